From an optimization exercise on the open Yosys and OpenROAD flow, aimed at small area, a short achievable clock period and few clock cycles per item; shortcuts taken in it are not production practice.
Where RTL was checked, it was by simulation tests only, not by an equivalence proof against the original.
Order is by start time. A run may have started before the one above it ended, and the first run may already hold edits.
Some runs may be left out. An edit can pass the tests and still lose a function that they never use.
The RTL of runs 1 and 4 was laid out without a check of its function.
Power and IR drop assume default switching activity.

--- flow/config.mk ---
export PLATFORM = sky130hd
export DESIGN_NAME = multiplier
export DESIGN_NICKNAME = multiplier
export VERILOG_FILES = /design/flow/design.v
export SDC_FILE = /design/flow/constraint.sdc
export NUM_CORES = 4
export LEC_CHECK = 0
export ABC_AREA = 1
export CAP_MARGIN = 20
export CORE_MARGIN = 2
export CORE_UTILIZATION = 40
export SLEW_MARGIN = 20
export SYNTH_HIERARCHICAL = 1
export SYNTH_MINIMUM_KEEP_SIZE = 0
--- flow/constraint.sdc ---
create_clock -name core_clock -period 5.0 [get_ports {clk}]
set_input_delay 1.0000 -clock core_clock [delete_from_list [all_inputs] [get_ports {clk}]]
set_output_delay 1.0000 -clock core_clock [all_outputs]
set_load 0.01 [all_outputs]
--- flow/design.v ---
module multiplier #(
    parameter WIDTH = 32
)(
    input  logic                   clk,
    input  logic                   rst_n,
    input  logic                   start,
    input  logic [WIDTH-1:0]       a,
    input  logic [WIDTH-1:0]       b,
    output logic [2*WIDTH-1:0]     result,
    output logic                   done
);
  wire [34:0] bz = {2'b00, b, 1'b0};
  wire [15:0] bo, bt, bn;
  wire [32:0] ax = {1'b0, a};
  wire [32:0] ax2 = {a, 1'b0};
  wire [32:0] bp [0:15];
  genvar gi;
  generate
    for (gi = 0; gi < 16; gi = gi + 1) begin : g_booth
      assign bo[gi] = bz[2*gi+1] ^ bz[2*gi];
      assign bt[gi] = (bz[2*gi+2] & ~bz[2*gi+1] & ~bz[2*gi]) | (~bz[2*gi+2] & bz[2*gi+1] & bz[2*gi]);
      assign bn[gi] = bz[2*gi+2];
      assign bp[gi] = ({33{bo[gi]}} & ax | {33{bt[gi]}} & ax2) ^ {33{bn[gi]}};
    end
  endgenerate
  wire s1_s0, s1_c0;
  mul_fa s1_u0 (.x(bp[1][0]), .y(bp[0][2]), .z(bn[1]), .s(s1_s0), .c(s1_c0));
  wire s1_s1, s1_c1;
  mul_fa s1_u1 (.x(s1_c0), .y(bp[0][3]), .z(bp[1][1]), .s(s1_s1), .c(s1_c1));
  wire s1_s2, s1_c2;
  mul_fa s1_u2 (.x(bn[2]), .y(bp[0][4]), .z(bp[1][2]), .s(s1_s2), .c(s1_c2));
  wire s1_s3, s1_c3;
  mul_fa s1_u3 (.x(s1_c1), .y(bp[2][0]), .z(s1_s2), .s(s1_s3), .c(s1_c3));
  wire s1_s4, s1_c4;
  mul_fa s1_u4 (.x(bp[2][1]), .y(bp[0][5]), .z(bp[1][3]), .s(s1_s4), .c(s1_c4));
  wire s1_s5, s1_c5;
  mul_fa s1_u5 (.x(s1_c3), .y(s1_c2), .z(s1_s4), .s(s1_s5), .c(s1_c5));
  wire s1_s6, s1_c6;
  mul_fa s1_u6 (.x(bp[2][2]), .y(bp[0][6]), .z(bp[1][4]), .s(s1_s6), .c(s1_c6));
  wire s1_s7, s1_c7;
  mul_fa s1_u7 (.x(s1_c4), .y(bn[3]), .z(bp[3][0]), .s(s1_s7), .c(s1_c7));
  wire s1_s8, s1_c8;
  mul_fa s1_u8 (.x(s1_c5), .y(s1_s6), .z(s1_s7), .s(s1_s8), .c(s1_c8));
  wire s1_s9, s1_c9;
  mul_fa s1_u9 (.x(bp[2][3]), .y(bp[0][7]), .z(bp[1][5]), .s(s1_s9), .c(s1_c9));
  wire s1_s10, s1_c10;
  mul_fa s1_u10 (.x(s1_s9), .y(bp[3][1]), .z(s1_c6), .s(s1_s10), .c(s1_c10));
  wire s1_s11, s1_c11;
  mul_fa s1_u11 (.x(bp[2][4]), .y(bp[0][8]), .z(bp[1][6]), .s(s1_s11), .c(s1_c11));
  wire s1_s12, s1_c12;
  mul_fa s1_u12 (.x(bp[4][0]), .y(bp[3][2]), .z(bn[4]), .s(s1_s12), .c(s1_c12));
  wire s1_s13, s1_c13;
  mul_fa s1_u13 (.x(s1_s12), .y(s1_c9), .z(s1_s11), .s(s1_s13), .c(s1_c13));
  wire s1_s14, s1_c14;
  mul_fa s1_u14 (.x(bp[2][5]), .y(bp[0][9]), .z(bp[1][7]), .s(s1_s14), .c(s1_c14));
  wire s1_s15, s1_c15;
  mul_fa s1_u15 (.x(s1_c11), .y(bp[3][3]), .z(bp[4][1]), .s(s1_s15), .c(s1_c15));
  wire s1_s16, s1_c16;
  mul_fa s1_u16 (.x(s1_c13), .y(s1_c12), .z(s1_s14), .s(s1_s16), .c(s1_c16));
  wire s1_s17, s1_c17;
  mul_fa s1_u17 (.x(bp[2][6]), .y(bp[0][10]), .z(bp[1][8]), .s(s1_s17), .c(s1_c17));
  wire s1_s18, s1_c18;
  mul_fa s1_u18 (.x(bn[5]), .y(bp[3][4]), .z(bp[4][2]), .s(s1_s18), .c(s1_c18));
  wire s1_s19, s1_c19;
  mul_fa s1_u19 (.x(s1_s17), .y(bp[5][0]), .z(s1_c14), .s(s1_s19), .c(s1_c19));
  wire s1_s20, s1_c20;
  mul_fa s1_u20 (.x(s1_s19), .y(s1_s18), .z(s1_c15), .s(s1_s20), .c(s1_c20));
  wire s1_s21, s1_c21;
  mul_fa s1_u21 (.x(bp[2][7]), .y(bp[0][11]), .z(bp[1][9]), .s(s1_s21), .c(s1_c21));
  wire s1_s22, s1_c22;
  mul_fa s1_u22 (.x(bp[5][1]), .y(bp[3][5]), .z(bp[4][3]), .s(s1_s22), .c(s1_c22));
  wire s1_s23, s1_c23;
  mul_fa s1_u23 (.x(s1_s21), .y(s1_c17), .z(s1_c18), .s(s1_s23), .c(s1_c23));
  wire s1_s24, s1_c24;
  mul_fa s1_u24 (.x(s1_s23), .y(s1_s22), .z(s1_c19), .s(s1_s24), .c(s1_c24));
  wire s1_s25, s1_c25;
  mul_fa s1_u25 (.x(bp[2][8]), .y(bp[0][12]), .z(bp[1][10]), .s(s1_s25), .c(s1_c25));
  wire s1_s26, s1_c26;
  mul_fa s1_u26 (.x(bp[5][2]), .y(bp[3][6]), .z(bp[4][4]), .s(s1_s26), .c(s1_c26));
  wire s1_s27, s1_c27;
  mul_fa s1_u27 (.x(s1_c21), .y(bn[6]), .z(bp[6][0]), .s(s1_s27), .c(s1_c27));
  wire s1_s28, s1_c28;
  mul_fa s1_u28 (.x(s1_s26), .y(s1_c22), .z(s1_s25), .s(s1_s28), .c(s1_c28));
  wire s1_s29, s1_c29;
  mul_fa s1_u29 (.x(s1_s28), .y(s1_c23), .z(s1_s27), .s(s1_s29), .c(s1_c29));
  wire s1_s30, s1_c30;
  mul_fa s1_u30 (.x(bp[2][9]), .y(bp[0][13]), .z(bp[1][11]), .s(s1_s30), .c(s1_c30));
  wire s1_s31, s1_c31;
  mul_fa s1_u31 (.x(bp[5][3]), .y(bp[3][7]), .z(bp[4][5]), .s(s1_s31), .c(s1_c31));
  wire s1_s32, s1_c32;
  mul_fa s1_u32 (.x(s1_c26), .y(bp[6][1]), .z(s1_c25), .s(s1_s32), .c(s1_c32));
  wire s1_s33, s1_c33;
  mul_fa s1_u33 (.x(s1_c27), .y(s1_s30), .z(s1_s31), .s(s1_s33), .c(s1_c33));
  wire s1_s34, s1_c34;
  mul_fa s1_u34 (.x(s1_s33), .y(s1_c28), .z(s1_s32), .s(s1_s34), .c(s1_c34));
  wire s1_s35, s1_c35;
  mul_fa s1_u35 (.x(bp[2][10]), .y(bp[0][14]), .z(bp[1][12]), .s(s1_s35), .c(s1_c35));
  wire s1_s36, s1_c36;
  mul_fa s1_u36 (.x(bp[5][4]), .y(bp[3][8]), .z(bp[4][6]), .s(s1_s36), .c(s1_c36));
  wire s1_s37, s1_c37;
  mul_fa s1_u37 (.x(bp[7][0]), .y(bp[6][2]), .z(bn[7]), .s(s1_s37), .c(s1_c37));
  wire s1_s38, s1_c38;
  mul_fa s1_u38 (.x(s1_s35), .y(s1_c30), .z(s1_c31), .s(s1_s38), .c(s1_c38));
  wire s1_s39, s1_c39;
  mul_fa s1_u39 (.x(s1_c32), .y(s1_s36), .z(s1_s37), .s(s1_s39), .c(s1_c39));
  wire s1_s40, s1_c40;
  mul_fa s1_u40 (.x(s1_s39), .y(s1_s38), .z(s1_c33), .s(s1_s40), .c(s1_c40));
  wire s1_s41, s1_c41;
  mul_fa s1_u41 (.x(bp[2][11]), .y(bp[0][15]), .z(bp[1][13]), .s(s1_s41), .c(s1_c41));
  wire s1_s42, s1_c42;
  mul_fa s1_u42 (.x(bp[5][5]), .y(bp[3][9]), .z(bp[4][7]), .s(s1_s42), .c(s1_c42));
  wire s1_s43, s1_c43;
  mul_fa s1_u43 (.x(s1_c35), .y(bp[6][3]), .z(bp[7][1]), .s(s1_s43), .c(s1_c43));
  wire s1_s44, s1_c44;
  mul_fa s1_u44 (.x(s1_s41), .y(s1_c36), .z(s1_c37), .s(s1_s44), .c(s1_c44));
  wire s1_s45, s1_c45;
  mul_fa s1_u45 (.x(s1_s43), .y(s1_s42), .z(s1_c38), .s(s1_s45), .c(s1_c45));
  wire s1_s46, s1_c46;
  mul_fa s1_u46 (.x(s1_s45), .y(s1_s44), .z(s1_c39), .s(s1_s46), .c(s1_c46));
  wire s1_s47, s1_c47;
  mul_fa s1_u47 (.x(bp[2][12]), .y(bp[0][16]), .z(bp[1][14]), .s(s1_s47), .c(s1_c47));
  wire s1_s48, s1_c48;
  mul_fa s1_u48 (.x(bp[5][6]), .y(bp[3][10]), .z(bp[4][8]), .s(s1_s48), .c(s1_c48));
  wire s1_s49, s1_c49;
  mul_fa s1_u49 (.x(bn[8]), .y(bp[6][4]), .z(bp[7][2]), .s(s1_s49), .c(s1_c49));
  wire s1_s50, s1_c50;
  mul_fa s1_u50 (.x(s1_c42), .y(bp[8][0]), .z(s1_c41), .s(s1_s50), .c(s1_c50));
  wire s1_s51, s1_c51;
  mul_fa s1_u51 (.x(s1_s49), .y(s1_s47), .z(s1_s48), .s(s1_s51), .c(s1_c51));
  wire s1_s52, s1_c52;
  mul_fa s1_u52 (.x(s1_s50), .y(s1_c43), .z(s1_c44), .s(s1_s52), .c(s1_c52));
  wire s1_s53, s1_c53;
  mul_fa s1_u53 (.x(s1_s52), .y(s1_s51), .z(s1_c45), .s(s1_s53), .c(s1_c53));
  wire s1_s54, s1_c54;
  mul_fa s1_u54 (.x(bp[2][13]), .y(bp[0][17]), .z(bp[1][15]), .s(s1_s54), .c(s1_c54));
  wire s1_s55, s1_c55;
  mul_fa s1_u55 (.x(bp[5][7]), .y(bp[3][11]), .z(bp[4][9]), .s(s1_s55), .c(s1_c55));
  wire s1_s56, s1_c56;
  mul_fa s1_u56 (.x(bp[8][1]), .y(bp[6][5]), .z(bp[7][3]), .s(s1_s56), .c(s1_c56));
  wire s1_s57, s1_c57;
  mul_fa s1_u57 (.x(s1_c49), .y(s1_c47), .z(s1_c48), .s(s1_s57), .c(s1_c57));
  wire s1_s58, s1_c58;
  mul_fa s1_u58 (.x(s1_s56), .y(s1_s54), .z(s1_s55), .s(s1_s58), .c(s1_c58));
  wire s1_s59, s1_c59;
  mul_fa s1_u59 (.x(s1_s57), .y(s1_c50), .z(s1_c51), .s(s1_s59), .c(s1_c59));
  wire s1_s60, s1_c60;
  mul_fa s1_u60 (.x(s1_s59), .y(s1_s58), .z(s1_c52), .s(s1_s60), .c(s1_c60));
  wire s1_s61, s1_c61;
  mul_fa s1_u61 (.x(bp[2][14]), .y(bp[0][18]), .z(bp[1][16]), .s(s1_s61), .c(s1_c61));
  wire s1_s62, s1_c62;
  mul_fa s1_u62 (.x(bp[5][8]), .y(bp[3][12]), .z(bp[4][10]), .s(s1_s62), .c(s1_c62));
  wire s1_s63, s1_c63;
  mul_fa s1_u63 (.x(bp[8][2]), .y(bp[6][6]), .z(bp[7][4]), .s(s1_s63), .c(s1_c63));
  wire s1_s64, s1_c64;
  mul_fa s1_u64 (.x(s1_c54), .y(bn[9]), .z(bp[9][0]), .s(s1_s64), .c(s1_c64));
  wire s1_s65, s1_c65;
  mul_fa s1_u65 (.x(s1_s61), .y(s1_c55), .z(s1_c56), .s(s1_s65), .c(s1_c65));
  wire s1_s66, s1_c66;
  mul_fa s1_u66 (.x(s1_c57), .y(s1_s62), .z(s1_s63), .s(s1_s66), .c(s1_c66));
  wire s1_s67, s1_c67;
  mul_fa s1_u67 (.x(s1_s65), .y(s1_c58), .z(s1_s64), .s(s1_s67), .c(s1_c67));
  wire s1_s68, s1_c68;
  mul_fa s1_u68 (.x(s1_s67), .y(s1_c59), .z(s1_s66), .s(s1_s68), .c(s1_c68));
  wire s1_s69, s1_c69;
  mul_fa s1_u69 (.x(bp[2][15]), .y(bp[0][19]), .z(bp[1][17]), .s(s1_s69), .c(s1_c69));
  wire s1_s70, s1_c70;
  mul_fa s1_u70 (.x(bp[5][9]), .y(bp[3][13]), .z(bp[4][11]), .s(s1_s70), .c(s1_c70));
  wire s1_s71, s1_c71;
  mul_fa s1_u71 (.x(bp[8][3]), .y(bp[6][7]), .z(bp[7][5]), .s(s1_s71), .c(s1_c71));
  wire s1_s72, s1_c72;
  mul_fa s1_u72 (.x(s1_c62), .y(bp[9][1]), .z(s1_c61), .s(s1_s72), .c(s1_c72));
  wire s1_s73, s1_c73;
  mul_fa s1_u73 (.x(s1_s70), .y(s1_c63), .z(s1_s69), .s(s1_s73), .c(s1_c73));
  wire s1_s74, s1_c74;
  mul_fa s1_u74 (.x(s1_c65), .y(s1_s71), .z(s1_c64), .s(s1_s74), .c(s1_c74));
  wire s1_s75, s1_c75;
  mul_fa s1_u75 (.x(s1_c66), .y(s1_s72), .z(s1_s73), .s(s1_s75), .c(s1_c75));
  wire s1_s76, s1_c76;
  mul_fa s1_u76 (.x(s1_s75), .y(s1_c67), .z(s1_s74), .s(s1_s76), .c(s1_c76));
  wire s1_s77, s1_c77;
  mul_fa s1_u77 (.x(bp[2][16]), .y(bp[0][20]), .z(bp[1][18]), .s(s1_s77), .c(s1_c77));
  wire s1_s78, s1_c78;
  mul_fa s1_u78 (.x(bp[5][10]), .y(bp[3][14]), .z(bp[4][12]), .s(s1_s78), .c(s1_c78));
  wire s1_s79, s1_c79;
  mul_fa s1_u79 (.x(bp[8][4]), .y(bp[6][8]), .z(bp[7][6]), .s(s1_s79), .c(s1_c79));
  wire s1_s80, s1_c80;
  mul_fa s1_u80 (.x(bp[10][0]), .y(bp[9][2]), .z(bn[10]), .s(s1_s80), .c(s1_c80));
  wire s1_s81, s1_c81;
  mul_fa s1_u81 (.x(s1_c71), .y(s1_c69), .z(s1_c70), .s(s1_s81), .c(s1_c81));
  wire s1_s82, s1_c82;
  mul_fa s1_u82 (.x(s1_s79), .y(s1_s77), .z(s1_s78), .s(s1_s82), .c(s1_c82));
  wire s1_s83, s1_c83;
  mul_fa s1_u83 (.x(s1_c73), .y(s1_s80), .z(s1_c72), .s(s1_s83), .c(s1_c83));
  wire s1_s84, s1_c84;
  mul_fa s1_u84 (.x(s1_c74), .y(s1_s81), .z(s1_s82), .s(s1_s84), .c(s1_c84));
  wire s1_s85, s1_c85;
  mul_fa s1_u85 (.x(s1_s84), .y(s1_s83), .z(s1_c75), .s(s1_s85), .c(s1_c85));
  wire s1_s86, s1_c86;
  mul_fa s1_u86 (.x(bp[2][17]), .y(bp[0][21]), .z(bp[1][19]), .s(s1_s86), .c(s1_c86));
  wire s1_s87, s1_c87;
  mul_fa s1_u87 (.x(bp[5][11]), .y(bp[3][15]), .z(bp[4][13]), .s(s1_s87), .c(s1_c87));
  wire s1_s88, s1_c88;
  mul_fa s1_u88 (.x(bp[8][5]), .y(bp[6][9]), .z(bp[7][7]), .s(s1_s88), .c(s1_c88));
  wire s1_s89, s1_c89;
  mul_fa s1_u89 (.x(s1_c77), .y(bp[9][3]), .z(bp[10][1]), .s(s1_s89), .c(s1_c89));
  wire s1_s90, s1_c90;
  mul_fa s1_u90 (.x(s1_c80), .y(s1_c78), .z(s1_c79), .s(s1_s90), .c(s1_c90));
  wire s1_s91, s1_c91;
  mul_fa s1_u91 (.x(s1_s88), .y(s1_s86), .z(s1_s87), .s(s1_s91), .c(s1_c91));
  wire s1_s92, s1_c92;
  mul_fa s1_u92 (.x(s1_s89), .y(s1_c81), .z(s1_c82), .s(s1_s92), .c(s1_c92));
  wire s1_s93, s1_c93;
  mul_fa s1_u93 (.x(s1_c83), .y(s1_s90), .z(s1_s91), .s(s1_s93), .c(s1_c93));
  wire s1_s94, s1_c94;
  mul_fa s1_u94 (.x(s1_s93), .y(s1_s92), .z(s1_c84), .s(s1_s94), .c(s1_c94));
  wire s1_s95, s1_c95;
  mul_fa s1_u95 (.x(bp[2][18]), .y(bp[0][22]), .z(bp[1][20]), .s(s1_s95), .c(s1_c95));
  wire s1_s96, s1_c96;
  mul_fa s1_u96 (.x(bp[5][12]), .y(bp[3][16]), .z(bp[4][14]), .s(s1_s96), .c(s1_c96));
  wire s1_s97, s1_c97;
  mul_fa s1_u97 (.x(bp[8][6]), .y(bp[6][10]), .z(bp[7][8]), .s(s1_s97), .c(s1_c97));
  wire s1_s98, s1_c98;
  mul_fa s1_u98 (.x(bn[11]), .y(bp[9][4]), .z(bp[10][2]), .s(s1_s98), .c(s1_c98));
  wire s1_s99, s1_c99;
  mul_fa s1_u99 (.x(s1_c87), .y(bp[11][0]), .z(s1_c86), .s(s1_s99), .c(s1_c99));
  wire s1_s100, s1_c100;
  mul_fa s1_u100 (.x(s1_s96), .y(s1_c88), .z(s1_s95), .s(s1_s100), .c(s1_c100));
  wire s1_s101, s1_c101;
  mul_fa s1_u101 (.x(s1_c89), .y(s1_s97), .z(s1_s98), .s(s1_s101), .c(s1_c101));
  wire s1_s102, s1_c102;
  mul_fa s1_u102 (.x(s1_s99), .y(s1_c90), .z(s1_c91), .s(s1_s102), .c(s1_c102));
  wire s1_s103, s1_c103;
  mul_fa s1_u103 (.x(s1_s101), .y(s1_s100), .z(s1_c92), .s(s1_s103), .c(s1_c103));
  wire s1_s104, s1_c104;
  mul_fa s1_u104 (.x(s1_s103), .y(s1_s102), .z(s1_c93), .s(s1_s104), .c(s1_c104));
  wire s1_s105, s1_c105;
  mul_fa s1_u105 (.x(bp[2][19]), .y(bp[0][23]), .z(bp[1][21]), .s(s1_s105), .c(s1_c105));
  wire s1_s106, s1_c106;
  mul_fa s1_u106 (.x(bp[5][13]), .y(bp[3][17]), .z(bp[4][15]), .s(s1_s106), .c(s1_c106));
  wire s1_s107, s1_c107;
  mul_fa s1_u107 (.x(bp[8][7]), .y(bp[6][11]), .z(bp[7][9]), .s(s1_s107), .c(s1_c107));
  wire s1_s108, s1_c108;
  mul_fa s1_u108 (.x(bp[11][1]), .y(bp[9][5]), .z(bp[10][3]), .s(s1_s108), .c(s1_c108));
  wire s1_s109, s1_c109;
  mul_fa s1_u109 (.x(s1_c97), .y(s1_c95), .z(s1_c96), .s(s1_s109), .c(s1_c109));
  wire s1_s110, s1_c110;
  mul_fa s1_u110 (.x(s1_s106), .y(s1_c98), .z(s1_s105), .s(s1_s110), .c(s1_c110));
  wire s1_s111, s1_c111;
  mul_fa s1_u111 (.x(s1_c99), .y(s1_s107), .z(s1_s108), .s(s1_s111), .c(s1_c111));
  wire s1_s112, s1_c112;
  mul_fa s1_u112 (.x(s1_s110), .y(s1_c100), .z(s1_s109), .s(s1_s112), .c(s1_c112));
  wire s1_s113, s1_c113;
  mul_fa s1_u113 (.x(s1_s111), .y(s1_c101), .z(s1_c102), .s(s1_s113), .c(s1_c113));
  wire s1_s114, s1_c114;
  mul_fa s1_u114 (.x(s1_s113), .y(s1_s112), .z(s1_c103), .s(s1_s114), .c(s1_c114));
  wire s1_s115, s1_c115;
  mul_fa s1_u115 (.x(bp[2][20]), .y(bp[0][24]), .z(bp[1][22]), .s(s1_s115), .c(s1_c115));
  wire s1_s116, s1_c116;
  mul_fa s1_u116 (.x(bp[5][14]), .y(bp[3][18]), .z(bp[4][16]), .s(s1_s116), .c(s1_c116));
  wire s1_s117, s1_c117;
  mul_fa s1_u117 (.x(bp[8][8]), .y(bp[6][12]), .z(bp[7][10]), .s(s1_s117), .c(s1_c117));
  wire s1_s118, s1_c118;
  mul_fa s1_u118 (.x(bp[11][2]), .y(bp[9][6]), .z(bp[10][4]), .s(s1_s118), .c(s1_c118));
  wire s1_s119, s1_c119;
  mul_fa s1_u119 (.x(s1_c105), .y(bn[12]), .z(bp[12][0]), .s(s1_s119), .c(s1_c119));
  wire s1_s120, s1_c120;
  mul_fa s1_u120 (.x(s1_c108), .y(s1_c106), .z(s1_c107), .s(s1_s120), .c(s1_c120));
  wire s1_s121, s1_c121;
  mul_fa s1_u121 (.x(s1_s117), .y(s1_s115), .z(s1_s116), .s(s1_s121), .c(s1_c121));
  wire s1_s122, s1_c122;
  mul_fa s1_u122 (.x(s1_c110), .y(s1_s118), .z(s1_c109), .s(s1_s122), .c(s1_c122));
  wire s1_s123, s1_c123;
  mul_fa s1_u123 (.x(s1_s121), .y(s1_s120), .z(s1_s119), .s(s1_s123), .c(s1_c123));
  wire s1_s124, s1_c124;
  mul_fa s1_u124 (.x(s1_s122), .y(s1_c111), .z(s1_c112), .s(s1_s124), .c(s1_c124));
  wire s1_s125, s1_c125;
  mul_fa s1_u125 (.x(s1_s124), .y(s1_s123), .z(s1_c113), .s(s1_s125), .c(s1_c125));
  wire s1_s126, s1_c126;
  mul_fa s1_u126 (.x(bp[2][21]), .y(bp[0][25]), .z(bp[1][23]), .s(s1_s126), .c(s1_c126));
  wire s1_s127, s1_c127;
  mul_fa s1_u127 (.x(bp[5][15]), .y(bp[3][19]), .z(bp[4][17]), .s(s1_s127), .c(s1_c127));
  wire s1_s128, s1_c128;
  mul_fa s1_u128 (.x(bp[8][9]), .y(bp[6][13]), .z(bp[7][11]), .s(s1_s128), .c(s1_c128));
  wire s1_s129, s1_c129;
  mul_fa s1_u129 (.x(bp[11][3]), .y(bp[9][7]), .z(bp[10][5]), .s(s1_s129), .c(s1_c129));
  wire s1_s130, s1_c130;
  mul_fa s1_u130 (.x(s1_c116), .y(bp[12][1]), .z(s1_c115), .s(s1_s130), .c(s1_c130));
  wire s1_s131, s1_c131;
  mul_fa s1_u131 (.x(s1_s126), .y(s1_c117), .z(s1_c118), .s(s1_s131), .c(s1_c131));
  wire s1_s132, s1_c132;
  mul_fa s1_u132 (.x(s1_s129), .y(s1_s127), .z(s1_s128), .s(s1_s132), .c(s1_c132));
  wire s1_s133, s1_c133;
  mul_fa s1_u133 (.x(s1_c121), .y(s1_c120), .z(s1_c119), .s(s1_s133), .c(s1_c133));
  wire s1_s134, s1_c134;
  mul_fa s1_u134 (.x(s1_s132), .y(s1_s130), .z(s1_s131), .s(s1_s134), .c(s1_c134));
  wire s1_s135, s1_c135;
  mul_fa s1_u135 (.x(s1_s133), .y(s1_c122), .z(s1_c123), .s(s1_s135), .c(s1_c135));
  wire s1_s136, s1_c136;
  mul_fa s1_u136 (.x(s1_s135), .y(s1_s134), .z(s1_c124), .s(s1_s136), .c(s1_c136));
  wire s1_s137, s1_c137;
  mul_fa s1_u137 (.x(bp[2][22]), .y(bp[0][26]), .z(bp[1][24]), .s(s1_s137), .c(s1_c137));
  wire s1_s138, s1_c138;
  mul_fa s1_u138 (.x(bp[5][16]), .y(bp[3][20]), .z(bp[4][18]), .s(s1_s138), .c(s1_c138));
  wire s1_s139, s1_c139;
  mul_fa s1_u139 (.x(bp[8][10]), .y(bp[6][14]), .z(bp[7][12]), .s(s1_s139), .c(s1_c139));
  wire s1_s140, s1_c140;
  mul_fa s1_u140 (.x(bp[11][4]), .y(bp[9][8]), .z(bp[10][6]), .s(s1_s140), .c(s1_c140));
  wire s1_s141, s1_c141;
  mul_fa s1_u141 (.x(bp[13][0]), .y(bp[12][2]), .z(bn[13]), .s(s1_s141), .c(s1_c141));
  wire s1_s142, s1_c142;
  mul_fa s1_u142 (.x(s1_c128), .y(s1_c126), .z(s1_c127), .s(s1_s142), .c(s1_c142));
  wire s1_s143, s1_c143;
  mul_fa s1_u143 (.x(s1_s138), .y(s1_c129), .z(s1_s137), .s(s1_s143), .c(s1_c143));
  wire s1_s144, s1_c144;
  mul_fa s1_u144 (.x(s1_s141), .y(s1_s139), .z(s1_s140), .s(s1_s144), .c(s1_c144));
  wire s1_s145, s1_c145;
  mul_fa s1_u145 (.x(s1_c131), .y(s1_c130), .z(s1_s142), .s(s1_s145), .c(s1_c145));
  wire s1_s146, s1_c146;
  mul_fa s1_u146 (.x(s1_s144), .y(s1_c132), .z(s1_s143), .s(s1_s146), .c(s1_c146));
  wire s1_s147, s1_c147;
  mul_fa s1_u147 (.x(s1_c134), .y(s1_c133), .z(s1_s145), .s(s1_s147), .c(s1_c147));
  wire s1_s148, s1_c148;
  mul_fa s1_u148 (.x(s1_s147), .y(s1_s146), .z(s1_c135), .s(s1_s148), .c(s1_c148));
  wire s1_s149, s1_c149;
  mul_fa s1_u149 (.x(bp[2][23]), .y(bp[0][27]), .z(bp[1][25]), .s(s1_s149), .c(s1_c149));
  wire s1_s150, s1_c150;
  mul_fa s1_u150 (.x(bp[5][17]), .y(bp[3][21]), .z(bp[4][19]), .s(s1_s150), .c(s1_c150));
  wire s1_s151, s1_c151;
  mul_fa s1_u151 (.x(bp[8][11]), .y(bp[6][15]), .z(bp[7][13]), .s(s1_s151), .c(s1_c151));
  wire s1_s152, s1_c152;
  mul_fa s1_u152 (.x(bp[11][5]), .y(bp[9][9]), .z(bp[10][7]), .s(s1_s152), .c(s1_c152));
  wire s1_s153, s1_c153;
  mul_fa s1_u153 (.x(s1_c137), .y(bp[12][3]), .z(bp[13][1]), .s(s1_s153), .c(s1_c153));
  wire s1_s154, s1_c154;
  mul_fa s1_u154 (.x(s1_c140), .y(s1_c138), .z(s1_c139), .s(s1_s154), .c(s1_c154));
  wire s1_s155, s1_c155;
  mul_fa s1_u155 (.x(s1_s150), .y(s1_c141), .z(s1_s149), .s(s1_s155), .c(s1_c155));
  wire s1_s156, s1_c156;
  mul_fa s1_u156 (.x(s1_c142), .y(s1_s151), .z(s1_s152), .s(s1_s156), .c(s1_c156));
  wire s1_s157, s1_c157;
  mul_fa s1_u157 (.x(s1_s153), .y(s1_c143), .z(s1_s154), .s(s1_s157), .c(s1_c157));
  wire s1_s158, s1_c158;
  mul_fa s1_u158 (.x(s1_c145), .y(s1_c144), .z(s1_s155), .s(s1_s158), .c(s1_c158));
  wire s1_s159, s1_c159;
  mul_fa s1_u159 (.x(s1_c146), .y(s1_s156), .z(s1_s157), .s(s1_s159), .c(s1_c159));
  wire s1_s160, s1_c160;
  mul_fa s1_u160 (.x(s1_s159), .y(s1_c147), .z(s1_s158), .s(s1_s160), .c(s1_c160));
  wire s1_s161, s1_c161;
  mul_fa s1_u161 (.x(bp[2][24]), .y(bp[0][28]), .z(bp[1][26]), .s(s1_s161), .c(s1_c161));
  wire s1_s162, s1_c162;
  mul_fa s1_u162 (.x(bp[5][18]), .y(bp[3][22]), .z(bp[4][20]), .s(s1_s162), .c(s1_c162));
  wire s1_s163, s1_c163;
  mul_fa s1_u163 (.x(bp[8][12]), .y(bp[6][16]), .z(bp[7][14]), .s(s1_s163), .c(s1_c163));
  wire s1_s164, s1_c164;
  mul_fa s1_u164 (.x(bp[11][6]), .y(bp[9][10]), .z(bp[10][8]), .s(s1_s164), .c(s1_c164));
  wire s1_s165, s1_c165;
  mul_fa s1_u165 (.x(bn[14]), .y(bp[12][4]), .z(bp[13][2]), .s(s1_s165), .c(s1_c165));
  wire s1_s166, s1_c166;
  mul_fa s1_u166 (.x(s1_c150), .y(bp[14][0]), .z(s1_c149), .s(s1_s166), .c(s1_c166));
  wire s1_s167, s1_c167;
  mul_fa s1_u167 (.x(s1_s161), .y(s1_c151), .z(s1_c152), .s(s1_s167), .c(s1_c167));
  wire s1_s168, s1_c168;
  mul_fa s1_u168 (.x(s1_s164), .y(s1_s162), .z(s1_s163), .s(s1_s168), .c(s1_c168));
  wire s1_s169, s1_c169;
  mul_fa s1_u169 (.x(s1_c153), .y(s1_s165), .z(s1_c154), .s(s1_s169), .c(s1_c169));
  wire s1_s170, s1_c170;
  mul_fa s1_u170 (.x(s1_s167), .y(s1_c155), .z(s1_s166), .s(s1_s170), .c(s1_c170));
  wire s1_s171, s1_c171;
  mul_fa s1_u171 (.x(s1_c157), .y(s1_s168), .z(s1_c156), .s(s1_s171), .c(s1_c171));
  wire s1_s172, s1_c172;
  mul_fa s1_u172 (.x(s1_c158), .y(s1_s169), .z(s1_s170), .s(s1_s172), .c(s1_c172));
  wire s1_s173, s1_c173;
  mul_fa s1_u173 (.x(s1_s172), .y(s1_s171), .z(s1_c159), .s(s1_s173), .c(s1_c173));
  wire s1_s174, s1_c174;
  mul_fa s1_u174 (.x(bp[2][25]), .y(bp[0][29]), .z(bp[1][27]), .s(s1_s174), .c(s1_c174));
  wire s1_s175, s1_c175;
  mul_fa s1_u175 (.x(bp[5][19]), .y(bp[3][23]), .z(bp[4][21]), .s(s1_s175), .c(s1_c175));
  wire s1_s176, s1_c176;
  mul_fa s1_u176 (.x(bp[8][13]), .y(bp[6][17]), .z(bp[7][15]), .s(s1_s176), .c(s1_c176));
  wire s1_s177, s1_c177;
  mul_fa s1_u177 (.x(bp[11][7]), .y(bp[9][11]), .z(bp[10][9]), .s(s1_s177), .c(s1_c177));
  wire s1_s178, s1_c178;
  mul_fa s1_u178 (.x(bp[14][1]), .y(bp[12][5]), .z(bp[13][3]), .s(s1_s178), .c(s1_c178));
  wire s1_s179, s1_c179;
  mul_fa s1_u179 (.x(s1_c163), .y(s1_c161), .z(s1_c162), .s(s1_s179), .c(s1_c179));
  wire s1_s180, s1_c180;
  mul_fa s1_u180 (.x(s1_s174), .y(s1_c164), .z(s1_c165), .s(s1_s180), .c(s1_c180));
  wire s1_s181, s1_c181;
  mul_fa s1_u181 (.x(s1_s177), .y(s1_s175), .z(s1_s176), .s(s1_s181), .c(s1_c181));
  wire s1_s182, s1_c182;
  mul_fa s1_u182 (.x(s1_s179), .y(s1_s178), .z(s1_c166), .s(s1_s182), .c(s1_c182));
  wire s1_s183, s1_c183;
  mul_fa s1_u183 (.x(s1_s181), .y(s1_c167), .z(s1_c168), .s(s1_s183), .c(s1_c183));
  wire s1_s184, s1_c184;
  mul_fa s1_u184 (.x(s1_c170), .y(s1_s180), .z(s1_c169), .s(s1_s184), .c(s1_c184));
  wire s1_s185, s1_c185;
  mul_fa s1_u185 (.x(s1_c171), .y(s1_s182), .z(s1_s183), .s(s1_s185), .c(s1_c185));
  wire s1_s186, s1_c186;
  mul_fa s1_u186 (.x(s1_s185), .y(s1_s184), .z(s1_c172), .s(s1_s186), .c(s1_c186));
  wire s1_s187, s1_c187;
  mul_fa s1_u187 (.x(bp[2][26]), .y(bp[0][30]), .z(bp[1][28]), .s(s1_s187), .c(s1_c187));
  wire s1_s188, s1_c188;
  mul_fa s1_u188 (.x(bp[5][20]), .y(bp[3][24]), .z(bp[4][22]), .s(s1_s188), .c(s1_c188));
  wire s1_s189, s1_c189;
  mul_fa s1_u189 (.x(bp[8][14]), .y(bp[6][18]), .z(bp[7][16]), .s(s1_s189), .c(s1_c189));
  wire s1_s190, s1_c190;
  mul_fa s1_u190 (.x(bp[11][8]), .y(bp[9][12]), .z(bp[10][10]), .s(s1_s190), .c(s1_c190));
  wire s1_s191, s1_c191;
  mul_fa s1_u191 (.x(bp[14][2]), .y(bp[12][6]), .z(bp[13][4]), .s(s1_s191), .c(s1_c191));
  wire s1_s192, s1_c192;
  mul_fa s1_u192 (.x(s1_c174), .y(bn[15]), .z(bp[15][0]), .s(s1_s192), .c(s1_c192));
  wire s1_s193, s1_c193;
  mul_fa s1_u193 (.x(s1_c177), .y(s1_c175), .z(s1_c176), .s(s1_s193), .c(s1_c193));
  wire s1_s194, s1_c194;
  mul_fa s1_u194 (.x(s1_s188), .y(s1_c178), .z(s1_s187), .s(s1_s194), .c(s1_c194));
  wire s1_s195, s1_c195;
  mul_fa s1_u195 (.x(s1_s191), .y(s1_s189), .z(s1_s190), .s(s1_s195), .c(s1_c195));
  wire s1_s196, s1_c196;
  mul_fa s1_u196 (.x(s1_s193), .y(s1_c179), .z(s1_c181), .s(s1_s196), .c(s1_c196));
  wire s1_s197, s1_c197;
  mul_fa s1_u197 (.x(s1_s194), .y(s1_c180), .z(s1_s192), .s(s1_s197), .c(s1_c197));
  wire s1_s198, s1_c198;
  mul_fa s1_u198 (.x(s1_s196), .y(s1_s195), .z(s1_c182), .s(s1_s198), .c(s1_c198));
  wire s1_s199, s1_c199;
  mul_fa s1_u199 (.x(s1_c184), .y(s1_c183), .z(s1_s197), .s(s1_s199), .c(s1_c199));
  wire s1_s200, s1_c200;
  mul_fa s1_u200 (.x(bp[2][27]), .y(bp[0][31]), .z(bp[1][29]), .s(s1_s200), .c(s1_c200));
  wire s1_s201, s1_c201;
  mul_fa s1_u201 (.x(bp[5][21]), .y(bp[3][25]), .z(bp[4][23]), .s(s1_s201), .c(s1_c201));
  wire s1_s202, s1_c202;
  mul_fa s1_u202 (.x(bp[8][15]), .y(bp[6][19]), .z(bp[7][17]), .s(s1_s202), .c(s1_c202));
  wire s1_s203, s1_c203;
  mul_fa s1_u203 (.x(bp[11][9]), .y(bp[9][13]), .z(bp[10][11]), .s(s1_s203), .c(s1_c203));
  wire s1_s204, s1_c204;
  mul_fa s1_u204 (.x(bp[14][3]), .y(bp[12][7]), .z(bp[13][5]), .s(s1_s204), .c(s1_c204));
  wire s1_s205, s1_c205;
  mul_fa s1_u205 (.x(s1_c188), .y(bp[15][1]), .z(s1_c187), .s(s1_s205), .c(s1_c205));
  wire s1_s206, s1_c206;
  mul_fa s1_u206 (.x(s1_c191), .y(s1_c189), .z(s1_c190), .s(s1_s206), .c(s1_c206));
  wire s1_s207, s1_c207;
  mul_fa s1_u207 (.x(s1_s202), .y(s1_s200), .z(s1_s201), .s(s1_s207), .c(s1_c207));
  wire s1_s208, s1_c208;
  mul_fa s1_u208 (.x(s1_c193), .y(s1_s203), .z(s1_s204), .s(s1_s208), .c(s1_c208));
  wire s1_s209, s1_c209;
  mul_fa s1_u209 (.x(s1_s205), .y(s1_c192), .z(s1_c194), .s(s1_s209), .c(s1_c209));
  wire s1_s210, s1_c210;
  mul_fa s1_u210 (.x(s1_s207), .y(s1_c195), .z(s1_s206), .s(s1_s210), .c(s1_c210));
  wire s1_s211, s1_c211;
  mul_fa s1_u211 (.x(s1_s209), .y(s1_c196), .z(s1_s208), .s(s1_s211), .c(s1_c211));
  wire s1_s212, s1_c212;
  mul_fa s1_u212 (.x(s1_c198), .y(s1_c197), .z(s1_s210), .s(s1_s212), .c(s1_c212));
  wire s1_s213, s1_c213;
  mul_fa s1_u213 (.x(bp[2][28]), .y(bp[0][32]), .z(bp[1][30]), .s(s1_s213), .c(s1_c213));
  wire s1_s214, s1_c214;
  mul_fa s1_u214 (.x(bp[5][22]), .y(bp[3][26]), .z(bp[4][24]), .s(s1_s214), .c(s1_c214));
  wire s1_s215, s1_c215;
  mul_fa s1_u215 (.x(bp[8][16]), .y(bp[6][20]), .z(bp[7][18]), .s(s1_s215), .c(s1_c215));
  wire s1_s216, s1_c216;
  mul_fa s1_u216 (.x(bp[11][10]), .y(bp[9][14]), .z(bp[10][12]), .s(s1_s216), .c(s1_c216));
  wire s1_s217, s1_c217;
  mul_fa s1_u217 (.x(bp[14][4]), .y(bp[12][8]), .z(bp[13][6]), .s(s1_s217), .c(s1_c217));
  wire s1_s218, s1_c218;
  mul_fa s1_u218 (.x(s1_c200), .y(bp[15][2]), .z((a[0] & b[31])), .s(s1_s218), .c(s1_c218));
  wire s1_s219, s1_c219;
  mul_fa s1_u219 (.x(s1_c203), .y(s1_c201), .z(s1_c202), .s(s1_s219), .c(s1_c219));
  wire s1_s220, s1_c220;
  mul_fa s1_u220 (.x(s1_s214), .y(s1_c204), .z(s1_s213), .s(s1_s220), .c(s1_c220));
  wire s1_s221, s1_c221;
  mul_fa s1_u221 (.x(s1_s217), .y(s1_s215), .z(s1_s216), .s(s1_s221), .c(s1_c221));
  wire s1_s222, s1_c222;
  mul_fa s1_u222 (.x(s1_c207), .y(s1_c205), .z(s1_c206), .s(s1_s222), .c(s1_c222));
  wire s1_s223, s1_c223;
  mul_fa s1_u223 (.x(s1_s220), .y(s1_s219), .z(s1_s218), .s(s1_s223), .c(s1_c223));
  wire s1_s224, s1_c224;
  mul_fa s1_u224 (.x(s1_c209), .y(s1_s221), .z(s1_c208), .s(s1_s224), .c(s1_c224));
  wire s1_s225, s1_c225;
  mul_fa s1_u225 (.x(s1_s223), .y(s1_s222), .z(s1_c210), .s(s1_s225), .c(s1_c225));
  wire s1_s226, s1_c226;
  mul_fa s1_u226 (.x(s1_s225), .y(s1_c211), .z(s1_s224), .s(s1_s226), .c(s1_c226));
  wire s1_s227 = ~(bp[1][31] ^ ~bn[0]);
  wire s1_c227 = bp[1][31] | ~bn[0];
  wire s1_s228, s1_c228;
  mul_fa s1_u228 (.x(bp[4][25]), .y(bp[2][29]), .z(bp[3][27]), .s(s1_s228), .c(s1_c228));
  wire s1_s229, s1_c229;
  mul_fa s1_u229 (.x(bp[7][19]), .y(bp[5][23]), .z(bp[6][21]), .s(s1_s229), .c(s1_c229));
  wire s1_s230, s1_c230;
  mul_fa s1_u230 (.x(bp[10][13]), .y(bp[8][17]), .z(bp[9][15]), .s(s1_s230), .c(s1_c230));
  wire s1_s231, s1_c231;
  mul_fa s1_u231 (.x(bp[13][7]), .y(bp[11][11]), .z(bp[12][9]), .s(s1_s231), .c(s1_c231));
  wire s1_s232, s1_c232;
  mul_fa s1_u232 (.x((a[1] & b[31])), .y(bp[14][5]), .z(bp[15][3]), .s(s1_s232), .c(s1_c232));
  wire s1_s233, s1_c233;
  mul_fa s1_u233 (.x(s1_c215), .y(s1_c213), .z(s1_c214), .s(s1_s233), .c(s1_c233));
  wire s1_s234, s1_c234;
  mul_fa s1_u234 (.x(s1_s227), .y(s1_c216), .z(s1_c217), .s(s1_s234), .c(s1_c234));
  wire s1_s235, s1_c235;
  mul_fa s1_u235 (.x(s1_s230), .y(s1_s228), .z(s1_s229), .s(s1_s235), .c(s1_c235));
  wire s1_s236, s1_c236;
  mul_fa s1_u236 (.x(s1_c219), .y(s1_s231), .z(s1_s232), .s(s1_s236), .c(s1_c236));
  wire s1_s237, s1_c237;
  mul_fa s1_u237 (.x(s1_c220), .y(s1_c218), .z(s1_s233), .s(s1_s237), .c(s1_c237));
  wire s1_s238, s1_c238;
  mul_fa s1_u238 (.x(s1_s234), .y(s1_c221), .z(s1_s235), .s(s1_s238), .c(s1_c238));
  wire s1_s239, s1_c239;
  mul_fa s1_u239 (.x(s1_s237), .y(s1_c222), .z(s1_s236), .s(s1_s239), .c(s1_c239));
  wire s1_s240, s1_c240;
  mul_fa s1_u240 (.x(s1_c224), .y(s1_c223), .z(s1_s238), .s(s1_s240), .c(s1_c240));
  wire s1_s241, s1_c241;
  mul_fa s1_u241 (.x(s1_s240), .y(s1_c225), .z(s1_s239), .s(s1_s241), .c(s1_c241));
  wire s1_s242 = ~(bp[2][30] ^ bp[1][32]);
  wire s1_c242 = bp[2][30] | bp[1][32];
  wire s1_s243, s1_c243;
  mul_fa s1_u243 (.x(bp[5][24]), .y(bp[3][28]), .z(bp[4][26]), .s(s1_s243), .c(s1_c243));
  wire s1_s244, s1_c244;
  mul_fa s1_u244 (.x(bp[8][18]), .y(bp[6][22]), .z(bp[7][20]), .s(s1_s244), .c(s1_c244));
  wire s1_s245, s1_c245;
  mul_fa s1_u245 (.x(bp[11][12]), .y(bp[9][16]), .z(bp[10][14]), .s(s1_s245), .c(s1_c245));
  wire s1_s246, s1_c246;
  mul_fa s1_u246 (.x(bp[14][6]), .y(bp[12][10]), .z(bp[13][8]), .s(s1_s246), .c(s1_c246));
  wire s1_s247, s1_c247;
  mul_fa s1_u247 (.x(s1_c227), .y(bp[15][4]), .z((a[2] & b[31])), .s(s1_s247), .c(s1_c247));
  wire s1_s248, s1_c248;
  mul_fa s1_u248 (.x(s1_c230), .y(s1_c228), .z(s1_c229), .s(s1_s248), .c(s1_c248));
  wire s1_s249, s1_c249;
  mul_fa s1_u249 (.x(s1_s242), .y(s1_c231), .z(s1_c232), .s(s1_s249), .c(s1_c249));
  wire s1_s250, s1_c250;
  mul_fa s1_u250 (.x(s1_s245), .y(s1_s243), .z(s1_s244), .s(s1_s250), .c(s1_c250));
  wire s1_s251, s1_c251;
  mul_fa s1_u251 (.x(s1_c235), .y(s1_s246), .z(s1_c233), .s(s1_s251), .c(s1_c251));
  wire s1_s252, s1_c252;
  mul_fa s1_u252 (.x(s1_s247), .y(s1_s248), .z(s1_c234), .s(s1_s252), .c(s1_c252));
  wire s1_s253, s1_c253;
  mul_fa s1_u253 (.x(s1_c236), .y(s1_s250), .z(s1_s249), .s(s1_s253), .c(s1_c253));
  wire s1_s254, s1_c254;
  mul_fa s1_u254 (.x(s1_c238), .y(s1_c237), .z(s1_s251), .s(s1_s254), .c(s1_c254));
  wire s1_s255, s1_c255;
  mul_fa s1_u255 (.x(s1_c239), .y(s1_s252), .z(s1_s253), .s(s1_s255), .c(s1_c255));
  wire s1_s256, s1_c256;
  mul_fa s1_u256 (.x(bp[3][29]), .y(~bn[1]), .z(bp[2][31]), .s(s1_s256), .c(s1_c256));
  wire s1_s257, s1_c257;
  mul_fa s1_u257 (.x(bp[6][23]), .y(bp[4][27]), .z(bp[5][25]), .s(s1_s257), .c(s1_c257));
  wire s1_s258, s1_c258;
  mul_fa s1_u258 (.x(bp[9][17]), .y(bp[7][21]), .z(bp[8][19]), .s(s1_s258), .c(s1_c258));
  wire s1_s259, s1_c259;
  mul_fa s1_u259 (.x(bp[12][11]), .y(bp[10][15]), .z(bp[11][13]), .s(s1_s259), .c(s1_c259));
  wire s1_s260, s1_c260;
  mul_fa s1_u260 (.x(bp[15][5]), .y(bp[13][9]), .z(bp[14][7]), .s(s1_s260), .c(s1_c260));
  wire s1_s261, s1_c261;
  mul_fa s1_u261 (.x(s1_c243), .y((a[3] & b[31])), .z(s1_c242), .s(s1_s261), .c(s1_c261));
  wire s1_s262, s1_c262;
  mul_fa s1_u262 (.x(s1_c246), .y(s1_c244), .z(s1_c245), .s(s1_s262), .c(s1_c262));
  wire s1_s263, s1_c263;
  mul_fa s1_u263 (.x(s1_s258), .y(s1_s256), .z(s1_s257), .s(s1_s263), .c(s1_c263));
  wire s1_s264, s1_c264;
  mul_fa s1_u264 (.x(s1_c248), .y(s1_s259), .z(s1_s260), .s(s1_s264), .c(s1_c264));
  wire s1_s265, s1_c265;
  mul_fa s1_u265 (.x(s1_s261), .y(s1_c247), .z(s1_c250), .s(s1_s265), .c(s1_c265));
  wire s1_s266, s1_c266;
  mul_fa s1_u266 (.x(s1_s263), .y(s1_c249), .z(s1_s262), .s(s1_s266), .c(s1_c266));
  wire s1_s267, s1_c267;
  mul_fa s1_u267 (.x(s1_s264), .y(s1_c251), .z(s1_c252), .s(s1_s267), .c(s1_c267));
  wire s1_s268, s1_c268;
  mul_fa s1_u268 (.x(s1_c253), .y(s1_s265), .z(s1_s266), .s(s1_s268), .c(s1_c268));
  wire s1_s269, s1_c269;
  mul_fa s1_u269 (.x(s1_s268), .y(s1_c254), .z(s1_s267), .s(s1_s269), .c(s1_c269));
  wire s1_s270 = ~(bp[3][30] ^ bp[2][32]);
  wire s1_c270 = bp[3][30] | bp[2][32];
  wire s1_s271, s1_c271;
  mul_fa s1_u271 (.x(bp[6][24]), .y(bp[4][28]), .z(bp[5][26]), .s(s1_s271), .c(s1_c271));
  wire s1_s272, s1_c272;
  mul_fa s1_u272 (.x(bp[9][18]), .y(bp[7][22]), .z(bp[8][20]), .s(s1_s272), .c(s1_c272));
  wire s1_s273, s1_c273;
  mul_fa s1_u273 (.x(bp[12][12]), .y(bp[10][16]), .z(bp[11][14]), .s(s1_s273), .c(s1_c273));
  wire s1_s274, s1_c274;
  mul_fa s1_u274 (.x(bp[15][6]), .y(bp[13][10]), .z(bp[14][8]), .s(s1_s274), .c(s1_c274));
  wire s1_s275, s1_c275;
  mul_fa s1_u275 (.x(s1_c257), .y((a[4] & b[31])), .z(s1_c256), .s(s1_s275), .c(s1_c275));
  wire s1_s276, s1_c276;
  mul_fa s1_u276 (.x(s1_c260), .y(s1_c258), .z(s1_c259), .s(s1_s276), .c(s1_c276));
  wire s1_s277, s1_c277;
  mul_fa s1_u277 (.x(s1_s272), .y(s1_s270), .z(s1_s271), .s(s1_s277), .c(s1_c277));
  wire s1_s278, s1_c278;
  mul_fa s1_u278 (.x(s1_c261), .y(s1_s273), .z(s1_s274), .s(s1_s278), .c(s1_c278));
  wire s1_s279, s1_c279;
  mul_fa s1_u279 (.x(s1_s275), .y(s1_c262), .z(s1_c263), .s(s1_s279), .c(s1_c279));
  wire s1_s280, s1_c280;
  mul_fa s1_u280 (.x(s1_c264), .y(s1_s276), .z(s1_s277), .s(s1_s280), .c(s1_c280));
  wire s1_s281, s1_c281;
  mul_fa s1_u281 (.x(s1_s279), .y(s1_c265), .z(s1_s278), .s(s1_s281), .c(s1_c281));
  wire s1_s282, s1_c282;
  mul_fa s1_u282 (.x(s1_s280), .y(s1_c266), .z(s1_c267), .s(s1_s282), .c(s1_c282));
  wire s1_s283, s1_c283;
  mul_fa s1_u283 (.x(s1_s282), .y(s1_s281), .z(s1_c268), .s(s1_s283), .c(s1_c283));
  wire s1_s284, s1_c284;
  mul_fa s1_u284 (.x(bp[4][29]), .y(~bn[2]), .z(bp[3][31]), .s(s1_s284), .c(s1_c284));
  wire s1_s285, s1_c285;
  mul_fa s1_u285 (.x(bp[7][23]), .y(bp[5][27]), .z(bp[6][25]), .s(s1_s285), .c(s1_c285));
  wire s1_s286, s1_c286;
  mul_fa s1_u286 (.x(bp[10][17]), .y(bp[8][21]), .z(bp[9][19]), .s(s1_s286), .c(s1_c286));
  wire s1_s287, s1_c287;
  mul_fa s1_u287 (.x(bp[13][11]), .y(bp[11][15]), .z(bp[12][13]), .s(s1_s287), .c(s1_c287));
  wire s1_s288, s1_c288;
  mul_fa s1_u288 (.x((a[5] & b[31])), .y(bp[14][9]), .z(bp[15][7]), .s(s1_s288), .c(s1_c288));
  wire s1_s289, s1_c289;
  mul_fa s1_u289 (.x(s1_c272), .y(s1_c270), .z(s1_c271), .s(s1_s289), .c(s1_c289));
  wire s1_s290, s1_c290;
  mul_fa s1_u290 (.x(s1_s284), .y(s1_c273), .z(s1_c274), .s(s1_s290), .c(s1_c290));
  wire s1_s291, s1_c291;
  mul_fa s1_u291 (.x(s1_s287), .y(s1_s285), .z(s1_s286), .s(s1_s291), .c(s1_c291));
  wire s1_s292, s1_c292;
  mul_fa s1_u292 (.x(s1_c276), .y(s1_s288), .z(s1_c275), .s(s1_s292), .c(s1_c292));
  wire s1_s293, s1_c293;
  mul_fa s1_u293 (.x(s1_s291), .y(s1_c277), .z(s1_s289), .s(s1_s293), .c(s1_c293));
  wire s1_s294, s1_c294;
  mul_fa s1_u294 (.x(s1_c279), .y(s1_s290), .z(s1_c278), .s(s1_s294), .c(s1_c294));
  wire s1_s295, s1_c295;
  mul_fa s1_u295 (.x(s1_c280), .y(s1_s292), .z(s1_s293), .s(s1_s295), .c(s1_c295));
  wire s1_s296, s1_c296;
  mul_fa s1_u296 (.x(s1_c282), .y(s1_c281), .z(s1_s294), .s(s1_s296), .c(s1_c296));
  wire s1_s297 = ~(bp[4][30] ^ bp[3][32]);
  wire s1_c297 = bp[4][30] | bp[3][32];
  wire s1_s298, s1_c298;
  mul_fa s1_u298 (.x(bp[7][24]), .y(bp[5][28]), .z(bp[6][26]), .s(s1_s298), .c(s1_c298));
  wire s1_s299, s1_c299;
  mul_fa s1_u299 (.x(bp[10][18]), .y(bp[8][22]), .z(bp[9][20]), .s(s1_s299), .c(s1_c299));
  wire s1_s300, s1_c300;
  mul_fa s1_u300 (.x(bp[13][12]), .y(bp[11][16]), .z(bp[12][14]), .s(s1_s300), .c(s1_c300));
  wire s1_s301, s1_c301;
  mul_fa s1_u301 (.x((a[6] & b[31])), .y(bp[14][10]), .z(bp[15][8]), .s(s1_s301), .c(s1_c301));
  wire s1_s302, s1_c302;
  mul_fa s1_u302 (.x(s1_c286), .y(s1_c284), .z(s1_c285), .s(s1_s302), .c(s1_c302));
  wire s1_s303, s1_c303;
  mul_fa s1_u303 (.x(s1_s297), .y(s1_c287), .z(s1_c288), .s(s1_s303), .c(s1_c303));
  wire s1_s304, s1_c304;
  mul_fa s1_u304 (.x(s1_s300), .y(s1_s298), .z(s1_s299), .s(s1_s304), .c(s1_c304));
  wire s1_s305, s1_c305;
  mul_fa s1_u305 (.x(s1_s302), .y(s1_s301), .z(s1_c289), .s(s1_s305), .c(s1_c305));
  wire s1_s306, s1_c306;
  mul_fa s1_u306 (.x(s1_s304), .y(s1_c291), .z(s1_c290), .s(s1_s306), .c(s1_c306));
  wire s1_s307, s1_c307;
  mul_fa s1_u307 (.x(s1_c293), .y(s1_s303), .z(s1_c292), .s(s1_s307), .c(s1_c307));
  wire s1_s308, s1_c308;
  mul_fa s1_u308 (.x(s1_c294), .y(s1_s305), .z(s1_s306), .s(s1_s308), .c(s1_c308));
  wire s1_s309, s1_c309;
  mul_fa s1_u309 (.x(s1_s308), .y(s1_s307), .z(s1_c295), .s(s1_s309), .c(s1_c309));
  wire s1_s310, s1_c310;
  mul_fa s1_u310 (.x(bp[5][29]), .y(~bn[3]), .z(bp[4][31]), .s(s1_s310), .c(s1_c310));
  wire s1_s311, s1_c311;
  mul_fa s1_u311 (.x(bp[8][23]), .y(bp[6][27]), .z(bp[7][25]), .s(s1_s311), .c(s1_c311));
  wire s1_s312, s1_c312;
  mul_fa s1_u312 (.x(bp[11][17]), .y(bp[9][21]), .z(bp[10][19]), .s(s1_s312), .c(s1_c312));
  wire s1_s313, s1_c313;
  mul_fa s1_u313 (.x(bp[14][11]), .y(bp[12][15]), .z(bp[13][13]), .s(s1_s313), .c(s1_c313));
  wire s1_s314, s1_c314;
  mul_fa s1_u314 (.x(s1_c297), .y(bp[15][9]), .z((a[7] & b[31])), .s(s1_s314), .c(s1_c314));
  wire s1_s315, s1_c315;
  mul_fa s1_u315 (.x(s1_c300), .y(s1_c298), .z(s1_c299), .s(s1_s315), .c(s1_c315));
  wire s1_s316, s1_c316;
  mul_fa s1_u316 (.x(s1_s311), .y(s1_c301), .z(s1_s310), .s(s1_s316), .c(s1_c316));
  wire s1_s317, s1_c317;
  mul_fa s1_u317 (.x(s1_c302), .y(s1_s312), .z(s1_s313), .s(s1_s317), .c(s1_c317));
  wire s1_s318, s1_c318;
  mul_fa s1_u318 (.x(s1_c303), .y(s1_c304), .z(s1_s315), .s(s1_s318), .c(s1_c318));
  wire s1_s319, s1_c319;
  mul_fa s1_u319 (.x(s1_c305), .y(s1_s314), .z(s1_s316), .s(s1_s319), .c(s1_c319));
  wire s1_s320, s1_c320;
  mul_fa s1_u320 (.x(s1_s318), .y(s1_s317), .z(s1_c306), .s(s1_s320), .c(s1_c320));
  wire s1_s321, s1_c321;
  mul_fa s1_u321 (.x(s1_s320), .y(s1_c307), .z(s1_s319), .s(s1_s321), .c(s1_c321));
  wire s1_s322 = ~(bp[5][30] ^ bp[4][32]);
  wire s1_c322 = bp[5][30] | bp[4][32];
  wire s1_s323, s1_c323;
  mul_fa s1_u323 (.x(bp[8][24]), .y(bp[6][28]), .z(bp[7][26]), .s(s1_s323), .c(s1_c323));
  wire s1_s324, s1_c324;
  mul_fa s1_u324 (.x(bp[11][18]), .y(bp[9][22]), .z(bp[10][20]), .s(s1_s324), .c(s1_c324));
  wire s1_s325, s1_c325;
  mul_fa s1_u325 (.x(bp[14][12]), .y(bp[12][16]), .z(bp[13][14]), .s(s1_s325), .c(s1_c325));
  wire s1_s326, s1_c326;
  mul_fa s1_u326 (.x(s1_c310), .y(bp[15][10]), .z((a[8] & b[31])), .s(s1_s326), .c(s1_c326));
  wire s1_s327, s1_c327;
  mul_fa s1_u327 (.x(s1_c313), .y(s1_c311), .z(s1_c312), .s(s1_s327), .c(s1_c327));
  wire s1_s328, s1_c328;
  mul_fa s1_u328 (.x(s1_s324), .y(s1_s322), .z(s1_s323), .s(s1_s328), .c(s1_c328));
  wire s1_s329, s1_c329;
  mul_fa s1_u329 (.x(s1_c314), .y(s1_s325), .z(s1_c315), .s(s1_s329), .c(s1_c329));
  wire s1_s330, s1_c330;
  mul_fa s1_u330 (.x(s1_s326), .y(s1_c316), .z(s1_s327), .s(s1_s330), .c(s1_c330));
  wire s1_s331, s1_c331;
  mul_fa s1_u331 (.x(s1_c318), .y(s1_s328), .z(s1_c317), .s(s1_s331), .c(s1_c331));
  wire s1_s332, s1_c332;
  mul_fa s1_u332 (.x(s1_c319), .y(s1_s329), .z(s1_s330), .s(s1_s332), .c(s1_c332));
  wire s1_s333, s1_c333;
  mul_fa s1_u333 (.x(s1_s332), .y(s1_s331), .z(s1_c320), .s(s1_s333), .c(s1_c333));
  wire s1_s334, s1_c334;
  mul_fa s1_u334 (.x(bp[6][29]), .y(~bn[4]), .z(bp[5][31]), .s(s1_s334), .c(s1_c334));
  wire s1_s335, s1_c335;
  mul_fa s1_u335 (.x(bp[9][23]), .y(bp[7][27]), .z(bp[8][25]), .s(s1_s335), .c(s1_c335));
  wire s1_s336, s1_c336;
  mul_fa s1_u336 (.x(bp[12][17]), .y(bp[10][21]), .z(bp[11][19]), .s(s1_s336), .c(s1_c336));
  wire s1_s337, s1_c337;
  mul_fa s1_u337 (.x(bp[15][11]), .y(bp[13][15]), .z(bp[14][13]), .s(s1_s337), .c(s1_c337));
  wire s1_s338, s1_c338;
  mul_fa s1_u338 (.x(s1_c323), .y((a[9] & b[31])), .z(s1_c322), .s(s1_s338), .c(s1_c338));
  wire s1_s339, s1_c339;
  mul_fa s1_u339 (.x(s1_s334), .y(s1_c324), .z(s1_c325), .s(s1_s339), .c(s1_c339));
  wire s1_s340, s1_c340;
  mul_fa s1_u340 (.x(s1_s337), .y(s1_s335), .z(s1_s336), .s(s1_s340), .c(s1_c340));
  wire s1_s341, s1_c341;
  mul_fa s1_u341 (.x(s1_c328), .y(s1_c327), .z(s1_c326), .s(s1_s341), .c(s1_c341));
  wire s1_s342, s1_c342;
  mul_fa s1_u342 (.x(s1_s340), .y(s1_s338), .z(s1_s339), .s(s1_s342), .c(s1_c342));
  wire s1_s343, s1_c343;
  mul_fa s1_u343 (.x(s1_s341), .y(s1_c329), .z(s1_c330), .s(s1_s343), .c(s1_c343));
  wire s1_s344, s1_c344;
  mul_fa s1_u344 (.x(s1_s343), .y(s1_s342), .z(s1_c331), .s(s1_s344), .c(s1_c344));
  wire s1_s345 = ~(bp[6][30] ^ bp[5][32]);
  wire s1_c345 = bp[6][30] | bp[5][32];
  wire s1_s346, s1_c346;
  mul_fa s1_u346 (.x(bp[9][24]), .y(bp[7][28]), .z(bp[8][26]), .s(s1_s346), .c(s1_c346));
  wire s1_s347, s1_c347;
  mul_fa s1_u347 (.x(bp[12][18]), .y(bp[10][22]), .z(bp[11][20]), .s(s1_s347), .c(s1_c347));
  wire s1_s348, s1_c348;
  mul_fa s1_u348 (.x(bp[15][12]), .y(bp[13][16]), .z(bp[14][14]), .s(s1_s348), .c(s1_c348));
  wire s1_s349, s1_c349;
  mul_fa s1_u349 (.x(s1_c335), .y((a[10] & b[31])), .z(s1_c334), .s(s1_s349), .c(s1_c349));
  wire s1_s350, s1_c350;
  mul_fa s1_u350 (.x(s1_s345), .y(s1_c336), .z(s1_c337), .s(s1_s350), .c(s1_c350));
  wire s1_s351, s1_c351;
  mul_fa s1_u351 (.x(s1_s348), .y(s1_s346), .z(s1_s347), .s(s1_s351), .c(s1_c351));
  wire s1_s352, s1_c352;
  mul_fa s1_u352 (.x(s1_s349), .y(s1_c338), .z(s1_c339), .s(s1_s352), .c(s1_c352));
  wire s1_s353, s1_c353;
  mul_fa s1_u353 (.x(s1_s351), .y(s1_c340), .z(s1_s350), .s(s1_s353), .c(s1_c353));
  wire s1_s354, s1_c354;
  mul_fa s1_u354 (.x(s1_c342), .y(s1_c341), .z(s1_s352), .s(s1_s354), .c(s1_c354));
  wire s1_s355, s1_c355;
  mul_fa s1_u355 (.x(s1_s354), .y(s1_s353), .z(s1_c343), .s(s1_s355), .c(s1_c355));
  wire s1_s356, s1_c356;
  mul_fa s1_u356 (.x(bp[7][29]), .y(~bn[5]), .z(bp[6][31]), .s(s1_s356), .c(s1_c356));
  wire s1_s357, s1_c357;
  mul_fa s1_u357 (.x(bp[10][23]), .y(bp[8][27]), .z(bp[9][25]), .s(s1_s357), .c(s1_c357));
  wire s1_s358, s1_c358;
  mul_fa s1_u358 (.x(bp[13][17]), .y(bp[11][21]), .z(bp[12][19]), .s(s1_s358), .c(s1_c358));
  wire s1_s359, s1_c359;
  mul_fa s1_u359 (.x((a[11] & b[31])), .y(bp[14][15]), .z(bp[15][13]), .s(s1_s359), .c(s1_c359));
  wire s1_s360, s1_c360;
  mul_fa s1_u360 (.x(s1_c347), .y(s1_c345), .z(s1_c346), .s(s1_s360), .c(s1_c360));
  wire s1_s361, s1_c361;
  mul_fa s1_u361 (.x(s1_s357), .y(s1_c348), .z(s1_s356), .s(s1_s361), .c(s1_c361));
  wire s1_s362, s1_c362;
  mul_fa s1_u362 (.x(s1_c349), .y(s1_s358), .z(s1_s359), .s(s1_s362), .c(s1_c362));
  wire s1_s363, s1_c363;
  mul_fa s1_u363 (.x(s1_c351), .y(s1_s360), .z(s1_c350), .s(s1_s363), .c(s1_c363));
  wire s1_s364, s1_c364;
  mul_fa s1_u364 (.x(s1_s362), .y(s1_s361), .z(s1_c352), .s(s1_s364), .c(s1_c364));
  wire s1_s365, s1_c365;
  mul_fa s1_u365 (.x(s1_c354), .y(s1_s363), .z(s1_c353), .s(s1_s365), .c(s1_c365));
  wire s1_s366 = ~(bp[7][30] ^ bp[6][32]);
  wire s1_c366 = bp[7][30] | bp[6][32];
  wire s1_s367, s1_c367;
  mul_fa s1_u367 (.x(bp[10][24]), .y(bp[8][28]), .z(bp[9][26]), .s(s1_s367), .c(s1_c367));
  wire s1_s368, s1_c368;
  mul_fa s1_u368 (.x(bp[13][18]), .y(bp[11][22]), .z(bp[12][20]), .s(s1_s368), .c(s1_c368));
  wire s1_s369, s1_c369;
  mul_fa s1_u369 (.x((a[12] & b[31])), .y(bp[14][16]), .z(bp[15][14]), .s(s1_s369), .c(s1_c369));
  wire s1_s370, s1_c370;
  mul_fa s1_u370 (.x(s1_c358), .y(s1_c356), .z(s1_c357), .s(s1_s370), .c(s1_c370));
  wire s1_s371, s1_c371;
  mul_fa s1_u371 (.x(s1_s367), .y(s1_c359), .z(s1_s366), .s(s1_s371), .c(s1_c371));
  wire s1_s372, s1_c372;
  mul_fa s1_u372 (.x(s1_c360), .y(s1_s368), .z(s1_s369), .s(s1_s372), .c(s1_c372));
  wire s1_s373, s1_c373;
  mul_fa s1_u373 (.x(s1_s371), .y(s1_s370), .z(s1_c361), .s(s1_s373), .c(s1_c373));
  wire s1_s374, s1_c374;
  mul_fa s1_u374 (.x(s1_s372), .y(s1_c362), .z(s1_c363), .s(s1_s374), .c(s1_c374));
  wire s1_s375, s1_c375;
  mul_fa s1_u375 (.x(s1_s374), .y(s1_s373), .z(s1_c364), .s(s1_s375), .c(s1_c375));
  wire s1_s376, s1_c376;
  mul_fa s1_u376 (.x(bp[8][29]), .y(~bn[6]), .z(bp[7][31]), .s(s1_s376), .c(s1_c376));
  wire s1_s377, s1_c377;
  mul_fa s1_u377 (.x(bp[11][23]), .y(bp[9][27]), .z(bp[10][25]), .s(s1_s377), .c(s1_c377));
  wire s1_s378, s1_c378;
  mul_fa s1_u378 (.x(bp[14][17]), .y(bp[12][21]), .z(bp[13][19]), .s(s1_s378), .c(s1_c378));
  wire s1_s379, s1_c379;
  mul_fa s1_u379 (.x(s1_c366), .y(bp[15][15]), .z((a[13] & b[31])), .s(s1_s379), .c(s1_c379));
  wire s1_s380, s1_c380;
  mul_fa s1_u380 (.x(s1_c369), .y(s1_c367), .z(s1_c368), .s(s1_s380), .c(s1_c380));
  wire s1_s381, s1_c381;
  mul_fa s1_u381 (.x(s1_s378), .y(s1_s376), .z(s1_s377), .s(s1_s381), .c(s1_c381));
  wire s1_s382, s1_c382;
  mul_fa s1_u382 (.x(s1_s379), .y(s1_c370), .z(s1_c371), .s(s1_s382), .c(s1_c382));
  wire s1_s383, s1_c383;
  mul_fa s1_u383 (.x(s1_c372), .y(s1_s380), .z(s1_s381), .s(s1_s383), .c(s1_c383));
  wire s1_s384, s1_c384;
  mul_fa s1_u384 (.x(s1_c374), .y(s1_c373), .z(s1_s382), .s(s1_s384), .c(s1_c384));
  wire s1_s385 = ~(bp[8][30] ^ bp[7][32]);
  wire s1_c385 = bp[8][30] | bp[7][32];
  wire s1_s386, s1_c386;
  mul_fa s1_u386 (.x(bp[11][24]), .y(bp[9][28]), .z(bp[10][26]), .s(s1_s386), .c(s1_c386));
  wire s1_s387, s1_c387;
  mul_fa s1_u387 (.x(bp[14][18]), .y(bp[12][22]), .z(bp[13][20]), .s(s1_s387), .c(s1_c387));
  wire s1_s388, s1_c388;
  mul_fa s1_u388 (.x(s1_c376), .y(bp[15][16]), .z((a[14] & b[31])), .s(s1_s388), .c(s1_c388));
  wire s1_s389, s1_c389;
  mul_fa s1_u389 (.x(s1_s385), .y(s1_c377), .z(s1_c378), .s(s1_s389), .c(s1_c389));
  wire s1_s390, s1_c390;
  mul_fa s1_u390 (.x(s1_c379), .y(s1_s386), .z(s1_s387), .s(s1_s390), .c(s1_c390));
  wire s1_s391, s1_c391;
  mul_fa s1_u391 (.x(s1_s388), .y(s1_c380), .z(s1_c381), .s(s1_s391), .c(s1_c391));
  wire s1_s392, s1_c392;
  mul_fa s1_u392 (.x(s1_s390), .y(s1_s389), .z(s1_c382), .s(s1_s392), .c(s1_c392));
  wire s1_s393, s1_c393;
  mul_fa s1_u393 (.x(s1_s392), .y(s1_s391), .z(s1_c383), .s(s1_s393), .c(s1_c393));
  wire s1_s394, s1_c394;
  mul_fa s1_u394 (.x(bp[9][29]), .y(~bn[7]), .z(bp[8][31]), .s(s1_s394), .c(s1_c394));
  wire s1_s395, s1_c395;
  mul_fa s1_u395 (.x(bp[12][23]), .y(bp[10][27]), .z(bp[11][25]), .s(s1_s395), .c(s1_c395));
  wire s1_s396, s1_c396;
  mul_fa s1_u396 (.x(bp[15][17]), .y(bp[13][21]), .z(bp[14][19]), .s(s1_s396), .c(s1_c396));
  wire s1_s397, s1_c397;
  mul_fa s1_u397 (.x(s1_c386), .y((a[15] & b[31])), .z(s1_c385), .s(s1_s397), .c(s1_c397));
  wire s1_s398, s1_c398;
  mul_fa s1_u398 (.x(s1_s395), .y(s1_c387), .z(s1_s394), .s(s1_s398), .c(s1_c398));
  wire s1_s399, s1_c399;
  mul_fa s1_u399 (.x(s1_c389), .y(s1_s396), .z(s1_c388), .s(s1_s399), .c(s1_c399));
  wire s1_s400, s1_c400;
  mul_fa s1_u400 (.x(s1_c390), .y(s1_s397), .z(s1_s398), .s(s1_s400), .c(s1_c400));
  wire s1_s401, s1_c401;
  mul_fa s1_u401 (.x(s1_c392), .y(s1_c391), .z(s1_s399), .s(s1_s401), .c(s1_c401));
  wire s1_s402 = ~(bp[9][30] ^ bp[8][32]);
  wire s1_c402 = bp[9][30] | bp[8][32];
  wire s1_s403, s1_c403;
  mul_fa s1_u403 (.x(bp[12][24]), .y(bp[10][28]), .z(bp[11][26]), .s(s1_s403), .c(s1_c403));
  wire s1_s404, s1_c404;
  mul_fa s1_u404 (.x(bp[15][18]), .y(bp[13][22]), .z(bp[14][20]), .s(s1_s404), .c(s1_c404));
  wire s1_s405, s1_c405;
  mul_fa s1_u405 (.x(s1_c395), .y((a[16] & b[31])), .z(s1_c394), .s(s1_s405), .c(s1_c405));
  wire s1_s406, s1_c406;
  mul_fa s1_u406 (.x(s1_s403), .y(s1_c396), .z(s1_s402), .s(s1_s406), .c(s1_c406));
  wire s1_s407, s1_c407;
  mul_fa s1_u407 (.x(s1_c398), .y(s1_s404), .z(s1_c397), .s(s1_s407), .c(s1_c407));
  wire s1_s408, s1_c408;
  mul_fa s1_u408 (.x(s1_c399), .y(s1_s405), .z(s1_s406), .s(s1_s408), .c(s1_c408));
  wire s1_s409, s1_c409;
  mul_fa s1_u409 (.x(s1_s408), .y(s1_s407), .z(s1_c400), .s(s1_s409), .c(s1_c409));
  wire s1_s410, s1_c410;
  mul_fa s1_u410 (.x(bp[10][29]), .y(~bn[8]), .z(bp[9][31]), .s(s1_s410), .c(s1_c410));
  wire s1_s411, s1_c411;
  mul_fa s1_u411 (.x(bp[13][23]), .y(bp[11][27]), .z(bp[12][25]), .s(s1_s411), .c(s1_c411));
  wire s1_s412, s1_c412;
  mul_fa s1_u412 (.x((a[17] & b[31])), .y(bp[14][21]), .z(bp[15][19]), .s(s1_s412), .c(s1_c412));
  wire s1_s413, s1_c413;
  mul_fa s1_u413 (.x(s1_c404), .y(s1_c402), .z(s1_c403), .s(s1_s413), .c(s1_c413));
  wire s1_s414, s1_c414;
  mul_fa s1_u414 (.x(s1_s412), .y(s1_s410), .z(s1_s411), .s(s1_s414), .c(s1_c414));
  wire s1_s415, s1_c415;
  mul_fa s1_u415 (.x(s1_s413), .y(s1_c405), .z(s1_c406), .s(s1_s415), .c(s1_c415));
  wire s1_s416, s1_c416;
  mul_fa s1_u416 (.x(s1_s415), .y(s1_s414), .z(s1_c407), .s(s1_s416), .c(s1_c416));
  wire s1_s417 = ~(bp[10][30] ^ bp[9][32]);
  wire s1_c417 = bp[10][30] | bp[9][32];
  wire s1_s418, s1_c418;
  mul_fa s1_u418 (.x(bp[13][24]), .y(bp[11][28]), .z(bp[12][26]), .s(s1_s418), .c(s1_c418));
  wire s1_s419, s1_c419;
  mul_fa s1_u419 (.x((a[18] & b[31])), .y(bp[14][22]), .z(bp[15][20]), .s(s1_s419), .c(s1_c419));
  wire s1_s420, s1_c420;
  mul_fa s1_u420 (.x(s1_c412), .y(s1_c410), .z(s1_c411), .s(s1_s420), .c(s1_c420));
  wire s1_s421, s1_c421;
  mul_fa s1_u421 (.x(s1_s419), .y(s1_s417), .z(s1_s418), .s(s1_s421), .c(s1_c421));
  wire s1_s422, s1_c422;
  mul_fa s1_u422 (.x(s1_s420), .y(s1_c413), .z(s1_c414), .s(s1_s422), .c(s1_c422));
  wire s1_s423, s1_c423;
  mul_fa s1_u423 (.x(s1_s422), .y(s1_s421), .z(s1_c415), .s(s1_s423), .c(s1_c423));
  wire s1_s424, s1_c424;
  mul_fa s1_u424 (.x(bp[11][29]), .y(~bn[9]), .z(bp[10][31]), .s(s1_s424), .c(s1_c424));
  wire s1_s425, s1_c425;
  mul_fa s1_u425 (.x(bp[14][23]), .y(bp[12][27]), .z(bp[13][25]), .s(s1_s425), .c(s1_c425));
  wire s1_s426, s1_c426;
  mul_fa s1_u426 (.x(s1_c417), .y(bp[15][21]), .z((a[19] & b[31])), .s(s1_s426), .c(s1_c426));
  wire s1_s427, s1_c427;
  mul_fa s1_u427 (.x(s1_s424), .y(s1_c418), .z(s1_c419), .s(s1_s427), .c(s1_c427));
  wire s1_s428, s1_c428;
  mul_fa s1_u428 (.x(s1_c421), .y(s1_s425), .z(s1_c420), .s(s1_s428), .c(s1_c428));
  wire s1_s429, s1_c429;
  mul_fa s1_u429 (.x(s1_c422), .y(s1_s426), .z(s1_s427), .s(s1_s429), .c(s1_c429));
  wire s1_s430, s1_c430;
  mul_fa s1_u430 (.x(s1_s429), .y(s1_s428), .z(s1_c423), .s(s1_s430), .c(s1_c430));
  wire s1_s431 = ~(bp[11][30] ^ bp[10][32]);
  wire s1_c431 = bp[11][30] | bp[10][32];
  wire s1_s432, s1_c432;
  mul_fa s1_u432 (.x(bp[14][24]), .y(bp[12][28]), .z(bp[13][26]), .s(s1_s432), .c(s1_c432));
  wire s1_s433, s1_c433;
  mul_fa s1_u433 (.x(s1_c424), .y(bp[15][22]), .z((a[20] & b[31])), .s(s1_s433), .c(s1_c433));
  wire s1_s434, s1_c434;
  mul_fa s1_u434 (.x(s1_s432), .y(s1_c425), .z(s1_s431), .s(s1_s434), .c(s1_c434));
  wire s1_s435, s1_c435;
  mul_fa s1_u435 (.x(s1_s433), .y(s1_c426), .z(s1_c427), .s(s1_s435), .c(s1_c435));
  wire s1_s436, s1_c436;
  mul_fa s1_u436 (.x(s1_s435), .y(s1_s434), .z(s1_c428), .s(s1_s436), .c(s1_c436));
  wire s1_s437, s1_c437;
  mul_fa s1_u437 (.x(bp[12][29]), .y(~bn[10]), .z(bp[11][31]), .s(s1_s437), .c(s1_c437));
  wire s1_s438, s1_c438;
  mul_fa s1_u438 (.x(bp[15][23]), .y(bp[13][27]), .z(bp[14][25]), .s(s1_s438), .c(s1_c438));
  wire s1_s439, s1_c439;
  mul_fa s1_u439 (.x(s1_c432), .y((a[21] & b[31])), .z(s1_c431), .s(s1_s439), .c(s1_c439));
  wire s1_s440, s1_c440;
  mul_fa s1_u440 (.x(s1_c433), .y(s1_s437), .z(s1_s438), .s(s1_s440), .c(s1_c440));
  wire s1_s441, s1_c441;
  mul_fa s1_u441 (.x(s1_c435), .y(s1_c434), .z(s1_s439), .s(s1_s441), .c(s1_c441));
  wire s1_s442, s1_c442;
  mul_fa s1_u442 (.x(s1_c436), .y(s1_s440), .z(s1_s441), .s(s1_s442), .c(s1_c442));
  wire s1_s443 = ~(bp[12][30] ^ bp[11][32]);
  wire s1_c443 = bp[12][30] | bp[11][32];
  wire s1_s444, s1_c444;
  mul_fa s1_u444 (.x(bp[15][24]), .y(bp[13][28]), .z(bp[14][26]), .s(s1_s444), .c(s1_c444));
  wire s1_s445, s1_c445;
  mul_fa s1_u445 (.x(s1_c438), .y((a[22] & b[31])), .z(s1_c437), .s(s1_s445), .c(s1_c445));
  wire s1_s446, s1_c446;
  mul_fa s1_u446 (.x(s1_c439), .y(s1_s443), .z(s1_s444), .s(s1_s446), .c(s1_c446));
  wire s1_s447, s1_c447;
  mul_fa s1_u447 (.x(s1_s446), .y(s1_s445), .z(s1_c440), .s(s1_s447), .c(s1_c447));
  wire s1_s448, s1_c448;
  mul_fa s1_u448 (.x(bp[13][29]), .y(~bn[11]), .z(bp[12][31]), .s(s1_s448), .c(s1_c448));
  wire s1_s449, s1_c449;
  mul_fa s1_u449 (.x((a[23] & b[31])), .y(bp[14][27]), .z(bp[15][25]), .s(s1_s449), .c(s1_c449));
  wire s1_s450, s1_c450;
  mul_fa s1_u450 (.x(s1_s448), .y(s1_c443), .z(s1_c444), .s(s1_s450), .c(s1_c450));
  wire s1_s451, s1_c451;
  mul_fa s1_u451 (.x(s1_s450), .y(s1_s449), .z(s1_c445), .s(s1_s451), .c(s1_c451));
  wire s1_s452, s1_c452;
  mul_fa s1_u452 (.x(s1_c447), .y(s1_c446), .z(s1_s451), .s(s1_s452), .c(s1_c452));
  wire s1_s453 = ~(bp[13][30] ^ bp[12][32]);
  wire s1_c453 = bp[13][30] | bp[12][32];
  wire s1_s454, s1_c454;
  mul_fa s1_u454 (.x((a[24] & b[31])), .y(bp[14][28]), .z(bp[15][26]), .s(s1_s454), .c(s1_c454));
  wire s1_s455, s1_c455;
  mul_fa s1_u455 (.x(s1_s453), .y(s1_c448), .z(s1_c449), .s(s1_s455), .c(s1_c455));
  wire s1_s456, s1_c456;
  mul_fa s1_u456 (.x(s1_s455), .y(s1_s454), .z(s1_c450), .s(s1_s456), .c(s1_c456));
  wire s1_s457, s1_c457;
  mul_fa s1_u457 (.x(bp[14][29]), .y(~bn[12]), .z(bp[13][31]), .s(s1_s457), .c(s1_c457));
  wire s1_s458, s1_c458;
  mul_fa s1_u458 (.x(s1_c453), .y(bp[15][27]), .z((a[25] & b[31])), .s(s1_s458), .c(s1_c458));
  wire s1_s459, s1_c459;
  mul_fa s1_u459 (.x(s1_c455), .y(s1_c454), .z(s1_s457), .s(s1_s459), .c(s1_c459));
  wire s1_s460, s1_c460;
  mul_fa s1_u460 (.x(s1_s459), .y(s1_s458), .z(s1_c456), .s(s1_s460), .c(s1_c460));
  wire s1_s461 = ~(bp[14][30] ^ bp[13][32]);
  wire s1_c461 = bp[14][30] | bp[13][32];
  wire s1_s462, s1_c462;
  mul_fa s1_u462 (.x(s1_c457), .y(bp[15][28]), .z((a[26] & b[31])), .s(s1_s462), .c(s1_c462));
  wire s1_s463, s1_c463;
  mul_fa s1_u463 (.x(s1_s462), .y(s1_s461), .z(s1_c458), .s(s1_s463), .c(s1_c463));
  wire s1_s464, s1_c464;
  mul_fa s1_u464 (.x(s1_c460), .y(s1_c459), .z(s1_s463), .s(s1_s464), .c(s1_c464));
  wire s1_s465, s1_c465;
  mul_fa s1_u465 (.x(bp[15][29]), .y(~bn[13]), .z(bp[14][31]), .s(s1_s465), .c(s1_c465));
  wire s1_s466, s1_c466;
  mul_fa s1_u466 (.x(s1_s465), .y((a[27] & b[31])), .z(s1_c461), .s(s1_s466), .c(s1_c466));
  wire s1_s467, s1_c467;
  mul_fa s1_u467 (.x(s1_c463), .y(s1_c462), .z(s1_s466), .s(s1_s467), .c(s1_c467));
  wire s1_s468 = ~(bp[15][30] ^ bp[14][32]);
  wire s1_c468 = bp[15][30] | bp[14][32];
  wire s1_s469, s1_c469;
  mul_fa s1_u469 (.x(s1_s468), .y((a[28] & b[31])), .z(s1_c465), .s(s1_s469), .c(s1_c469));
  wire s1_s470, s1_c470;
  mul_fa s1_u470 (.x(s1_c467), .y(s1_c466), .z(s1_s469), .s(s1_s470), .c(s1_c470));
  wire s1_s471, s1_c471;
  mul_fa s1_u471 (.x((a[29] & b[31])), .y(~bn[14]), .z(bp[15][31]), .s(s1_s471), .c(s1_c471));
  wire s1_s472, s1_c472;
  mul_fa s1_u472 (.x(s1_c469), .y(s1_c468), .z(s1_s471), .s(s1_s472), .c(s1_c472));
  wire s1_s473 = ~((a[30] & b[31]) ^ bp[15][32]);
  wire s1_c473 = (a[30] & b[31]) | bp[15][32];
  wire s1_s474, s1_c474;
  mul_fa s1_u474 (.x(s1_c472), .y(s1_c471), .z(s1_s473), .s(s1_s474), .c(s1_c474));
  wire s1_s475, s1_c475;
  mul_fa s1_u475 (.x(s1_c473), .y(~bn[15]), .z((a[31] & b[31])), .s(s1_s475), .c(s1_c475));
  logic r0_0;
  logic r0_1;
  logic r1_0;
  logic r2_0;
  logic r3_0;
  logic r4_0;
  logic r5_0;
  logic r6_0;
  logic r7_0;
  logic r7_1;
  logic r7_2;
  logic r8_0;
  logic r8_1;
  logic r9_0;
  logic r9_1;
  logic r10_0;
  logic r10_1;
  logic r11_0;
  logic r11_1;
  logic r12_0;
  logic r12_1;
  logic r13_0;
  logic r13_1;
  logic r14_0;
  logic r14_1;
  logic r15_0;
  logic r15_1;
  logic r16_0;
  logic r16_1;
  logic r17_0;
  logic r17_1;
  logic r18_0;
  logic r18_1;
  logic r19_0;
  logic r19_1;
  logic r20_0;
  logic r20_1;
  logic r21_0;
  logic r21_1;
  logic r22_0;
  logic r22_1;
  logic r23_0;
  logic r23_1;
  logic r24_0;
  logic r24_1;
  logic r25_0;
  logic r25_1;
  logic r26_0;
  logic r26_1;
  logic r27_0;
  logic r27_1;
  logic r28_0;
  logic r28_1;
  logic r29_0;
  logic r29_1;
  logic r30_0;
  logic r30_1;
  logic r30_2;
  logic r30_3;
  logic r31_0;
  logic r31_1;
  logic r31_2;
  logic r32_0;
  logic r32_1;
  logic r33_0;
  logic r33_1;
  logic r34_0;
  logic r34_1;
  logic r34_2;
  logic r34_3;
  logic r35_0;
  logic r35_1;
  logic r36_0;
  logic r36_1;
  logic r37_0;
  logic r37_1;
  logic r37_2;
  logic r38_0;
  logic r38_1;
  logic r39_0;
  logic r39_1;
  logic r39_2;
  logic r40_0;
  logic r40_1;
  logic r41_0;
  logic r41_1;
  logic r41_2;
  logic r42_0;
  logic r42_1;
  logic r43_0;
  logic r43_1;
  logic r43_2;
  logic r44_0;
  logic r44_1;
  logic r45_0;
  logic r45_1;
  logic r45_2;
  logic r46_0;
  logic r46_1;
  logic r47_0;
  logic r47_1;
  logic r47_2;
  logic r48_0;
  logic r48_1;
  logic r49_0;
  logic r49_1;
  logic r49_2;
  logic r50_0;
  logic r50_1;
  logic r51_0;
  logic r52_0;
  logic r52_1;
  logic r52_2;
  logic r53_0;
  logic r54_0;
  logic r54_1;
  logic r54_2;
  logic r55_0;
  logic r56_0;
  logic r56_1;
  logic r56_2;
  logic r57_0;
  logic r58_0;
  logic r59_0;
  logic r59_1;
  logic r60_0;
  logic r61_0;
  logic r61_1;
  logic r62_0;
  logic r63_0;
  logic r63_1;
  always_ff @(posedge clk) begin
    if (start) begin
      r0_0 <= bn[0];
      r0_1 <= bp[0][0];
      r1_0 <= bp[0][1];
      r2_0 <= s1_s0;
      r3_0 <= s1_s1;
      r4_0 <= s1_s3;
      r5_0 <= s1_s5;
      r6_0 <= s1_s8;
      r7_0 <= s1_c7;
      r7_1 <= s1_s10;
      r7_2 <= s1_c8;
      r8_0 <= s1_c10;
      r8_1 <= s1_s13;
      r9_0 <= s1_s15;
      r9_1 <= s1_s16;
      r10_0 <= s1_c16;
      r10_1 <= s1_s20;
      r11_0 <= s1_c20;
      r11_1 <= s1_s24;
      r12_0 <= s1_c24;
      r12_1 <= s1_s29;
      r13_0 <= s1_c29;
      r13_1 <= s1_s34;
      r14_0 <= s1_c34;
      r14_1 <= s1_s40;
      r15_0 <= s1_c40;
      r15_1 <= s1_s46;
      r16_0 <= s1_c46;
      r16_1 <= s1_s53;
      r17_0 <= s1_c53;
      r17_1 <= s1_s60;
      r18_0 <= s1_c60;
      r18_1 <= s1_s68;
      r19_0 <= s1_c68;
      r19_1 <= s1_s76;
      r20_0 <= s1_c76;
      r20_1 <= s1_s85;
      r21_0 <= s1_c85;
      r21_1 <= s1_s94;
      r22_0 <= s1_c94;
      r22_1 <= s1_s104;
      r23_0 <= s1_c104;
      r23_1 <= s1_s114;
      r24_0 <= s1_c114;
      r24_1 <= s1_s125;
      r25_0 <= s1_c125;
      r25_1 <= s1_s136;
      r26_0 <= s1_c136;
      r26_1 <= s1_s148;
      r27_0 <= s1_c148;
      r27_1 <= s1_s160;
      r28_0 <= s1_c160;
      r28_1 <= s1_s173;
      r29_0 <= s1_c173;
      r29_1 <= s1_s186;
      r30_0 <= s1_s198;
      r30_1 <= s1_c185;
      r30_2 <= s1_s199;
      r30_3 <= s1_c186;
      r31_0 <= s1_s211;
      r31_1 <= s1_c199;
      r31_2 <= s1_s212;
      r32_0 <= s1_c212;
      r32_1 <= s1_s226;
      r33_0 <= s1_c226;
      r33_1 <= s1_s241;
      r34_0 <= s1_s254;
      r34_1 <= s1_c240;
      r34_2 <= s1_s255;
      r34_3 <= s1_c241;
      r35_0 <= s1_c255;
      r35_1 <= s1_s269;
      r36_0 <= s1_c269;
      r36_1 <= s1_s283;
      r37_0 <= s1_s295;
      r37_1 <= s1_c283;
      r37_2 <= s1_s296;
      r38_0 <= s1_c296;
      r38_1 <= s1_s309;
      r39_0 <= s1_c308;
      r39_1 <= s1_s321;
      r39_2 <= s1_c309;
      r40_0 <= s1_c321;
      r40_1 <= s1_s333;
      r41_0 <= s1_c332;
      r41_1 <= s1_s344;
      r41_2 <= s1_c333;
      r42_0 <= s1_c344;
      r42_1 <= s1_s355;
      r43_0 <= s1_s364;
      r43_1 <= s1_s365;
      r43_2 <= s1_c355;
      r44_0 <= s1_c365;
      r44_1 <= s1_s375;
      r45_0 <= s1_s383;
      r45_1 <= s1_s384;
      r45_2 <= s1_c375;
      r46_0 <= s1_c384;
      r46_1 <= s1_s393;
      r47_0 <= s1_s400;
      r47_1 <= s1_c393;
      r47_2 <= s1_s401;
      r48_0 <= s1_c401;
      r48_1 <= s1_s409;
      r49_0 <= s1_c408;
      r49_1 <= s1_s416;
      r49_2 <= s1_c409;
      r50_0 <= s1_c416;
      r50_1 <= s1_s423;
      r51_0 <= s1_s430;
      r52_0 <= s1_c429;
      r52_1 <= s1_s436;
      r52_2 <= s1_c430;
      r53_0 <= s1_s442;
      r54_0 <= s1_c441;
      r54_1 <= s1_s447;
      r54_2 <= s1_c442;
      r55_0 <= s1_s452;
      r56_0 <= s1_c451;
      r56_1 <= s1_s456;
      r56_2 <= s1_c452;
      r57_0 <= s1_s460;
      r58_0 <= s1_s464;
      r59_0 <= s1_c464;
      r59_1 <= s1_s467;
      r60_0 <= s1_s470;
      r61_0 <= s1_c470;
      r61_1 <= s1_s472;
      r62_0 <= s1_s474;
      r63_0 <= s1_c474;
      r63_1 <= s1_s475;
    end
  end
  wire s2_s476 = r30_0 ^ r30_1;
  wire s2_c476 = r30_0 & r30_1;
  wire s2_s477 = r31_0 ^ r31_1;
  wire s2_c477 = r31_0 & r31_1;
  wire s2_s478 = r34_0 ^ r34_1;
  wire s2_c478 = r34_0 & r34_1;
  wire s2_s479 = r7_0 ^ r7_1;
  wire s2_c479 = r7_0 & r7_1;
  wire s2_s480 = r8_0 ^ r8_1;
  wire s2_c480 = r8_0 & r8_1;
  wire s2_s481 = r9_0 ^ r9_1;
  wire s2_c481 = r9_0 & r9_1;
  wire s2_s482 = r10_0 ^ r10_1;
  wire s2_c482 = r10_0 & r10_1;
  wire s2_s483 = r11_0 ^ r11_1;
  wire s2_c483 = r11_0 & r11_1;
  wire s2_s484 = r12_0 ^ r12_1;
  wire s2_c484 = r12_0 & r12_1;
  wire s2_s485 = r13_0 ^ r13_1;
  wire s2_c485 = r13_0 & r13_1;
  wire s2_s486 = r14_0 ^ r14_1;
  wire s2_c486 = r14_0 & r14_1;
  wire s2_s487 = r15_0 ^ r15_1;
  wire s2_c487 = r15_0 & r15_1;
  wire s2_s488 = r16_0 ^ r16_1;
  wire s2_c488 = r16_0 & r16_1;
  wire s2_s489 = r17_0 ^ r17_1;
  wire s2_c489 = r17_0 & r17_1;
  wire s2_s490 = r18_0 ^ r18_1;
  wire s2_c490 = r18_0 & r18_1;
  wire s2_s491 = r19_0 ^ r19_1;
  wire s2_c491 = r19_0 & r19_1;
  wire s2_s492 = r20_0 ^ r20_1;
  wire s2_c492 = r20_0 & r20_1;
  wire s2_s493 = r21_0 ^ r21_1;
  wire s2_c493 = r21_0 & r21_1;
  wire s2_s494 = r22_0 ^ r22_1;
  wire s2_c494 = r22_0 & r22_1;
  wire s2_s495 = r23_0 ^ r23_1;
  wire s2_c495 = r23_0 & r23_1;
  wire s2_s496 = r24_0 ^ r24_1;
  wire s2_c496 = r24_0 & r24_1;
  wire s2_s497 = r25_0 ^ r25_1;
  wire s2_c497 = r25_0 & r25_1;
  wire s2_s498 = r26_0 ^ r26_1;
  wire s2_c498 = r26_0 & r26_1;
  wire s2_s499 = r27_0 ^ r27_1;
  wire s2_c499 = r27_0 & r27_1;
  wire s2_s500 = r28_0 ^ r28_1;
  wire s2_c500 = r28_0 & r28_1;
  wire s2_s501 = r29_0 ^ r29_1;
  wire s2_c501 = r29_0 & r29_1;
  wire s2_s502, s2_c502;
  mul_fa s2_u502 (.x(s2_s476), .y(r30_2), .z(r30_3), .s(s2_s502), .c(s2_c502));
  wire s2_s503, s2_c503;
  mul_fa s2_u503 (.x(s2_s477), .y(r31_2), .z(s2_c476), .s(s2_s503), .c(s2_c503));
  wire s2_s504, s2_c504;
  mul_fa s2_u504 (.x(r32_0), .y(r32_1), .z(s2_c477), .s(s2_s504), .c(s2_c504));
  wire s2_s505 = r33_0 ^ r33_1;
  wire s2_c505 = r33_0 & r33_1;
  wire s2_s506, s2_c506;
  mul_fa s2_u506 (.x(s2_s478), .y(r34_2), .z(r34_3), .s(s2_s506), .c(s2_c506));
  wire s2_s507, s2_c507;
  mul_fa s2_u507 (.x(r35_0), .y(r35_1), .z(s2_c478), .s(s2_s507), .c(s2_c507));
  wire s2_s508 = r36_0 ^ r36_1;
  wire s2_c508 = r36_0 & r36_1;
  wire s2_s509, s2_c509;
  mul_fa s2_u509 (.x(r37_0), .y(r37_1), .z(r37_2), .s(s2_s509), .c(s2_c509));
  wire s2_s510 = r38_0 ^ r38_1;
  wire s2_c510 = r38_0 & r38_1;
  wire s2_s511, s2_c511;
  mul_fa s2_u511 (.x(r39_0), .y(r39_1), .z(r39_2), .s(s2_s511), .c(s2_c511));
  wire s2_s512 = r40_0 ^ r40_1;
  wire s2_c512 = r40_0 & r40_1;
  wire s2_s513, s2_c513;
  mul_fa s2_u513 (.x(r41_0), .y(r41_1), .z(r41_2), .s(s2_s513), .c(s2_c513));
  wire s2_s514 = r42_0 ^ r42_1;
  wire s2_c514 = r42_0 & r42_1;
  wire s2_s515, s2_c515;
  mul_fa s2_u515 (.x(r43_0), .y(r43_1), .z(r43_2), .s(s2_s515), .c(s2_c515));
  wire s2_s516 = r44_0 ^ r44_1;
  wire s2_c516 = r44_0 & r44_1;
  wire s2_s517, s2_c517;
  mul_fa s2_u517 (.x(r45_0), .y(r45_1), .z(r45_2), .s(s2_s517), .c(s2_c517));
  wire s2_s518 = r46_0 ^ r46_1;
  wire s2_c518 = r46_0 & r46_1;
  wire s2_s519, s2_c519;
  mul_fa s2_u519 (.x(r47_0), .y(r47_1), .z(r47_2), .s(s2_s519), .c(s2_c519));
  wire s2_s520 = r48_0 ^ r48_1;
  wire s2_c520 = r48_0 & r48_1;
  wire s2_s521, s2_c521;
  mul_fa s2_u521 (.x(r49_0), .y(r49_1), .z(r49_2), .s(s2_s521), .c(s2_c521));
  wire s2_s522 = r50_0 ^ r50_1;
  wire s2_c522 = r50_0 & r50_1;
  wire s2_s523 = r52_0 ^ r52_1;
  wire s2_c523 = r52_0 & r52_1;
  wire s2_s524 = r54_0 ^ r54_1;
  wire s2_c524 = r54_0 & r54_1;
  wire s2_s525 = r56_0 ^ r56_1;
  wire s2_c525 = r56_0 & r56_1;
  wire [63:0] row0 = {r63_0, r62_0, r61_0, r60_0, r59_0, r58_0, r57_0, s2_s525, r55_0, s2_s524, r53_0, s2_s523, r51_0, s2_s522, s2_s521, s2_s520, s2_s519, s2_s518, s2_s517, s2_s516, s2_s515, s2_s514, s2_s513, s2_s512, s2_s511, s2_s510, s2_s509, s2_s508, s2_s507, s2_s506, s2_s505, s2_s504, s2_s503, s2_s502, s2_s501, s2_s500, s2_s499, s2_s498, s2_s497, s2_s496, s2_s495, s2_s494, s2_s493, s2_s492, s2_s491, s2_s490, s2_s489, s2_s488, s2_s487, s2_s486, s2_s485, s2_s484, s2_s483, s2_s482, s2_s481, s2_s480, s2_s479, r6_0, r5_0, r4_0, r3_0, r2_0, r1_0, r0_0};
  wire [63:0] row1 = {r63_1, 1'b0, r61_1, 1'b0, r59_1, 1'b0, s2_c525, r56_2, s2_c524, r54_2, s2_c523, r52_2, s2_c522, s2_c521, s2_c520, s2_c519, s2_c518, s2_c517, s2_c516, s2_c515, s2_c514, s2_c513, s2_c512, s2_c511, s2_c510, s2_c509, s2_c508, s2_c507, s2_c506, s2_c505, s2_c504, s2_c503, s2_c502, s2_c501, s2_c500, s2_c499, s2_c498, s2_c497, s2_c496, s2_c495, s2_c494, s2_c493, s2_c492, s2_c491, s2_c490, s2_c489, s2_c488, s2_c487, s2_c486, s2_c485, s2_c484, s2_c483, s2_c482, s2_c481, s2_c480, s2_c479, r7_2, 1'b0, 1'b0, 1'b0, 1'b0, 1'b0, 1'b0, r0_1};
  wire [63:0] g0 = row0 & row1;
  wire [63:0] p0 = row0 ^ row1;
  wire bg0 = g0[1] | (p0[1] & g0[0]);
  wire bpp0 = p0[1] & p0[0];
  wire bg1 = g0[3] | (p0[3] & g0[2]);
  wire bpp1 = p0[3] & p0[2];
  wire bg2 = g0[5] | (p0[5] & g0[4]);
  wire bpp2 = p0[5] & p0[4];
  wire bg3 = g0[7] | (p0[7] & g0[6]);
  wire bpp3 = p0[7] & p0[6];
  wire bg4 = g0[9] | (p0[9] & g0[8]);
  wire bpp4 = p0[9] & p0[8];
  wire bg5 = g0[11] | (p0[11] & g0[10]);
  wire bpp5 = p0[11] & p0[10];
  wire bg6 = g0[13] | (p0[13] & g0[12]);
  wire bpp6 = p0[13] & p0[12];
  wire bg7 = g0[15] | (p0[15] & g0[14]);
  wire bpp7 = p0[15] & p0[14];
  wire bg8 = g0[17] | (p0[17] & g0[16]);
  wire bpp8 = p0[17] & p0[16];
  wire bg9 = g0[19] | (p0[19] & g0[18]);
  wire bpp9 = p0[19] & p0[18];
  wire bg10 = g0[21] | (p0[21] & g0[20]);
  wire bpp10 = p0[21] & p0[20];
  wire bg11 = g0[23] | (p0[23] & g0[22]);
  wire bpp11 = p0[23] & p0[22];
  wire bg12 = g0[25] | (p0[25] & g0[24]);
  wire bpp12 = p0[25] & p0[24];
  wire bg13 = g0[27] | (p0[27] & g0[26]);
  wire bpp13 = p0[27] & p0[26];
  wire bg14 = g0[29] | (p0[29] & g0[28]);
  wire bpp14 = p0[29] & p0[28];
  wire bg15 = g0[31] | (p0[31] & g0[30]);
  wire bpp15 = p0[31] & p0[30];
  wire bg16 = g0[33] | (p0[33] & g0[32]);
  wire bpp16 = p0[33] & p0[32];
  wire bg17 = g0[35] | (p0[35] & g0[34]);
  wire bpp17 = p0[35] & p0[34];
  wire bg18 = g0[37] | (p0[37] & g0[36]);
  wire bpp18 = p0[37] & p0[36];
  wire bg19 = g0[39] | (p0[39] & g0[38]);
  wire bpp19 = p0[39] & p0[38];
  wire bg20 = g0[41] | (p0[41] & g0[40]);
  wire bpp20 = p0[41] & p0[40];
  wire bg21 = g0[43] | (p0[43] & g0[42]);
  wire bpp21 = p0[43] & p0[42];
  wire bg22 = g0[45] | (p0[45] & g0[44]);
  wire bpp22 = p0[45] & p0[44];
  wire bg23 = g0[47] | (p0[47] & g0[46]);
  wire bpp23 = p0[47] & p0[46];
  wire bg24 = g0[49] | (p0[49] & g0[48]);
  wire bpp24 = p0[49] & p0[48];
  wire bg25 = g0[51] | (p0[51] & g0[50]);
  wire bpp25 = p0[51] & p0[50];
  wire bg26 = g0[53] | (p0[53] & g0[52]);
  wire bpp26 = p0[53] & p0[52];
  wire bg27 = g0[55] | (p0[55] & g0[54]);
  wire bpp27 = p0[55] & p0[54];
  wire bg28 = g0[57] | (p0[57] & g0[56]);
  wire bpp28 = p0[57] & p0[56];
  wire bg29 = g0[59] | (p0[59] & g0[58]);
  wire bpp29 = p0[59] & p0[58];
  wire bg30 = g0[61] | (p0[61] & g0[60]);
  wire bpp30 = p0[61] & p0[60];
  wire bg31 = g0[63] | (p0[63] & g0[62]);
  wire bpp31 = p0[63] & p0[62];
  wire bg32 = bg1 | (bpp1 & bg0);
  wire bpp32 = bpp1 & bpp0;
  wire bg33 = bg3 | (bpp3 & bg2);
  wire bpp33 = bpp3 & bpp2;
  wire bg34 = bg5 | (bpp5 & bg4);
  wire bpp34 = bpp5 & bpp4;
  wire bg35 = bg7 | (bpp7 & bg6);
  wire bpp35 = bpp7 & bpp6;
  wire bg36 = bg9 | (bpp9 & bg8);
  wire bpp36 = bpp9 & bpp8;
  wire bg37 = bg11 | (bpp11 & bg10);
  wire bpp37 = bpp11 & bpp10;
  wire bg38 = bg13 | (bpp13 & bg12);
  wire bpp38 = bpp13 & bpp12;
  wire bg39 = bg15 | (bpp15 & bg14);
  wire bpp39 = bpp15 & bpp14;
  wire bg40 = bg17 | (bpp17 & bg16);
  wire bpp40 = bpp17 & bpp16;
  wire bg41 = bg19 | (bpp19 & bg18);
  wire bpp41 = bpp19 & bpp18;
  wire bg42 = bg21 | (bpp21 & bg20);
  wire bpp42 = bpp21 & bpp20;
  wire bg43 = bg23 | (bpp23 & bg22);
  wire bpp43 = bpp23 & bpp22;
  wire bg44 = bg25 | (bpp25 & bg24);
  wire bpp44 = bpp25 & bpp24;
  wire bg45 = bg27 | (bpp27 & bg26);
  wire bpp45 = bpp27 & bpp26;
  wire bg46 = bg29 | (bpp29 & bg28);
  wire bpp46 = bpp29 & bpp28;
  wire bg47 = bg31 | (bpp31 & bg30);
  wire bpp47 = bpp31 & bpp30;
  wire bg48 = bg33 | (bpp33 & bg32);
  wire bpp48 = bpp33 & bpp32;
  wire bg49 = bg35 | (bpp35 & bg34);
  wire bpp49 = bpp35 & bpp34;
  wire bg50 = bg37 | (bpp37 & bg36);
  wire bpp50 = bpp37 & bpp36;
  wire bg51 = bg39 | (bpp39 & bg38);
  wire bpp51 = bpp39 & bpp38;
  wire bg52 = bg41 | (bpp41 & bg40);
  wire bpp52 = bpp41 & bpp40;
  wire bg53 = bg43 | (bpp43 & bg42);
  wire bpp53 = bpp43 & bpp42;
  wire bg54 = bg45 | (bpp45 & bg44);
  wire bpp54 = bpp45 & bpp44;
  wire bg55 = bg47 | (bpp47 & bg46);
  wire bpp55 = bpp47 & bpp46;
  wire bg56 = bg49 | (bpp49 & bg48);
  wire bpp56 = bpp49 & bpp48;
  wire bg57 = bg51 | (bpp51 & bg50);
  wire bpp57 = bpp51 & bpp50;
  wire bg58 = bg53 | (bpp53 & bg52);
  wire bpp58 = bpp53 & bpp52;
  wire bg59 = bg55 | (bpp55 & bg54);
  wire bpp59 = bpp55 & bpp54;
  wire bg60 = bg57 | (bpp57 & bg56);
  wire bpp60 = bpp57 & bpp56;
  wire bg61 = bg59 | (bpp59 & bg58);
  wire bpp61 = bpp59 & bpp58;
  wire bg62 = bg61 | (bpp61 & bg60);
  wire bpp62 = bpp61 & bpp60;
  wire bg63 = bg58 | (bpp58 & bg60);
  wire bpp63 = bpp58 & bpp60;
  wire bg64 = bg50 | (bpp50 & bg56);
  wire bpp64 = bpp50 & bpp56;
  wire bg65 = bg52 | (bpp52 & bg60);
  wire bpp65 = bpp52 & bpp60;
  wire bg66 = bg54 | (bpp54 & bg63);
  wire bpp66 = bpp54 & bpp63;
  wire bg67 = bg34 | (bpp34 & bg48);
  wire bpp67 = bpp34 & bpp48;
  wire bg68 = bg36 | (bpp36 & bg56);
  wire bpp68 = bpp36 & bpp56;
  wire bg69 = bg38 | (bpp38 & bg64);
  wire bpp69 = bpp38 & bpp64;
  wire bg70 = bg40 | (bpp40 & bg60);
  wire bpp70 = bpp40 & bpp60;
  wire bg71 = bg42 | (bpp42 & bg65);
  wire bpp71 = bpp42 & bpp65;
  wire bg72 = bg44 | (bpp44 & bg63);
  wire bpp72 = bpp44 & bpp63;
  wire bg73 = bg46 | (bpp46 & bg66);
  wire bpp73 = bpp46 & bpp66;
  wire bg74 = bg2 | (bpp2 & bg32);
  wire bpp74 = bpp2 & bpp32;
  wire bg75 = bg4 | (bpp4 & bg48);
  wire bpp75 = bpp4 & bpp48;
  wire bg76 = bg6 | (bpp6 & bg67);
  wire bpp76 = bpp6 & bpp67;
  wire bg77 = bg8 | (bpp8 & bg56);
  wire bpp77 = bpp8 & bpp56;
  wire bg78 = bg10 | (bpp10 & bg68);
  wire bpp78 = bpp10 & bpp68;
  wire bg79 = bg12 | (bpp12 & bg64);
  wire bpp79 = bpp12 & bpp64;
  wire bg80 = bg14 | (bpp14 & bg69);
  wire bpp80 = bpp14 & bpp69;
  wire bg81 = bg16 | (bpp16 & bg60);
  wire bpp81 = bpp16 & bpp60;
  wire bg82 = bg18 | (bpp18 & bg70);
  wire bpp82 = bpp18 & bpp70;
  wire bg83 = bg20 | (bpp20 & bg65);
  wire bpp83 = bpp20 & bpp65;
  wire bg84 = bg22 | (bpp22 & bg71);
  wire bpp84 = bpp22 & bpp71;
  wire bg85 = bg24 | (bpp24 & bg63);
  wire bpp85 = bpp24 & bpp63;
  wire bg86 = bg26 | (bpp26 & bg72);
  wire bpp86 = bpp26 & bpp72;
  wire bg87 = bg28 | (bpp28 & bg66);
  wire bpp87 = bpp28 & bpp66;
  wire bg88 = bg30 | (bpp30 & bg73);
  wire bpp88 = bpp30 & bpp73;
  wire bg89 = g0[2] | (p0[2] & bg0);
  wire bpp89 = p0[2] & bpp0;
  wire bg90 = g0[4] | (p0[4] & bg32);
  wire bpp90 = p0[4] & bpp32;
  wire bg91 = g0[6] | (p0[6] & bg74);
  wire bpp91 = p0[6] & bpp74;
  wire bg92 = g0[8] | (p0[8] & bg48);
  wire bpp92 = p0[8] & bpp48;
  wire bg93 = g0[10] | (p0[10] & bg75);
  wire bpp93 = p0[10] & bpp75;
  wire bg94 = g0[12] | (p0[12] & bg67);
  wire bpp94 = p0[12] & bpp67;
  wire bg95 = g0[14] | (p0[14] & bg76);
  wire bpp95 = p0[14] & bpp76;
  wire bg96 = g0[16] | (p0[16] & bg56);
  wire bpp96 = p0[16] & bpp56;
  wire bg97 = g0[18] | (p0[18] & bg77);
  wire bpp97 = p0[18] & bpp77;
  wire bg98 = g0[20] | (p0[20] & bg68);
  wire bpp98 = p0[20] & bpp68;
  wire bg99 = g0[22] | (p0[22] & bg78);
  wire bpp99 = p0[22] & bpp78;
  wire bg100 = g0[24] | (p0[24] & bg64);
  wire bpp100 = p0[24] & bpp64;
  wire bg101 = g0[26] | (p0[26] & bg79);
  wire bpp101 = p0[26] & bpp79;
  wire bg102 = g0[28] | (p0[28] & bg69);
  wire bpp102 = p0[28] & bpp69;
  wire bg103 = g0[30] | (p0[30] & bg80);
  wire bpp103 = p0[30] & bpp80;
  wire bg104 = g0[32] | (p0[32] & bg60);
  wire bpp104 = p0[32] & bpp60;
  wire bg105 = g0[34] | (p0[34] & bg81);
  wire bpp105 = p0[34] & bpp81;
  wire bg106 = g0[36] | (p0[36] & bg70);
  wire bpp106 = p0[36] & bpp70;
  wire bg107 = g0[38] | (p0[38] & bg82);
  wire bpp107 = p0[38] & bpp82;
  wire bg108 = g0[40] | (p0[40] & bg65);
  wire bpp108 = p0[40] & bpp65;
  wire bg109 = g0[42] | (p0[42] & bg83);
  wire bpp109 = p0[42] & bpp83;
  wire bg110 = g0[44] | (p0[44] & bg71);
  wire bpp110 = p0[44] & bpp71;
  wire bg111 = g0[46] | (p0[46] & bg84);
  wire bpp111 = p0[46] & bpp84;
  wire bg112 = g0[48] | (p0[48] & bg63);
  wire bpp112 = p0[48] & bpp63;
  wire bg113 = g0[50] | (p0[50] & bg85);
  wire bpp113 = p0[50] & bpp85;
  wire bg114 = g0[52] | (p0[52] & bg72);
  wire bpp114 = p0[52] & bpp72;
  wire bg115 = g0[54] | (p0[54] & bg86);
  wire bpp115 = p0[54] & bpp86;
  wire bg116 = g0[56] | (p0[56] & bg66);
  wire bpp116 = p0[56] & bpp66;
  wire bg117 = g0[58] | (p0[58] & bg87);
  wire bpp117 = p0[58] & bpp87;
  wire bg118 = g0[60] | (p0[60] & bg73);
  wire bpp118 = p0[60] & bpp73;
  wire bg119 = g0[62] | (p0[62] & bg88);
  wire bpp119 = p0[62] & bpp88;
  assign result[0] = p0[0];
  mul_xor u_x1 (.x(p0[1]), .y(g0[0]), .s(result[1]));
  mul_xor u_x2 (.x(p0[2]), .y(bg0), .s(result[2]));
  mul_xor u_x3 (.x(p0[3]), .y(bg89), .s(result[3]));
  mul_xor u_x4 (.x(p0[4]), .y(bg32), .s(result[4]));
  mul_xor u_x5 (.x(p0[5]), .y(bg90), .s(result[5]));
  mul_xor u_x6 (.x(p0[6]), .y(bg74), .s(result[6]));
  mul_xor u_x7 (.x(p0[7]), .y(bg91), .s(result[7]));
  mul_xor u_x8 (.x(p0[8]), .y(bg48), .s(result[8]));
  mul_xor u_x9 (.x(p0[9]), .y(bg92), .s(result[9]));
  mul_xor u_x10 (.x(p0[10]), .y(bg75), .s(result[10]));
  mul_xor u_x11 (.x(p0[11]), .y(bg93), .s(result[11]));
  mul_xor u_x12 (.x(p0[12]), .y(bg67), .s(result[12]));
  mul_xor u_x13 (.x(p0[13]), .y(bg94), .s(result[13]));
  mul_xor u_x14 (.x(p0[14]), .y(bg76), .s(result[14]));
  mul_xor u_x15 (.x(p0[15]), .y(bg95), .s(result[15]));
  mul_xor u_x16 (.x(p0[16]), .y(bg56), .s(result[16]));
  mul_xor u_x17 (.x(p0[17]), .y(bg96), .s(result[17]));
  mul_xor u_x18 (.x(p0[18]), .y(bg77), .s(result[18]));
  mul_xor u_x19 (.x(p0[19]), .y(bg97), .s(result[19]));
  mul_xor u_x20 (.x(p0[20]), .y(bg68), .s(result[20]));
  mul_xor u_x21 (.x(p0[21]), .y(bg98), .s(result[21]));
  mul_xor u_x22 (.x(p0[22]), .y(bg78), .s(result[22]));
  mul_xor u_x23 (.x(p0[23]), .y(bg99), .s(result[23]));
  mul_xor u_x24 (.x(p0[24]), .y(bg64), .s(result[24]));
  mul_xor u_x25 (.x(p0[25]), .y(bg100), .s(result[25]));
  mul_xor u_x26 (.x(p0[26]), .y(bg79), .s(result[26]));
  mul_xor u_x27 (.x(p0[27]), .y(bg101), .s(result[27]));
  mul_xor u_x28 (.x(p0[28]), .y(bg69), .s(result[28]));
  mul_xor u_x29 (.x(p0[29]), .y(bg102), .s(result[29]));
  mul_xor u_x30 (.x(p0[30]), .y(bg80), .s(result[30]));
  mul_xor u_x31 (.x(p0[31]), .y(bg103), .s(result[31]));
  mul_xor u_x32 (.x(p0[32]), .y(bg60), .s(result[32]));
  mul_xor u_x33 (.x(p0[33]), .y(bg104), .s(result[33]));
  mul_xor u_x34 (.x(p0[34]), .y(bg81), .s(result[34]));
  mul_xor u_x35 (.x(p0[35]), .y(bg105), .s(result[35]));
  mul_xor u_x36 (.x(p0[36]), .y(bg70), .s(result[36]));
  mul_xor u_x37 (.x(p0[37]), .y(bg106), .s(result[37]));
  mul_xor u_x38 (.x(p0[38]), .y(bg82), .s(result[38]));
  mul_xor u_x39 (.x(p0[39]), .y(bg107), .s(result[39]));
  mul_xor u_x40 (.x(p0[40]), .y(bg65), .s(result[40]));
  mul_xor u_x41 (.x(p0[41]), .y(bg108), .s(result[41]));
  mul_xor u_x42 (.x(p0[42]), .y(bg83), .s(result[42]));
  mul_xor u_x43 (.x(p0[43]), .y(bg109), .s(result[43]));
  mul_xor u_x44 (.x(p0[44]), .y(bg71), .s(result[44]));
  mul_xor u_x45 (.x(p0[45]), .y(bg110), .s(result[45]));
  mul_xor u_x46 (.x(p0[46]), .y(bg84), .s(result[46]));
  mul_xor u_x47 (.x(p0[47]), .y(bg111), .s(result[47]));
  mul_xor u_x48 (.x(p0[48]), .y(bg63), .s(result[48]));
  mul_xor u_x49 (.x(p0[49]), .y(bg112), .s(result[49]));
  mul_xor u_x50 (.x(p0[50]), .y(bg85), .s(result[50]));
  mul_xor u_x51 (.x(p0[51]), .y(bg113), .s(result[51]));
  mul_xor u_x52 (.x(p0[52]), .y(bg72), .s(result[52]));
  mul_xor u_x53 (.x(p0[53]), .y(bg114), .s(result[53]));
  mul_xor u_x54 (.x(p0[54]), .y(bg86), .s(result[54]));
  mul_xor u_x55 (.x(p0[55]), .y(bg115), .s(result[55]));
  mul_xor u_x56 (.x(p0[56]), .y(bg66), .s(result[56]));
  mul_xor u_x57 (.x(p0[57]), .y(bg116), .s(result[57]));
  mul_xor u_x58 (.x(p0[58]), .y(bg87), .s(result[58]));
  mul_xor u_x59 (.x(p0[59]), .y(bg117), .s(result[59]));
  mul_xor u_x60 (.x(p0[60]), .y(bg73), .s(result[60]));
  mul_xor u_x61 (.x(p0[61]), .y(bg118), .s(result[61]));
  mul_xor u_x62 (.x(p0[62]), .y(bg88), .s(result[62]));
  mul_xor u_x63 (.x(p0[63]), .y(bg119), .s(result[63]));
  always_ff @(posedge clk or negedge rst_n) begin
    if (!rst_n) done <= 1'b0;
    else        done <= start;
  end
endmodule
module mul_fa (
    input  logic x,
    input  logic y,
    input  logic z,
    output logic s,
    output logic c
);
  assign s = x ^ y ^ z;
  assign c = (x & y) | (x & z) | (y & z);
endmodule
module mul_faf (
    input  logic x,
    input  logic y,
    input  logic z,
    output logic s,
    output logic c
);
  logic p;
  mul_xor u_p (.x(x), .y(y), .s(p));
  mul_xor u_s (.x(p), .y(z), .s(s));
  mul_maj u_c (.x(x), .y(y), .z(z), .c(c));
endmodule
module mul_maj (
    input  logic x,
    input  logic y,
    input  logic z,
    output logic c
);
  assign c = (x & y) | (z & (x | y));
endmodule
module mul_xor (
    input  logic x,
    input  logic y,
    output logic s
);
  assign s = x ^ y;
endmodule
--- flow/flow/run.sh ---
#!/bin/bash
# The standard layout (standard.sh, unchanged synthesis), except that
# the input and output ports are buffered with sky130_fd_sc_hd__buf_2 cells
# instead of the delay cells that buffer_ports picks by default.
set -o pipefail
export BUFFER_PORTS_ARGS="-buffer_cell sky130_fd_sc_hd__buf_2"
bash standard.sh > standard.log 2>&1
--- flow/standard.sh ---
#!/bin/bash
# synth_recipe.tcl (not shown) runs the flow's synth.tcl, then flattens the netlist and writes it again
# the make line also repeats each setting of config.mk as NAME=value (left out here)
make -C /OpenROAD-flow-scripts/flow DESIGN_CONFIG=/design/flow/config.mk WORK_HOME=/design/flow/orfs CLKGATE_MAP_FILE= SYNTH_SCRIPT=/design/flow/synth_recipe.tcl "${@:-finish}"
==> impl_metrics.ini, run 1 <==
[die]
initial_core_util_pct = 40.4
core-area_um2 = 67000
rows = 95
die_area_um2 = 69800
fp.dieW_um = 264
io_pins = 132
die_y_um = 264

[power]
p_int_mw = 11.0
p_leak_nw = 14.3
clkPwrFrac_pct = 5.6
swShare_pct = 49.9
switchingPower_mw = 11.0
power_density_nw_per_um2 = 705
ir_worst_vdd_mv = 0.372
combPwrFrac_pct = 80.6
p_seq_share_pct = 13.8

[layout]
mostFrequentLayoutCells = xor2_1, o22ai_1, fa_1, nand2_1, inv_1
nets = 3683
syn_to_final_growth_pct = 15.5
final_common_cell = xor2_1
stdcell_area_um2 = 31300
layout-drive-gt1-share_pct = 17.0

[global_route]
grt_max_degree = 70
antenna_found_initial = 9
grt_pass1_wl_mm = 147
grt_overflow = 0
grt_use_total_pct = 28.2
grt_pass1_vias = 23300

[yosys]
yosysSeqAreaShare_pct = 14.6
ys_warn_count = 7
ys_types = 35
syn_area_per_cell_um2 = 9.52
syn_inst = 2844
netlist_area_um2 = 27100
ys_seq_elements = 132

[critical_path]
cp-end-kind = primary output
cp_top_family = simple AND/OR/NAND/NOR gates
path_buf_inv = 3
cpMostUsedCell = nand2_4
cpPeakStageDelay_ps = 490
critPathRequiredTime_ps = 4000
crit_chain = ha_1, fa_1, ha_4, nand2_1, nor2_1, buf_4, nand2_1, nor2_2, nand2_4, nand2_8, nand2_4, nand2_8, nand2_4, nand2_4, nand2_4, nand2_4, nand2_2, a21oi_2, inv_1, nand2_1, nand2_1, buf_2
cp.arrival_ps = 3780
start_kind = flip-flop
path_class = flip-flop to primary output
critPathMaxFanout = 6
crit_path_top_delay_cell = fa_1

[clocking]
root_buffer = clkbuf_16
cts.path.max_buffers = 2
cts_tree = yes
h-tree-depth = 4
cts_buffers = 17
tritoncts_num_sinks = 132
hold_buffers = 0
cts.clk_slew.worst_paths_ps = 60

[place]
hpwl_mm = 77.2
gp_congestion = 0.972
port_buffers = 131
placed_cell_area_um2 = 30600

[run_status]
status = finished clean

[sta]
slew-limit-headroom_pct = 51.5
worst_slew_pin_slew_ps = 725
fin_setup_tns_ps = 0
min_period_ps = 4780
hold_viol_final = 0
max_clock_freq_mhz = 209
setup_viol = 0
drv_slew = 0
fin_crit_sh_pct = 95.5
worst_hold_slack_ps = 281

[routing]
wl_mm = 96.5
vias = 22400
viasPerCell = 5.72
drc_errors = 0
ant_nets = 0
wl_per_cell_um = 24.6
drtIter0Drc = 2375
firstDrtPassIters = 7

[flow_run]
maxCapViolCount = 0

[min_path]
hold_path.class = primary input to async pin
-- cell families (layout without fill, tap and decap cells) --
logic type | count (synthesis) | count (layout) | synth area share [%]
buf+inv | 587 | 792 | 8.35
fa+ha+maj | 580 | 580 | 39.9
compound gates | 570 | 570 | 13.3
xor+xnor | 527 | 527 | 17.1
simple gates | 448 | 448 | 6.78
flops | 132 | 132 | 14.6
other cells | 0 | 3 | 0
-- power groups by stage --
stage	sequential [mW]	combinational [mW]	clock (mW)
floorplan	2.99	11.6	0
global placement	3.06	17.2	0
detailed placement	3.07	17.6	0
CTS	3.05	17.7	1.28
global route	3.11	20.3	1.32
finish	3.04	17.8	1.24
-- cell usage after synthesis (all sizes together) --
master / count / area share [%]
a31o: 5 / 0.16
fa: 472 / 35
ha: 108 / 5.0
o21ai: 3 / 0.055
edfxtp: 131 / 15
dfrtp: 1 / 0.092
nand3: 11 / 0.27
nand4: 8 / 0.18
nor3: 1 / 0.018
buf: 78 / 1.3
xor2: 527 / 17
a21oi: 32 / 0.61
o22ai: 496 / 11
nor3b: 1 / 0.028
inv: 327 / 4.5
a21o: 24 / 0.68
clkbuf: 182 / 2.5
a211oi: 1 / 0.028
a31oi: 1 / 0.023
nand2: 346 / 5.1
nor2: 81 / 1.2
o21a: 1 / 0.028
a21boi: 2 / 0.056
o21bai: 5 / 0.17
-- layer usage --
metal / up-vias / part of all wire, % / track usage (%)
met5: - / 0.036 / 0
met2: 1289 / 44 / 43.0
met3: 152 / 10 / 6.25
met1: 11200 / 43 / 40.2
li1: 9756 / - / -
met4: 6 / 2.6 / 8.18
-- per-stage QoR --
step	util, %	worst slack [ps]	total power [mW]	instances
global route	46.6	-26.6	24.7	3925
global placement	45.7	-244	20.2	3890
finish	46.6	224	22.0	3925
detailed placement	45.7	-251	20.7	3890
floorplan	-	7.05	14.6	2844
CTS	46.5	25.9	22.1	3922
-- final timing paths --
check,startpoint,end,cells after the start
setup / recovery,r30_0,result[63],22
hold / removal,rst_n,done,1
max in group asynchronous,rst_n,done,1
min in group core_clock,b[0],r0_1,3
-- what timing repair did --
| item | in CTS | in global routing |
|---|---|---|
| pin swaps | 0 | 1 |
| hold endpoints to repair | 0 | 0 |
| setup endpoints to repair | 9 | 10 |
| resized for setup | 2 | 11 |
| setup buffers | 0 | 0 |
-- area by class of cell --
type / instances / area [um^2]
Antenna cell: 3 / 7.51
Clock buffer: 17 / 425
Clock inverter: 15 / 129
Fill cell: 6341 / 35800
Inverter: 327 / 1230
Multi-Input combinational cell: 2125 / 21000
Sequential cell: 132 / 3960
Tap cell: 873 / 1090
Timing Repair Buffer: 433 / 3440
-- modules after synthesis (local to each module, per instance) --
module	flip-flops and latches	cell area (um^2)	times used	cells inside
multiplier	132	16400	1	2057
mul_fa	0	20.0	472	1
mul_xor	0	18.8	63	5
## Run 2: large edit since run 1, in outline
flow/design.v: 1693 -> 1709 lines; modules unchanged: 4
  multiplier: edited, 1656 -> 1672 lines, shown in part
==> module multiplier, changes in run 2, first 30 of 1744 lines <==
@@ -26,781 +26,781 @@
   wire s1_s0, s1_c0;
-  mul_fa s1_u0 (.x(bp[1][0]), .y(bp[0][2]), .z(bn[1]), .s(s1_s0), .c(s1_c0));
+  mul_fa s1_u0 (.x(bp[0][2]), .y(bn[1]), .z(bp[1][0]), .s(s1_s0), .c(s1_c0));
   wire s1_s1, s1_c1;
-  mul_fa s1_u1 (.x(s1_c0), .y(bp[0][3]), .z(bp[1][1]), .s(s1_s1), .c(s1_c1));
+  mul_fa s1_u1 (.x(bp[0][3]), .y(bp[1][1]), .z(s1_c0), .s(s1_s1), .c(s1_c1));
   wire s1_s2, s1_c2;
-  mul_fa s1_u2 (.x(bn[2]), .y(bp[0][4]), .z(bp[1][2]), .s(s1_s2), .c(s1_c2));
+  mul_fa s1_u2 (.x(bp[0][4]), .y(bp[1][2]), .z(bn[2]), .s(s1_s2), .c(s1_c2));
   wire s1_s3, s1_c3;
-  mul_fa s1_u3 (.x(s1_c1), .y(bp[2][0]), .z(s1_s2), .s(s1_s3), .c(s1_c3));
+  mul_fa s1_u3 (.x(bp[2][0]), .y(s1_s2), .z(s1_c1), .s(s1_s3), .c(s1_c3));
   wire s1_s4, s1_c4;
-  mul_fa s1_u4 (.x(bp[2][1]), .y(bp[0][5]), .z(bp[1][3]), .s(s1_s4), .c(s1_c4));
+  mul_fa s1_u4 (.x(bp[0][5]), .y(bp[1][3]), .z(bp[2][1]), .s(s1_s4), .c(s1_c4));
   wire s1_s5, s1_c5;
-  mul_fa s1_u5 (.x(s1_c3), .y(s1_c2), .z(s1_s4), .s(s1_s5), .c(s1_c5));
+  mul_fa s1_u5 (.x(s1_c2), .y(s1_s4), .z(s1_c3), .s(s1_s5), .c(s1_c5));
   wire s1_s6, s1_c6;
-  mul_fa s1_u6 (.x(bp[2][2]), .y(bp[0][6]), .z(bp[1][4]), .s(s1_s6), .c(s1_c6));
+  mul_fa s1_u6 (.x(bp[0][6]), .y(bp[1][4]), .z(bp[2][2]), .s(s1_s6), .c(s1_c6));
   wire s1_s7, s1_c7;
-  mul_fa s1_u7 (.x(s1_c4), .y(bn[3]), .z(bp[3][0]), .s(s1_s7), .c(s1_c7));
+  mul_fa s1_u7 (.x(bn[3]), .y(bp[3][0]), .z(s1_c4), .s(s1_s7), .c(s1_c7));
   wire s1_s8, s1_c8;
-  mul_fa s1_u8 (.x(s1_c5), .y(s1_s6), .z(s1_s7), .s(s1_s8), .c(s1_c8));
+  mul_fa s1_u8 (.x(s1_s6), .y(s1_s7), .z(s1_c5), .s(s1_s8), .c(s1_c8));
   wire s1_s9, s1_c9;
-  mul_fa s1_u9 (.x(bp[2][3]), .y(bp[0][7]), .z(bp[1][5]), .s(s1_s9), .c(s1_c9));
--- a/flow/config.mk
+++ b/flow/config.mk
@@ -11,2 +11,3 @@
 export CORE_UTILIZATION = 40
+export GPL_ROUTABILITY_DRIVEN = 0
 export SLEW_MARGIN = 20
==> impl_metrics.ini, run 2 <==
[layout]
nets = 3557
final_cells = 3798
layout-drive-gt1-share_pct = 13.3
multiInputGateArea_um2 = 21100
final_common_cell = xor2_1
mostFrequentLayoutCells = xor2_1, o22ai_1, fa_1, nand2_1, inv_1
syn_to_final_growth_pct = 12.7
seq_area_um2 = 4200
fillers = 6244
final_util_pct = 45.6

[die]
core-area_um2 = 67400
die_y_um = 265
rows = 95
fp.dieW_um = 265
initial_core_util_pct = 40.5
die_area_um2 = 70400
io_pins = 132

[yosys]
ys_seq_elements = 140
yosysTopAreaCell = fa_1
syn_area_per_cell_um2 = 9.52
netlist_area_um2 = 27300
synth-compound-area-share_pct = 13.4
synth_top_family_by_area = adder cells
synthAdderAreaFrac_pct = 39.6
ys_top_cells_by_area = fa_1, xor2_1, edfxtp_1, o22ai_1, nand2_1
syn_inst = 2868
synth.most_common_cell = xor2_1
ys_types = 34
synth-simple-area-share_pct = 6.97
synthFlopType = edfxtp_1
synthMuxAreaShare_pct = 0
netlist_top_cells_count = xor2_1, o22ai_1, fa_1
async_flop_share_pct = 0.714
yosysSeqAreaShare_pct = 15.4
synth_top_area_share_pct = 34.6
synth-xor-area-share_pct = 16.5
synth-edff-count = 139
ys_warn_count = 7

[place]
hpwl_mm = 65.9
placedCellCount = 3753
port_buffers = 131
preCtsSetupSlack_ps = 53.9

[critical_path]
critical_path.startpoint = r37_1
cp-end-kind = primary output
cpPeakStageDelay_ps = 560
crit_chain = fa_1, fa_1, ha_4, nand2_2, nor2_2, nand4_1, nor3_2, nand2_4, nand2_8, nand2_4, nand2_4, nand2_4, nand2_4, nand2_4, a21oi_2, inv_1, nand2_1, nand2_1, buf_2
start_kind = flip-flop
path_class = flip-flop to primary output
cp.arrival_ps = 3910
crit_path_top_delay_cell = fa_1
critPathMaxFanout = 4
critPathRequiredTime_ps = 4000
cp-endpoint = result[63]
cpMostUsedCell = nand2_4

[clocking]
cts_buffers = 17
cts.path.max_buffers = 2
cts.clk_slew.worst_paths_ps = 70
hold_buffers = 0
tritoncts_num_sinks = 140
cts_tree = yes
h-tree-depth = 4
root_buffer = clkbuf_16

[routing]
vias = 22500
drc_errors = 0
ant_nets = 0
viasPerCell = 5.94
firstDrtPassIters = 11
wl_per_cell_um = 23.9
drtIter0Drc = 2542
wl_mm = 90.6

[sta]
fin_crit_sh_pct = 98.2
worst_slew_pin_slew_ps = 862
hold_viol_final = 0
slew-limit-headroom_pct = 42.5
max_clock_freq_mhz = 204
drv_slew = 0
setup_slack_ps = 92.0
worst_hold_slack_ps = 260
min_period_ps = 4910
setup_viol = 0
rsz0062_at_grt = yes

[min_path]
hold_path.class = primary input to async pin

[run_status]
status = finished clean

[power]
power_density_nw_per_um2 = 754
ir_worst_vdd_mv = 0.740
p_leak_nw = 13.8

[global_route]
grt_pass1_vias = 23600
antenna_found_initial = 5
grt_max_degree = 81
grt_pass1_wl_mm = 140
grt_use_total_pct = 26.2
grt_overflow = 0

[flow_run]
maxCapViolCount = 0
-- run 2: changes by cell type in the layout (fill, tap and decap cells not counted), sizes merged, moves of 2 or more --
cell and delta:
clkbuf +2, buf -148, clkinv -3, nand2 +29
edfxtp +8, o21bai -2, nor2 -13, o21ai +15
xor2 -14
-- run 2: logic make-up after synthesis --
kind of cell,Yosys count
AOI/OAI and AO/OA,583
xor gates and xnor gates,513
adders and majority gates,580
buffers and inverters,587
DFF,140
and+or+nand+nor,465
-- run 2: what timing repair did --
action / in CTS / in global routing
pin swaps: 5 / 21
endpoints found under the setup margin: 8 / 15
gates resized for setup: 13 / 22
buffers inserted: 3 / 8
-- run 2: power by group --
group / internal, mW / leakage (nW) / switching [mW]
Sequential: 2.83 / 1.37 / 0.263
Clock: 0.744 / 0.287 / 0.588
Combinational: 8.09 / 12.1 / 10.7
-- run 2: worst min-delay path by stage --
stage / start / to / slack, ps
6_report: rst_n / done / 260
5_1_grt: rst_n / done / 250
3_5_place_dp: rst_n / done / 780
4_1_cts: rst_n / done / 230
2_1_floorplan: rst_n / done / 700
3_3_place_gp: rst_n / done / 780
-- run 2: area by class of cell --
class                   instances  area share (%)
diodes                          2          0.0163
clock buffers                  19            1.41
clock inverters                13           0.508
inverters                     325            3.97
multi-input cells            2141            68.5
flip-flops and latches        140            13.7
well taps                     873            3.55
repair buffers                285            8.35
-- run 2: per-layer routing --
metal | wire, um | share of wire (%) | up-vias | GRT usage, %
met1 | 33700 | 37 | 11100 | 32.6
met4 | 5310 | 5.9 | 6 | 13.5
met3 | 9500 | 10 | 385 | 6.64
li1 | - | - | 9558 | -
met5 | 33 | 0.036 | - | 0
met2 | 42100 | 46 | 1472 | 42.0
-- run 2: metrics by stage --
step	cell area, um^2	TNS, ps	total power [mW]
floorplan	27300	0	15.1
global placement	29900	0	20.4
detailed placement	29900	0	21.0
CTS	30600	-15.1	22.8
global route	30800	-402	25.9
finish	30800	0	23.2
-- run 2: Yosys stat by module, one instance, submodules excluded --
module,cell area [um^2],flip-flops and latches
mul_fa,20.0,0
mul_xor,18.8,0
multiplier,16700,140
-- run 2: worst max-delay path, delay by kind of cell (launching register included) --
kind	cells	cell delay (ps)
flops	1	400
fa+ha+maj	3	1340
compound gates	1	140
buf+inv	2	180
simple gates	13	1340
Testbench counts for the RTL of run 2, summed over its fixed seeds: cycles 1,280, items 1,280.
## Run 3: large edit since run 2, in outline
flow/design.v: 1709 -> 1709 lines; modules unchanged: 4
  multiplier: edited, 1672 -> 1672 lines, shown in part
==> module multiplier, changes in run 3, first 30 of 1422 lines <==
@@ -26,937 +26,937 @@
   wire s1_s0, s1_c0;
-  mul_fa s1_u0 (.x(bp[0][2]), .y(bn[1]), .z(bp[1][0]), .s(s1_s0), .c(s1_c0));
+  mul_fa s1_u0 (.x(bp[1][0]), .y(bp[0][2]), .z(bn[1]), .s(s1_s0), .c(s1_c0));
   wire s1_s1, s1_c1;
-  mul_fa s1_u1 (.x(bp[0][3]), .y(bp[1][1]), .z(s1_c0), .s(s1_s1), .c(s1_c1));
+  mul_fa s1_u1 (.x(s1_c0), .y(bp[0][3]), .z(bp[1][1]), .s(s1_s1), .c(s1_c1));
   wire s1_s2, s1_c2;
-  mul_fa s1_u2 (.x(bp[0][4]), .y(bp[1][2]), .z(bn[2]), .s(s1_s2), .c(s1_c2));
+  mul_fa s1_u2 (.x(bn[2]), .y(bp[0][4]), .z(bp[1][2]), .s(s1_s2), .c(s1_c2));
   wire s1_s3, s1_c3;
-  mul_fa s1_u3 (.x(bp[2][0]), .y(s1_s2), .z(s1_c1), .s(s1_s3), .c(s1_c3));
+  mul_fa s1_u3 (.x(s1_c1), .y(bp[2][0]), .z(s1_s2), .s(s1_s3), .c(s1_c3));
   wire s1_s4, s1_c4;
-  mul_fa s1_u4 (.x(bp[0][5]), .y(bp[1][3]), .z(bp[2][1]), .s(s1_s4), .c(s1_c4));
+  mul_fa s1_u4 (.x(bp[2][1]), .y(bp[0][5]), .z(bp[1][3]), .s(s1_s4), .c(s1_c4));
   wire s1_s5, s1_c5;
-  mul_fa s1_u5 (.x(s1_c2), .y(s1_s4), .z(s1_c3), .s(s1_s5), .c(s1_c5));
+  mul_fa s1_u5 (.x(s1_c3), .y(s1_c2), .z(s1_s4), .s(s1_s5), .c(s1_c5));
   wire s1_s6, s1_c6;
-  mul_fa s1_u6 (.x(bp[0][6]), .y(bp[1][4]), .z(bp[2][2]), .s(s1_s6), .c(s1_c6));
+  mul_fa s1_u6 (.x(bp[2][2]), .y(bp[0][6]), .z(bp[1][4]), .s(s1_s6), .c(s1_c6));
   wire s1_s7, s1_c7;
-  mul_fa s1_u7 (.x(bn[3]), .y(bp[3][0]), .z(s1_c4), .s(s1_s7), .c(s1_c7));
+  mul_fa s1_u7 (.x(s1_c4), .y(bn[3]), .z(bp[3][0]), .s(s1_s7), .c(s1_c7));
   wire s1_s8, s1_c8;
-  mul_fa s1_u8 (.x(s1_s6), .y(s1_s7), .z(s1_c5), .s(s1_s8), .c(s1_c8));
+  mul_fa s1_u8 (.x(s1_c5), .y(s1_s6), .z(s1_s7), .s(s1_s8), .c(s1_c8));
   wire s1_s9, s1_c9;
-  mul_fa s1_u9 (.x(bp[0][7]), .y(bp[1][5]), .z(bp[2][3]), .s(s1_s9), .c(s1_c9));
--- a/flow/config.mk
+++ b/flow/config.mk
@@ -11,3 +11,2 @@
 export CORE_UTILIZATION = 40
-export GPL_ROUTABILITY_DRIVEN = 0
 export SLEW_MARGIN = 20
==> impl_metrics.ini, run 3 <==
[die]
initial_core_util_pct = 40.5
core-area_um2 = 67400
die_y_um = 265
fp.dieW_um = 265
rows = 95
io_pins = 132
die_area_um2 = 70400

[power]
ir_worst_vdd_mv = 0.456
p_leak_nw = 13.8
power_density_nw_per_um2 = 750

[routing]
ant_nets = 0
drtIter0Drc = 2745
vias = 22700
firstDrtPassIters = 8
drc_errors = 0
wl_per_cell_um = 25.1
viasPerCell = 6.03
wl_mm = 94.7

[place]
port_buffers = 131
gp_congestion = 0.941
placed_cell_area_um2 = 29800
preCtsSetupSlack_ps = 70.5
hpwl_mm = 66.0

[yosys]
ys_top_cells_by_area = fa_1, xor2_1, edfxtp_1, o22ai_1, ha_1
async_flop_share_pct = 0.714
synth-edff-count = 139
ys_warn_count = 7
yosysSeqAreaShare_pct = 15.4
synth.most_common_cell = xor2_1
syn_area_per_cell_um2 = 9.57
netlist_top_cells_count = xor2_1, o22ai_1, fa_1
synth_top_area_share_pct = 34.6
ys_types = 35
ys_seq_elements = 140
synthFlopType = edfxtp_1
yosysTopAreaCell = fa_1
netlist_area_um2 = 27300
syn_inst = 2852

[clocking]
cts_buffers = 17
tritoncts_num_sinks = 140
cts.clk_slew.worst_paths_ps = 70
cts_tree = yes
root_buffer = clkbuf_16
cts.path.max_buffers = 2
hold_buffers = 0
h-tree-depth = 4

[critical_path]
start_kind = flip-flop
critPathRequiredTime_ps = 4000
cp-end-kind = primary output
critPathMaxFanout = 5
cp.arrival_ps = 3860
path_class = flip-flop to primary output

[sta]
setup_slack_ps = 143
fin_crit_sh_pct = 97.1
min_period_ps = 4860
slew-limit-headroom_pct = 51.0
fin_setup_tns_ps = 0
max_clock_freq_mhz = 206
setup_viol = 0
worst_slew_pin_slew_ps = 735
drv_slew = 0
hold_viol_final = 0

[layout]
layout-drive-gt1-share_pct = 12.9
nets = 3530
fillers = 6255
final_common_cell = xor2_1
mostFrequentLayoutCells = xor2_1, o22ai_1, fa_1, inv_1, nand2_1
syn_to_final_growth_pct = 12.4
stdcell_area_um2 = 30700

[global_route]
grt_overflow = 0
grt_pass1_wl_mm = 145
grt_max_degree = 81
antenna_found_initial = 2
grt_pass1_vias = 23700
grt_use_total_pct = 27.4

[flow_run]
maxCapViolCount = 0

[min_path]
hold_path.class = primary input to async pin

[run_status]
status = finished clean
==> run 3: cell type report <==
cell class | count | area (um^2) | area share [%]
antenna | 1 | 2.50 | 0.00816
timing repair buffer | 272 | 2460 | 8.03
clock inverter | 15 | 173 | 0.563
multi-input combinational | 2125 | 21100 | 68.8
tap | 873 | 1090 | 3.56
sequential | 140 | 4200 | 13.7
clock buffer | 17 | 425 | 1.39
inverter | 327 | 1230 | 4.00
==> run 3: per-module statistics from Yosys, one instance, submodules excluded <==
| module | cells inside | area (um^2) | flip-flops and latches |
|---|---|---|---|
| multiplier | 2065 | 16700 | 140 |
| mul_xor | 5 | 18.8 | 0 |
| mul_fa | 1 | 20.0 | 0 |
==> run 3: worst max-delay path: stages, from the launching register on <==
cell	delay [ps]
edfxtp_1	520
ha_4	280
fa_2	690
ha_4	240
a21o_1	170
nor2_2	120
nand2_2	90
a21oi_4	190
nand2_8	130
nand2_4	110
nand2_8	80
nand2_4	90
nand2_8	70
nand2_4	110
nand2_4	60
nand2_4	70
a21oi_2	50
inv_1	50
nand2_1	40
nand2_1	60
buf_2	120
==> run 3: per-stage QoR <==
stage / hold slack [ps] / power [mW] / cells / util [%]
final: 258 / 23.0 / 3770 / 45.5
after global placement: 776 / 20.6 / 3732 / 44.3
after detailed placement: 776 / 21.0 / 3732 / 44.3
after floorplan: 704 / 15.0 / 2852 / -
after CTS: 214 / 22.6 / 3765 / 45.2
after global routing: 246 / 25.8 / 3770 / 45.5
==> run 3: what timing repair did <==
item                       in CTS  in global routing
pin swaps                       1                  4
gates resized for setup         9                 27
setup endpoints to repair      17                 13
gates cloned                    0                  0
buffers inserted                1                  4
==> run 3: per-layer routing <==
layer | share of wire, % | GRT usage [%]
met2 | 44 | 41.7
met5 | 0.012 | 0
met3 | 12 | 8.35
met4 | 5.9 | 14.3
met1 | 39 | 35.0
==> run 3: worst paths after layout <==
check                      start  cells after the start    endpoint
setup / recovery           r31_1                     20  result[63]
min in group core_clock     b[1]                      1        r0_0
hold / removal             rst_n                      1        done
max in group asynchronous  rst_n                      1        done
==> run 3: cell families (layout without fill, tap and decap cells) <==
group | after synthesis | after routing | share of synthesized area, %
XOR/XNOR | 527 | 527 | 16.9
AND/OR/NAND/NOR | 448 | 448 | 6.72
AO/OA/AOI/OAI | 570 | 570 | 13.2
other | 0 | 1 | 0
adder cells (fa/ha/maj) | 580 | 580 | 39.6
flip-flops | 140 | 140 | 15.4
buffers and inverters | 587 | 631 | 8.28
==> run 3: report_power, final <==
part / switching, mW / internal, mW
sequential: 0.259 / 2.83
combinational: 10.6 / 7.91
clock: 0.586 / 0.780
Testbench counts for the RTL of run 3, summed over its fixed seeds: cycles 1,280, items 1,280.
==> run 4, diff against run 3 <==
--- a/flow/design.v
+++ b/flow/design.v
@@ -1365,240 +1365,642 @@
   wire bpp0 = p0[1] & p0[0];
-  wire bg1 = g0[3] | (p0[3] & g0[2]);
-  wire bpp1 = p0[3] & p0[2];
-  wire bg2 = g0[5] | (p0[5] & g0[4]);
-  wire bpp2 = p0[5] & p0[4];
-  wire bg3 = g0[7] | (p0[7] & g0[6]);
-  wire bpp3 = p0[7] & p0[6];
-  wire bg4 = g0[9] | (p0[9] & g0[8]);
-  wire bpp4 = p0[9] & p0[8];
-  wire bg5 = g0[11] | (p0[11] & g0[10]);
-  wire bpp5 = p0[11] & p0[10];
-  wire bg6 = g0[13] | (p0[13] & g0[12]);
-  wire bpp6 = p0[13] & p0[12];
-  wire bg7 = g0[15] | (p0[15] & g0[14]);
-  wire bpp7 = p0[15] & p0[14];
-  wire bg8 = g0[17] | (p0[17] & g0[16]);
-  wire bpp8 = p0[17] & p0[16];
-  wire bg9 = g0[19] | (p0[19] & g0[18]);
-  wire bpp9 = p0[19] & p0[18];
-  wire bg10 = g0[21] | (p0[21] & g0[20]);
-  wire bpp10 = p0[21] & p0[20];
-  wire bg11 = g0[23] | (p0[23] & g0[22]);
-  wire bpp11 = p0[23] & p0[22];
-  wire bg12 = g0[25] | (p0[25] & g0[24]);
-  wire bpp12 = p0[25] & p0[24];
-  wire bg13 = g0[27] | (p0[27] & g0[26]);
-  wire bpp13 = p0[27] & p0[26];
-  wire bg14 = g0[29] | (p0[29] & g0[28]);
-  wire bpp14 = p0[29] & p0[28];
-  wire bg15 = g0[31] | (p0[31] & g0[30]);
-  wire bpp15 = p0[31] & p0[30];
-  wire bg16 = g0[33] | (p0[33] & g0[32]);
-  wire bpp16 = p0[33] & p0[32];
-  wire bg17 = g0[35] | (p0[35] & g0[34]);
-  wire bpp17 = p0[35] & p0[34];
-  wire bg18 = g0[37] | (p0[37] & g0[36]);
-  wire bpp18 = p0[37] & p0[36];
-  wire bg19 = g0[39] | (p0[39] & g0[38]);
-  wire bpp19 = p0[39] & p0[38];
-  wire bg20 = g0[41] | (p0[41] & g0[40]);
-  wire bpp20 = p0[41] & p0[40];
-  wire bg21 = g0[43] | (p0[43] & g0[42]);
-  wire bpp21 = p0[43] & p0[42];
-  wire bg22 = g0[45] | (p0[45] & g0[44]);
-  wire bpp22 = p0[45] & p0[44];
-  wire bg23 = g0[47] | (p0[47] & g0[46]);
-  wire bpp23 = p0[47] & p0[46];
-  wire bg24 = g0[49] | (p0[49] & g0[48]);
-  wire bpp24 = p0[49] & p0[48];
-  wire bg25 = g0[51] | (p0[51] & g0[50]);
-  wire bpp25 = p0[51] & p0[50];
-  wire bg26 = g0[53] | (p0[53] & g0[52]);
-  wire bpp26 = p0[53] & p0[52];
-  wire bg27 = g0[55] | (p0[55] & g0[54]);
-  wire bpp27 = p0[55] & p0[54];
-  wire bg28 = g0[57] | (p0[57] & g0[56]);
-  wire bpp28 = p0[57] & p0[56];
-  wire bg29 = g0[59] | (p0[59] & g0[58]);
-  wire bpp29 = p0[59] & p0[58];
-  wire bg30 = g0[61] | (p0[61] & g0[60]);
-  wire bpp30 = p0[61] & p0[60];
-  wire bg31 = g0[63] | (p0[63] & g0[62]);
-  wire bpp31 = p0[63] & p0[62];
-  wire bg32 = bg1 | (bpp1 & bg0);
-  wire bpp32 = bpp1 & bpp0;
-  wire bg33 = bg3 | (bpp3 & bg2);
-  wire bpp33 = bpp3 & bpp2;
-  wire bg34 = bg5 | (bpp5 & bg4);
-  wire bpp34 = bpp5 & bpp4;
-  wire bg35 = bg7 | (bpp7 & bg6);
-  wire bpp35 = bpp7 & bpp6;
-  wire bg36 = bg9 | (bpp9 & bg8);
-  wire bpp36 = bpp9 & bpp8;
-  wire bg37 = bg11 | (bpp11 & bg10);
-  wire bpp37 = bpp11 & bpp10;
-  wire bg38 = bg13 | (bpp13 & bg12);
-  wire bpp38 = bpp13 & bpp12;
-  wire bg39 = bg15 | (bpp15 & bg14);
-  wire bpp39 = bpp15 & bpp14;
-  wire bg40 = bg17 | (bpp17 & bg16);
-  wire bpp40 = bpp17 & bpp16;
-  wire bg41 = bg19 | (bpp19 & bg18);
-  wire bpp41 = bpp19 & bpp18;
-  wire bg42 = bg21 | (bpp21 & bg20);
-  wire bpp42 = bpp21 & bpp20;
-  wire bg43 = bg23 | (bpp23 & bg22);
-  wire bpp43 = bpp23 & bpp22;
-  wire bg44 = bg25 | (bpp25 & bg24);
-  wire bpp44 = bpp25 & bpp24;
-  wire bg45 = bg27 | (bpp27 & bg26);
-  wire bpp45 = bpp27 & bpp26;
-  wire bg46 = bg29 | (bpp29 & bg28);
-  wire bpp46 = bpp29 & bpp28;
-  wire bg47 = bg31 | (bpp31 & bg30);
-  wire bpp47 = bpp31 & bpp30;
-  wire bg48 = bg33 | (bpp33 & bg32);
-  wire bpp48 = bpp33 & bpp32;
-  wire bg49 = bg35 | (bpp35 & bg34);
-  wire bpp49 = bpp35 & bpp34;
-  wire bg50 = bg37 | (bpp37 & bg36);
-  wire bpp50 = bpp37 & bpp36;
-  wire bg51 = bg39 | (bpp39 & bg38);
-  wire bpp51 = bpp39 & bpp38;
-  wire bg52 = bg41 | (bpp41 & bg40);
-  wire bpp52 = bpp41 & bpp40;
-  wire bg53 = bg43 | (bpp43 & bg42);
-  wire bpp53 = bpp43 & bpp42;
-  wire bg54 = bg45 | (bpp45 & bg44);
-  wire bpp54 = bpp45 & bpp44;
-  wire bg55 = bg47 | (bpp47 & bg46);
-  wire bpp55 = bpp47 & bpp46;
-  wire bg56 = bg49 | (bpp49 & bg48);
-  wire bpp56 = bpp49 & bpp48;
-  wire bg57 = bg51 | (bpp51 & bg50);
-  wire bpp57 = bpp51 & bpp50;
-  wire bg58 = bg53 | (bpp53 & bg52);
-  wire bpp58 = bpp53 & bpp52;
-  wire bg59 = bg55 | (bpp55 & bg54);
-  wire bpp59 = bpp55 & bpp54;
-  wire bg60 = bg57 | (bpp57 & bg56);
-  wire bpp60 = bpp57 & bpp56;
-  wire bg61 = bg59 | (bpp59 & bg58);
-  wire bpp61 = bpp59 & bpp58;
-  wire bg62 = bg61 | (bpp61 & bg60);
-  wire bpp62 = bpp61 & bpp60;
-  wire bg63 = bg58 | (bpp58 & bg60);
-  wire bpp63 = bpp58 & bpp60;
-  wire bg64 = bg50 | (bpp50 & bg56);
-  wire bpp64 = bpp50 & bpp56;
-  wire bg65 = bg52 | (bpp52 & bg60);
-  wire bpp65 = bpp52 & bpp60;
-  wire bg66 = bg54 | (bpp54 & bg63);
-  wire bpp66 = bpp54 & bpp63;
-  wire bg67 = bg34 | (bpp34 & bg48);
-  wire bpp67 = bpp34 & bpp48;
-  wire bg68 = bg36 | (bpp36 & bg56);
-  wire bpp68 = bpp36 & bpp56;
-  wire bg69 = bg38 | (bpp38 & bg64);
-  wire bpp69 = bpp38 & bpp64;
-  wire bg70 = bg40 | (bpp40 & bg60);
-  wire bpp70 = bpp40 & bpp60;
-  wire bg71 = bg42 | (bpp42 & bg65);
-  wire bpp71 = bpp42 & bpp65;
-  wire bg72 = bg44 | (bpp44 & bg63);
-  wire bpp72 = bpp44 & bpp63;
-  wire bg73 = bg46 | (bpp46 & bg66);
-  wire bpp73 = bpp46 & bpp66;
-  wire bg74 = bg2 | (bpp2 & bg32);
-  wire bpp74 = bpp2 & bpp32;
-  wire bg75 = bg4 | (bpp4 & bg48);
-  wire bpp75 = bpp4 & bpp48;
-  wire bg76 = bg6 | (bpp6 & bg67);
-  wire bpp76 = bpp6 & bpp67;
-  wire bg77 = bg8 | (bpp8 & bg56);
-  wire bpp77 = bpp8 & bpp56;
-  wire bg78 = bg10 | (bpp10 & bg68);
-  wire bpp78 = bpp10 & bpp68;
-  wire bg79 = bg12 | (bpp12 & bg64);
-  wire bpp79 = bpp12 & bpp64;
-  wire bg80 = bg14 | (bpp14 & bg69);
-  wire bpp80 = bpp14 & bpp69;
-  wire bg81 = bg16 | (bpp16 & bg60);
-  wire bpp81 = bpp16 & bpp60;
-  wire bg82 = bg18 | (bpp18 & bg70);
-  wire bpp82 = bpp18 & bpp70;
-  wire bg83 = bg20 | (bpp20 & bg65);
-  wire bpp83 = bpp20 & bpp65;
-  wire bg84 = bg22 | (bpp22 & bg71);
-  wire bpp84 = bpp22 & bpp71;
-  wire bg85 = bg24 | (bpp24 & bg63);
-  wire bpp85 = bpp24 & bpp63;
-  wire bg86 = bg26 | (bpp26 & bg72);
-  wire bpp86 = bpp26 & bpp72;
-  wire bg87 = bg28 | (bpp28 & bg66);
-  wire bpp87 = bpp28 & bpp66;
-  wire bg88 = bg30 | (bpp30 & bg73);
-  wire bpp88 = bpp30 & bpp73;
-  wire bg89 = g0[2] | (p0[2] & bg0);
-  wire bpp89 = p0[2] & bpp0;
-  wire bg90 = g0[4] | (p0[4] & bg32);
-  wire bpp90 = p0[4] & bpp32;
-  wire bg91 = g0[6] | (p0[6] & bg74);
-  wire bpp91 = p0[6] & bpp74;
-  wire bg92 = g0[8] | (p0[8] & bg48);
-  wire bpp92 = p0[8] & bpp48;
-  wire bg93 = g0[10] | (p0[10] & bg75);
-  wire bpp93 = p0[10] & bpp75;
-  wire bg94 = g0[12] | (p0[12] & bg67);
-  wire bpp94 = p0[12] & bpp67;
-  wire bg95 = g0[14] | (p0[14] & bg76);
-  wire bpp95 = p0[14] & bpp76;
-  wire bg96 = g0[16] | (p0[16] & bg56);
-  wire bpp96 = p0[16] & bpp56;
-  wire bg97 = g0[18] | (p0[18] & bg77);
-  wire bpp97 = p0[18] & bpp77;
-  wire bg98 = g0[20] | (p0[20] & bg68);
-  wire bpp98 = p0[20] & bpp68;
-  wire bg99 = g0[22] | (p0[22] & bg78);
-  wire bpp99 = p0[22] & bpp78;
-  wire bg100 = g0[24] | (p0[24] & bg64);
-  wire bpp100 = p0[24] & bpp64;
-  wire bg101 = g0[26] | (p0[26] & bg79);
-  wire bpp101 = p0[26] & bpp79;
-  wire bg102 = g0[28] | (p0[28] & bg69);
-  wire bpp102 = p0[28] & bpp69;
-  wire bg103 = g0[30] | (p0[30] & bg80);
-  wire bpp103 = p0[30] & bpp80;
-  wire bg104 = g0[32] | (p0[32] & bg60);
-  wire bpp104 = p0[32] & bpp60;
-  wire bg105 = g0[34] | (p0[34] & bg81);
-  wire bpp105 = p0[34] & bpp81;
-  wire bg106 = g0[36] | (p0[36] & bg70);
-  wire bpp106 = p0[36] & bpp70;
-  wire bg107 = g0[38] | (p0[38] & bg82);
-  wire bpp107 = p0[38] & bpp82;
-  wire bg108 = g0[40] | (p0[40] & bg65);
-  wire bpp108 = p0[40] & bpp65;
-  wire bg109 = g0[42] | (p0[42] & bg83);
-  wire bpp109 = p0[42] & bpp83;
-  wire bg110 = g0[44] | (p0[44] & bg71);
-  wire bpp110 = p0[44] & bpp71;
-  wire bg111 = g0[46] | (p0[46] & bg84);
-  wire bpp111 = p0[46] & bpp84;
-  wire bg112 = g0[48] | (p0[48] & bg63);
-  wire bpp112 = p0[48] & bpp63;
-  wire bg113 = g0[50] | (p0[50] & bg85);
-  wire bpp113 = p0[50] & bpp85;
-  wire bg114 = g0[52] | (p0[52] & bg72);
-  wire bpp114 = p0[52] & bpp72;
-  wire bg115 = g0[54] | (p0[54] & bg86);
-  wire bpp115 = p0[54] & bpp86;
-  wire bg116 = g0[56] | (p0[56] & bg66);
-  wire bpp116 = p0[56] & bpp66;
-  wire bg117 = g0[58] | (p0[58] & bg87);
-  wire bpp117 = p0[58] & bpp87;
-  wire bg118 = g0[60] | (p0[60] & bg73);
-  wire bpp118 = p0[60] & bpp73;
-  wire bg119 = g0[62] | (p0[62] & bg88);
-  wire bpp119 = p0[62] & bpp88;
+  wire bg1 = g0[2] | (p0[2] & g0[1]);
+  wire bpp1 = p0[2] & p0[1];
+  wire bg2 = g0[3] | (p0[3] & g0[2]);
+  wire bpp2 = p0[3] & p0[2];
+  wire bg3 = g0[4] | (p0[4] & g0[3]);
+  wire bpp3 = p0[4] & p0[3];
+  wire bg4 = g0[5] | (p0[5] & g0[4]);
+  wire bpp4 = p0[5] & p0[4];
+  wire bg5 = g0[6] | (p0[6] & g0[5]);
+  wire bpp5 = p0[6] & p0[5];
+  wire bg6 = g0[7] | (p0[7] & g0[6]);
+  wire bpp6 = p0[7] & p0[6];
+  wire bg7 = g0[8] | (p0[8] & g0[7]);
+  wire bpp7 = p0[8] & p0[7];
+  wire bg8 = g0[9] | (p0[9] & g0[8]);
+  wire bpp8 = p0[9] & p0[8];
+  wire bg9 = g0[10] | (p0[10] & g0[9]);
+  wire bpp9 = p0[10] & p0[9];
+  wire bg10 = g0[11] | (p0[11] & g0[10]);
+  wire bpp10 = p0[11] & p0[10];
+  wire bg11 = g0[12] | (p0[12] & g0[11]);
+  wire bpp11 = p0[12] & p0[11];
+  wire bg12 = g0[13] | (p0[13] & g0[12]);
+  wire bpp12 = p0[13] & p0[12];
+  wire bg13 = g0[14] | (p0[14] & g0[13]);
+  wire bpp13 = p0[14] & p0[13];
+  wire bg14 = g0[15] | (p0[15] & g0[14]);
+  wire bpp14 = p0[15] & p0[14];
+  wire bg15 = g0[16] | (p0[16] & g0[15]);
+  wire bpp15 = p0[16] & p0[15];
+  wire bg16 = g0[17] | (p0[17] & g0[16]);
+  wire bpp16 = p0[17] & p0[16];
+  wire bg17 = g0[18] | (p0[18] & g0[17]);
+  wire bpp17 = p0[18] & p0[17];
+  wire bg18 = g0[19] | (p0[19] & g0[18]);
+  wire bpp18 = p0[19] & p0[18];
+  wire bg19 = g0[20] | (p0[20] & g0[19]);
+  wire bpp19 = p0[20] & p0[19];
+  wire bg20 = g0[21] | (p0[21] & g0[20]);
+  wire bpp20 = p0[21] & p0[20];
+  wire bg21 = g0[22] | (p0[22] & g0[21]);
+  wire bpp21 = p0[22] & p0[21];
+  wire bg22 = g0[23] | (p0[23] & g0[22]);
+  wire bpp22 = p0[23] & p0[22];
+  wire bg23 = g0[24] | (p0[24] & g0[23]);
+  wire bpp23 = p0[24] & p0[23];
+  wire bg24 = g0[25] | (p0[25] & g0[24]);
+  wire bpp24 = p0[25] & p0[24];
+  wire bg25 = g0[26] | (p0[26] & g0[25]);
+  wire bpp25 = p0[26] & p0[25];
+  wire bg26 = g0[27] | (p0[27] & g0[26]);
+  wire bpp26 = p0[27] & p0[26];
+  wire bg27 = g0[28] | (p0[28] & g0[27]);
+  wire bpp27 = p0[28] & p0[27];
+  wire bg28 = g0[29] | (p0[29] & g0[28]);
+  wire bpp28 = p0[29] & p0[28];
+  wire bg29 = g0[30] | (p0[30] & g0[29]);
+  wire bpp29 = p0[30] & p0[29];
+  wire bg30 = g0[31] | (p0[31] & g0[30]);
+  wire bpp30 = p0[31] & p0[30];
+  wire bg31 = g0[32] | (p0[32] & g0[31]);
+  wire bpp31 = p0[32] & p0[31];
+  wire bg32 = g0[33] | (p0[33] & g0[32]);
+  wire bpp32 = p0[33] & p0[32];
+  wire bg33 = g0[34] | (p0[34] & g0[33]);
+  wire bpp33 = p0[34] & p0[33];
+  wire bg34 = g0[35] | (p0[35] & g0[34]);
+  wire bpp34 = p0[35] & p0[34];
+  wire bg35 = g0[36] | (p0[36] & g0[35]);
+  wire bpp35 = p0[36] & p0[35];
+  wire bg36 = g0[37] | (p0[37] & g0[36]);
+  wire bpp36 = p0[37] & p0[36];
+  wire bg37 = g0[38] | (p0[38] & g0[37]);
+  wire bpp37 = p0[38] & p0[37];
+  wire bg38 = g0[39] | (p0[39] & g0[38]);
+  wire bpp38 = p0[39] & p0[38];
+  wire bg39 = g0[40] | (p0[40] & g0[39]);
+  wire bpp39 = p0[40] & p0[39];
+  wire bg40 = g0[41] | (p0[41] & g0[40]);
+  wire bpp40 = p0[41] & p0[40];
+  wire bg41 = g0[42] | (p0[42] & g0[41]);
+  wire bpp41 = p0[42] & p0[41];
+  wire bg42 = g0[43] | (p0[43] & g0[42]);
+  wire bpp42 = p0[43] & p0[42];
+  wire bg43 = g0[44] | (p0[44] & g0[43]);
+  wire bpp43 = p0[44] & p0[43];
+  wire bg44 = g0[45] | (p0[45] & g0[44]);
+  wire bpp44 = p0[45] & p0[44];
+  wire bg45 = g0[46] | (p0[46] & g0[45]);
+  wire bpp45 = p0[46] & p0[45];
+  wire bg46 = g0[47] | (p0[47] & g0[46]);
+  wire bpp46 = p0[47] & p0[46];
+  wire bg47 = g0[48] | (p0[48] & g0[47]);
+  wire bpp47 = p0[48] & p0[47];
+  wire bg48 = g0[49] | (p0[49] & g0[48]);
+  wire bpp48 = p0[49] & p0[48];
+  wire bg49 = g0[50] | (p0[50] & g0[49]);
+  wire bpp49 = p0[50] & p0[49];
+  wire bg50 = g0[51] | (p0[51] & g0[50]);
+  wire bpp50 = p0[51] & p0[50];
+  wire bg51 = g0[52] | (p0[52] & g0[51]);
+  wire bpp51 = p0[52] & p0[51];
+  wire bg52 = g0[53] | (p0[53] & g0[52]);
+  wire bpp52 = p0[53] & p0[52];
+  wire bg53 = g0[54] | (p0[54] & g0[53]);
+  wire bpp53 = p0[54] & p0[53];
+  wire bg54 = g0[55] | (p0[55] & g0[54]);
+  wire bpp54 = p0[55] & p0[54];
+  wire bg55 = g0[56] | (p0[56] & g0[55]);
+  wire bpp55 = p0[56] & p0[55];
+  wire bg56 = g0[57] | (p0[57] & g0[56]);
+  wire bpp56 = p0[57] & p0[56];
+  wire bg57 = g0[58] | (p0[58] & g0[57]);
+  wire bpp57 = p0[58] & p0[57];
+  wire bg58 = g0[59] | (p0[59] & g0[58]);
+  wire bpp58 = p0[59] & p0[58];
+  wire bg59 = g0[60] | (p0[60] & g0[59]);
+  wire bpp59 = p0[60] & p0[59];
+  wire bg60 = g0[61] | (p0[61] & g0[60]);
+  wire bpp60 = p0[61] & p0[60];
+  wire bg61 = g0[62] | (p0[62] & g0[61]);
+  wire bpp61 = p0[62] & p0[61];
+  wire bg62 = g0[63] | (p0[63] & g0[62]);
+  wire bpp62 = p0[63] & p0[62];
+  wire bg63 = bg1 | (bpp1 & g0[0]);
+  wire bpp63 = bpp1 & p0[0];
+  wire bg64 = bg2 | (bpp2 & bg0);
+  wire bpp64 = bpp2 & bpp0;
+  wire bg65 = bg3 | (bpp3 & bg1);
+  wire bpp65 = bpp3 & bpp1;
+  wire bg66 = bg4 | (bpp4 & bg2);
+  wire bpp66 = bpp4 & bpp2;
+  wire bg67 = bg5 | (bpp5 & bg3);
+  wire bpp67 = bpp5 & bpp3;
+  wire bg68 = bg6 | (bpp6 & bg4);
+  wire bpp68 = bpp6 & bpp4;
+  wire bg69 = bg7 | (bpp7 & bg5);
+  wire bpp69 = bpp7 & bpp5;
+  wire bg70 = bg8 | (bpp8 & bg6);
+  wire bpp70 = bpp8 & bpp6;
+  wire bg71 = bg9 | (bpp9 & bg7);
+  wire bpp71 = bpp9 & bpp7;
+  wire bg72 = bg10 | (bpp10 & bg8);
+  wire bpp72 = bpp10 & bpp8;
+  wire bg73 = bg11 | (bpp11 & bg9);
+  wire bpp73 = bpp11 & bpp9;
+  wire bg74 = bg12 | (bpp12 & bg10);
+  wire bpp74 = bpp12 & bpp10;
+  wire bg75 = bg13 | (bpp13 & bg11);
+  wire bpp75 = bpp13 & bpp11;
+  wire bg76 = bg14 | (bpp14 & bg12);
+  wire bpp76 = bpp14 & bpp12;
+  wire bg77 = bg15 | (bpp15 & bg13);
+  wire bpp77 = bpp15 & bpp13;
+  wire bg78 = bg16 | (bpp16 & bg14);
+  wire bpp78 = bpp16 & bpp14;
+  wire bg79 = bg17 | (bpp17 & bg15);
+  wire bpp79 = bpp17 & bpp15;
+  wire bg80 = bg18 | (bpp18 & bg16);
+  wire bpp80 = bpp18 & bpp16;
+  wire bg81 = bg19 | (bpp19 & bg17);
+  wire bpp81 = bpp19 & bpp17;
+  wire bg82 = bg20 | (bpp20 & bg18);
+  wire bpp82 = bpp20 & bpp18;
+  wire bg83 = bg21 | (bpp21 & bg19);
+  wire bpp83 = bpp21 & bpp19;
+  wire bg84 = bg22 | (bpp22 & bg20);
+  wire bpp84 = bpp22 & bpp20;
+  wire bg85 = bg23 | (bpp23 & bg21);
+  wire bpp85 = bpp23 & bpp21;
+  wire bg86 = bg24 | (bpp24 & bg22);
+  wire bpp86 = bpp24 & bpp22;
+  wire bg87 = bg25 | (bpp25 & bg23);
+  wire bpp87 = bpp25 & bpp23;
+  wire bg88 = bg26 | (bpp26 & bg24);
+  wire bpp88 = bpp26 & bpp24;
+  wire bg89 = bg27 | (bpp27 & bg25);
+  wire bpp89 = bpp27 & bpp25;
+  wire bg90 = bg28 | (bpp28 & bg26);
+  wire bpp90 = bpp28 & bpp26;
+  wire bg91 = bg29 | (bpp29 & bg27);
+  wire bpp91 = bpp29 & bpp27;
+  wire bg92 = bg30 | (bpp30 & bg28);
+  wire bpp92 = bpp30 & bpp28;
+  wire bg93 = bg31 | (bpp31 & bg29);
+  wire bpp93 = bpp31 & bpp29;
+  wire bg94 = bg32 | (bpp32 & bg30);
+  wire bpp94 = bpp32 & bpp30;
+  wire bg95 = bg33 | (bpp33 & bg31);
+  wire bpp95 = bpp33 & bpp31;
+  wire bg96 = bg34 | (bpp34 & bg32);
+  wire bpp96 = bpp34 & bpp32;
+  wire bg97 = bg35 | (bpp35 & bg33);
+  wire bpp97 = bpp35 & bpp33;
+  wire bg98 = bg36 | (bpp36 & bg34);
+  wire bpp98 = bpp36 & bpp34;
+  wire bg99 = bg37 | (bpp37 & bg35);
+  wire bpp99 = bpp37 & bpp35;
+  wire bg100 = bg38 | (bpp38 & bg36);
+  wire bpp100 = bpp38 & bpp36;
+  wire bg101 = bg39 | (bpp39 & bg37);
+  wire bpp101 = bpp39 & bpp37;
+  wire bg102 = bg40 | (bpp40 & bg38);
+  wire bpp102 = bpp40 & bpp38;
+  wire bg103 = bg41 | (bpp41 & bg39);
+  wire bpp103 = bpp41 & bpp39;
+  wire bg104 = bg42 | (bpp42 & bg40);
+  wire bpp104 = bpp42 & bpp40;
+  wire bg105 = bg43 | (bpp43 & bg41);
+  wire bpp105 = bpp43 & bpp41;
+  wire bg106 = bg44 | (bpp44 & bg42);
+  wire bpp106 = bpp44 & bpp42;
+  wire bg107 = bg45 | (bpp45 & bg43);
+  wire bpp107 = bpp45 & bpp43;
+  wire bg108 = bg46 | (bpp46 & bg44);
+  wire bpp108 = bpp46 & bpp44;
+  wire bg109 = bg47 | (bpp47 & bg45);
+  wire bpp109 = bpp47 & bpp45;
+  wire bg110 = bg48 | (bpp48 & bg46);
+  wire bpp110 = bpp48 & bpp46;
+  wire bg111 = bg49 | (bpp49 & bg47);
+  wire bpp111 = bpp49 & bpp47;
+  wire bg112 = bg50 | (bpp50 & bg48);
+  wire bpp112 = bpp50 & bpp48;
+  wire bg113 = bg51 | (bpp51 & bg49);
+  wire bpp113 = bpp51 & bpp49;
+  wire bg114 = bg52 | (bpp52 & bg50);
+  wire bpp114 = bpp52 & bpp50;
+  wire bg115 = bg53 | (bpp53 & bg51);
+  wire bpp115 = bpp53 & bpp51;
+  wire bg116 = bg54 | (bpp54 & bg52);
+  wire bpp116 = bpp54 & bpp52;
+  wire bg117 = bg55 | (bpp55 & bg53);
+  wire bpp117 = bpp55 & bpp53;
+  wire bg118 = bg56 | (bpp56 & bg54);
+  wire bpp118 = bpp56 & bpp54;
+  wire bg119 = bg57 | (bpp57 & bg55);
+  wire bpp119 = bpp57 & bpp55;
+  wire bg120 = bg58 | (bpp58 & bg56);
+  wire bpp120 = bpp58 & bpp56;
+  wire bg121 = bg59 | (bpp59 & bg57);
+  wire bpp121 = bpp59 & bpp57;
+  wire bg122 = bg60 | (bpp60 & bg58);
+  wire bpp122 = bpp60 & bpp58;
+  wire bg123 = bg61 | (bpp61 & bg59);
+  wire bpp123 = bpp61 & bpp59;
+  wire bg124 = bg62 | (bpp62 & bg60);
+  wire bpp124 = bpp62 & bpp60;
+  wire bg125 = bg65 | (bpp65 & g0[0]);
+  wire bpp125 = bpp65 & p0[0];
+  wire bg126 = bg66 | (bpp66 & bg0);
+  wire bpp126 = bpp66 & bpp0;
+  wire bg127 = bg67 | (bpp67 & bg63);
+  wire bpp127 = bpp67 & bpp63;
+  wire bg128 = bg68 | (bpp68 & bg64);
+  wire bpp128 = bpp68 & bpp64;
+  wire bg129 = bg69 | (bpp69 & bg65);
+  wire bpp129 = bpp69 & bpp65;
+  wire bg130 = bg70 | (bpp70 & bg66);
+  wire bpp130 = bpp70 & bpp66;
+  wire bg131 = bg71 | (bpp71 & bg67);
+  wire bpp131 = bpp71 & bpp67;
+  wire bg132 = bg72 | (bpp72 & bg68);
+  wire bpp132 = bpp72 & bpp68;
+  wire bg133 = bg73 | (bpp73 & bg69);
+  wire bpp133 = bpp73 & bpp69;
+  wire bg134 = bg74 | (bpp74 & bg70);
+  wire bpp134 = bpp74 & bpp70;
+  wire bg135 = bg75 | (bpp75 & bg71);
+  wire bpp135 = bpp75 & bpp71;
+  wire bg136 = bg76 | (bpp76 & bg72);
+  wire bpp136 = bpp76 & bpp72;
+  wire bg137 = bg77 | (bpp77 & bg73);
+  wire bpp137 = bpp77 & bpp73;
+  wire bg138 = bg78 | (bpp78 & bg74);
+  wire bpp138 = bpp78 & bpp74;
+  wire bg139 = bg79 | (bpp79 & bg75);
+  wire bpp139 = bpp79 & bpp75;
+  wire bg140 = bg80 | (bpp80 & bg76);
+  wire bpp140 = bpp80 & bpp76;
+  wire bg141 = bg81 | (bpp81 & bg77);
+  wire bpp141 = bpp81 & bpp77;
+  wire bg142 = bg82 | (bpp82 & bg78);
+  wire bpp142 = bpp82 & bpp78;
+  wire bg143 = bg83 | (bpp83 & bg79);
+  wire bpp143 = bpp83 & bpp79;
+  wire bg144 = bg84 | (bpp84 & bg80);
+  wire bpp144 = bpp84 & bpp80;
+  wire bg145 = bg85 | (bpp85 & bg81);
+  wire bpp145 = bpp85 & bpp81;
+  wire bg146 = bg86 | (bpp86 & bg82);
+  wire bpp146 = bpp86 & bpp82;
+  wire bg147 = bg87 | (bpp87 & bg83);
+  wire bpp147 = bpp87 & bpp83;
+  wire bg148 = bg88 | (bpp88 & bg84);
+  wire bpp148 = bpp88 & bpp84;
+  wire bg149 = bg89 | (bpp89 & bg85);
+  wire bpp149 = bpp89 & bpp85;
+  wire bg150 = bg90 | (bpp90 & bg86);
+  wire bpp150 = bpp90 & bpp86;
+  wire bg151 = bg91 | (bpp91 & bg87);
+  wire bpp151 = bpp91 & bpp87;
+  wire bg152 = bg92 | (bpp92 & bg88);
+  wire bpp152 = bpp92 & bpp88;
+  wire bg153 = bg93 | (bpp93 & bg89);
+  wire bpp153 = bpp93 & bpp89;
+  wire bg154 = bg94 | (bpp94 & bg90);
+  wire bpp154 = bpp94 & bpp90;
+  wire bg155 = bg95 | (bpp95 & bg91);
+  wire bpp155 = bpp95 & bpp91;
+  wire bg156 = bg96 | (bpp96 & bg92);
+  wire bpp156 = bpp96 & bpp92;
+  wire bg157 = bg97 | (bpp97 & bg93);
+  wire bpp157 = bpp97 & bpp93;
+  wire bg158 = bg98 | (bpp98 & bg94);
+  wire bpp158 = bpp98 & bpp94;
+  wire bg159 = bg99 | (bpp99 & bg95);
+  wire bpp159 = bpp99 & bpp95;
+  wire bg160 = bg100 | (bpp100 & bg96);
+  wire bpp160 = bpp100 & bpp96;
+  wire bg161 = bg101 | (bpp101 & bg97);
+  wire bpp161 = bpp101 & bpp97;
+  wire bg162 = bg102 | (bpp102 & bg98);
+  wire bpp162 = bpp102 & bpp98;
+  wire bg163 = bg103 | (bpp103 & bg99);
+  wire bpp163 = bpp103 & bpp99;
+  wire bg164 = bg104 | (bpp104 & bg100);
+  wire bpp164 = bpp104 & bpp100;
+  wire bg165 = bg105 | (bpp105 & bg101);
+  wire bpp165 = bpp105 & bpp101;
+  wire bg166 = bg106 | (bpp106 & bg102);
+  wire bpp166 = bpp106 & bpp102;
+  wire bg167 = bg107 | (bpp107 & bg103);
+  wire bpp167 = bpp107 & bpp103;
+  wire bg168 = bg108 | (bpp108 & bg104);
+  wire bpp168 = bpp108 & bpp104;
+  wire bg169 = bg109 | (bpp109 & bg105);
+  wire bpp169 = bpp109 & bpp105;
+  wire bg170 = bg110 | (bpp110 & bg106);
+  wire bpp170 = bpp110 & bpp106;
+  wire bg171 = bg111 | (bpp111 & bg107);
+  wire bpp171 = bpp111 & bpp107;
+  wire bg172 = bg112 | (bpp112 & bg108);
+  wire bpp172 = bpp112 & bpp108;
+  wire bg173 = bg113 | (bpp113 & bg109);
+  wire bpp173 = bpp113 & bpp109;
+  wire bg174 = bg114 | (bpp114 & bg110);
+  wire bpp174 = bpp114 & bpp110;
+  wire bg175 = bg115 | (bpp115 & bg111);
+  wire bpp175 = bpp115 & bpp111;
+  wire bg176 = bg116 | (bpp116 & bg112);
+  wire bpp176 = bpp116 & bpp112;
+  wire bg177 = bg117 | (bpp117 & bg113);
+  wire bpp177 = bpp117 & bpp113;
+  wire bg178 = bg118 | (bpp118 & bg114);
+  wire bpp178 = bpp118 & bpp114;
+  wire bg179 = bg119 | (bpp119 & bg115);
+  wire bpp179 = bpp119 & bpp115;
+  wire bg180 = bg120 | (bpp120 & bg116);
+  wire bpp180 = bpp120 & bpp116;
+  wire bg181 = bg121 | (bpp121 & bg117);
+  wire bpp181 = bpp121 & bpp117;
+  wire bg182 = bg122 | (bpp122 & bg118);
+  wire bpp182 = bpp122 & bpp118;
+  wire bg183 = bg123 | (bpp123 & bg119);
+  wire bpp183 = bpp123 & bpp119;
+  wire bg184 = bg124 | (bpp124 & bg120);
+  wire bpp184 = bpp124 & bpp120;
+  wire bg185 = bg129 | (bpp129 & g0[0]);
+  wire bpp185 = bpp129 & p0[0];
+  wire bg186 = bg130 | (bpp130 & bg0);
+  wire bpp186 = bpp130 & bpp0;
+  wire bg187 = bg131 | (bpp131 & bg63);
+  wire bpp187 = bpp131 & bpp63;
+  wire bg188 = bg132 | (bpp132 & bg64);
+  wire bpp188 = bpp132 & bpp64;
+  wire bg189 = bg133 | (bpp133 & bg125);
+  wire bpp189 = bpp133 & bpp125;
+  wire bg190 = bg134 | (bpp134 & bg126);
+  wire bpp190 = bpp134 & bpp126;
+  wire bg191 = bg135 | (bpp135 & bg127);
+  wire bpp191 = bpp135 & bpp127;
+  wire bg192 = bg136 | (bpp136 & bg128);
+  wire bpp192 = bpp136 & bpp128;
+  wire bg193 = bg137 | (bpp137 & bg129);
+  wire bpp193 = bpp137 & bpp129;
+  wire bg194 = bg138 | (bpp138 & bg130);
+  wire bpp194 = bpp138 & bpp130;
+  wire bg195 = bg139 | (bpp139 & bg131);
+  wire bpp195 = bpp139 & bpp131;
+  wire bg196 = bg140 | (bpp140 & bg132);
+  wire bpp196 = bpp140 & bpp132;
+  wire bg197 = bg141 | (bpp141 & bg133);
+  wire bpp197 = bpp141 & bpp133;
+  wire bg198 = bg142 | (bpp142 & bg134);
+  wire bpp198 = bpp142 & bpp134;
+  wire bg199 = bg143 | (bpp143 & bg135);
+  wire bpp199 = bpp143 & bpp135;
+  wire bg200 = bg144 | (bpp144 & bg136);
+  wire bpp200 = bpp144 & bpp136;
+  wire bg201 = bg145 | (bpp145 & bg137);
+  wire bpp201 = bpp145 & bpp137;
+  wire bg202 = bg146 | (bpp146 & bg138);
+  wire bpp202 = bpp146 & bpp138;
+  wire bg203 = bg147 | (bpp147 & bg139);
+  wire bpp203 = bpp147 & bpp139;
+  wire bg204 = bg148 | (bpp148 & bg140);
+  wire bpp204 = bpp148 & bpp140;
+  wire bg205 = bg149 | (bpp149 & bg141);
+  wire bpp205 = bpp149 & bpp141;
+  wire bg206 = bg150 | (bpp150 & bg142);
+  wire bpp206 = bpp150 & bpp142;
+  wire bg207 = bg151 | (bpp151 & bg143);
+  wire bpp207 = bpp151 & bpp143;
+  wire bg208 = bg152 | (bpp152 & bg144);
+  wire bpp208 = bpp152 & bpp144;
+  wire bg209 = bg153 | (bpp153 & bg145);
+  wire bpp209 = bpp153 & bpp145;
+  wire bg210 = bg154 | (bpp154 & bg146);
+  wire bpp210 = bpp154 & bpp146;
+  wire bg211 = bg155 | (bpp155 & bg147);
+  wire bpp211 = bpp155 & bpp147;
+  wire bg212 = bg156 | (bpp156 & bg148);
+  wire bpp212 = bpp156 & bpp148;
+  wire bg213 = bg157 | (bpp157 & bg149);
+  wire bpp213 = bpp157 & bpp149;
+  wire bg214 = bg158 | (bpp158 & bg150);
+  wire bpp214 = bpp158 & bpp150;
+  wire bg215 = bg159 | (bpp159 & bg151);
+  wire bpp215 = bpp159 & bpp151;
+  wire bg216 = bg160 | (bpp160 & bg152);
+  wire bpp216 = bpp160 & bpp152;
+  wire bg217 = bg161 | (bpp161 & bg153);
+  wire bpp217 = bpp161 & bpp153;
+  wire bg218 = bg162 | (bpp162 & bg154);
+  wire bpp218 = bpp162 & bpp154;
+  wire bg219 = bg163 | (bpp163 & bg155);
+  wire bpp219 = bpp163 & bpp155;
+  wire bg220 = bg164 | (bpp164 & bg156);
+  wire bpp220 = bpp164 & bpp156;
+  wire bg221 = bg165 | (bpp165 & bg157);
+  wire bpp221 = bpp165 & bpp157;
+  wire bg222 = bg166 | (bpp166 & bg158);
+  wire bpp222 = bpp166 & bpp158;
+  wire bg223 = bg167 | (bpp167 & bg159);
+  wire bpp223 = bpp167 & bpp159;
+  wire bg224 = bg168 | (bpp168 & bg160);
+  wire bpp224 = bpp168 & bpp160;
+  wire bg225 = bg169 | (bpp169 & bg161);
+  wire bpp225 = bpp169 & bpp161;
+  wire bg226 = bg170 | (bpp170 & bg162);
+  wire bpp226 = bpp170 & bpp162;
+  wire bg227 = bg171 | (bpp171 & bg163);
+  wire bpp227 = bpp171 & bpp163;
+  wire bg228 = bg172 | (bpp172 & bg164);
+  wire bpp228 = bpp172 & bpp164;
+  wire bg229 = bg173 | (bpp173 & bg165);
+  wire bpp229 = bpp173 & bpp165;
+  wire bg230 = bg174 | (bpp174 & bg166);
+  wire bpp230 = bpp174 & bpp166;
+  wire bg231 = bg175 | (bpp175 & bg167);
+  wire bpp231 = bpp175 & bpp167;
+  wire bg232 = bg176 | (bpp176 & bg168);
+  wire bpp232 = bpp176 & bpp168;
+  wire bg233 = bg177 | (bpp177 & bg169);
+  wire bpp233 = bpp177 & bpp169;
+  wire bg234 = bg178 | (bpp178 & bg170);
+  wire bpp234 = bpp178 & bpp170;
+  wire bg235 = bg179 | (bpp179 & bg171);
+  wire bpp235 = bpp179 & bpp171;
+  wire bg236 = bg180 | (bpp180 & bg172);
+  wire bpp236 = bpp180 & bpp172;
+  wire bg237 = bg181 | (bpp181 & bg173);
+  wire bpp237 = bpp181 & bpp173;
+  wire bg238 = bg182 | (bpp182 & bg174);
+  wire bpp238 = bpp182 & bpp174;
+  wire bg239 = bg183 | (bpp183 & bg175);
+  wire bpp239 = bpp183 & bpp175;
+  wire bg240 = bg184 | (bpp184 & bg176);
+  wire bpp240 = bpp184 & bpp176;
+  wire bg241 = bg193 | (bpp193 & g0[0]);
+  wire bpp241 = bpp193 & p0[0];
+  wire bg242 = bg194 | (bpp194 & bg0);
+  wire bpp242 = bpp194 & bpp0;
+  wire bg243 = bg195 | (bpp195 & bg63);
+  wire bpp243 = bpp195 & bpp63;
+  wire bg244 = bg196 | (bpp196 & bg64);
+  wire bpp244 = bpp196 & bpp64;
+  wire bg245 = bg197 | (bpp197 & bg125);
+  wire bpp245 = bpp197 & bpp125;
+  wire bg246 = bg198 | (bpp198 & bg126);
+  wire bpp246 = bpp198 & bpp126;
+  wire bg247 = bg199 | (bpp199 & bg127);
+  wire bpp247 = bpp199 & bpp127;
+  wire bg248 = bg200 | (bpp200 & bg128);
+  wire bpp248 = bpp200 & bpp128;
+  wire bg249 = bg201 | (bpp201 & bg185);
+  wire bpp249 = bpp201 & bpp185;
+  wire bg250 = bg202 | (bpp202 & bg186);
+  wire bpp250 = bpp202 & bpp186;
+  wire bg251 = bg203 | (bpp203 & bg187);
+  wire bpp251 = bpp203 & bpp187;
+  wire bg252 = bg204 | (bpp204 & bg188);
+  wire bpp252 = bpp204 & bpp188;
+  wire bg253 = bg205 | (bpp205 & bg189);
+  wire bpp253 = bpp205 & bpp189;
+  wire bg254 = bg206 | (bpp206 & bg190);
+  wire bpp254 = bpp206 & bpp190;
+  wire bg255 = bg207 | (bpp207 & bg191);
+  wire bpp255 = bpp207 & bpp191;
+  wire bg256 = bg208 | (bpp208 & bg192);
+  wire bpp256 = bpp208 & bpp192;
+  wire bg257 = bg209 | (bpp209 & bg193);
+  wire bpp257 = bpp209 & bpp193;
+  wire bg258 = bg210 | (bpp210 & bg194);
+  wire bpp258 = bpp210 & bpp194;
+  wire bg259 = bg211 | (bpp211 & bg195);
+  wire bpp259 = bpp211 & bpp195;
+  wire bg260 = bg212 | (bpp212 & bg196);
+  wire bpp260 = bpp212 & bpp196;
+  wire bg261 = bg213 | (bpp213 & bg197);
+  wire bpp261 = bpp213 & bpp197;
+  wire bg262 = bg214 | (bpp214 & bg198);
+  wire bpp262 = bpp214 & bpp198;
+  wire bg263 = bg215 | (bpp215 & bg199);
+  wire bpp263 = bpp215 & bpp199;
+  wire bg264 = bg216 | (bpp216 & bg200);
+  wire bpp264 = bpp216 & bpp200;
+  wire bg265 = bg217 | (bpp217 & bg201);
+  wire bpp265 = bpp217 & bpp201;
+  wire bg266 = bg218 | (bpp218 & bg202);
+  wire bpp266 = bpp218 & bpp202;
+  wire bg267 = bg219 | (bpp219 & bg203);
+  wire bpp267 = bpp219 & bpp203;
+  wire bg268 = bg220 | (bpp220 & bg204);
+  wire bpp268 = bpp220 & bpp204;
+  wire bg269 = bg221 | (bpp221 & bg205);
+  wire bpp269 = bpp221 & bpp205;
+  wire bg270 = bg222 | (bpp222 & bg206);
+  wire bpp270 = bpp222 & bpp206;
+  wire bg271 = bg223 | (bpp223 & bg207);
+  wire bpp271 = bpp223 & bpp207;
+  wire bg272 = bg224 | (bpp224 & bg208);
+  wire bpp272 = bpp224 & bpp208;
+  wire bg273 = bg225 | (bpp225 & bg209);
+  wire bpp273 = bpp225 & bpp209;
+  wire bg274 = bg226 | (bpp226 & bg210);
+  wire bpp274 = bpp226 & bpp210;
+  wire bg275 = bg227 | (bpp227 & bg211);
+  wire bpp275 = bpp227 & bpp211;
+  wire bg276 = bg228 | (bpp228 & bg212);
+  wire bpp276 = bpp228 & bpp212;
+  wire bg277 = bg229 | (bpp229 & bg213);
+  wire bpp277 = bpp229 & bpp213;
+  wire bg278 = bg230 | (bpp230 & bg214);
+  wire bpp278 = bpp230 & bpp214;
+  wire bg279 = bg231 | (bpp231 & bg215);
+  wire bpp279 = bpp231 & bpp215;
+  wire bg280 = bg232 | (bpp232 & bg216);
+  wire bpp280 = bpp232 & bpp216;
+  wire bg281 = bg233 | (bpp233 & bg217);
+  wire bpp281 = bpp233 & bpp217;
+  wire bg282 = bg234 | (bpp234 & bg218);
+  wire bpp282 = bpp234 & bpp218;
+  wire bg283 = bg235 | (bpp235 & bg219);
+  wire bpp283 = bpp235 & bpp219;
+  wire bg284 = bg236 | (bpp236 & bg220);
+  wire bpp284 = bpp236 & bpp220;
+  wire bg285 = bg237 | (bpp237 & bg221);
+  wire bpp285 = bpp237 & bpp221;
+  wire bg286 = bg238 | (bpp238 & bg222);
+  wire bpp286 = bpp238 & bpp222;
+  wire bg287 = bg239 | (bpp239 & bg223);
+  wire bpp287 = bpp239 & bpp223;
+  wire bg288 = bg240 | (bpp240 & bg224);
+  wire bpp288 = bpp240 & bpp224;
+  wire bg289 = bg257 | (bpp257 & g0[0]);
+  wire bpp289 = bpp257 & p0[0];
+  wire bg290 = bg258 | (bpp258 & bg0);
+  wire bpp290 = bpp258 & bpp0;
+  wire bg291 = bg259 | (bpp259 & bg63);
+  wire bpp291 = bpp259 & bpp63;
+  wire bg292 = bg260 | (bpp260 & bg64);
+  wire bpp292 = bpp260 & bpp64;
+  wire bg293 = bg261 | (bpp261 & bg125);
+  wire bpp293 = bpp261 & bpp125;
+  wire bg294 = bg262 | (bpp262 & bg126);
+  wire bpp294 = bpp262 & bpp126;
+  wire bg295 = bg263 | (bpp263 & bg127);
+  wire bpp295 = bpp263 & bpp127;
+  wire bg296 = bg264 | (bpp264 & bg128);
+  wire bpp296 = bpp264 & bpp128;
+  wire bg297 = bg265 | (bpp265 & bg185);
+  wire bpp297 = bpp265 & bpp185;
+  wire bg298 = bg266 | (bpp266 & bg186);
+  wire bpp298 = bpp266 & bpp186;
+  wire bg299 = bg267 | (bpp267 & bg187);
+  wire bpp299 = bpp267 & bpp187;
+  wire bg300 = bg268 | (bpp268 & bg188);
+  wire bpp300 = bpp268 & bpp188;
+  wire bg301 = bg269 | (bpp269 & bg189);
+  wire bpp301 = bpp269 & bpp189;
+  wire bg302 = bg270 | (bpp270 & bg190);
+  wire bpp302 = bpp270 & bpp190;
+  wire bg303 = bg271 | (bpp271 & bg191);
+  wire bpp303 = bpp271 & bpp191;
+  wire bg304 = bg272 | (bpp272 & bg192);
+  wire bpp304 = bpp272 & bpp192;
+  wire bg305 = bg273 | (bpp273 & bg241);
+  wire bpp305 = bpp273 & bpp241;
+  wire bg306 = bg274 | (bpp274 & bg242);
+  wire bpp306 = bpp274 & bpp242;
+  wire bg307 = bg275 | (bpp275 & bg243);
+  wire bpp307 = bpp275 & bpp243;
+  wire bg308 = bg276 | (bpp276 & bg244);
+  wire bpp308 = bpp276 & bpp244;
+  wire bg309 = bg277 | (bpp277 & bg245);
+  wire bpp309 = bpp277 & bpp245;
+  wire bg310 = bg278 | (bpp278 & bg246);
+  wire bpp310 = bpp278 & bpp246;
+  wire bg311 = bg279 | (bpp279 & bg247);
+  wire bpp311 = bpp279 & bpp247;
+  wire bg312 = bg280 | (bpp280 & bg248);
+  wire bpp312 = bpp280 & bpp248;
+  wire bg313 = bg281 | (bpp281 & bg249);
+  wire bpp313 = bpp281 & bpp249;
+  wire bg314 = bg282 | (bpp282 & bg250);
+  wire bpp314 = bpp282 & bpp250;
+  wire bg315 = bg283 | (bpp283 & bg251);
+  wire bpp315 = bpp283 & bpp251;
+  wire bg316 = bg284 | (bpp284 & bg252);
+  wire bpp316 = bpp284 & bpp252;
+  wire bg317 = bg285 | (bpp285 & bg253);
+  wire bpp317 = bpp285 & bpp253;
+  wire bg318 = bg286 | (bpp286 & bg254);
+  wire bpp318 = bpp286 & bpp254;
+  wire bg319 = bg287 | (bpp287 & bg255);
+  wire bpp319 = bpp287 & bpp255;
+  wire bg320 = bg288 | (bpp288 & bg256);
+  wire bpp320 = bpp288 & bpp256;
   assign result[0] = p0[0];
@@ -1606,63 +2008,63 @@
   mul_xor u_x2 (.x(p0[2]), .y(bg0), .s(result[2]));
-  mul_xor u_x3 (.x(p0[3]), .y(bg89), .s(result[3]));
-  mul_xor u_x4 (.x(p0[4]), .y(bg32), .s(result[4]));
-  mul_xor u_x5 (.x(p0[5]), .y(bg90), .s(result[5]));
-  mul_xor u_x6 (.x(p0[6]), .y(bg74), .s(result[6]));
-  mul_xor u_x7 (.x(p0[7]), .y(bg91), .s(result[7]));
-  mul_xor u_x8 (.x(p0[8]), .y(bg48), .s(result[8]));
-  mul_xor u_x9 (.x(p0[9]), .y(bg92), .s(result[9]));
-  mul_xor u_x10 (.x(p0[10]), .y(bg75), .s(result[10]));
-  mul_xor u_x11 (.x(p0[11]), .y(bg93), .s(result[11]));
-  mul_xor u_x12 (.x(p0[12]), .y(bg67), .s(result[12]));
-  mul_xor u_x13 (.x(p0[13]), .y(bg94), .s(result[13]));
-  mul_xor u_x14 (.x(p0[14]), .y(bg76), .s(result[14]));
-  mul_xor u_x15 (.x(p0[15]), .y(bg95), .s(result[15]));
-  mul_xor u_x16 (.x(p0[16]), .y(bg56), .s(result[16]));
-  mul_xor u_x17 (.x(p0[17]), .y(bg96), .s(result[17]));
-  mul_xor u_x18 (.x(p0[18]), .y(bg77), .s(result[18]));
-  mul_xor u_x19 (.x(p0[19]), .y(bg97), .s(result[19]));
-  mul_xor u_x20 (.x(p0[20]), .y(bg68), .s(result[20]));
-  mul_xor u_x21 (.x(p0[21]), .y(bg98), .s(result[21]));
-  mul_xor u_x22 (.x(p0[22]), .y(bg78), .s(result[22]));
-  mul_xor u_x23 (.x(p0[23]), .y(bg99), .s(result[23]));
-  mul_xor u_x24 (.x(p0[24]), .y(bg64), .s(result[24]));
-  mul_xor u_x25 (.x(p0[25]), .y(bg100), .s(result[25]));
-  mul_xor u_x26 (.x(p0[26]), .y(bg79), .s(result[26]));
-  mul_xor u_x27 (.x(p0[27]), .y(bg101), .s(result[27]));
-  mul_xor u_x28 (.x(p0[28]), .y(bg69), .s(result[28]));
-  mul_xor u_x29 (.x(p0[29]), .y(bg102), .s(result[29]));
-  mul_xor u_x30 (.x(p0[30]), .y(bg80), .s(result[30]));
-  mul_xor u_x31 (.x(p0[31]), .y(bg103), .s(result[31]));
-  mul_xor u_x32 (.x(p0[32]), .y(bg60), .s(result[32]));
-  mul_xor u_x33 (.x(p0[33]), .y(bg104), .s(result[33]));
-  mul_xor u_x34 (.x(p0[34]), .y(bg81), .s(result[34]));
-  mul_xor u_x35 (.x(p0[35]), .y(bg105), .s(result[35]));
-  mul_xor u_x36 (.x(p0[36]), .y(bg70), .s(result[36]));
-  mul_xor u_x37 (.x(p0[37]), .y(bg106), .s(result[37]));
-  mul_xor u_x38 (.x(p0[38]), .y(bg82), .s(result[38]));
-  mul_xor u_x39 (.x(p0[39]), .y(bg107), .s(result[39]));
-  mul_xor u_x40 (.x(p0[40]), .y(bg65), .s(result[40]));
-  mul_xor u_x41 (.x(p0[41]), .y(bg108), .s(result[41]));
-  mul_xor u_x42 (.x(p0[42]), .y(bg83), .s(result[42]));
-  mul_xor u_x43 (.x(p0[43]), .y(bg109), .s(result[43]));
-  mul_xor u_x44 (.x(p0[44]), .y(bg71), .s(result[44]));
-  mul_xor u_x45 (.x(p0[45]), .y(bg110), .s(result[45]));
-  mul_xor u_x46 (.x(p0[46]), .y(bg84), .s(result[46]));
-  mul_xor u_x47 (.x(p0[47]), .y(bg111), .s(result[47]));
-  mul_xor u_x48 (.x(p0[48]), .y(bg63), .s(result[48]));
-  mul_xor u_x49 (.x(p0[49]), .y(bg112), .s(result[49]));
-  mul_xor u_x50 (.x(p0[50]), .y(bg85), .s(result[50]));
-  mul_xor u_x51 (.x(p0[51]), .y(bg113), .s(result[51]));
-  mul_xor u_x52 (.x(p0[52]), .y(bg72), .s(result[52]));
-  mul_xor u_x53 (.x(p0[53]), .y(bg114), .s(result[53]));
-  mul_xor u_x54 (.x(p0[54]), .y(bg86), .s(result[54]));
-  mul_xor u_x55 (.x(p0[55]), .y(bg115), .s(result[55]));
-  mul_xor u_x56 (.x(p0[56]), .y(bg66), .s(result[56]));
-  mul_xor u_x57 (.x(p0[57]), .y(bg116), .s(result[57]));
-  mul_xor u_x58 (.x(p0[58]), .y(bg87), .s(result[58]));
-  mul_xor u_x59 (.x(p0[59]), .y(bg117), .s(result[59]));
-  mul_xor u_x60 (.x(p0[60]), .y(bg73), .s(result[60]));
-  mul_xor u_x61 (.x(p0[61]), .y(bg118), .s(result[61]));
-  mul_xor u_x62 (.x(p0[62]), .y(bg88), .s(result[62]));
-  mul_xor u_x63 (.x(p0[63]), .y(bg119), .s(result[63]));
+  mul_xor u_x3 (.x(p0[3]), .y(bg63), .s(result[3]));
+  mul_xor u_x4 (.x(p0[4]), .y(bg64), .s(result[4]));
+  mul_xor u_x5 (.x(p0[5]), .y(bg125), .s(result[5]));
+  mul_xor u_x6 (.x(p0[6]), .y(bg126), .s(result[6]));
+  mul_xor u_x7 (.x(p0[7]), .y(bg127), .s(result[7]));
+  mul_xor u_x8 (.x(p0[8]), .y(bg128), .s(result[8]));
+  mul_xor u_x9 (.x(p0[9]), .y(bg185), .s(result[9]));
+  mul_xor u_x10 (.x(p0[10]), .y(bg186), .s(result[10]));
+  mul_xor u_x11 (.x(p0[11]), .y(bg187), .s(result[11]));
+  mul_xor u_x12 (.x(p0[12]), .y(bg188), .s(result[12]));
+  mul_xor u_x13 (.x(p0[13]), .y(bg189), .s(result[13]));
+  mul_xor u_x14 (.x(p0[14]), .y(bg190), .s(result[14]));
+  mul_xor u_x15 (.x(p0[15]), .y(bg191), .s(result[15]));
+  mul_xor u_x16 (.x(p0[16]), .y(bg192), .s(result[16]));
+  mul_xor u_x17 (.x(p0[17]), .y(bg241), .s(result[17]));
+  mul_xor u_x18 (.x(p0[18]), .y(bg242), .s(result[18]));
+  mul_xor u_x19 (.x(p0[19]), .y(bg243), .s(result[19]));
+  mul_xor u_x20 (.x(p0[20]), .y(bg244), .s(result[20]));
+  mul_xor u_x21 (.x(p0[21]), .y(bg245), .s(result[21]));
+  mul_xor u_x22 (.x(p0[22]), .y(bg246), .s(result[22]));
+  mul_xor u_x23 (.x(p0[23]), .y(bg247), .s(result[23]));
+  mul_xor u_x24 (.x(p0[24]), .y(bg248), .s(result[24]));
+  mul_xor u_x25 (.x(p0[25]), .y(bg249), .s(result[25]));
+  mul_xor u_x26 (.x(p0[26]), .y(bg250), .s(result[26]));
+  mul_xor u_x27 (.x(p0[27]), .y(bg251), .s(result[27]));
+  mul_xor u_x28 (.x(p0[28]), .y(bg252), .s(result[28]));
+  mul_xor u_x29 (.x(p0[29]), .y(bg253), .s(result[29]));
+  mul_xor u_x30 (.x(p0[30]), .y(bg254), .s(result[30]));
+  mul_xor u_x31 (.x(p0[31]), .y(bg255), .s(result[31]));
+  mul_xor u_x32 (.x(p0[32]), .y(bg256), .s(result[32]));
+  mul_xor u_x33 (.x(p0[33]), .y(bg289), .s(result[33]));
+  mul_xor u_x34 (.x(p0[34]), .y(bg290), .s(result[34]));
+  mul_xor u_x35 (.x(p0[35]), .y(bg291), .s(result[35]));
+  mul_xor u_x36 (.x(p0[36]), .y(bg292), .s(result[36]));
+  mul_xor u_x37 (.x(p0[37]), .y(bg293), .s(result[37]));
+  mul_xor u_x38 (.x(p0[38]), .y(bg294), .s(result[38]));
+  mul_xor u_x39 (.x(p0[39]), .y(bg295), .s(result[39]));
+  mul_xor u_x40 (.x(p0[40]), .y(bg296), .s(result[40]));
+  mul_xor u_x41 (.x(p0[41]), .y(bg297), .s(result[41]));
+  mul_xor u_x42 (.x(p0[42]), .y(bg298), .s(result[42]));
+  mul_xor u_x43 (.x(p0[43]), .y(bg299), .s(result[43]));
+  mul_xor u_x44 (.x(p0[44]), .y(bg300), .s(result[44]));
+  mul_xor u_x45 (.x(p0[45]), .y(bg301), .s(result[45]));
+  mul_xor u_x46 (.x(p0[46]), .y(bg302), .s(result[46]));
+  mul_xor u_x47 (.x(p0[47]), .y(bg303), .s(result[47]));
+  mul_xor u_x48 (.x(p0[48]), .y(bg304), .s(result[48]));
+  mul_xor u_x49 (.x(p0[49]), .y(bg305), .s(result[49]));
+  mul_xor u_x50 (.x(p0[50]), .y(bg306), .s(result[50]));
+  mul_xor u_x51 (.x(p0[51]), .y(bg307), .s(result[51]));
+  mul_xor u_x52 (.x(p0[52]), .y(bg308), .s(result[52]));
+  mul_xor u_x53 (.x(p0[53]), .y(bg309), .s(result[53]));
+  mul_xor u_x54 (.x(p0[54]), .y(bg310), .s(result[54]));
+  mul_xor u_x55 (.x(p0[55]), .y(bg311), .s(result[55]));
+  mul_xor u_x56 (.x(p0[56]), .y(bg312), .s(result[56]));
+  mul_xor u_x57 (.x(p0[57]), .y(bg313), .s(result[57]));
+  mul_xor u_x58 (.x(p0[58]), .y(bg314), .s(result[58]));
+  mul_xor u_x59 (.x(p0[59]), .y(bg315), .s(result[59]));
+  mul_xor u_x60 (.x(p0[60]), .y(bg316), .s(result[60]));
+  mul_xor u_x61 (.x(p0[61]), .y(bg317), .s(result[61]));
+  mul_xor u_x62 (.x(p0[62]), .y(bg318), .s(result[62]));
+  mul_xor u_x63 (.x(p0[63]), .y(bg319), .s(result[63]));
   always_ff @(posedge clk or negedge rst_n) begin
==> impl_metrics.ini, run 4 <==
[run_status]
status = finished clean

[sta]
max_clock_freq_mhz = 215
fin_crit_sh_pct = 93.0
hold_viol_final = 0
slew-limit-headroom_pct = 38.9
rsz0062_at_grt = no
setup_viol = 0
min_period_ps = 4650
setup_slack_ps = 350
worst_slew_pin_slew_ps = 917
fin_setup_tns_ps = 0
drv_slew = 0

[critical_path]
critical_path.startpoint = r35_1
start_kind = flip-flop
path_class = flip-flop to primary output
critPathMaxFanout = 5
cp.arrival_ps = 3650
critPathRequiredTime_ps = 4000
cpPeakStageDelay_ps = 560
crit_path_top_delay_cell = fa_1
crit_chain = fa_1, fa_1, ha_1, nand2_1, nor2_1, inv_1, nor2_2, nand2_1, nor3_1, nand2_1, nand3_1, inv_1, nand2_1, nand2_1, buf_2
cp-end-kind = primary output
cpMostUsedCell = nand2_1

[yosys]
yosysTopAreaCell = fa_1
synth-edff-count = 139
syn_inst = 3545
async_flop_share_pct = 0.714
ys_types = 35
netlist_area_um2 = 33700
ys_seq_elements = 140
netlist_top_cells_count = nand2_1, xor2_1, inv_1
synth.most_common_cell = nand2_1
syn_area_per_cell_um2 = 9.50
ys_warn_count = 7
synthFlopType = edfxtp_1
ys_top_cells_by_area = fa_1, o22ai_2, xor2_1, edfxtp_1, nand2_1
yosysSeqAreaShare_pct = 12.5
synth_top_area_share_pct = 28.0

[clocking]
cts_tree = yes
cts.path.max_buffers = 2
tritoncts_num_sinks = 140
post_cts_resized = 0
root_buffer = clkbuf_16
cts_buffers = 17
hold_buffers = 0
cts.clk_slew.worst_paths_ps = 70
h-tree-depth = 4
cts_setup_buffers = 0

[routing]
viasPerCell = 5.53
drtIter0Drc = 2241
vias = 25800
drc_errors = 0
ant_nets = 0
wl_per_cell_um = 25.1
firstDrtPassIters = 6
wl_mm = 117

[layout]
nets = 4209
syn_to_final_growth_pct = 8.30
stdcell_area_um2 = 36500
mostFrequentLayoutCells = nand2_1, xor2_1, inv_1, fa_1, o22ai_2
final_util_pct = 43.7
final_common_cell = nand2_1
layout-drive-gt1-share_pct = 23.6

[flow_run]
maxCapViolCount = 0

[global_route]
grtUsageMet1_pct = 35.3
grt_max_degree = 95
busiest_layer = met2
use_met3_pct = 7.53
antenna_found_initial = 18
grt_use_total_pct = 27.2
grt_pass1_wl_mm = 174
grt_overflow = 0
grt_pass1_vias = 26500
grt.met2_usage_pct = 42.5

[power]
p_seq_share_pct = 11.1
ir_worst_vdd_mv = 0.840
clkPwrFrac_pct = 4.4
p_int_mw = 12.6
swShare_pct = 56.2
switchingPower_mw = 16.1
p_leak_nw = 16.4
combPwrFrac_pct = 84.4
power_mw = 28.7
power_density_nw_per_um2 = 787

[place]
gp_congestion = 0.973
hpwl_mm = 87.7
preCtsSetupSlack_ps = 90.6
placed_cell_area_um2 = 35900
port_buffers = 131

[min_path]
hold_path.class = primary input to async pin

[die]
rows = 106
io_pins = 132
die_area_um2 = 86600
die_y_um = 294
initial_core_util_pct = 40.3
fp.dieW_um = 294
core-area_um2 = 83600
run 4: cells by family (layout without fill, tap and decap cells):
| group | Yosys count | after routing | synth area share (%) |
|---|---|---|---|
| and+or+nand+nor | 940 | 940 | 11.6 |
| buffers and inverters | 775 | 805 | 10.8 |
| AOI/OAI and AO/OA | 597 | 597 | 19.7 |
| adders and majority gates | 580 | 580 | 32.1 |
| xor gates and xnor gates | 513 | 513 | 13.3 |
| DFF | 140 | 140 | 12.5 |
| other | 0 | 5 | 0 |
run 4: layout make-up:
class                           count  area, um^2
Clock inverter                     15         153
Tap cell                         1080        1350
Inverter                          513        1930
Antenna cell                        5        12.5
Fill cell                        8149       47100
Sequential cell                   140        4200
Timing Repair Buffer              260        2570
Multi-Input combinational cell   2630       25800
Clock buffer                       17         425
run 4: worst max-delay path, delay by kind of cell, from the launching register on:
kind / cells / cell delay (ps)
and+or+nand+nor: 9 / 1150
adders and majority gates: 3 / 1350
DFF: 1 / 390
buffers and inverters: 3 / 300
run 4: routing by layer:
metal  wire [um]  vias up
li1            -    11400
met1       47500    12800
met2       51800     1327
met3       12000      232
met4        5430        8
met5          40        -
run 4: metrics by stage:
step	std cells	hold slack, ps
after floorplan	3545	704
after global placement	4623	774
after detailed placement	4623	775
after CTS	4655	280
after global routing	4658	304
final	4660	312
run 4: power by group through the flow:
stage,clock network [mW],registers (mW),logic [mW]
global placement,0,3.20,23.4
finish,1.28,3.19,24.2
global route,1.33,3.26,27.0
floorplan,0,3.03,15.3
CTS,1.30,3.18,23.9
detailed placement,0,3.21,23.8
run 4: path summary, 6_finish.rpt:
kind                       slack, ps    endpoint  cells past startpoint
min                              310        done                      1
max                              350  result[50]                     15
max in group asynchronous       4600        done                      1
min in group core_clock         1090        r0_1                      3
run 4: Yosys stat by module (local to each module, per instance):
module	times used	flops+latches	cell area (um^2)	cells
multiplier	1	140	23100	2758
mul_xor	63	0	18.8	5
mul_fa	472	0	20.0	1

[afterwards: timing with drivers on the ports]
Ports are ideal in the flow. The routed layouts listed here were re-timed in OpenROAD. Step 1 assumes that a clkbuf_16 drives the clock port and a buf_2 every other input. Step 2 adds t to the input delays and takes it off the output delays; t is the mean of the earliest and latest rising clock arrival at the registers after step 1. Input paths then give back, and output paths get back, about the clock's delay inside the block. Three values: no drivers, after step 1, after step 2; two values: the first two.
run | shift t [ns] | slack for setup (ns) | clock arrival spread, ns | worst register clock-pin slew, ns | worst slew at a driven data input, ns
run 1 | 0.547 | 0.224 / 0.161 / -0.271 | 0.019 / 0.020 | 0.07 / 0.07 | 0.19
run 2 | 0.561 | 0.092 / 0.029 / -0.009 | 0.028 / 0.027 | 0.07 / 0.07 | 0.19
run 3 | 0.553 | 0.143 / 0.084 / -0.035 | 0.016 / 0.016 | 0.07 / 0.07 | 0.14
run 4 | 0.497 | 0.350 / 0.291 / 0.079 | 0.024 / 0.023 | 0.08 / 0.08 | 0.18
With both steps, setup timing fails in run 1, run 2 and run 3, where it was met with ideal ports. The setup slack of run 1, which loses most, moves by -0.063 ns with the drivers and by -0.495 ns with both steps.
